From an optimization exercise on the open Yosys and OpenROAD flow, aimed at small area and a short achievable clock period; shortcuts taken in it are not production practice. RTL that was checked went through simulation tests only; none was proved equivalent to the original. The runs stand in the order in which they began. Some may have run side by side, so a run need not build on the results above it, and the first need not be the original design. The series may have gaps, and a smaller design here may also do less where the tests do not look. The RTL of runs 2, 7 to 16, 18, 19, 22, 24, 26, 30, 31 and 35 was laid out without a check of its function.

**flow/run.sh**
```bash
#!/bin/bash
# synth_recipe.tcl (not shown) runs the flow's synth.tcl, then flattens the netlist and writes it again
# the make line also repeats each setting of config.mk as NAME=value (left out here)
make -C /OpenROAD-flow-scripts/flow DESIGN_CONFIG=/design/flow/config.mk WORK_HOME=/design/flow/orfs CLKGATE_MAP_FILE= SYNTH_SCRIPT=/design/flow/synth_recipe.tcl finish
```
**flow/config.mk**
```make
export PLATFORM = sky130hd
export DESIGN_NAME = cordic_cos
export DESIGN_NICKNAME = cordic_cos
export VERILOG_FILES = /design/flow/design.v
export SDC_FILE = /design/flow/constraint.sdc
export NUM_CORES = 4
export LEC_CHECK = 0
export CAP_MARGIN = 20
export CORE_MARGIN = 2
export CORE_UTILIZATION = 40
export SLEW_MARGIN = 20
```
**flow/constraint.sdc**
```tcl
create_clock -name core_clock -period 10.0 [get_ports {clk}]
set_input_delay 2.0000 -clock core_clock [delete_from_list [all_inputs] [get_ports {clk}]]
set_output_delay 2.0000 -clock core_clock [all_outputs]
set_load 0.01 [all_outputs]
```
**flow/design.v**
```verilog
`timescale 1ns/1ps
module lut_arctan(
    input  wire [4:0] idx,        
    output reg  [31:0] atan_val
);
    always @(*) begin
        case(idx)
            5'd0:  atan_val = 32'h3243F6A9;  
            5'd1:  atan_val = 32'h1DAC6705;  
            5'd2:  atan_val = 32'h0FADBAFC;  
            5'd3:  atan_val = 32'h07F56EA6;
            5'd4:  atan_val = 32'h03FEAB76;
            5'd5:  atan_val = 32'h01FFD55B;
            5'd6:  atan_val = 32'h00FFFABA;
            5'd7:  atan_val = 32'h007FFFD5;
            5'd8:  atan_val = 32'h003FFFFF;
            5'd9:  atan_val = 32'h001FFFFF;
            5'd10: atan_val = 32'h000FFFFF;
            5'd11: atan_val = 32'h0007FFFF;
            5'd12: atan_val = 32'h0003FFFF;
            5'd13: atan_val = 32'h0001FFFF;
            5'd14: atan_val = 32'h0000FFFF;
            5'd15: atan_val = 32'h00007FFF;
            default: atan_val = 32'h0;
        endcase
    end
endmodule
module cordic_cos #(
    parameter WIDTH = 32,
    parameter ITER  = 16        
)(
    input  wire                 clk,
    input  wire                 rst,
    input  wire [WIDTH-1:0]     angle_in,   
    output reg  [WIDTH-1:0]     cos_out,    
    output reg  [WIDTH-1:0]     sin_out     
);
    localparam [WIDTH-1:0] K = 32'h4DBA76D0;
    reg signed [WIDTH-1:0] x, y;
    reg [WIDTH-1:0] z;
    reg [4:0] i;
    reg busy;
    wire [WIDTH-1:0] atan_val;
    lut_arctan arctan_lookup(.idx(i[4:0]), .atan_val(atan_val));
    always @(posedge clk or posedge rst) begin
        if (rst) begin
            x       <= 0;
            y       <= 0;
            z       <= 0;
            i       <= 0;
            busy    <= 0;
            cos_out <= 0;
            sin_out <= 0;
        end else begin
            if (!busy) begin
                x    <= K;
                y    <= 0;
                z    <= angle_in;
                i    <= 0;
                busy <= 1;
            end else if (i < ITER) begin
                if (z[WIDTH-1] == 0) begin  
                    x <= x - (y >>> i);
                    y <= y + (x >>> i);
                    z <= z - atan_val;
                end else begin
                    x <= x + (y >>> i);
                    y <= y - (x >>> i);
                    z <= z + atan_val;
                end
                i <= i + 1;
            end else begin
                cos_out <= x;
                sin_out <= y;
                busy <= 0;
            end
        end
    end
endmodule
```
==> results.toml, run 1 <==
[placed_design]
io_buffers = 97
dp_hpwl_mm = 46.60
dp_cells = 2726
gp_congestion = 1.041

[routing]
dr.pass1.iters = 6
drt_iter0_drc = 1751
drcViolationCount = 0
vias_per_cell = 6.195
ant_nets = 0
drt-total-wl_mm = 63.89
wl_per_cell_um = 23.15
route.vias.total = 17098

[sta]
fmax_ghz = 0.1312
hold_viol_final = 0
grt_setup_unrepaired = "false"
worst_slew_pin_slew_ns = 1.040
finClkSkew_ns = 0.01617
slew_viol_final = 0
setup_viol = 0
relSlewSlack_pct = 28.65
fin_tns_setup_ns = 0
fin_crit_ns = 7.622
finalCritPeriodShare_pct = 76.22

[synthesis]
synth-edff-count = 0
avgSynthCellArea_um2 = 8.278
ys_types = 90
synthCells = 2148
ys_ff_latch = 166
netlist_area_mm2 = 0.01778
synthTopCellsByArea = "dfrtp_1 (23%), mux4_2 (9.0%), ha_1 (8.2%)"
yosysTopAreaCell = "dfrtp_1"
synth_ff_type = "dfrtp_1"
synth_nets = 2301
synth_warnings = 2
async_flop_share_pct = 100.0
netlist.area_leader.share_pct = 23.36
yosysSeqAreaShare_pct = 23.36

[global_routing]
grt_use_total_pct = 27.84
overflow = 0
grt_max_degree = 126
grt_pass1_wl_mm = 99.62
antenna_found_initial = 2
grt_pass1_vias = 16755

[clock_tree]
htreeDepth = 4
numCtsBuffers = 17
cts_resized = 0
root_buffer = "clkbuf_16"
cts.hold.buffers_added = 0
numClockSinks = 166
clk_pin_slew_ns = 0.07
cts_tree = "built"
clock_latency_ns = 0.50
cts_setup_buffers = 0
clock_path_buffers = 2

[layout]
synthToLayoutAreaGrowth_pct = 10.99
drive_above_1_share_pct = 9.649
final_core_util_pct = 44.82
instances_no_fill = 2760
fin_nets = 2306
fill_cells = 4423

[floorplanning]
dieWidth_um = 214.8
initial_core_util_pct = 40.38
coreArea_mm2 = 0.04403
fp.dieH_um = 214.8
die-area_mm2 = 0.04615
rows = 77
io_pins = 98

[run]
maxCapViolCount = 0

[setup_path]
crit_fanout = 63
r2r_start = "i[1]"
setup.worst_path.start_class = "flip-flop"
critPathKind = "flip-flop to flip-flop"
reg2reg_to = "x[31]"
cp.required_ns = 10.37
crit_path_end = "x[31]"
end_kind = "flip-flop"
worstPathArrival_ns = 7.99
r2r_cells = 23
worstSetupStartpoint = "i[1]"
r2r_slack_ns = 2.38

[outcome]
status = "finished clean"

[worst_hold_path]
worstHoldPathType = "flip-flop to flip-flop"
==> worst min-delay path by stage <==
| stage | from | endpoint | slack (ns) | cells after the start |
|---|---|---|---|---|
| after floorplan | z[27] | z[27] | 0.48 | 2 |
| after global placement | sin_out[20] | sin_out[20] | 0.46 | 2 |
| after detailed placement | sin_out[20] | sin_out[20] | 0.46 | 2 |
| after CTS | sin_out[20] | sin_out[20] | 0.48 | 2 |
| after global routing | cos_out[14] | cos_out[14] | 0.50 | 2 |
| final | cos_out[12] | cos_out[12] | 0.47 | 2 |
==> layout by cell type, fill, tap and decap left out, types with 9 or more instances in the layout <==
master / count
a211oi_1: 16
nand3_1: 31
a22oi_1: 12
clkbuf_16: 17
mux4_2: 71
xnor2_1: 90
nor2b_1: 21
a21o_1: 48
clkdlybuf4s50_1: 97
ha_1: 116
nor2_1: 175
o211ai_1: 24
mux2_2: 36
o21ai_0: 98
o21bai_1: 14
dfrtp_1: 159
inv_1: 43
nand2_1: 360
xor2_1: 71
nor3_1: 36
a31oi_1: 30
o21a_1: 10
a221o_1: 11
a21oi_1: 207
o22ai_1: 19
o31ai_1: 9
and3_1: 23
a211o_1: 10
and2_1: 14
buf_4: 24
nand2b_1: 27
mux2i_1: 73
==> cell families after synthesis <==
group	count (synthesis)	synth area share, %
and+or+nand+nor	744	18.70
DFF	166	23.36
muxes	183	15.59
xor gates and xnor gates	162	8.022
AOI/OAI and AO/OA	588	21.27
adders and majority gates	119	8.500
buffers and inverters	186	4.560
==> cell usage after synthesis (all sizes together), types with 17 or more instances <==
master  count
a21o       48
o211ai     24
inv        48
nor2b      22
nor3       41
mux2       38
ha        116
o22ai      19
nand2     360
a31oi      30
mux4       71
o21ai      99
a21oi     207
a211oi     17
nor2      177
nand3      32
xnor2      91
and3       24
buf        67
dfrtp     166
clkbuf     69
xor2       71
nand2b     27
mux2i      74
==> registers in the layout, indices dropped and copies added, names as in the netlist <==
name,cells
x,32
sin_out,32
y,32
z,32
i,5
cos_out,32
busy,1
==> final cells by class <==
| type | instances | area [µm²] | area share [%] |
|---|---|---|---|
| flip-flops and latches | 166 | 4173 | 21.14 |
| well taps | 592 | 740.7 | 3.753 |
| diodes | 2 | 5.005 | 0.02536 |
| repair buffers | 122 | 1171 | 5.934 |
| clock inverters | 13 | 180.2 | 0.9130 |
| inverters | 50 | 192.7 | 0.9764 |
| clock buffers | 19 | 442.9 | 2.244 |
| multi-input cells | 1796 | 12830 | 65.01 |
==> metal layers <==
| layer | wire [µm] | GRT usage (%) | vias up |
|---|---|---|---|
| li1 | - | - | 7834 |
| met4 | 2328 | 11.62 | 0 |
| met2 | 28920 | 44.16 | 775 |
| met1 | 27170 | 36.74 | 8339 |
| met5 | 0 | 0 | - |
| met3 | 5472 | 6.016 | 150 |
==> per-stage QoR <==
step | cell area [µm²] | setup slack, ns | hold slack, ns
2_1_floorplan | 17780 | 3.510 | 0.4767
3_3_place_gp | 19110 | 2.667 | 0.4595
3_5_place_dp | 19110 | 2.522 | 0.4630
4_1_cts | 19730 | 2.490 | 0.4792
5_1_grt | 19730 | 1.834 | 0.4977
6_report | 19740 | 2.378 | 0.4715
==> worst max-delay path, cell delays in order, from the launching register on <==
cell	delay, ns
dfrtp_4	0.95
buf_4	0.84
mux4_2	0.62
mux2i_1	0.35
o2bb2ai_1	0.16
nor3_1	0.43
ha_1	0.25
and3_1	0.21
and2_1	0.18
and3_1	0.31
nor2_1	0.08
xnor2_1	0.17
ha_1	0.41
nand2_1	0.07
o21ai_0	0.23
a311oi_1	0.09
o21a_1	0.16
o31a_1	0.33
o311ai_0	0.77
nand4_1	0.17
a21oi_1	0.19
xnor2_1	0.16
nand3_1	0.09
nor3b_2	0.18
Power of run 1 is not shown: the default activity estimate is doubtful for this run.
==> run 2: changes to the inputs <==
==> flow/design.v (replaced) <==
`timescale 1ns/1ps
module cordic_cos (
    input  wire        clk,
    input  wire        rst,
    input  wire [31:0] angle_in,
    output reg  [31:0] cos_out,
    output reg  [31:0] sin_out
);
    localparam [31:0] K = 32'h4DBA76D0;
    reg [4:0] c;
    wire load = c[4] & c[0];
    wire publ = c[4] & ~c[0];
    always @(posedge clk or posedge rst) begin
        if (rst)
            c <= 5'd17;
        else if (c[4])
            c <= c[0] ? 5'd0 : 5'd17;
        else
            c <= c + 5'd1;
    end
    reg [31:0] atan;
    always @(*) begin
        case (c[3:0])
            4'd0:  atan = 32'h3243F6A9;
            4'd1:  atan = 32'h1DAC6705;
            4'd2:  atan = 32'h0FADBAFC;
            4'd3:  atan = 32'h07F56EA6;
            4'd4:  atan = 32'h03FEAB76;
            4'd5:  atan = 32'h01FFD55B;
            4'd6:  atan = 32'h00FFFABA;
            4'd7:  atan = 32'h007FFFD5;
            4'd8:  atan = 32'h003FFFFF;
            4'd9:  atan = 32'h001FFFFF;
            4'd10: atan = 32'h000FFFFF;
            4'd11: atan = 32'h0007FFFF;
            4'd12: atan = 32'h0003FFFF;
            4'd13: atan = 32'h0001FFFF;
            4'd14: atan = 32'h0000FFFF;
            default: atan = 32'h00007FFF;
        endcase
    end
    reg signed [31:0] x, y;
    reg        [31:0] z;
    wire signed [31:0] xs = x >>> c[3:0];
    wire signed [31:0] ys = y >>> c[3:0];
    wire neg = z[31];
    wire [31:0] xn = x + (ys ^ {32{~neg}}) + {31'd0, ~neg};
    wire [31:0] yn = y + (xs ^ {32{neg}})  + {31'd0, neg};
    wire [31:0] zn = z + (atan ^ {32{~neg}}) + {31'd0, ~neg};
    always @(posedge clk) begin
        if (load) begin
            x <= K;
            y <= 32'd0;
            z <= angle_in;
        end else begin
            x <= xn;
            y <= yn;
            z <= zn;
        end
    end
    always @(posedge clk or posedge rst) begin
        if (rst) begin
            cos_out <= 32'd0;
            sin_out <= 32'd0;
        end else if (publ) begin
            cos_out <= x;
            sin_out <= y;
        end
    end
endmodule
==> run 2 against run 1 <==
Compared with the run above: still clean; maximum frequency increased by 25%; worst setup slack better by 1.5 ns; via count decreased by 30%; critical endpoint is now y[28].
==> results.toml, run 2 <==
[layout]
fin_area_mm2 = 0.01584
fin_nets = 1795
synthToLayoutAreaGrowth_pct = 13.67
fill_cells = 3422
drive_above_1_share_pct = 11.30
mostFrequentLayoutCell = "nand2_1"
n_antenna_cell = 0
final_cell_mix = "nand2_1 (176), a21oi_1 (141), nor2_1 (138), xnor2_1 (131), ha_1 (108)"

[sta]
relSlewSlack_pct = 38.27
slew_viol_final = 0
fin_tns_setup_ns = 0
finClkSkew_ns = 0.01403
grt_setup_unrepaired = "false"
hold_viol_final = 0
worst_slew_pin_slew_ns = 0.9259
setup_viol = 0
finalCritPeriodShare_pct = 60.85
fin_crit_ns = 6.085
fmax_ghz = 0.1643

[synthesis]
netlist_area_mm2 = 0.01394
synthTopCellsByArea = "dfxtp_1 (14%), dfrtp_1 (12%), ha_1 (9.7%)"
netlist_top_cells_count = "nand2_1 (177), a21oi_1 (141), nor2_1 (140)"
synth_ff_type = "dfxtp_1"
netlist.area_leader.share_pct = 13.79
ys_ff_latch = 165
yosysSeqAreaShare_pct = 26.19
yosysTopAreaCell = "dfxtp_1"
async_flop_share_pct = 41.82
synth_most_common_cell = "nand2_1"
synthCells = 1607
ys_types = 75
synth_nets = 1752
synth_warnings = 1
synth-edff-count = 0
avgSynthCellArea_um2 = 8.674

[clock_tree]
numClockSinks = 165
cts_setup_buffers = 0
clk_pin_slew_ns = 0.08
cts_resized = 0
clock_latency_ns = 0.46
cts_tree = "built"
htreeDepth = 4
clock_path_buffers = 2
numCtsBuffers = 17
cts.hold.buffers_added = 0
root_buffer = "clkbuf_16"

[setup_path]
reg2reg_to = "y[28]"
crit_chain = "buf_4 > mux4_2 > mux4_2 > nor2_1 > a21oi_1 > fa_1 > nor2b_1 > o21ai_0 > a21boi_0 > o21ai_0 > o31ai_1 > o21ai_0 > o31ai_1 > a211oi_1 > or3_1 > a21oi_1"
r2r_cells = 16
cp.required_ns = 10.38
cpPeakStageDelay_ns = 0.88
cpMaxStageDelayCell = "dfstp_4"
r2r_slack_ns = 3.92
crit_fanout = 58
setup.worst_path.start_class = "flip-flop"
critPathKind = "flip-flop to flip-flop"
worstPathArrival_ns = 6.46
r2r_start = "c[0]"
end_kind = "flip-flop"
crit_top_cell = "o21ai_0"

[run]
maxCapViolCount = 0

[worst_hold_path]
min_path_cells = 1
min_to = "sin_out[17]"
worstHoldPathType = "flip-flop to flip-flop"
min_from = "sin_out[17]"

[routing]
drt-total-wl_mm = 39.90
drcViolationCount = 0
ant_nets = 0
wl_per_cell_um = 18.84
dr.pass1.iters = 5
vias_per_cell = 5.617
route.vias.total = 11897
drt_iter0_drc = 797

[global_routing]
grt_max_degree = 72
grt_pass1_wl_mm = 64.17
grt_pass1_vias = 11666
grt_use_total_pct = 22.46
overflow = 0
antenna_found_initial = 0

[placed_design]
io_buffers = 97
dp_hpwl_mm = 29.91
placed_cell_area_mm2 = 0.01525
gp_congestion = 0.8972

[outcome]
status = "finished clean"

[floorplanning]
fp.dieH_um = 190.7
io_pins = 98
rows = 68
die-area_mm2 = 0.03636
coreArea_mm2 = 0.03446
initial_core_util_pct = 40.45
dieWidth_um = 190.7
==> run 2: changes by cell type after synthesis, sizes merged, moves of 37 or more <==
cell and change:
nand2 -183, xnor2 +40, mux4 -39, a21oi -66
dfrtp -99, dfxtp +96, mux2 +43, nor2 -37
==> run 2: final cells by class <==
| cell class | count | area [µm²] | share of cell area (%) |
|---|---|---|---|
| Multi-Input combinational cell | 1322 | 9831 | 62.05 |
| Sequential cell | 165 | 3659 | 23.09 |
| Timing Repair Buffer | 110 | 1069 | 6.744 |
| Tap cell | 455 | 569.3 | 3.593 |
| Clock buffer | 19 | 442.9 | 2.796 |
| Clock inverter | 13 | 146.4 | 0.9240 |
| Inverter | 34 | 127.6 | 0.8055 |
==> run 2: worst max path at each step <==
stage | startpoint | slack (ns) | depth (start not counted) | to
floorplan | c[0] | 4.96 | 23 | y[28]
global placement | c[0] | 4.18 | 16 | y[28]
detailed placement | c[0] | 4.01 | 16 | y[28]
CTS | c[0] | 3.98 | 16 | y[28]
global route | c[0] | 3.50 | 16 | y[28]
finish | c[0] | 3.92 | 16 | y[28]
==> run 2: layer usage <==
layer | vias up | global-route usage [%] | wire length, µm
li1 | 5855 | - | -
met1 | 5689 | 30.45 | 18630
met2 | 299 | 35.97 | 18210
met3 | 54 | 4.325 | 2041
met4 | 0 | 7.126 | 1018
met5 | - | 0 | 0
==> run 2: critical path: cells and delay by family (launching register included) <==
kind	cells	cell delay, ns
muxes	2	1.19
DFF	1	0.88
buffers and inverters	1	0.74
and+or+nand+nor	3	0.63
AOI/OAI and AO/OA	9	2.07
adders and majority gates	1	0.43
==> run 2: stage by stage <==
stage | hold WS [ns] | utilization [%] | cells | worst slack [ns]
3_5_place_dp | 0.4955 | 44.27 | 2086 | 4.012
5_1_grt | 0.5233 | 45.98 | 2118 | 3.504
2_1_floorplan | 0.4870 | - | 1607 | 4.959
6_report | 0.5053 | 45.98 | 2118 | 3.915
3_3_place_gp | 0.4924 | 44.27 | 2086 | 4.185
4_1_cts | 0.5116 | 45.98 | 2118 | 3.979
==> run 2: kinds of logic after synthesis <==
logic type                 count (synthesis)  share of synthesized area [%]
AOI/OAI and AO/OA                        435                          19.96
xor gates and xnor gates                 166                          10.43
adders and majority gates                111                          10.13
buffers and inverters                    120                          3.402
DFF                                      165                          26.19
muxes                                    174                          16.10
and+or+nand+nor                          436                          13.80
Power of run 2 is not shown: the default activity estimate is doubtful for this run.
==> run 3: changes to the inputs <==
--- a/flow/design.v
+++ b/flow/design.v
@@ -42,6 +42,11 @@
     reg signed [31:0] x, y;
     reg        [31:0] z;
-    wire signed [31:0] xs = x >>> c[3:0];
-    wire signed [31:0] ys = y >>> c[3:0];
+    reg [3:0] sx, syn;
+    always @(posedge clk) begin
+        sx  <= (load | c[4]) ? 4'd0 : c[3:0] + 4'd1;
+        syn <= ~((load | c[4]) ? 4'd0 : c[3:0] + 4'd1);
+    end
+    wire signed [31:0] xs = x >>> sx;
+    wire signed [31:0] ys = y >>> ~syn;
     wire neg = z[31];
     wire [31:0] xn = x + (ys ^ {32{~neg}}) + {31'd0, ~neg};
--- a/flow/config.mk
+++ b/flow/config.mk
@@ -9,3 +9,4 @@
 export CORE_MARGIN = 2
 export CORE_UTILIZATION = 40
+export SETUP_SLACK_MARGIN = 5
 export SLEW_MARGIN = 20
==> run 3 against run 2 <==
Compared with the run above: still clean on timing, DRC and antenna; worst setup slack gained 1.4 ns; via count grew 0.13%; maximum frequency grew 29%; hold slack gained 0.0012 ns; clock-buffer cell count grew 2; clock skew shrank 0.0034 ns; first-iteration DRC count grew 1.4%; global-route usage shrank 1.1 points; critical path depth is the same; synthesized cell count grew 0.19%; area after synthesis grew 1.6%; critical path type unchanged.
==> results.toml, run 3 <==
[routing]
drt_iter0_drc = 808
dr.pass1.iters = 5
vias_per_cell = 5.614
route.vias.total = 11912
ant_nets = 0
wl_per_cell_um = 18.36
drt-total-wl_mm = 38.96
drcViolationCount = 0

[sta]
hold_viol_final = 0
relSlewSlack_pct = 31.09
setup_viol = 0
slew_viol_final = 0
grt_setup_unrepaired = "true"
finalCritPeriodShare_pct = 47.15
finClkSkew_ns = 0.01065
timing.final.ws_setup_ns = 5.285
fmax_ghz = 0.2121
worst_slew_pin_slew_ns = 1.031
fin_crit_ns = 4.715
fin_tns_setup_ns = 0

[setup_path]
cp.required_ns = 10.32
reg2reg_to = "x[30]"
crit_fanout = 34
crit_path_end = "x[30]"
setup.worst_path.start_class = "flip-flop"
end_kind = "flip-flop"
worstSetupStartpoint = "syn[0]"
worstPathArrival_ns = 5.03
r2r_cells = 16
critPathKind = "flip-flop to flip-flop"
r2r_start = "syn[0]"
r2r_slack_ns = 5.29

[synthesis]
synth_warnings = 1
netlist.area_leader.share_pct = 14.70
avgSynthCellArea_um2 = 8.796
ys_ff_latch = 173
synth-edff-count = 0
netlist_area_mm2 = 0.01416
synthTopCellsByArea = "dfxtp_1 (15%), dfrtp_1 (12%), ha_1 (9.5%)"
yosysSeqAreaShare_pct = 26.91
synthCells = 1610
ys_types = 74
synth_most_common_cell = "nand2_1"
synth_ff_type = "dfxtp_1"
netlist_top_cells_count = "nand2_1 (149), a21oi_1 (129), xnor2_1 (123)"
async_flop_share_pct = 39.88
synth_nets = 1755
yosysTopAreaCell = "dfxtp_1"

[global_routing]
grt_pass1_vias = 11429
grt_max_degree = 70
antenna_found_initial = 1
grt_use_total_pct = 21.33
grt_pass1_wl_mm = 61.86
overflow = 0

[layout]
final_core_util_pct = 46.45
final-seq-area_mm2 = 0.003819
multi_input_area_mm2 = 0.009846
fill_cells = 3427
synthToLayoutAreaGrowth_pct = 13.85
fin_area_mm2 = 0.01612
mostFrequentLayoutCell = "nand2_1"
drive_above_1_share_pct = 11.34
fin_nets = 1799
n_antenna_cell = 0
final_cell_mix = "nand2_1 (148), a21oi_1 (129), xnor2_1 (123), nor2_1 (116), ha_1 (108)"

[clock_tree]
clock_path_buffers = 2
clock_latency_ns = 0.46
cts.hold.buffers_added = 0
cts_tree = "built"
root_buffer = "clkbuf_16"
numCtsBuffers = 17
clk_pin_slew_ns = 0.07
numClockSinks = 173
htreeDepth = 4

[floorplanning]
initial_core_util_pct = 40.79
coreArea_mm2 = 0.03471
io_pins = 98
dieWidth_um = 192.2
rows = 68
die-area_mm2 = 0.03692
fp.dieH_um = 192.2

[placed_design]
io_buffers = 97
dp_hpwl_mm = 29.59
place_ws_ns = 4.448
gp_congestion = 0.9031
placed_cell_area_mm2 = 0.01548

[worst_hold_path]
worstHoldPathType = "flip-flop to flip-flop"

[run]
maxCapViolCount = 0

[outcome]
status = "finished clean"
run 3: cell count changes after synthesis, moves of 9 or more:
cell	previous run	this run
inv_1	32	52
nor2_1	140	118
a21oi_1	141	129
mux2i_1	61	80
nor2b_1	24	15
nand2_1	177	149
run 3: final cells by class:
class,instances,area share [%]
Sequential cell,173,23.68
Tap cell,455,3.531
Multi-Input combinational cell,1296,61.07
Clock inverter,11,0.6829
Inverter,57,1.366
Clock buffer,21,2.856
Timing Repair Buffer,109,6.814
run 3: what timing repair did:
| item | CTS | global route |
|---|---|---|
| gates resized for setup | 6 | 10 |
| setup endpoints to repair | 12 | 6 |
| pin swaps | 0 | 0 |
| setup buffers | 0 | 1 |
| hold endpoints to repair | 0 | 0 |
run 3: worst min-delay path by stage:
stage,startpoint,to,cells after the start
5_1_grt,cos_out[6],cos_out[6],1
3_3_place_gp,cos_out[7],cos_out[7],1
4_1_cts,cos_out[6],cos_out[6],1
6_report,cos_out[16],cos_out[16],1
3_5_place_dp,c[4],sx[3],1
2_1_floorplan,c[4],sx[3],1
run 3: critical path, stage by stage (launching register included):
cell and delay [ns]:
dfxtp_1 0.32, buf_6 0.33, mux4_2 0.62, mux2_2 0.33, o21ai_0 0.20, xnor2_1 0.17, inv_1 0.08, fa_1 0.38
nor2b_1 0.21, o2111ai_1 0.20, a2111oi_2 0.46, nor2_1 0.15, o21bai_2 0.27, a31oi_1 0.27, o2111ai_1 0.31, and3_1 0.19
o21ai_0 0.08
run 3: kinds of logic after synthesis:
family                   share of synthesized area (%)
flip-flops                                       26.91
AND/OR/NAND/NOR                                  13.16
buffers and inverters                            3.782
XOR/XNOR                                         9.339
adder cells (fa/ha/maj)                          9.966
multiplexers                                     17.60
AO/OA/AOI/OAI                                    19.24
run 3: metal layers:
layer	track usage [%]	up-vias	part of all wire, %
li1	-	5889	-
met1	28.73	5722	47
met2	36.16	265	48
met3	2.942	36	3.6
met4	4.786	0	1.3
met5	0	-	0
run 3: metrics by stage:
| step | std cells | hold slack (ns) |
|---|---|---|
| 3_3_place_gp | 2089 | 0.4906 |
| 5_1_grt | 2122 | 0.5172 |
| 3_5_place_dp | 2089 | 0.4953 |
| 2_1_floorplan | 1610 | 0.4708 |
| 4_1_cts | 2121 | 0.5115 |
| 6_report | 2122 | 0.5065 |
Power of run 3 is not shown: the default activity estimate is doubtful for this run.
==> run 4: changes to the inputs <==
==> flow/flow/run.sh (new file) <==
#!/bin/bash
# Standard ORFS layout, with two changes: ABC maps for delay (flow/abc_map.script,
# classic delay-driven "map") instead of ORFS's speed script, and repair_timing aims
# for a larger setup margin. The SDC, period and all other steps are the standard flow's own.
set -euo pipefail
W=$PWD
export MY_ABC_SCRIPT=$W/flow/abc_map.script
export MY_ABC_D=2000
MARGIN=$(cat $W/flow/margin.txt)
bash $W/standard.sh SYNTH_SCRIPT=$W/flow/my_synth.tcl SETUP_SLACK_MARGIN=$MARGIN finish > $W/flow_standard.log 2>&1
==> flow/flow/abc_map.script (new file) <==
strash
dch
map {D}
topo
stime -c
buffer -c
upsize -c {D}
dnsize -c {D}
stime -c
==> flow/flow/margin.txt (new file) <==
6.8
==> flow/flow/my_synth.tcl (new file) <==
proc synth {args} { yosys synth -nofsm -noshare {*}$args }
proc abc {args} {
  set new {}
  set skip 0
  foreach a $args {
    if {$skip} { set skip 0; lappend new $::env(MY_ABC_SCRIPT); continue }
    if {$a eq "-script"} { set skip 1; lappend new $a; continue }
    lappend new $a
  }
  if {[info exists ::env(MY_ABC_D)]} {
    set i [lsearch $new -D]
    if {$i >= 0} { set new [lreplace $new $i [expr {$i+1}]] }
    lappend new -D $::env(MY_ABC_D)
  }
  puts "MY ABC: $new"
  yosys abc {*}$new
}
source $::env(SCRIPTS_DIR)/synth.tcl
# left out here: clear keep_hierarchy, flatten, clean up, hide names made inside functions, write 1_2_yosys.v
==> flow/standard.sh (new file) <==
#!/bin/bash
# synth_recipe.tcl (not shown) runs the flow's synth.tcl, then flattens the netlist and writes it again
# the make line also repeats each setting of config.mk as NAME=value (left out here)
make -C /OpenROAD-flow-scripts/flow DESIGN_CONFIG=/design/flow/config.mk WORK_HOME=/design/flow/orfs CLKGATE_MAP_FILE= SYNTH_SCRIPT=/design/flow/synth_recipe.tcl "${@:-finish}"
--- a/flow/config.mk
+++ b/flow/config.mk
@@ -9,4 +9,3 @@
 export CORE_MARGIN = 2
 export CORE_UTILIZATION = 40
-export SETUP_SLACK_MARGIN = 5
 export SLEW_MARGIN = 20
removed: flow/run.sh
==> run 4 against run 3 <==
Compared with the run above: synthesized cell count up 36%; die area up 5.4%; clock skew up 0.0059 ns.
==> results.toml, run 4 <==
[run]
maxCapViolCount = 0

[synthesis]
yosysTopAreaCell = "dfxtp_1"
ys_types = 72
yosys.area_share.simple_pct = 20.92
netlist_area_mm2 = 0.01494
synth_xor_area_share_pct = 6.684
ys_ff_latch = 173
synth-compound-area-share_pct = 28.14
async_flop_share_pct = 39.88
synth_most_common_cell = "nand2_1"
synthMuxAreaShare_pct = 0.7957
synth_top_family_by_area = "compound AO/OA/AOI/OAI gates"
synth_fa_ha_area_share_pct = 9.448
synth-edff-count = 0
yosysSeqAreaShare_pct = 25.51
synthCells = 2193
netlist.area_leader.share_pct = 13.94
synthTopCellsByArea = "dfxtp_1 (14%), dfrtp_1 (11%), nand2_1 (9.4%)"
synth_nets = 2338
synth_warnings = 1
synth_ff_type = "dfxtp_1"
avgSynthCellArea_um2 = 6.812
netlist_top_cells_count = "nand2_1 (375), a21oi_1 (263), o21ai_0 (261)"

[setup_path]
worstSetupStartpoint = "syn[0]"
r2r_cells = 20
r2r_slack_ns = 6.42
cp.required_ns = 10.37
crit_fanout = 5
reg2reg_to = "x[26]"
critPathKind = "flip-flop to flip-flop"
worstPathArrival_ns = 3.95
end_kind = "flip-flop"
crit_path_end = "x[26]"
r2r_start = "syn[0]"
setup.worst_path.start_class = "flip-flop"

[clock_tree]
clock_latency_ns = 0.47
numClockSinks = 173
cts.hold.buffers_added = 0
numCtsBuffers = 17
htreeDepth = 4
clock_path_buffers = 2
clk_pin_slew_ns = 0.08
cts_tree = "built"
root_buffer = "clkbuf_16"

[routing]
wl_per_cell_um = 20.33
ant_nets = 0
drcViolationCount = 0
vias_per_cell = 5.792
dr.pass1.iters = 5
drt-total-wl_mm = 59.19
route.vias.total = 16860
drt_iter0_drc = 1497

[global_routing]
grt_max_degree = 80
grt_use_total_pct = 27.81
grt_pass1_wl_mm = 84.37
overflow = 0
antenna_found_initial = 0
grt_pass1_vias = 15445

[layout]
drive_above_1_share_pct = 32.30
mostFrequentLayoutCell = "nand2_1"
fill_cells = 3362
synthToLayoutAreaGrowth_pct = 43.27
final_cell_mix = "nand2_1 (313), nor2_1 (179), inv_1 (178), a21oi_1 (177), buf_4 (153)"
final_core_util_pct = 58.32
fin_nets = 2575
n_antenna_cell = 0

[sta]
fmax_ghz = 0.2793
hold_viol_final = 0
whs_ns = 0.5032
grt_setup_unrepaired = "true"
slew_viol_final = 0
fin_crit_ns = 3.580
relSlewSlack_pct = 31.06
finClkSkew_ns = 0.01653
finalCritPeriodShare_pct = 35.80
worst_slew_pin_slew_ns = 1.034
fin_tns_setup_ns = 0
setup_viol = 0

[floorplanning]
rows = 70
fp.dieH_um = 197.3
coreArea_mm2 = 0.03670
initial_core_util_pct = 40.71
dieWidth_um = 197.3
die-area_mm2 = 0.03891
io_pins = 98

[placed_design]
io_buffers = 97
gp_congestion = 0.9666
dp_hpwl_mm = 39.46

[worst_hold_path]
worstHoldPathType = "flip-flop to flip-flop"

[outcome]
status = "finished clean"
## run 4: cell type report
| cell class | count | area, µm² | share of cell area, % |
|---|---|---|---|
| clock buffer | 17 | 425.4 | 1.988 |
| clock inverter | 15 | 170.2 | 0.7951 |
| inverter | 219 | 892.1 | 4.168 |
| multi-input combinational | 1707 | 12360 | 57.74 |
| sequential | 173 | 3839 | 17.94 |
| tap | 468 | 585.6 | 2.736 |
| timing repair buffer | 310 | 3119 | 14.57 |
| timing repair inverter | 2 | 12.51 | 0.05846 |
## run 4: worst min-delay path by stage
stage	from	to	slack (ns)	cells after the start
after floorplan	x[25]	cos_out[25]	0.45	2
after global placement	x[17]	cos_out[17]	0.48	2
after detailed placement	x[21]	cos_out[21]	0.48	2
after CTS	cos_out[3]	cos_out[3]	0.51	1
after global routing	sin_out[17]	sin_out[17]	0.52	1
final	sin_out[16]	sin_out[16]	0.50	1
## run 4: metrics by stage
step / area [µm²] / setup WS (ns) / std cells
global placement: 16170 / 5.614 / 2677
detailed placement: 16170 / 5.605 / 2677
floorplan: 14950 / 6.820 / 2193
CTS: 18360 / 6.543 / 2785
global route: 21400 / 6.272 / 2911
finish: 21400 / 6.420 / 2911
## run 4: cells by family (layout without fill, tap and decap cells)
| logic type | after synthesis | count (layout) |
|---|---|---|
| AOI/OAI and AO/OA | 724 | 724 |
| xor gates and xnor gates | 114 | 114 |
| adders and majority gates | 111 | 111 |
| buffers and inverters | 313 | 563 |
| DFF | 173 | 173 |
| muxes | 11 | 11 |
| and+or+nand+nor | 747 | 747 |
## run 4: timing repair
item	4_1_cts	5_1_grt
cloned	11	11
pin swaps	63	182
resized for setup	355	528
setup buffers	65	115
setup endpoints to repair	148	70
## run 4: per-layer routing
metal | track usage (%) | share of wire (%)
met1 | 34.85 | 41
met2 | 47.78 | 48
met3 | 3.295 | 5.7
met4 | 12.73 | 5.2
met5 | 0 | 0
## run 4: worst max-delay path, cell delays in order (launching register included)
cell and delay, ns:
dfxtp_4 0.42, buf_12 0.17, buf_16 0.14, nand2_4 0.07
o21ai_4 0.08, mux2i_2 0.21, nand2_1 0.11, o21ai_2 0.10
nor2_1 0.08, a31oi_1 0.23, xor2_1 0.23, ha_2 0.34
a21oi_2 0.18, o21ai_1 0.12, a21oi_1 0.18, nand2_2 0.13
a21oi_2 0.18, o21bai_2 0.10, a21oi_2 0.15, o21ai_1 0.07
a21o_1 0.17
Power of run 4 is left out: the tool's default activity adds up to more than one toggle a clock period on the data nets, which glitch-free logic cannot reach.
==> run 5: changes to the inputs <==
==> flow/flow/run.sh (replaced) <==
#!/bin/bash
# Standard ORFS layout, with these changes: ABC maps for delay (flow/abc_map.script,
# classic delay-driven "map") instead of ORFS's speed script, ports are buffered with
# buf_1 (resized later as timing needs), and repair_timing aims for a larger setup
# margin. The SDC, period and all other steps are the standard flow's own.
set -euo pipefail
W=$PWD
export MY_ABC_SCRIPT=$W/flow/abc_map.script
export MY_ABC_D=2000
MARGIN=$(cat $W/flow/margin.txt)
bash $W/standard.sh SYNTH_SCRIPT=$W/flow/my_synth.tcl SETUP_SLACK_MARGIN=$MARGIN \
  "BUFFER_PORTS_ARGS=-buffer_cell sky130_fd_sc_hd__buf_1" finish > $W/flow_standard.log 2>&1
==> flow/flow/abc_map.script (replaced) <==
strash
dch
map -B 0.9 {D}
topo
stime -c
buffer -c
upsize -c {D}
dnsize -c {D}
stime -c
==> flow/flow/margin.txt (replaced) <==
5.8
==> run 5 against run 4 <==
Compared with the run above: clock-buffer cell count grew 3; register-to-register slack worse by 0.33 ns; sequential share of layout area is 6.3 points higher; maximum frequency fell by 8.3%; synthesized cell count fell by 3.4%; flip-flop and latch count did not move; non-clock buffer count is 203 lower; die area is 2.4% lower.
==> results.toml, run 5 <==
[floorplanning]
io_pins = 98
coreArea_mm2 = 0.03574
fp.dieH_um = 194.9
rows = 69
die-area_mm2 = 0.03798
dieWidth_um = 194.9
initial_core_util_pct = 40.78

[worst_hold_path]
min_from = "sin_out[0]"
worstHoldPathType = "flip-flop to flip-flop"

[sta]
hold_viol_final = 0
slew_viol_final = 0
fin_tns_setup_ns = 0
relSlewSlack_pct = 39.44
fmax_ghz = 0.2560
worst_slew_pin_slew_ns = 0.9083
fin_crit_ns = 3.906
grt_setup_unrepaired = "false"
finalCritPeriodShare_pct = 39.06
setup_viol = 0
finClkSkew_ns = 0.01095

[clock_tree]
cts.hold.buffers_added = 0
cts_tree = "built"
numClockSinks = 173
numCtsBuffers = 17
root_buffer = "clkbuf_16"
clock_path_buffers = 2
clock_latency_ns = 0.46
htreeDepth = 4
clk_pin_slew_ns = 0.07

[synthesis]
netlist_top_cells_count = "nand2_1 (455), o21ai_0 (281), inv_1 (214)"
synth-edff-count = 0
ys_ff_latch = 173
avgSynthCellArea_um2 = 6.882
ys_types = 59
synth_nets = 2263
synth_warnings = 1
netlist.area_leader.share_pct = 14.28
yosysTopAreaCell = "dfxtp_1"
synthTopCellsByArea = "dfxtp_1 (14%), nand2_1 (12%), dfrtp_1 (12%)"
synthCells = 2118
netlist_area_mm2 = 0.01458
synth_most_common_cell = "nand2_1"
synth_ff_type = "dfxtp_1"
async_flop_share_pct = 39.88
yosysSeqAreaShare_pct = 26.15

[layout]
final-seq-area_mm2 = 0.003830
fin_nets = 2309
multi_input_area_mm2 = 0.009562
fill_cells = 3767
drive_above_1_share_pct = 6.615
mostFrequentLayoutCell = "nand2_1"
synthToLayoutAreaGrowth_pct = 8.601
final_cell_mix = "nand2_1 (453), o21ai_0 (281), inv_1 (211), a21oi_1 (170), nor2_1 (136)"
n_antenna_cell = 0

[setup_path]
end_kind = "flip-flop"
crit_chain = "o21ai_0 > o21ai_0 > mux2i_1 > mux2i_1 > xor2_1 > ha_1 > a21o_1 > a31oi_1 > o21ai_0 > a21oi_1 > inv_1 > nand4_1 > nand2_1 > nand3_1 > a21o_1 > nand3_1"
worstPathArrival_ns = 4.21
crit_fanout = 53
cpMaxStageDelayCell = "dfxtp_4"
cp.required_ns = 10.30
path_buf_inv = 1
worstSetupStartpoint = "syn[0]"
setup.worst_path.start_class = "flip-flop"
critPathKind = "flip-flop to flip-flop"
cpPeakStageDelay_ns = 0.65
r2r_start = "syn[0]"
path_delay_family = "compound AO/OA/AOI/OAI gates"
crit_top_cell = "o21ai_0"

[global_routing]
grt_pass1_vias = 13346
grt_pass1_wl_mm = 72.79
overflow = 0
grt_use_total_pct = 24.39
antenna_found_initial = 0
grt_max_degree = 81

[routing]
dr.pass1.iters = 5
wl_per_cell_um = 17.56
route.vias.total = 14173
drt_iter0_drc = 1000
vias_per_cell = 5.373
drcViolationCount = 0
drt-total-wl_mm = 46.34
ant_nets = 0

[outcome]
status = "finished clean"

[placed_design]
gp_congestion = 1.016
dp_hpwl_mm = 36.54
io_buffers = 97

[run]
maxCapViolCount = 0
run 5: changes by cell type after synthesis, moves of 13 or more:
cell and delta:
o21ai_0 +20, nand2_2 +24, nand3_1 +31, nor2_1 -96, o211ai_1 -26, a31oi_1 -16, a21oi_1 -93, o21ai_1 -13
nand2_1 +80, mux2i_1 +47
run 5: cell families (layout without fill, tap and decap cells):
family                   count (synthesis)  after routing  share of synthesized area (%)
flip-flops                             173            173                          26.15
buffers and inverters                  302            361                          8.353
adder cells (fa/ha/maj)                111            111                          9.683
AO/OA/AOI/OAI                          569            569                          21.39
AND/OR/NAND/NOR                        790            790                          23.33
multiplexers                            66             66                          4.661
XOR/XNOR                               107            107                          6.430
run 5: stage by stage:
| stage | hold WS, ns | worst slack, ns | std cells | cell area (µm²) | utilization (%) |
|---|---|---|---|---|---|
| 2_1_floorplan | 0.4521 | 6.263 | 2118 | 14580 | - |
| 3_3_place_gp | 0.4652 | 5.502 | 2600 | 15200 | 42.52 |
| 3_5_place_dp | 0.4721 | 5.510 | 2600 | 15200 | 42.52 |
| 4_1_cts | 0.4884 | 5.851 | 2632 | 15740 | 44.04 |
| 5_1_grt | 0.5045 | 5.814 | 2638 | 15830 | 44.29 |
| 6_report | 0.4828 | 6.094 | 2638 | 15830 | 44.29 |
run 5: timing repair:
action                                  in CTS  in global routing
setup buffers                                0                  5
endpoints found under the setup margin       8                 35
gates resized for setup                      5                 12
gates cloned                                 0                  1
run 5: worst register-to-register path: stages, from the launching register on:
cell	delay, ns
dfxtp_4	0.65
o21ai_0	0.22
o21ai_0	0.29
mux2i_1	0.20
mux2i_1	0.24
xor2_1	0.29
ha_1	0.36
a21o_1	0.21
a31oi_1	0.17
o21ai_0	0.16
a21oi_1	0.32
inv_1	0.15
nand4_1	0.10
nand2_1	0.11
nand3_1	0.11
a21o_1	0.12
nand3_1	0.06
run 5: area by class of cell:
type	instances	share of cell area [%]
multi-input combinational	1643	60.41
sequential	173	24.20
inverter	221	5.383
tap	461	3.644
timing repair buffer	107	2.925
clock buffer	20	2.822
clock inverter	12	0.5770
timing repair inverter	1	0.04743
run 5: final timing paths:
check                              end  slack (ns)  cells past startpoint
max                              x[24]        6.09                     16
min                         sin_out[0]        0.48                      2
max reg2reg                      x[24]        6.09                     16
min reg2reg                 sin_out[0]        0.48                      2
max in group asynchronous   cos_out[0]        7.60                      3
min in group asynchronous  cos_out[23]        1.76                      3
run 5: layer usage:
layer / track usage [%] / up-vias / wire [µm]
met2: 41.31 / 349 / 21840
met5: 0 / - / 0
met3: 3.817 / 79 / 2219
met1: 31.34 / 6530 / 20940
li1: - / 7215 / -
met4: 8.821 / 0 / 1331
Power of run 5 is not shown: the default activity estimate is doubtful for this run.
==> run 6: changes to the inputs <==
==> flow/flow/margin.txt (replaced) <==
6.3
==> run 6 against run 5 <==
Compared with the run above: die area is the same; worst setup slack gained 0.38 ns; routed wire length up 2.1%; maximum frequency is 11% higher; largest cell class unchanged; sequential share of layout area shrank 0.53 points; flip-flop and latch count unchanged; critical path type unchanged; cell count grew 0.99%; clock skew is 0.0062 ns higher; cell area up 2.8%; clock-buffer cell count did not move; still clean.
==> results.toml, run 6 <==
[sta]
timing.final.ws_setup_ns = 6.473
grt_setup_unrepaired = "true"
finClkSkew_ns = 0.01716
slew_viol_final = 0
setup_viol = 0
fin_crit_ns = 3.527
finalCritPeriodShare_pct = 35.27
fmax_ghz = 0.2835
relSlewSlack_pct = 39.50
hold_viol_final = 0
fin_tns_setup_ns = 0
worst_slew_pin_slew_ns = 0.9075

[routing]
route.vias.total = 14493
ant_nets = 0
vias_per_cell = 5.440
drt-total-wl_mm = 47.29
wl_per_cell_um = 17.75
drt_iter0_drc = 1202
dr.pass1.iters = 9
drcViolationCount = 0

[synthesis]
synthCells = 2118
synth_ff_type = "dfxtp_1"
synth-edff-count = 0
synthTopCellsByArea = "dfxtp_1 (14%), nand2_1 (12%), dfrtp_1 (12%)"
synth_most_common_cell = "nand2_1"
ys_ff_latch = 173
netlist.area_leader.share_pct = 14.28
yosysSeqAreaShare_pct = 26.15
synth_warnings = 1
async_flop_share_pct = 39.88
avgSynthCellArea_um2 = 6.882
synth_nets = 2263
ys_types = 59
netlist_top_cells_count = "nand2_1 (455), o21ai_0 (281), inv_1 (214)"
netlist_area_mm2 = 0.01458
yosysTopAreaCell = "dfxtp_1"

[setup_path]
reg2reg_to = "y[30]"
crit_fanout = 4
path_buf_inv = 3
cpMaxStageDelayCell = "dfxtp_1"
r2r_slack_ns = 6.47
end_kind = "flip-flop"
r2r_cells = 15
critPathKind = "flip-flop to flip-flop"
worstSetupStartpoint = "x[27]"
worstPathArrival_ns = 3.88
cp.required_ns = 10.36
setup.worst_path.start_class = "flip-flop"
crit_top_cell = "o21ai_0"
crit_chain = "inv_1 > o21ai_0 > o21ai_0 > o21ai_0 > inv_1 > o21ai_0 > xor2_1 > ha_1 > nand2_1 > inv_1 > nand3_1 > nor3_1 > nand4_1 > a21oi_1 > nor2_1"
path_delay_family = "compound AO/OA/AOI/OAI gates"
cpPeakStageDelay_ns = 0.51
r2r_start = "x[27]"

[floorplanning]
dieWidth_um = 194.9
coreArea_mm2 = 0.03574
initial_core_util_pct = 40.78
rows = 69
fp.dieH_um = 194.9
io_pins = 98
die-area_mm2 = 0.03798

[global_routing]
antenna_found_initial = 0
overflow = 0
grt_pass1_wl_mm = 73.13
grt_max_degree = 85
grt_pass1_vias = 13498
grt_use_total_pct = 24.47

[clock_tree]
numCtsBuffers = 17
root_buffer = "clkbuf_16"
cts_tree = "built"
numClockSinks = 173
htreeDepth = 4
clock_latency_ns = 0.47
clk_pin_slew_ns = 0.08
clock_path_buffers = 2

[layout]
mostFrequentLayoutCell = "nand2_1"
drive_above_1_share_pct = 9.351
n_antenna_cell = 0
final_cell_mix = "nand2_1 (453), o21ai_0 (254), inv_1 (207), a21oi_1 (163), nor2_1 (136)"
synthToLayoutAreaGrowth_pct = 11.59
fin_nets = 2335

[outcome]
status = "finished clean"

[worst_hold_path]
min_to = "sin_out[0]"
min_from = "sin_out[0]"
worstHoldPathType = "flip-flop to flip-flop"
min_path_cells = 2

[placed_design]
io_buffers = 97
dp_hpwl_mm = 36.14
gp_congestion = 1.017
place_ws_ns = 5.607

[run]
maxCapViolCount = 0
## run 6: cell counts after synthesis
Identical to the previous run, type by type.
## run 6: tightest hold or removal path: stages (launching register included)
cell     delay [ns]
dfrtp_1        0.34
nand2_1        0.05
o21ai_0        0.05
## run 6: worst max path at each step
stage                        to  slack, ns  cells past startpoint
after detailed placement  x[22]       5.61                     14
final                     y[30]       6.47                     15
after global placement    x[22]       5.71                     12
after CTS                 x[22]       6.20                     16
after floorplan           z[26]       6.81                     18
after global routing      x[22]       6.26                     16
## run 6: layout make-up
class	count	area, µm²
multi-input cells	1643	9687
fillers	3751	19480
repair buffers	132	691.9
well taps	461	576.8
clock inverters	12	98.84
repair inverters	2	12.51
clock buffers	20	467.9
flip-flops and latches	173	3849
inverters	221	880.8
## run 6: kinds of logic (layout without fill, tap and decap cells)
kind of cell | count (synthesis) | after routing | share of synthesized area, %
simple gates | 790 | 790 | 23.33
compound gates | 569 | 569 | 21.39
buf+inv | 302 | 387 | 8.353
flops | 173 | 173 | 26.15
fa+ha+maj | 111 | 111 | 9.683
xor+xnor | 107 | 107 | 6.430
mux | 66 | 66 | 4.661
## run 6: layer usage
layer,GRT usage (%),vias up,share of wire [%]
li1,-,7260,-
met4,8.029,0,2.7
met2,42.42,478,48
met5,0,-,0
met1,30.84,6666,43
met3,4.060,89,6.5
## run 6: timing repair
item | in CTS | in global routing
endpoints found under the setup margin | 60 | 38
hold endpoints to repair | 0 | 0
resized for setup | 21 | 77
pin swaps | 0 | 9
buffers inserted | 4 | 25
cloned | 1 | 1
hold buffers | 0 | 0
## run 6: through the flow
stage / utilization [%] / hold slack, ns / std cells / instance area, µm²
global placement: 42.53 / 0.4650 / 2601 / 15200
detailed placement: 42.53 / 0.4712 / 2601 / 15200
global route: 45.51 / 0.5074 / 2664 / 16260
CTS: 44.35 / 0.4889 / 2638 / 15850
floorplan: - / 0.4521 / 2118 / 14580
finish: 45.51 / 0.4824 / 2664 / 16260
Power of run 6 is not shown: the default activity estimate is doubtful for this run.
==> run 7: changes to the inputs <==
--- a/flow/design.v
+++ b/flow/design.v
@@ -1,3 +1,24 @@
 `timescale 1ns/1ps
+module sra16 (
+    input  wire [31:0] d,
+    input  wire [3:0]  h,
+    input  wire [3:0]  q,
+    output wire [31:0] o
+);
+    wire [46:0] de = {{15{d[31]}}, d};
+    wire [46:0] m;
+    genvar k;
+    generate
+        for (k = 0; k < 44; k = k + 1) begin : lo
+            assign m[k] = (h[0] & de[k]) | (h[1] & de[k+1]) | (h[2] & de[k+2]) | (h[3] & de[k+3]);
+        end
+        for (k = 44; k < 47; k = k + 1) begin : hi
+            assign m[k] = d[31];
+        end
+        for (k = 0; k < 32; k = k + 1) begin : out
+            assign o[k] = (q[0] & m[k]) | (q[1] & m[k+4]) | (q[2] & m[k+8]) | (q[3] & m[k+12]);
+        end
+    endgenerate
+endmodule
 module cordic_cos (
     input  wire        clk,
@@ -40,17 +61,27 @@
         endcase
     end
-    reg signed [31:0] x, y;
-    reg        [31:0] z;
-    reg [3:0] sx, syn;
+    wire [3:0] snext = (load | c[4]) ? 4'd0 : c[3:0] + 4'd1;
+    wire [3:0] hn = 4'b0001 << snext[1:0];
+    wire [3:0] qn = 4'b0001 << snext[3:2];
+    reg  [3:0] hx, qx, hyn, qyn;
     always @(posedge clk) begin
-        sx  <= (load | c[4]) ? 4'd0 : c[3:0] + 4'd1;
-        syn <= ~((load | c[4]) ? 4'd0 : c[3:0] + 4'd1);
+        hx  <= hn;
+        qx  <= qn;
+        hyn <= ~hn;
+        qyn <= ~qn;
     end
-    wire signed [31:0] xs = x >>> sx;
-    wire signed [31:0] ys = y >>> ~syn;
-    wire neg = z[31];
-    wire [31:0] xn = x + (ys ^ {32{~neg}}) + {31'd0, ~neg};
-    wire [31:0] yn = y + (xs ^ {32{neg}})  + {31'd0, neg};
-    wire [31:0] zn = z + (atan ^ {32{~neg}}) + {31'd0, ~neg};
+    reg [31:0] x, y, z;
+    wire [31:0] xs, ys;
+    sra16 shx (.d(x), .h(hx), .q(qx), .o(xs));
+    sra16 shy (.d(y), .h(~hyn), .q(~qyn), .o(ys));
+    wire [31:0] sx = {32{~z[31]}};    
+    wire [31:0] sy = {32{z[31]}};     
+    wire [31:0] ax = x ^ sx, ay = y ^ sy, az = z ^ sx;
+    wire [31:0] cx = (ax + ys) ^ ax ^ ys;        
+    wire [31:0] cy = (ay + xs) ^ ay ^ xs;
+    wire [31:0] cz = (az + atan) ^ az ^ atan;
+    wire [31:0] xn = x ^ ys ^ cx;
+    wire [31:0] yn = y ^ xs ^ cy;
+    wire [31:0] zn = z ^ atan ^ cz;
     always @(posedge clk) begin
         if (load) begin
==> flow/flow/margin.txt (replaced) <==
7.0
==> run 7 against run 6 <==
Compared with the run above: clock skew decreased by 0.0052 ns; core utilization rose by 8.9 points; global-route usage rose by 2.2 points; hold slack gained 0.0013 ns; flip-flop and latch count is 8 higher; register-to-register slack improved by 0.45 ns; cell area is 27% higher; critical path depth rose by 3; largest cell class unchanged; critical endpoint is now y[25]; die area increased by 5.8%; cell count is 14% higher.
==> results.toml, run 7 <==
[outcome]
status = "finished clean"

[routing]
route.vias.total = 17329
wl_per_cell_um = 19.18
drt-total-wl_mm = 58.36
vias_per_cell = 5.697
dr.pass1.iters = 8
drcViolationCount = 0
ant_nets = 0
drt_iter0_drc = 1712

[setup_path]
worstPathArrival_ns = 3.44
crit_fanout = 6
cp.required_ns = 10.36
critPathKind = "flip-flop to flip-flop"
end_kind = "flip-flop"
setup.worst_path.start_class = "flip-flop"

[global_routing]
gr-usage-met3_pct = 5.422
grt_use_total_pct = 26.71
gr-usage-met1_pct = 35.78
overflow = 0
grt_max_degree = 108
busiest_layer = "met2"
grt_pass1_wl_mm = 85.48
met2_usage_pct = 42.09
antenna_found_initial = 0
grt_pass1_vias = 15439

[synthesis]
yosysSeqAreaShare_pct = 25.71
synthCells = 2282
ys_ff_latch = 181
synth_warnings = 1
netlist_area_mm2 = 0.01544
async_flop_share_pct = 38.12
synth-edff-count = 0
synth_nets = 2419
yosysTopAreaCell = "dfxtp_1"
netlist.area_leader.share_pct = 14.52
avgSynthCellArea_um2 = 6.768
ys_types = 48
netlist_top_cells_count = "nand2_1 (486), inv_1 (216), o21ai_0 (206)"
synth_ff_type = "dfxtp_1"
synthTopCellsByArea = "dfxtp_1 (15%), nand2_1 (12%), dfrtp_1 (11%)"
synth_most_common_cell = "nand2_1"

[sta]
finalCritPeriodShare_pct = 30.80
hold_viol_final = 0
setup_viol = 0
worst_slew_pin_slew_ns = 0.9161
relSlewSlack_pct = 38.93
fmax_ghz = 0.3247
slew_viol_final = 0
fin_crit_ns = 3.080
grt_setup_unrepaired = "true"
finClkSkew_ns = 0.01193
fin_tns_setup_ns = 0

[floorplanning]
coreArea_mm2 = 0.03784
io_pins = 98
rows = 71
dieWidth_um = 200.5
fp.dieH_um = 200.5
die-area_mm2 = 0.04020
initial_core_util_pct = 40.81

[placed_design]
gp_congestion = 1.036
dp_hpwl_mm = 41.15
io_buffers = 97

[clock_tree]
numCtsBuffers = 17
clk_pin_slew_ns = 0.07
htreeDepth = 4
numClockSinks = 181
root_buffer = "clkbuf_16"
clock_latency_ns = 0.47
clock_path_buffers = 2
cts_tree = "built"

[layout]
mostFrequentLayoutCell = "nand2_1"
final_cell_mix = "nand2_1 (420), buf_4 (192), inv_1 (177), o21ai_0 (149), a21oi_1 (142)"
n_antenna_cell = 0
fin_nets = 2655
synthToLayoutAreaGrowth_pct = 33.41
drive_above_1_share_pct = 29.79

[run]
maxCapViolCount = 0

[worst_hold_path]
worstHoldPathType = "flip-flop to flip-flop"
run 7: cell count changes after synthesis, moves of 22 or more:
cell      change
nand2_1      +31
o21ai_0      -75
o22ai_1      +78
o221ai_1     +22
nand2_2      -23
xnor2_1      +92
nor2_1       +61
a21oi_1      +33
mux2i_1      -51
run 7: final timing paths:
| kind | cells past startpoint | slack, ns | endpoint | startpoint |
|---|---|---|---|---|
| max | 18 | 6.92 | y[25] | hx[1] |
| min | 2 | 0.48 | cos_out[2] | cos_out[2] |
| max reg2reg | 18 | 6.92 | y[25] | hx[1] |
| min reg2reg | 2 | 0.48 | cos_out[2] | cos_out[2] |
| max in group asynchronous | 3 | 7.55 | c[2] | rst |
| min in group asynchronous | 3 | 1.83 | cos_out[21] | rst |
run 7: repair_timing:
item / 4_1_cts / 5_1_grt
hold buffers: 0 / 0
setup endpoints to repair: 113 / 130
gates cloned: 4 / 3
pin swaps: 24 / 126
endpoints found under the hold margin: 0 / 0
resized for setup: 182 / 469
setup buffers: 73 / 126
run 7: final cells by class:
| cell class | instances | area [µm²] |
|---|---|---|
| multi-input cells | 1786 | 12190 |
| clock buffers | 19 | 442.9 |
| well taps | 511 | 639.4 |
| flip-flops and latches | 181 | 4053 |
| repair buffers | 304 | 2178 |
| repair inverters | 5 | 35.03 |
| inverters | 223 | 904.6 |
| clock inverters | 13 | 162.7 |
| fillers | 3577 | 17240 |
run 7: through the flow:
step	hold slack, ns	utilization [%]	setup WS (ns)	std cells	area (µm²)
global route	0.5024	54.45	6.816	3042	20600
floorplan	0.4740	-	7.181	2282	15450
detailed placement	0.4706	42.55	6.026	2804	16100
global placement	0.4661	42.55	6.058	2804	16100
CTS	0.4887	47.24	6.956	2913	17880
finish	0.4837	54.45	6.920	3042	20600
run 7: logic make-up (layout without fill, tap and decap cells):
family	Yosys count	count (layout)	share of synthesized area [%]
AOI/OAI and AO/OA	640	640	24.12
DFF	181	181	25.71
adders and majority gates	103	103	8.490
buffers and inverters	315	564	8.061
xor gates and xnor gates	195	195	11.06
and+or+nand+nor	848	848	22.55
run 7: worst max-delay path, cell delays in order (launching register included):
cell,delay (ns)
dfxtp_4,0.39
clkinvlp_4,0.19
buf_6,0.14
o22ai_1,0.09
nor2_2,0.21
inv_1,0.13
a22oi_1,0.24
o221ai_2,0.20
ha_4,0.35
nand2_1,0.10
inv_1,0.14
nand2_2,0.09
nand2_4,0.09
o21bai_4,0.14
nand4_1,0.17
nand2_2,0.13
nand2_1,0.05
nand2_1,0.05
nor2_1,0.05
run 7: routing by layer:
| metal | routed length [µm] | up-vias |
|---|---|---|
| met5 | 0 | - |
| met4 | 2909 | 0 |
| met3 | 5101 | 176 |
| met2 | 25750 | 849 |
| met1 | 24590 | 8059 |
| li1 | - | 8245 |
Power of run 7 is left out: the tool's default activity adds up to more than one toggle a clock period on the data nets, which glitch-free logic cannot reach.
==> run 8: changes to the inputs <==
==> flow/flow/margin.txt (replaced) <==
6.8
==> run 8 against run 7 <==
Compared with the run above: still clean on timing, DRC and antenna; maximum frequency fell by 2.0%; critical path depth down 4; worst setup slack worse by 0.064 ns; non-clock buffer count is 119 lower; clock skew down 0.0012 ns; synthesized cell count stayed put; register-to-register slack lost 0.06 ns; cell area is 12% lower; flip-flop and latch count unchanged; largest cell class unchanged; highest routed layer is now met5.
==> results.toml, run 8 <==
[synthesis]
synth_warnings = 1
netlist_top_cells_count = "nand2_1 (486), inv_1 (216), o21ai_0 (206)"
async_flop_share_pct = 38.12
synthCells = 2282
avgSynthCellArea_um2 = 6.768
synth-edff-count = 0
synth_ff_type = "dfxtp_1"
synth_nets = 2419
synth_most_common_cell = "nand2_1"
ys_ff_latch = 181
netlist_area_mm2 = 0.01544
yosysTopAreaCell = "dfxtp_1"
ys_types = 48
synthTopCellsByArea = "dfxtp_1 (15%), nand2_1 (12%), dfrtp_1 (11%)"
yosysSeqAreaShare_pct = 25.71
netlist.area_leader.share_pct = 14.52

[routing]
wl_per_cell_um = 18.81
vias_per_cell = 5.684
dr.pass1.iters = 8
route.vias.total = 16613
drcViolationCount = 0
drt-total-wl_mm = 54.98
drt_iter0_drc = 1729
ant_nets = 0

[floorplanning]
io_pins = 98
coreArea_mm2 = 0.03784
die-area_mm2 = 0.04020
initial_core_util_pct = 40.81
fp.dieH_um = 200.5
rows = 71
dieWidth_um = 200.5

[sta]
fmax_ghz = 0.3181
finClkSkew_ns = 0.01071
setup_viol = 0
grt_setup_unrepaired = "true"
worst_slew_pin_slew_ns = 0.9180
fin_crit_ns = 3.144
slew_viol_final = 0
relSlewSlack_pct = 38.80
hold_viol_final = 0
fin_tns_setup_ns = 0
finalCritPeriodShare_pct = 31.44

[setup_path]
reg2reg_to = "y[25]"
end_kind = "flip-flop"
r2r_slack_ns = 6.86
r2r_start = "hx[2]"
worstPathArrival_ns = 3.51
crit_fanout = 17
critPathKind = "flip-flop to flip-flop"
cp.required_ns = 10.36
worstSetupStartpoint = "hx[2]"
r2r_cells = 14
setup.worst_path.start_class = "flip-flop"
crit_path_end = "y[25]"

[layout]
synthToLayoutAreaGrowth_pct = 17.79
final_cell_mix = "nand2_1 (474), inv_1 (195), a21oi_1 (179), o21ai_0 (170), nor2_1 (170)"
drive_above_1_share_pct = 13.27
n_antenna_cell = 0
final-seq-area_mm2 = 0.004028
fill_cells = 3879
mostFrequentLayoutCell = "nand2_1"
fin_nets = 2536
multi_input_area_mm2 = 0.01088

[worst_hold_path]
worstHoldPathType = "flip-flop to flip-flop"
min_path_cells = 2

[global_routing]
grt_pass1_wl_mm = 83.63
overflow = 0
grt_pass1_vias = 15069
grt_max_degree = 108
grt_use_total_pct = 26.23
antenna_found_initial = 1

[clock_tree]
htreeDepth = 4
numCtsBuffers = 17
clk_pin_slew_ns = 0.07
cts.hold.buffers_added = 0
cts_tree = "built"
numClockSinks = 181
clock_latency_ns = 0.47
clock_path_buffers = 2
root_buffer = "clkbuf_16"

[placed_design]
gp_congestion = 1.036
dp_hpwl_mm = 41.15
io_buffers = 97

[outcome]
status = "finished clean"

[run]
maxCapViolCount = 0
==> run 8: final cells by class <==
class                   count  share of cell area (%)
multi-input cells        1786                   59.81
flip-flops and latches    181                   22.14
repair buffers            185                   6.155
inverters                 223                   4.862
well taps                 511                   3.514
clock buffers              19                   2.435
clock inverters            13                  0.8941
repair inverters            5                  0.1926
==> run 8: logic make-up after synthesis <==
kind of cell    count (synthesis)  synth area share, %
xor+xnor                      195                11.06
compound gates                640                24.12
simple gates                  848                22.55
fa+ha+maj                     103                8.490
flops                         181                25.71
buf+inv                       315                8.061
==> run 8: stage by stage <==
| step | utilization (%) | instance area, µm² | cells | worst slack, ns | hold slack [ns] |
|---|---|---|---|---|---|
| 2_1_floorplan | - | 15450 | 2282 | 7.181 | 0.4740 |
| 3_3_place_gp | 42.55 | 16100 | 2804 | 6.058 | 0.4661 |
| 3_5_place_dp | 42.55 | 16100 | 2804 | 6.026 | 0.4706 |
| 4_1_cts | 45.22 | 17110 | 2860 | 6.803 | 0.4887 |
| 5_1_grt | 48.07 | 18190 | 2923 | 6.738 | 0.5024 |
| 6_report | 48.07 | 18190 | 2923 | 6.856 | 0.4839 |
==> run 8: how the worst min path moves through the flow <==
stage | from | end | slack, ns
after CTS | cos_out[2] | cos_out[2] | 0.49
after global routing | cos_out[1] | cos_out[1] | 0.50
after floorplan | y[0] | sin_out[0] | 0.47
after global placement | cos_out[16] | cos_out[16] | 0.47
after detailed placement | cos_out[2] | cos_out[2] | 0.47
final | cos_out[2] | cos_out[2] | 0.48
==> run 8: what timing repair did <==
| item | in CTS | in global routing |
|---|---|---|
| cloned | 4 | 2 |
| buffers inserted | 20 | 61 |
| endpoints found under the hold margin | 0 | 0 |
| gates resized for setup | 66 | 179 |
| pin swaps | 2 | 50 |
| setup endpoints to repair | 68 | 70 |
==> run 8: critical path: stages (launching register included) <==
cell and delay (ns):
dfxtp_4 0.43, inv_6 0.17, o22ai_1 0.11, o21ai_0 0.48
o2111ai_1 0.24, ha_1 0.43, nand3_1 0.10, nand2_1 0.20
a21oi_2 0.13, o21bai_1 0.27, nand4_1 0.17, nand2_1 0.15
nand2_1 0.06, nand2_1 0.05, nor2_1 0.04
==> run 8: metal layers <==
layer  wire length, µm  GRT usage (%)  vias up
li1                  -              -     8002
met1             23990          35.12     7639
met2             23710          40.59      807
met3              4754          5.536      163
met4              2517          11.75        2
met5                18              0        -
Power of run 8 is left out for the same reason.
==> run 9: changes to the inputs <==
==> flow/flow/run.sh (replaced) <==
#!/bin/bash
# Standard ORFS layout (standard.sh and its settings), with these changes:
# - ABC maps for delay (flow/abc_map.script, classic delay-driven "map") instead of
#   ORFS's speed script;
# - ports are buffered with buf_1 (resized later as timing needs);
# - repair_timing aims for a larger setup margin up to CTS (flow/margin_cts.txt) than
#   after global routing (flow/margin_grt.txt);
# - flow/extra.txt: further ORFS variables for the steps after CTS.
# The SDC, period and all other steps are the standard flow's own.
set -euo pipefail
W=$PWD
export MY_ABC_SCRIPT=$W/flow/abc_map.script
M1=$(cat $W/flow/margin_cts.txt)
M2=$(cat $W/flow/margin_grt.txt)
EXTRA=$(cat $W/flow/extra.txt)
bash $W/standard.sh SYNTH_SCRIPT=$W/flow/my_synth.tcl SETUP_SLACK_MARGIN=$M1 \
  "BUFFER_PORTS_ARGS=-buffer_cell sky130_fd_sc_hd__buf_1" cts > $W/flow_to_cts.log 2>&1
bash $W/standard.sh SYNTH_SCRIPT=$W/flow/my_synth.tcl SETUP_SLACK_MARGIN=$M2 \
  "BUFFER_PORTS_ARGS=-buffer_cell sky130_fd_sc_hd__buf_1" $EXTRA finish > $W/flow_finish.log 2>&1
==> flow/flow/extra.txt (new file) <==
RECOVER_POWER=100
==> flow/flow/margin_cts.txt (new file) <==
7.0
==> flow/flow/margin_grt.txt (new file) <==
6.0
--- a/flow/config.mk
+++ b/flow/config.mk
@@ -8,4 +8,4 @@
 export CAP_MARGIN = 20
 export CORE_MARGIN = 2
-export CORE_UTILIZATION = 40
+export CORE_UTILIZATION = 65
 export SLEW_MARGIN = 20
removed: flow/flow/margin.txt
==> run 9 against run 8 <==
Compared with the run above: now fails the layout checks on max-capacitance violations, max-slew violations; cell count fell by 7.8%; via count up 2.7%; non-clock buffer count is 34 lower; worst setup slack worse by 2.2 ns.
==> results.toml, run 9 <==
[setup_path]
crit_path_end = "x[19]"
cp.required_ns = 10.29
r2r_cells = 5
worstPathArrival_ns = 5.64
setup.worst_path.start_class = "flip-flop"
worstSetupStartpoint = "c[0]"
end_kind = "flip-flop"
crit_fanout = 72
reg2reg_to = "x[19]"
r2r_slack_ns = 4.65
r2r_start = "c[0]"
critPathKind = "flip-flop to flip-flop"

[outcome]
status = "complete, but fails checks"
so_faults = "max-capacitance violations, max-slew violations"

[clock_tree]
htreeDepth = 4
clock_latency_ns = 0.45
numCtsBuffers = 17
cts.hold.buffers_added = 0
cts_tree = "built"
root_buffer = "clkbuf_16"
clk_pin_slew_ns = 0.07
numClockSinks = 181
clock_path_buffers = 2

[synthesis]
synth_ff_type = "dfxtp_1"
yosysTopAreaCell = "dfxtp_1"
ys_types = 48
netlist_top_cells_count = "nand2_1 (486), inv_1 (216), o21ai_0 (206)"
netlist_area_mm2 = 0.01544
netlist.area_leader.share_pct = 14.52
synth_nets = 2419
synth_most_common_cell = "nand2_1"
synth_warnings = 1
ys_ff_latch = 181
avgSynthCellArea_um2 = 6.768
synthCells = 2282
synthTopCellsByArea = "dfxtp_1 (15%), nand2_1 (12%), dfrtp_1 (11%)"
synth-edff-count = 0
yosysSeqAreaShare_pct = 25.71
async_flop_share_pct = 38.12

[worst_hold_path]
worstHoldPathType = "flip-flop to flip-flop"

[global_routing]
grt_max_degree = 130
grt_pass1_vias = 15601
overflow = 0
grt_use_total_pct = 42.48
grt_pass1_wl_mm = 82.33
antenna_found_initial = 1

[sta]
setup_viol = 0
worst_slew_pin_slew_ns = 3.673
grt_setup_unrepaired = "false"
finClkSkew_ns = 0.01695
slew_viol_final = 331
relSlewSlack_pct = -144.9
fin_crit_ns = 5.350
fin_tns_setup_ns = 0
fmax_ghz = 0.1869
hold_viol_final = 0
finalCritPeriodShare_pct = 53.50

[layout]
drive_above_1_share_pct = 7.573
final_core_util_pct = 73.58
synthToLayoutAreaGrowth_pct = 11.49
mostFrequentLayoutCell = "nand2_1"
fin_area_mm2 = 0.01722
final_cell_mix = "nand2_1 (485), inv_1 (206), o21ai_0 (198), a21oi_1 (198), nor2_1 (187)"
fin_nets = 2501
n_antenna_cell = 0

[placed_design]
dp_hpwl_mm = 38.99
gp_congestion = 1.042
placed_cell_area_mm2 = 0.01586
io_buffers = 97

[floorplanning]
rows = 56
io_pins = 98
coreArea_mm2 = 0.02340
fp.dieH_um = 158.1
dieWidth_um = 158.1
die-area_mm2 = 0.02501
initial_core_util_pct = 66.00

[routing]
vias_per_cell = 6.330
drcViolationCount = 0
dr.pass1.iters = 11
drt-total-wl_mm = 53.61
drt_iter0_drc = 2490
ant_nets = 0
route.vias.total = 17067
wl_per_cell_um = 19.88

[run]
maxCapViolCount = 4
[run 9: routing by layer]
metal  GRT usage, %  vias up  part of all wire (%)
met5              0        -                     0
met4          22.35        0                   6.2
met3          9.581      243                    12
met2          64.76     1173                    42
met1          56.10     7713                    39
li1               -     7938                     -
[run 9: kinds of logic after synthesis]
kind of cell	Yosys count	synth area share, %
AOI/OAI and AO/OA	640	24.12
xor gates and xnor gates	195	11.06
adders and majority gates	103	8.490
buffers and inverters	315	8.061
DFF	181	25.71
and+or+nand+nor	848	22.55
[run 9: what timing repair did]
item	in CTS	in global routing
buffers inserted	49	0
setup endpoints to repair	85	0
resized for setup	135	0
[run 9: worst min path at each step]
stage / from / endpoint / slack, ns / depth (start not counted)
3_5_place_dp: sin_out[9] / sin_out[9] / 0.47 / 2
6_report: cos_out[27] / cos_out[27] / 0.48 / 2
2_1_floorplan: y[0] / sin_out[0] / 0.47 / 2
5_1_grt: cos_out[27] / cos_out[27] / 0.51 / 2
3_3_place_gp: cos_out[15] / cos_out[15] / 0.46 / 2
4_1_cts: cos_out[27] / cos_out[27] / 0.49 / 2
[run 9: per-stage QoR]
step	hold WS (ns)	cells	setup slack (ns)
6_report	0.4817	2696	4.650
5_1_grt	0.5073	2696	4.218
4_1_cts	0.4869	2696	6.961
3_5_place_dp	0.4704	2611	6.030
3_3_place_gp	0.4634	2611	6.097
2_1_floorplan	0.4740	2282	7.181
[run 9: final cells by class]
cell class	count	area [µm²]
sequential	181	3995
fill	1957	6183
clock buffer	22	529.3
inverter	223	873.3
timing repair inverter	4	27.53
tap	319	399.1
timing repair buffer	151	837.1
clock inverter	10	76.32
multi-input combinational	1786	10480
[run 9: critical path, cell delays in order (launching register included)]
cell      delay, ns
dfstp_1        0.40
clkbuf_1       0.16
nand2_1        1.99
inv_1          1.84
a21oi_1        0.55
o21ai_0        0.20
Power of run 9 is left out for the same reason.
==> run 10: changes to the inputs <==
==> flow/flow/extra.txt (replaced) <==
==> run 10 against run 9 <==
Compared with the run above: now clean on timing, DRC and antenna; non-clock buffer count stayed put; critical path depth increased by 6; global-route usage unchanged; cell area grew 0.84%; clock skew grew 0.0043 ns; flip-flop and latch count unchanged; first-iteration DRC count decreased by 1.8%; area after synthesis stayed put; cell count unchanged; synthesized cell count did not move.
==> results.toml, run 10 <==
[setup_path]
cpPeakStageDelay_ns = 0.64
r2r_slack_ns = 6.54
worstSetupStartpoint = "y[28]"
path_buf_inv = 1
r2r_cells = 11
path_delay_family = "compound AO/OA/AOI/OAI gates"
end_kind = "flip-flop"
crit_fanout = 5
worstPathArrival_ns = 3.77
cpMaxStageDelayCell = "o21ai_0"
critPathKind = "flip-flop to flip-flop"
cp.required_ns = 10.31
crit_chain = "inv_1 > o21ai_0 > a21oi_1 > o221ai_1 > ha_1 > a21oi_1 > o21ai_0 > a21o_1 > o21bai_1 > a21oi_1 > o21ai_0"
r2r_start = "y[28]"
reg2reg_to = "x[19]"
setup.worst_path.start_class = "flip-flop"

[sta]
relSlewSlack_pct = 28.72
timing.final.ws_setup_ns = 6.536
grt_setup_unrepaired = "false"
finClkSkew_ns = 0.02123
fin_tns_setup_ns = 0
finalCritPeriodShare_pct = 34.64
slew_viol_final = 0
fin_crit_ns = 3.464
fmax_ghz = 0.2887
worst_slew_pin_slew_ns = 1.069
hold_viol_final = 0
setup_viol = 0

[floorplanning]
rows = 56
coreArea_mm2 = 0.02340
die-area_mm2 = 0.02501
io_pins = 98
dieWidth_um = 158.1
initial_core_util_pct = 66.00
fp.dieH_um = 158.1

[global_routing]
grt_max_degree = 130
antenna_found_initial = 1
grt_use_total_pct = 42.48
overflow = 0
grt_pass1_vias = 15601
grt_pass1_wl_mm = 82.33

[worst_hold_path]
min_from = "cos_out[27]"
min_path_cells = 2
worstHoldPathType = "flip-flop to flip-flop"
min_to = "cos_out[27]"

[clock_tree]
cts_tree = "built"
clock_latency_ns = 0.46
numCtsBuffers = 17
root_buffer = "clkbuf_16"
clk_pin_slew_ns = 0.09
clock_path_buffers = 2
htreeDepth = 4
numClockSinks = 181

[synthesis]
netlist_top_cells_count = "nand2_1 (486), inv_1 (216), o21ai_0 (206)"
netlist.area_leader.share_pct = 14.52
ys_ff_latch = 181
synth_warnings = 1
synthTopCellsByArea = "dfxtp_1 (15%), nand2_1 (12%), dfrtp_1 (11%)"
synthCells = 2282
synth_most_common_cell = "nand2_1"
synth_nets = 2419
async_flop_share_pct = 38.12
ys_types = 48
yosysTopAreaCell = "dfxtp_1"
synth-edff-count = 0
avgSynthCellArea_um2 = 6.768
netlist_area_mm2 = 0.01544
yosysSeqAreaShare_pct = 25.71
synth_ff_type = "dfxtp_1"

[routing]
vias_per_cell = 6.328
drcViolationCount = 0
dr.pass1.iters = 8
route.vias.total = 17059
wl_per_cell_um = 19.86
drt-total-wl_mm = 53.54
ant_nets = 0
drt_iter0_drc = 2444

[placed_design]
dp_hpwl_mm = 38.99
dp_cells = 2611
place_ws_ns = 6.030
io_buffers = 97
gp_congestion = 1.042

[layout]
instances_no_fill = 2696
final_cell_mix = "nand2_1 (483), inv_1 (205), a21oi_1 (194), nor2_1 (187), o21ai_0 (186)"
drive_above_1_share_pct = 8.835
mostFrequentLayoutCell = "nand2_1"
fin_nets = 2501
fill_cells = 1922
synthToLayoutAreaGrowth_pct = 12.43
n_antenna_cell = 0

[run]
maxCapViolCount = 0

[outcome]
status = "finished clean"
==> run 10: worst register-to-register path, delay by kind of cell (launching register included) <==
family | cells | cell delay [ns]
AOI/OAI and AO/OA | 9 | 2.18
adders and majority gates | 1 | 0.36
buffers and inverters | 1 | 0.18
DFF | 1 | 0.59
==> run 10: worst max-delay path by stage <==
stage / end / cells past startpoint
3_5_place_dp: y[22] / 15
4_1_cts: x[12] / 16
3_3_place_gp: x[26] / 13
6_report: x[19] / 11
5_1_grt: x[25] / 15
2_1_floorplan: x[26] / 17
==> run 10: routing by layer <==
| metal | track usage, % | routed length (µm) | vias to the layer above |
|---|---|---|---|
| met5 | 0 | 0 | - |
| met4 | 22.35 | 3168 | 0 |
| met3 | 9.581 | 6459 | 229 |
| met2 | 64.76 | 22760 | 1149 |
| met1 | 56.10 | 21150 | 7745 |
| li1 | - | - | 7936 |
==> run 10: logic make-up after synthesis <==
logic type / share of synthesized area, %
compound gates: 24.12
xor+xnor: 11.06
fa+ha+maj: 8.490
buf+inv: 8.061
flops: 25.71
simple gates: 22.55
==> run 10: what timing repair did <==
| item | CTS | global route |
|---|---|---|
| gates resized for setup | 135 | 0 |
| endpoints found under the setup margin | 85 | 0 |
| buffers inserted | 49 | 0 |
| hold buffers | 0 | 0 |
==> run 10: area by class of cell <==
| cell class | instances | area (µm²) | share of cell area [%] |
|---|---|---|---|
| repair inverters | 4 | 27.53 | 0.1585 |
| well taps | 319 | 399.1 | 2.299 |
| repair buffers | 151 | 875.8 | 5.044 |
| clock buffers | 22 | 529.3 | 3.048 |
| clock inverters | 10 | 76.32 | 0.4395 |
| flip-flops and latches | 181 | 4004 | 23.06 |
| inverters | 223 | 878.3 | 5.058 |
| multi-input cells | 1786 | 10570 | 60.89 |
==> run 10: per-stage QoR <==
step / cell area, µm² / util [%] / hold slack [ns]
finish: 17360 / 74.20 / 0.4808
global route: 17360 / 74.20 / 0.5073
CTS: 17360 / 74.20 / 0.4869
detailed placement: 15860 / 67.77 / 0.4704
global placement: 15860 / 67.77 / 0.4634
floorplan: 15450 / - / 0.4740
Power of run 10 is left out for the same reason.
==> run 11: changes to the inputs <==
==> flow/flow/run.sh (replaced) <==
#!/bin/bash
# Standard ORFS layout (standard.sh and its settings), with these changes:
# - adders use Yosys's default Brent-Kung carry network instead of ORFS's Kogge-Stone
#   extra map (SYNTH_OPERATIONS_ARGS set, so synth.tcl adds no -extra-map);
# - ABC maps for delay (flow/abc_map.script, classic delay-driven "map") instead of
#   ORFS's speed script;
# - ports are buffered with buf_1 (resized later as timing needs);
# - repair_timing aims for a larger setup margin (flow/margin.txt).
# The SDC, period and all other steps are the standard flow's own.
set -euo pipefail
W=$PWD
export MY_ABC_SCRIPT=$W/flow/abc_map.script
M=$(cat $W/flow/margin.txt)
bash $W/standard.sh SYNTH_SCRIPT=$W/flow/my_synth.tcl SYNTH_OPERATIONS_ARGS=-nofsm \
  SETUP_SLACK_MARGIN=$M "BUFFER_PORTS_ARGS=-buffer_cell sky130_fd_sc_hd__buf_1" \
  finish > $W/flow_standard.log 2>&1
==> flow/flow/margin.txt (new file) <==
6.8
--- a/flow/config.mk
+++ b/flow/config.mk
@@ -8,4 +8,4 @@
 export CAP_MARGIN = 20
 export CORE_MARGIN = 2
-export CORE_UTILIZATION = 65
+export CORE_UTILIZATION = 40
 export SLEW_MARGIN = 20
removed: flow/flow/extra.txt
removed: flow/flow/margin_cts.txt
removed: flow/flow/margin_grt.txt
==> run 11 against run 10 <==
Compared with the run above: critical path depth up 6; die area up 44%; first-iteration DRC count down 43%; via count down 21%; global-route usage down 19 points; clock skew down 0.0099 ns; maximum frequency down 9.4%; flip-flop and latch count unchanged; worst setup slack worse by 0.36 ns; critical endpoint is now y[22].
==> results.toml, run 11 <==
[sta]
whs_ns = 0.4819
relSlewSlack_pct = 37.51
grt_setup_unrepaired = "true"
hold_viol_final = 0
setup_viol = 0
slew_viol_final = 0
timing.final.ws_setup_ns = 6.175
fin_tns_setup_ns = 0
fmax_ghz = 0.2614
fin_crit_ns = 3.825
worst_slew_pin_slew_ns = 0.9373
finClkSkew_ns = 0.01131
finalCritPeriodShare_pct = 38.25

[setup_path]
cpMaxStageDelayCell = "fa_2"
end_kind = "flip-flop"
crit_top_cell = "buf_4"
cpPeakStageDelay_ns = 0.60
crit_chain = "clkinvlp_2 > o22ai_1 > nor3_2 > buf_4 > inv_1 > ha_1 > nand4_1 > nor2_1 > nand2_1 > nand2_2 > buf_6 > inv_4 > o21bai_4 > a31oi_4 > fa_2 > buf_4 > a21oi_2"
crit_fanout = 11
cp.required_ns = 10.34
path_delay_family = "buffers and inverters"
worstPathArrival_ns = 4.16
setup.worst_path.start_class = "flip-flop"
path_buf_inv = 6
critPathKind = "flip-flop to flip-flop"

[synthesis]
synth_nets = 1907
yosysTopAreaCell = "dfxtp_1"
ys_ff_latch = 181
netlist.area_leader.share_pct = 16.10
yosysSeqAreaShare_pct = 28.85
synth_ff_type = "dfxtp_1"
synthTopCellsByArea = "dfxtp_1 (16%), dfrtp_1 (12%), ha_1 (8.4%)"
synth_warnings = 1
async_flop_share_pct = 38.12
synthCells = 1733
ys_types = 53
synth-edff-count = 1
avgSynthCellArea_um2 = 7.962
netlist_top_cells_count = "nand2_1 (217), inv_1 (210), o21ai_0 (167)"
netlist_area_mm2 = 0.01380
synth_most_common_cell = "nand2_1"

[global_routing]
antenna_found_initial = 0
busiest_layer = "met2"
grt_use_total_pct = 23.51
met2_usage_pct = 38.62
grt_pass1_vias = 12307
grt_max_degree = 130
gr-usage-met1_pct = 30.41
overflow = 0
gr-usage-met3_pct = 3.837
grt_pass1_wl_mm = 66.52

[placed_design]
place_ws_ns = 5.225
dp_hpwl_mm = 28.16
gp_congestion = 0.9234
io_buffers = 97

[layout]
final_cell_mix = "nand2_1 (199), inv_1 (161), o21ai_0 (129), buf_4 (123), a21oi_1 (102)"
n_antenna_cell = 0
fill_cells = 3004
synthToLayoutAreaGrowth_pct = 34.25
mostFrequentLayoutCell = "nand2_1"
drive_above_1_share_pct = 30.88
fin_nets = 2104

[clock_tree]
root_buffer = "clkbuf_16"
numClockSinks = 181
htreeDepth = 4
clk_pin_slew_ns = 0.08
cts.hold.buffers_added = 0
cts_tree = "built"
clock_latency_ns = 0.47
clock_path_buffers = 2
numCtsBuffers = 17

[routing]
ant_nets = 0
route.vias.total = 13418
dr.pass1.iters = 6
drt_iter0_drc = 1405
drcViolationCount = 0
vias_per_cell = 5.595
wl_per_cell_um = 19.14
drt-total-wl_mm = 45.91

[floorplanning]
io_pins = 98
fp.dieH_um = 189.7
coreArea_mm2 = 0.03429
rows = 68
initial_core_util_pct = 40.24
die-area_mm2 = 0.03600
dieWidth_um = 189.7

[worst_hold_path]
worstHoldPathType = "flip-flop to flip-flop"

[outcome]
status = "finished clean"

[run]
maxCapViolCount = 0
## run 11: layout make-up
type / count / area [µm²] / share of cell area [%]
Timing Repair inverter: 10 / 92.59 / 0.4998
Clock buffer: 17 / 425.4 / 2.297
Multi-Input combinational cell: 1234 / 10350 / 55.87
Inverter: 224 / 938.4 / 5.066
Timing Repair Buffer: 262 / 1979 / 10.69
Clock inverter: 15 / 135.1 / 0.7295
Sequential cell: 181 / 4035 / 21.78
Tap cell: 455 / 569.3 / 3.073
## run 11: cells by family after synthesis
family | after synthesis | synth area share (%)
buf+inv | 318 | 9.213
compound gates | 502 | 22.65
flops | 181 | 28.85
simple gates | 418 | 12.99
xor+xnor | 174 | 11.04
fa+ha+maj | 140 | 15.25
## run 11: stage by stage
step                      std cells  cell area, µm²  util (%)
final                          2398           18520     54.03
after detailed placement       2198           14540     42.41
after floorplan                1733           14040         -
after global placement         2198           14540     42.41
after CTS                      2321           16860     49.18
after global routing           2398           18520     54.03
## run 11: path summary, 6_finish.rpt
path	start	end	slack, ns	cells past startpoint
setup / recovery	qx[1]	y[22]	6.18	17
hold / removal	cos_out[3]	cos_out[3]	0.48	2
setup reg to reg	qx[1]	y[22]	6.18	17
hold reg to reg	cos_out[3]	cos_out[3]	0.48	2
max in group asynchronous	rst	c[2]	7.54	3
min in group asynchronous	rst	cos_out[12]	1.83	3
## run 11: worst register-to-register path, cell delays in order (launching register included)
cell	delay, ns
dfxtp_2	0.51
clkinvlp_2	0.56
o22ai_1	0.42
nor3_2	0.08
buf_4	0.16
inv_1	0.06
ha_1	0.18
nand4_1	0.17
nor2_1	0.14
nand2_1	0.08
nand2_2	0.13
buf_6	0.13
inv_4	0.04
o21bai_4	0.17
a31oi_4	0.11
fa_2	0.60
buf_4	0.11
a21oi_2	0.04
## run 11: per-layer routing
layer / vias up / part of all wire (%) / wire, µm
met5: - / 0 / 0
met4: 0 / 4.9 / 2238
met3: 162 / 7.6 / 3497
met2: 633 / 47 / 21590
met1: 6358 / 40 / 18580
li1: 6265 / - / -
## run 11: repair_timing
item / CTS / global route
gates cloned: 11 / 4
endpoints found under the setup margin: 86 / 74
gates resized for setup: 225 / 226
setup buffers: 80 / 73
pin swaps: 85 / 104
Power of run 11 is not shown: the default activity estimate is doubtful for this run.
==> run 12: changes to the inputs <==
==> flow/flow/margin.txt (replaced) <==
6.5
==> run 12 against run 11 <==
Compared with the run above: maximum frequency fell by 2.2%; cell count fell by 1.3%; clock-buffer cell count rose by 10; still clean on timing, DRC and antenna.
==> results.toml, run 12 <==
[synthesis]
netlist.area_leader.share_pct = 16.10
ys_types = 53
ys_ff_latch = 181
synthTopCellsByArea = "dfxtp_1 (16%), dfrtp_1 (12%), ha_1 (8.4%)"
synth_nets = 1907
netlist_area_mm2 = 0.01380
netlist_top_cells_count = "nand2_1 (217), inv_1 (210), o21ai_0 (167)"
async_flop_share_pct = 38.12
synth_warnings = 1
synthCells = 1733
avgSynthCellArea_um2 = 7.962
synth-edff-count = 1
synth_most_common_cell = "nand2_1"
yosysSeqAreaShare_pct = 28.85
yosysTopAreaCell = "dfxtp_1"
synth_ff_type = "dfxtp_1"

[clock_tree]
clock_latency_ns = 0.46
clock_path_buffers = 2
clk_pin_slew_ns = 0.07
numClockSinks = 181
root_buffer = "clkbuf_16"
cts_tree = "built"
numCtsBuffers = 17
cts.hold.buffers_added = 0
htreeDepth = 4

[floorplanning]
initial_core_util_pct = 40.24
dieWidth_um = 189.7
io_pins = 98
die-area_mm2 = 0.03600
coreArea_mm2 = 0.03429
rows = 68
fp.dieH_um = 189.7

[outcome]
status = "finished clean"

[sta]
setup_viol = 0
finalCritPeriodShare_pct = 39.11
relSlewSlack_pct = 32.03
grt_setup_unrepaired = "true"
worst_slew_pin_slew_ns = 1.020
fin_crit_ns = 3.911
fin_tns_setup_ns = 0
hold_viol_final = 0
slew_viol_final = 0
fmax_ghz = 0.2557
finClkSkew_ns = 0.01502

[routing]
drcViolationCount = 0
vias_per_cell = 5.522
ant_nets = 0
route.vias.total = 13075
drt_iter0_drc = 1003
wl_per_cell_um = 18.76
drt-total-wl_mm = 44.41
dr.pass1.iters = 7

[global_routing]
grt_use_total_pct = 24.06
grt_pass1_vias = 12551
overflow = 0
antenna_found_initial = 0
grt_pass1_wl_mm = 67.88
grt_max_degree = 130

[setup_path]
crit_fanout = 6
cp.required_ns = 10.30
setup.worst_path.start_class = "flip-flop"
critPathKind = "flip-flop to flip-flop"
end_kind = "flip-flop"
worstPathArrival_ns = 4.21

[layout]
final-seq-area_mm2 = 0.004023
final_core_util_pct = 51.06
synthToLayoutAreaGrowth_pct = 26.88
mostFrequentLayoutCell = "nand2_1"
fin_nets = 2074
fill_cells = 3250
final_cell_mix = "nand2_1 (201), inv_1 (180), o21ai_0 (146), buf_4 (115), a21oi_1 (108)"
fin_area_mm2 = 0.01751
drive_above_1_share_pct = 23.89
instances_no_fill = 2368
n_antenna_cell = 0
multi_input_area_mm2 = 0.009752

[placed_design]
placed_cell_area_mm2 = 0.01440
dp_hpwl_mm = 28.53
io_buffers = 97
gp_congestion = 0.9236
dp_cells = 2198

[worst_hold_path]
worstHoldPathType = "flip-flop to flip-flop"

[run]
maxCapViolCount = 0
## run 12: area by class of cell
class / count / share of cell area (%)
clock buffers: 27 / 2.995
clock inverters: 5 / 0.3431
inverters: 224 / 5.153
repair inverters: 8 / 0.3216
multi-input cells: 1234 / 55.70
flip-flops and latches: 181 / 22.98
repair buffers: 234 / 9.255
well taps: 455 / 3.252
## run 12: worst max-delay path, cell delays in order (launching register included)
cell,delay (ns)
dfxtp_4,0.39
clkinvlp_4,0.16
o22ai_1,0.12
a221oi_2,0.39
buf_4,0.20
o221ai_1,0.17
fa_2,0.41
inv_2,0.07
nor2_2,0.05
a211oi_2,0.28
o21ai_2,0.13
nand2_1,0.09
nand2_2,0.11
buf_4,0.16
inv_2,0.08
o21bai_4,0.09
a31oi_4,0.15
fa_2,0.47
o21ai_1,0.16
a21oi_1,0.07
## run 12: stage by stage
stage,hold slack [ns],worst slack [ns]
2_1_floorplan,0.4740,6.484
3_3_place_gp,0.4642,5.391
3_5_place_dp,0.4719,5.348
4_1_cts,0.4882,6.342
5_1_grt,0.5080,5.925
6_report,0.4784,6.089
## run 12: what timing repair did
item,in CTS,in global routing
pin swaps,65,77
buffers inserted,92,35
endpoints found under the setup margin,71,53
gates resized for setup,211,122
gates cloned,11,0
## run 12: final timing paths
kind                             start     endpoint  slack [ns]  depth (start not counted)
setup / recovery                 hx[1]        y[22]        6.09                         19
hold reg to reg            cos_out[30]  cos_out[30]        0.48                          2
hold / removal             cos_out[30]  cos_out[30]        0.48                          2
setup reg to reg                 hx[1]        y[22]        6.09                         19
min in group asynchronous          rst  cos_out[19]        1.82                          3
max in group asynchronous          rst         c[1]        7.49                          3
## run 12: logic make-up (layout without fill, tap and decap cells)
logic type | count (synthesis) | in the layout | synth area share, %
simple gates | 418 | 418 | 12.99
compound gates | 502 | 502 | 22.65
xor+xnor | 174 | 174 | 11.04
buf+inv | 318 | 498 | 9.213
flops | 181 | 181 | 28.85
fa+ha+maj | 140 | 140 | 15.25
## run 12: per-layer routing
metal  part of all wire (%)  track usage [%]  up-vias  wire length [µm]
met5                      0                0        -                 0
met2                     47            39.42      529             21070
met4                    4.3            11.66        0              1916
li1                       -                -     6212                 -
met3                    6.6            4.962       95              2926
met1                     42            30.27     6239             18500
Power of run 12 is not shown: the default activity estimate is doubtful for this run.
==> run 13: changes to the inputs <==
==> flow/flow/run.sh (replaced) <==
#!/bin/bash
# The standard layout (standard.sh, with its config and SDC), with these changes:
# - synthesis runs ORFS's synth.tcl through flow/my_synth.tcl, which differs from
#   synth_recipe.tcl only in the ABC script: flow/abc_map.script (delay-driven
#   mapping) with the delay target in flow/abc_d.txt;
# - repair_timing aims for the setup margin in flow/margin.txt;
# - flow/make_args.txt: further ORFS variables, one per line (port buffer cell, ...).
# The clock period, SDC, reset and I/O constraints are the standard flow's own.
set -euo pipefail
W=$PWD
export MY_ABC_SCRIPT=$W/flow/abc_map.script
export MY_ABC_D=$(cat $W/flow/abc_d.txt)
M=$(cat $W/flow/margin.txt)
ARGS=()
while IFS= read -r line; do [ -n "$line" ] && ARGS+=("$line"); done < $W/flow/make_args.txt
bash $W/standard.sh SYNTH_SCRIPT=$W/flow/my_synth.tcl SETUP_SLACK_MARGIN=$M "${ARGS[@]}" \
  finish > $W/flow_standard.log 2>&1
==> flow/flow/abc_d.txt (new file) <==
1000
==> flow/flow/make_args.txt (new file) <==
BUFFER_PORTS_ARGS=-buffer_cell sky130_fd_sc_hd__buf_1
ADDER_MAP_FILE=
==> flow/flow/margin.txt (replaced) <==
6.8
==> run 13 against run 12 <==
Compared with the run above: sequential share of layout area shrank 2.7 points; flip-flop and latch count unchanged; critical endpoint is now cos_out[0]; critical path depth fell by 18; routed wire length grew 37%; register-to-register slack improved by 0.89 ns; core utilization decreased by 7.7 points; area after synthesis is 33% higher.
==> results.toml, run 13 <==
[clock_tree]
cts.hold.buffers_added = 0
clk_pin_slew_ns = 0.09
clock_latency_ns = 0.52
cts_tree = "built"
clock_path_buffers = 2
numCtsBuffers = 17
htreeDepth = 4
numClockSinks = 181
root_buffer = "clkbuf_16"

[routing]
drcViolationCount = 0
drt_iter0_drc = 1537
wl_per_cell_um = 15.67
ant_nets = 0
vias_per_cell = 4.928
route.vias.total = 19131
dr.pass1.iters = 6
drt-total-wl_mm = 60.84

[worst_hold_path]
min_to = "cos_out[11]"
min_from = "cos_out[11]"
min_path_cells = 2
worstHoldPathType = "flip-flop to flip-flop"

[layout]
n_antenna_cell = 0
synthToLayoutAreaGrowth_pct = 6.943
fin_nets = 3303
drive_above_1_share_pct = 9.476
final_cell_mix = "nand2_1 (1134), nor2_1 (415), inv_1 (375), o21ai_0 (185), nand3_1 (158)"
mostFrequentLayoutCell = "nand2_1"

[synthesis]
netlist_top_cells_count = "nand2_1 (1136), nor2_1 (415), inv_1 (376)"
yosysTopAreaCell = "nand2_1"
netlist_area_mm2 = 0.01842
yosysSeqAreaShare_pct = 21.56
netlist.area_leader.share_pct = 23.15
synth_nets = 3274
synth_warnings = 1
synth-edff-count = 0
synthMuxAreaShare_pct = 0.7337
synth_fa_ha_area_share_pct = 0
synthCells = 3240
async_flop_share_pct = 38.12
synth_xor_area_share_pct = 9.654
ys_ff_latch = 181
synth_most_common_cell = "nand2_1"
avgSynthCellArea_um2 = 5.684
synth_top_family_by_area = "simple AND/OR/NAND/NOR gates"
synthTopCellsByArea = "nand2_1 (23%), dfxtp_1 (12%), dfrtp_1 (9.1%)"
ys_types = 44
synth-compound-area-share_pct = 10.80
yosys.area_share.simple_pct = 45.77
synth_ff_type = "dfxtp_1"

[setup_path]
crit_chain = "buf_1"
cpMaxStageDelayCell = "dfrtp_1"
r2r_start = "qyn[3]"
path_buf_inv = 1
critPathKind = "flip-flop to output pin"
crit_fanout = 2
end_kind = "output pin"
r2r_slack_ns = 6.98
cp.required_ns = 8.00
setup.worst_path.start_class = "flip-flop"
cpPeakStageDelay_ns = 0.41
r2r_cells = 15
path_delay_family = "flip-flops"
worstSetupStartpoint = "cos_out[0]"
reg2reg_to = "x[17]"
worstPathArrival_ns = 1.11

[global_routing]
grt_pass1_wl_mm = 96.05
grt_max_degree = 72
antenna_found_initial = 0
grt_use_total_pct = 25.99
overflow = 0
grt_pass1_vias = 17580

[sta]
fmax_ghz = 0.3220
relSlewSlack_pct = 38.37
worst_slew_pin_slew_ns = 0.9244
fin_tns_setup_ns = 0
finClkSkew_ns = 0.01759
setup_viol = 0
hold_viol_final = 0
fin_crit_ns = 3.105
finalCritPeriodShare_pct = 31.05
grt_setup_unrepaired = "true"
slew_viol_final = 0

[placed_design]
gp_congestion = 0.9324
io_buffers = 97
dp_hpwl_mm = 48.17

[floorplanning]
fp.dieH_um = 218.6
initial_core_util_pct = 40.58
io_pins = 98
dieWidth_um = 218.6
die-area_mm2 = 0.04777
rows = 78
coreArea_mm2 = 0.04538

[run]
maxCapViolCount = 0

[outcome]
status = "finished clean"
-- run 13: area by class of cell --
class / count / area, µm²
clock buffers: 17 / 425.4
clock inverters: 15 / 187.7
well taps: 600 / 750.7
fillers: 5106 / 25690
inverters: 413 / 1565
repair buffers: 103 / 432.9
flip-flops and latches: 181 / 3993
multi-input cells: 2553 / 12340
-- run 13: per-stage QoR --
step	instances	utilization (%)	hold slack (ns)	area, µm²	setup WS, ns
after global placement	3849	41.92	0.4646	19020	6.560
after CTS	3882	43.32	0.4899	19660	6.830
after floorplan	3240	-	0.4646	18420	7.246
after detailed placement	3849	41.92	0.4710	19020	6.578
after global routing	3882	43.40	0.5063	19700	6.795
final	3882	43.40	0.4828	19700	6.895
-- run 13: cell families (layout without fill, tap and decap cells) --
family / Yosys count / count (layout)
and+or+nand+nor: 1965 / 1965
buffers and inverters: 506 / 548
AOI/OAI and AO/OA: 373 / 373
xor gates and xnor gates: 203 / 203
DFF: 181 / 181
muxes: 12 / 12
-- run 13: worst max-delay path by stage --
stage,end,cells past startpoint
floorplan,c[1],1
global placement,z[21],10
detailed placement,z[21],10
CTS,y[11],15
global route,y[31],18
finish,cos_out[0],1
-- run 13: layer usage --
metal | vias up | GRT usage (%) | wire length, µm
li1 | 10006 | - | -
met1 | 8509 | 34.40 | 27900
met2 | 534 | 43.11 | 28160
met3 | 82 | 4.342 | 3326
met4 | 0 | 7.823 | 1451
met5 | - | 0 | 0
-- run 13: repair_timing --
| item | 4_1_cts | 5_1_grt |
|---|---|---|
| endpoints found under the setup margin | 42 | 63 |
| pin swaps | 0 | 0 |
| buffers inserted | 1 | 0 |
| resized for setup | 2 | 21 |
Power of run 13 is not shown: the default activity estimate is doubtful for this run.
==> run 14: changes to the inputs <==
==> flow/flow/abc_d.txt (replaced) <==
1500
==> flow/flow/abc_map.script (replaced) <==
strash
dch
amap
topo
stime -c
buffer -c
upsize -c {D}
dnsize -c {D}
stime -c
==> run 14 against run 13 <==
Compared with the run above: cell count down 23%; non-clock buffer count increased by 368; cell area increased by 12%; maximum frequency down 18%; area after synthesis fell by 19%; register-to-register slack worse by 0.75 ns; sequential share of layout area shrank 1.8 points; clock-buffer cell count unchanged; critical path type is now flip-flop to flip-flop; largest cell class unchanged.
==> results.toml, run 14 <==
[clock_tree]
numCtsBuffers = 17
numClockSinks = 181
clock_latency_ns = 0.48
cts.hold.buffers_added = 0
root_buffer = "clkbuf_16"
clk_pin_slew_ns = 0.08
clock_path_buffers = 2
cts_tree = "built"
htreeDepth = 4

[routing]
vias_per_cell = 6.406
dr.pass1.iters = 10
ant_nets = 0
drt-total-wl_mm = 66.14
route.vias.total = 19026
drcViolationCount = 0
wl_per_cell_um = 22.27
drt_iter0_drc = 2437

[synthesis]
netlist_top_cells_count = "nor2_1 (367), o22ai_1 (207), a21oi_1 (171)"
yosysTopAreaCell = "dfxtp_1"
netlist.area_leader.share_pct = 15.08
ys_ff_latch = 181
synthCells = 2084
netlist_area_mm2 = 0.01487
synthTopCellsByArea = "dfxtp_1 (15%), dfrtp_1 (11%), nor2_1 (9.3%)"
synth_warnings = 1
synth_ff_type = "dfxtp_1"
yosysSeqAreaShare_pct = 26.70
avgSynthCellArea_um2 = 7.137
async_flop_share_pct = 38.12
ys_types = 72
synth-edff-count = 0
synth_most_common_cell = "nor2_1"
synth_nets = 2118

[setup_path]
crit_chain = "buf_12 > inv_12 > buf_12 > o22ai_1 > a221oi_2 > buf_4 > nor2_1 > nor2_1 > o221ai_2 > o21ai_2 > or3_4 > o21a_1 > nor3_4 > a2111oi_2 > o21ai_1 > a31oi_2 > o21ai_1 > a21oi_1"
cp.required_ns = 10.40
crit_fanout = 6
path_depth = 18
path_delay_family = "compound AO/OA/AOI/OAI gates"
worstPathArrival_ns = 4.17
setup.worst_path.start_class = "flip-flop"
worstSetupStartpoint = "hx[2]"
path_buf_inv = 4
cpPeakStageDelay_ns = 0.44
r2r_start = "hx[2]"
r2r_slack_ns = 6.23
r2r_cells = 18
reg2reg_to = "y[31]"
critPathKind = "flip-flop to flip-flop"
cpMaxStageDelayCell = "nor2_1"
crit_path_end = "y[31]"
end_kind = "flip-flop"

[run]
maxCapViolCount = 0

[global_routing]
grt_use_total_pct = 30.90
grt_pass1_vias = 17042
grt_pass1_wl_mm = 94.32
antenna_found_initial = 2
grt_max_degree = 85
overflow = 0

[sta]
finClkSkew_ns = 0.01745
worst_slew_pin_slew_ns = 0.9196
fin_tns_setup_ns = 0
finalCritPeriodShare_pct = 37.69
timing.final.ws_setup_ns = 6.231
hold_viol_final = 0
grt_setup_unrepaired = "true"
relSlewSlack_pct = 38.70
whs_ns = 0.5245
slew_viol_final = 0
fmax_ghz = 0.2654
setup_viol = 0
fin_crit_ns = 3.769

[floorplanning]
dieWidth_um = 196.8
die-area_mm2 = 0.03874
io_pins = 98
initial_core_util_pct = 40.63
fp.dieH_um = 196.8
coreArea_mm2 = 0.03661
rows = 70

[layout]
fin_area_mm2 = 0.02214
fin_nets = 2522
synthToLayoutAreaGrowth_pct = 48.84
final_cell_mix = "buf_4 (303), nor2_1 (295), o22ai_1 (179), a21oi_1 (155), nand2_1 (111)"
drive_above_1_share_pct = 41.10
mostFrequentLayoutCell = "buf_4"

[placed_design]
dp_hpwl_mm = 40.26
io_buffers = 97
placed_cell_area_mm2 = 0.01538
place_ws_ns = 5.485
gp_congestion = 0.9903

[worst_hold_path]
min_from = "cos_out[25]"
worstHoldPathType = "flip-flop to flip-flop"

[outcome]
status = "finished clean"
## run 14: changes by cell type after synthesis, sizes merged, moves of 43 or more
cell	previous run	this run
o21a	4	80
nand3	162	0
xnor2	57	0
a221oi	0	62
o22a	0	43
nand2	1202	143
inv	411	185
or3	0	52
nor2	520	378
o22ai	0	209
a21oi	114	174
xor2	146	0
## run 14: cell families after synthesis
kind of cell           synth area share, %
flip-flops                           26.70
buffers and inverters                8.261
AO/OA/AOI/OAI                        44.21
AND/OR/NAND/NOR                      20.83
## run 14: repair_timing
item,CTS,global route
buffers inserted,240,119
setup endpoints to repair,83,67
gates cloned,10,1
endpoints found under the hold margin,0,0
pin swaps,143,149
resized for setup,507,291
## run 14: how the worst min path moves through the flow
| stage | to | slack (ns) | cells after the start |
|---|---|---|---|
| final | cos_out[25] | 0.52 | 2 |
| after global routing | sin_out[26] | 0.54 | 2 |
| after CTS | sin_out[10] | 0.53 | 2 |
| after detailed placement | sin_out[13] | 0.51 | 2 |
| after global placement | cos_out[23] | 0.50 | 2 |
| after floorplan | cos_out[31] | 0.49 | 2 |
## run 14: final cells by class
type	count	area (µm²)
inverters	186	839.6
diodes	1	2.502
multi-input cells	1624	12270
repair inverters	7	67.56
well taps	468	585.6
clock buffers	17	425.4
fillers	3021	14470
flip-flops and latches	181	4095
repair buffers	471	3690
clock inverters	15	162.7
## run 14: tightest hold or removal path, delay by kind of cell, from the launching register on
kind             cells  cell delay [ns]
AO/OA/AOI/OAI        1             0.10
flip-flops           1             0.34
AND/OR/NAND/NOR      1             0.05
## run 14: metrics by stage
step | instances | utilization [%]
floorplan | 2084 | -
global placement | 2565 | 42.02
detailed placement | 2565 | 42.02
CTS | 2847 | 54.62
global route | 2969 | 60.46
finish | 2970 | 60.47
## run 14: metal layers
metal	global-route usage [%]	share of wire, %
met5	0	0.10
met2	49.48	45
met1	38.94	39
met4	15.04	6.1
met3	7.512	10
Power of run 14 is not shown: the default activity estimate is doubtful for this run.
==> run 15: changes to the inputs <==
==> flow/flow/abc_d.txt (replaced) <==
2000
==> flow/flow/abc_map.script (replaced) <==
strash
dch
map -B 0.9 {D}
topo
stime -c
buffer -c
upsize -c {D}
dnsize -c {D}
stime -c
==> flow/flow/make_args.txt (replaced) <==
BUFFER_PORTS_ARGS=-buffer_cell sky130_fd_sc_hd__buf_1
CTS_ARGS=-sink_clustering_enable -repair_clock_nets -dont_use_dummy_load
==> run 15 against run 14 <==
Compared with the run above: still clean on timing, DRC and antenna; hold slack worse by 0.041 ns; worst setup slack better by 0.65 ns; critical path type unchanged; global-route usage is 4.8 points lower.
==> results.toml, run 15 <==
[setup_path]
worstSetupStartpoint = "hyn[3]"
worstPathArrival_ns = 3.46
cpPeakStageDelay_ns = 0.39
setup.worst_path.start_class = "flip-flop"
cp.required_ns = 10.34
path_buf_inv = 4
path_delay_family = "compound AO/OA/AOI/OAI gates"
r2r_cells = 15
path_depth = 15
cpMaxStageDelayCell = "ha_1"
end_kind = "flip-flop"
reg2reg_to = "x[25]"
r2r_start = "hyn[3]"
critPathKind = "flip-flop to flip-flop"
r2r_slack_ns = 6.89
crit_fanout = 9
crit_path_end = "x[25]"
crit_chain = "clkinvlp_4 > buf_4 > buf_4 > a21oi_1 > o21ai_2 > a22oi_1 > o221ai_2 > ha_1 > nand2_1 > nor2_2 > inv_1 > nor4_1 > nand2_1 > a21oi_1 > nor2_1"

[layout]
final_cell_mix = "nand2_1 (474), inv_1 (197), a21oi_1 (174), o21ai_0 (169), nor2_1 (168)"
mostFrequentLayoutCell = "nand2_1"
synthToLayoutAreaGrowth_pct = 16.91
n_antenna_cell = 0
final_core_util_pct = 47.71
drive_above_1_share_pct = 13.17
fin_nets = 2538

[routing]
route.vias.total = 16566
dr.pass1.iters = 6
wl_per_cell_um = 19.02
drcViolationCount = 0
vias_per_cell = 5.693
drt-total-wl_mm = 55.34
ant_nets = 0
drt_iter0_drc = 1854

[global_routing]
grt_use_total_pct = 26.08
grt_max_degree = 108
grt_pass1_vias = 15018
grt_pass1_wl_mm = 83.23
antenna_found_initial = 1
overflow = 0

[floorplanning]
coreArea_mm2 = 0.03784
fp.dieH_um = 200.5
rows = 71
dieWidth_um = 200.5
initial_core_util_pct = 40.81
io_pins = 98
die-area_mm2 = 0.04020

[synthesis]
synthTopCellsByArea = "dfxtp_1 (15%), nand2_1 (12%), dfrtp_1 (11%)"
synth_most_common_cell = "nand2_1"
ys_ff_latch = 181
async_flop_share_pct = 38.12
synth_ff_type = "dfxtp_1"
synth-edff-count = 0
avgSynthCellArea_um2 = 6.768
synth_nets = 2419
netlist_top_cells_count = "nand2_1 (486), inv_1 (216), o21ai_0 (206)"
netlist.area_leader.share_pct = 14.52
yosysSeqAreaShare_pct = 25.71
yosysTopAreaCell = "dfxtp_1"
synth_warnings = 1
ys_types = 48
netlist_area_mm2 = 0.01544
synthCells = 2282

[sta]
setup_viol = 0
hold_viol_final = 0
finClkSkew_ns = 0.01936
worst_slew_pin_slew_ns = 0.9095
fin_crit_ns = 3.114
fin_tns_setup_ns = 0
grt_setup_unrepaired = "true"
fmax_ghz = 0.3211
slew_viol_final = 0
relSlewSlack_pct = 39.36
finalCritPeriodShare_pct = 31.14
whs_ns = 0.4832

[outcome]
status = "finished clean"

[worst_hold_path]
worstHoldPathType = "flip-flop to flip-flop"

[clock_tree]
root_buffer = "clkbuf_16"
cts_tree = "built"
htreeDepth = 4
clock_latency_ns = 0.46
numCtsBuffers = 17
clk_pin_slew_ns = 0.07
clock_path_buffers = 2
numClockSinks = 181
cts.hold.buffers_added = 0

[placed_design]
gp_congestion = 1.036
dp_hpwl_mm = 41.15
io_buffers = 97

[run]
maxCapViolCount = 0
run 15: worst min path at each step:
stage                           start           to  slack [ns]  cells after the start
after CTS                  cos_out[2]   cos_out[2]        0.49                      2
after global routing       cos_out[1]   cos_out[1]        0.50                      2
final                      cos_out[2]   cos_out[2]        0.48                      2
after detailed placement   cos_out[2]   cos_out[2]        0.47                      2
after floorplan                  y[0]   sin_out[0]        0.47                      2
after global placement    cos_out[16]  cos_out[16]        0.47                      2
run 15: area by class of cell:
type,count,area (µm²)
Multi-Input combinational cell,1786,10890
Sequential cell,181,4026
Inverter,223,888.4
Timing Repair inverter,5,35.03
Clock buffer,17,425.4
Timing Repair Buffer,187,1149
Fill cell,3907,19790
Tap cell,511,639.4
run 15: logic make-up after synthesis:
family,after synthesis,share of synthesized area (%)
simple gates,848,22.55
buf+inv,315,8.061
compound gates,640,24.12
flops,181,25.71
xor+xnor,195,11.06
fa+ha+maj,103,8.490
run 15: through the flow:
step           area, µm²  setup WS [ns]  instances
6_report           18060          6.886       2910
5_1_grt            18060          6.736       2910
4_1_cts            16890          6.796       2848
3_5_place_dp       16100          6.026       2804
3_3_place_gp       16100          6.058       2804
2_1_floorplan      15450          7.181       2282
run 15: worst reg2reg max path, delay by kind of cell, from the launching register on:
| family | cells | cell delay (ns) |
|---|---|---|
| flops | 1 | 0.38 |
| buf+inv | 4 | 0.55 |
| compound gates | 5 | 0.88 |
| simple gates | 5 | 0.82 |
| fa+ha+maj | 1 | 0.39 |
run 15: layer usage:
metal / part of all wire (%) / vias to the layer above / GRT usage [%]
li1: - / 7973 / -
met5: 0.034 / - / 0
met4: 4.0 / 2 / 11.14
met1: 43 / 7628 / 35.34
met2: 44 / 828 / 40.30
met3: 8.9 / 135 / 5.227
run 15: repair_timing:
action,in CTS,in global routing
hold endpoints to repair,0,0
resized for setup,62,195
setup endpoints to repair,68,68
buffers inserted,23,60
cloned,4,2
pin swaps,1,48
Power of run 15 is not shown: default switching activity piles up to over one toggle a cycle in this logic, so the estimate is an artifact.
==> run 16: changes to the inputs <==
--- a/flow/design.v
+++ b/flow/design.v
@@ -61,18 +61,16 @@
         endcase
     end
-    wire [3:0] snext = (load | c[4]) ? 4'd0 : c[3:0] + 4'd1;
-    wire [3:0] hn = 4'b0001 << snext[1:0];
-    wire [3:0] qn = 4'b0001 << snext[3:2];
-    reg  [3:0] hx, qx, hyn, qyn;
+    wire [1:0] lnext = c[4] ? 2'd0 : c[1:0] + 2'd1;
+    wire [3:0] hn = 4'b0001 << lnext;
+    reg  [3:0] hx, hyn;
     always @(posedge clk) begin
         hx  <= hn;
-        qx  <= qn;
         hyn <= ~hn;
-        qyn <= ~qn;
     end
+    wire [3:0] qs = 4'b0001 << c[3:2];
     reg [31:0] x, y, z;
     wire [31:0] xs, ys;
-    sra16 shx (.d(x), .h(hx), .q(qx), .o(xs));
-    sra16 shy (.d(y), .h(~hyn), .q(~qyn), .o(ys));
+    sra16 shx (.d(x), .h(hx), .q(qs), .o(xs));
+    sra16 shy (.d(y), .h(~hyn), .q(qs), .o(ys));
     wire [31:0] sx = {32{~z[31]}};    
     wire [31:0] sy = {32{z[31]}};     
==> run 16 against run 15 <==
Compared with the run above: still clean on timing, DRC and antenna; synthesized cell count shrank 2.1%; register-to-register slack lost 0.10 ns; maximum frequency shrank 3.2%; sequential share of layout area shrank 1.4 points; first-iteration DRC count shrank 1.8%; critical path depth is the same; via count grew 0.80%; core utilization grew 0.90 points; clock skew grew 0.0011 ns; global-route usage grew 1.6 points; routed wire length grew 2.8%; hold slack lost 0.0029 ns; critical path type unchanged.
==> results.toml, run 16 <==
[clock_tree]
numClockSinks = 173
root_buffer = "clkbuf_16"
clock_path_buffers = 2
cts_tree = "built"
clk_pin_slew_ns = 0.06
clock_latency_ns = 0.45
cts.hold.buffers_added = 0
numCtsBuffers = 17
htreeDepth = 4

[setup_path]
worstPathArrival_ns = 3.55
crit_fanout = 32
cp.required_ns = 10.33
end_kind = "flip-flop"
setup.worst_path.start_class = "flip-flop"
critPathKind = "flip-flop to flip-flop"

[global_routing]
grt_use_total_pct = 27.70
grt_max_degree = 124
grt_pass1_vias = 14945
antenna_found_initial = 0
grt_pass1_wl_mm = 84.75
overflow = 0

[routing]
vias_per_cell = 5.786
wl_per_cell_um = 19.71
drt-total-wl_mm = 56.88
ant_nets = 0
route.vias.total = 16699
drcViolationCount = 0
wl_met1_mm = 24.65
dr.max_layer_used = "met4"
dr_wl_met2_mm = 24.57
route.met3.wl_mm = 5.094
drt_iter0_drc = 1820
dr.pass1.iters = 8

[synthesis]
netlist_area_mm2 = 0.01531
synthCells = 2234
yosysTopAreaCell = "dfxtp_1"
synthTopCellsByArea = "dfxtp_1 (14%), dfrtp_1 (11%), nand2_1 (10%)"
ys_ff_latch = 173
synth_warnings = 1
ys_types = 56
avgSynthCellArea_um2 = 6.852
async_flop_share_pct = 39.88
synth-edff-count = 0
synth_nets = 2371
yosysSeqAreaShare_pct = 24.90
synth_ff_type = "dfxtp_1"
netlist.area_leader.share_pct = 13.60
synth_most_common_cell = "nand2_1"
netlist_top_cells_count = "nand2_1 (426), inv_1 (221), a21oi_1 (215)"

[run]
maxCapViolCount = 0

[worst_hold_path]
worstHoldPathType = "flip-flop to flip-flop"

[layout]
drive_above_1_share_pct = 14.48
mostFrequentLayoutCell = "nand2_1"
synthToLayoutAreaGrowth_pct = 19.62
final_cell_mix = "nand2_1 (414), inv_1 (204), a21oi_1 (195), nor2_1 (176), o21ai_0 (168)"
fin_nets = 2514
final-seq-area_mm2 = 0.003832
final_core_util_pct = 48.61
fill_cells = 3838
multi_input_area_mm2 = 0.01094
n_antenna_cell = 0

[sta]
hold_viol_final = 0
setup_viol = 0
grt_setup_unrepaired = "true"
whs_ns = 0.4803
worst_slew_pin_slew_ns = 0.9730
fin_crit_ns = 3.217
fmax_ghz = 0.3109
slew_viol_final = 0
finClkSkew_ns = 0.02044
finalCritPeriodShare_pct = 32.17
relSlewSlack_pct = 35.14
fin_tns_setup_ns = 0

[floorplanning]
die-area_mm2 = 0.03985
coreArea_mm2 = 0.03767
dieWidth_um = 199.6
fp.dieH_um = 199.6
io_pins = 98
initial_core_util_pct = 40.64
rows = 71

[outcome]
status = "finished clean"

[placed_design]
dp_hpwl_mm = 41.10
gp_congestion = 1.043
io_buffers = 97
run 16: final timing paths:
check                      cells past startpoint     endpoint       start  slack [ns]
max in group asynchronous                      3         c[2]         rst        7.51
min reg2reg                                    2   sin_out[4]  sin_out[4]        0.48
max reg2reg                                   15        x[23]      hyn[0]        6.78
min                                            2   sin_out[4]  sin_out[4]        0.48
max                                           15        x[23]      hyn[0]        6.78
min in group asynchronous                      3  sin_out[27]         rst        1.83
run 16: metrics by stage:
stage / area [µm²] / std cells / setup WS, ns
2_1_floorplan: 15310 / 2234 / 7.004
3_3_place_gp: 15930 / 2759 / 5.847
3_5_place_dp: 15930 / 2759 / 5.788
4_1_cts: 17080 / 2809 / 6.767
5_1_grt: 18310 / 2886 / 6.684
6_report: 18310 / 2886 / 6.783
run 16: per-layer routing:
| metal | GRT usage (%) | vias to the layer above |
|---|---|---|
| met4 | 11.19 | 0 |
| met5 | 0 | - |
| met2 | 42.81 | 916 |
| met1 | 38.18 | 7717 |
| li1 | - | 7892 |
| met3 | 4.675 | 174 |
run 16: cell families after synthesis:
| logic type | share of synthesized area [%] |
|---|---|
| and+or+nand+nor | 21.51 |
| muxes | 0.07355 |
| AOI/OAI and AO/OA | 24.95 |
| xor gates and xnor gates | 11.10 |
| DFF | 24.90 |
| buffers and inverters | 8.901 |
| adders and majority gates | 8.566 |
run 16: what timing repair did:
| action | in CTS | in global routing |
|---|---|---|
| endpoints found under the setup margin | 87 | 68 |
| gates cloned | 8 | 4 |
| buffers inserted | 25 | 73 |
| gates resized for setup | 95 | 165 |
| pin swaps | 6 | 55 |
run 16: final cells by class:
class                   instances  share of cell area (%)
repair buffers                212                   8.200
clock buffers                  17                   2.323
well taps                     511                   3.492
multi-input cells            1738                   59.76
repair inverters                6                  0.2460
flip-flops and latches        173                   20.93
inverters                     229                   5.050
run 16: worst max-delay path: stages, from the launching register on:
cell and delay, ns:
dfxtp_1 0.36, buf_12 0.21, o22ai_1 0.13, nor3_2 0.17
buf_4 0.15, inv_1 0.06, a22oi_1 0.17, o221ai_1 0.19
ha_1 0.42, a21oi_1 0.30, o21ai_1 0.19, a21oi_1 0.18
nand2_2 0.13, a21o_1 0.18, a21oi_1 0.11, o21ai_0 0.11
Power of run 16 is left out for the same reason.
==> run 17: changes to the inputs <==
--- a/flow/design.v
+++ b/flow/design.v
@@ -20,4 +20,37 @@
         end
     endgenerate
+endmodule
+module carries32 (
+    input  wire [31:0] a,
+    input  wire [31:0] b,
+    output wire [31:0] c
+);
+    wire [31:0] g [0:6];
+    wire [31:0] p [0:6];
+    assign g[0] = a & b;
+    assign p[0] = a ^ b;
+    genvar l, k;
+    generate
+        for (l = 0; l < 5; l = l + 1) begin : ks
+            for (k = 0; k < 32; k = k + 1) begin : bk
+                if ((k & 1) && k >= (1 << l)) begin : n
+                    assign g[l+1][k] = g[l][k] | (p[l][k] & g[l][k - (1 << l)]);
+                    assign p[l+1][k] = p[l][k] & p[l][k - (1 << l)];
+                end else begin : w
+                    assign g[l+1][k] = g[l][k];
+                    assign p[l+1][k] = p[l][k];
+                end
+            end
+        end
+        for (k = 0; k < 32; k = k + 1) begin : ev
+            if (!(k & 1) && k >= 2) begin : n
+                assign g[6][k] = g[5][k] | (p[5][k] & g[5][k-1]);
+            end else begin : w
+                assign g[6][k] = g[5][k];
+            end
+            assign p[6][k] = p[5][k];
+        end
+    endgenerate
+    assign c = {g[6][30:0], 1'b0};
 endmodule
 module cordic_cos (
@@ -61,22 +94,27 @@
         endcase
     end
-    wire [1:0] lnext = c[4] ? 2'd0 : c[1:0] + 2'd1;
-    wire [3:0] hn = 4'b0001 << lnext;
-    reg  [3:0] hx, hyn;
+    wire [3:0] snext = (load | c[4]) ? 4'd0 : c[3:0] + 4'd1;
+    wire [3:0] hn = 4'b0001 << snext[1:0];
+    wire [3:0] qn = 4'b0001 << snext[3:2];
+    reg  [3:0] hx, qx, hyn, qyn;
     always @(posedge clk) begin
         hx  <= hn;
+        qx  <= qn;
         hyn <= ~hn;
+        qyn <= ~qn;
     end
-    wire [3:0] qs = 4'b0001 << c[3:2];
     reg [31:0] x, y, z;
+    reg        zpos;
     wire [31:0] xs, ys;
-    sra16 shx (.d(x), .h(hx), .q(qs), .o(xs));
-    sra16 shy (.d(y), .h(~hyn), .q(qs), .o(ys));
-    wire [31:0] sx = {32{~z[31]}};    
+    sra16 shx (.d(x), .h(hx), .q(qx), .o(xs));
+    sra16 shy (.d(y), .h(~hyn), .q(~qyn), .o(ys));
+    wire [31:0] sx = {32{zpos}};      
     wire [31:0] sy = {32{z[31]}};     
     wire [31:0] ax = x ^ sx, ay = y ^ sy, az = z ^ sx;
-    wire [31:0] cx = (ax + ys) ^ ax ^ ys;        
-    wire [31:0] cy = (ay + xs) ^ ay ^ xs;
-    wire [31:0] cz = (az + atan) ^ az ^ atan;
+    wire [31:0] cx, cy;                          
+    carries32 kx (.a(ax), .b(ys), .c(cx));
+    carries32 ky (.a(ay), .b(xs), .c(cy));
+    wire [31:0] cz;
+    carries32 kz (.a(az), .b(atan), .c(cz));
     wire [31:0] xn = x ^ ys ^ cx;
     wire [31:0] yn = y ^ xs ^ cy;
@@ -84,4 +122,5 @@
     always @(posedge clk) begin
         if (load) begin
+            zpos <= ~angle_in[31];
             x <= K;
             y <= 32'd0;
@@ -90,4 +129,5 @@
             x <= xn;
             y <= yn;
+            zpos <= ~zn[31];
             z <= zn;
         end
==> flow/flow/margin.txt (replaced) <==
7.0
==> run 17 against run 16 <==
Compared with the run above: clock-buffer cell count unchanged; critical path depth rose by 3; hold slack improved by 0.00093 ns; critical endpoint is now zpos; largest cell class unchanged.
==> results.toml, run 17 <==
[outcome]
status = "finished clean"

[setup_path]
cpMaxStageDelayCell = "dfstp_2"
critPathKind = "flip-flop to flip-flop"
setup.worst_path.start_class = "flip-flop"
crit_top_cell = "ha_4"
crit_chain = "buf_6 > ha_4 > inv_4 > ha_4 > o22ai_4 > inv_2 > ha_4 > a21o_1 > a21oi_2 > nand2_2 > a21oi_4 > o21ai_4 > nand2_1 > nand4_1 > nand3_1 > nand3_1 > nand2_1 > inv_1"
path_buf_inv = 4
cpPeakStageDelay_ns = 0.59
worstPathArrival_ns = 3.41
end_kind = "flip-flop"
cp.required_ns = 10.35
crit_fanout = 4
path_delay_family = "compound AO/OA/AOI/OAI gates"

[global_routing]
antenna_found_initial = 0
overflow = 0
grt_max_degree = 103
grt_use_total_pct = 25.66
grt_pass1_wl_mm = 74.34
grt_pass1_vias = 13788

[synthesis]
synthTopCellsByArea = "dfxtp_1 (16%), dfrtp_1 (12%), xor2_1 (11%)"
synthCells = 2044
synth_nets = 2176
synth_ff_type = "dfxtp_1"
synth_most_common_cell = "nand2_1"
synth_warnings = 2
netlist.area_leader.share_pct = 15.81
avgSynthCellArea_um2 = 6.999
synth-edff-count = 0
yosysTopAreaCell = "dfxtp_1"
ys_types = 54
async_flop_share_pct = 37.91
netlist_area_mm2 = 0.01431
netlist_top_cells_count = "nand2_1 (380), inv_1 (224), nor2_1 (192)"
ys_ff_latch = 182
yosysSeqAreaShare_pct = 27.90

[routing]
ant_nets = 0
drcViolationCount = 0
wl_per_cell_um = 18.62
route.vias.total = 15139
dr.pass1.iters = 6
drt_iter0_drc = 1334
drt-total-wl_mm = 50.98
vias_per_cell = 5.529

[clock_tree]
clock_latency_ns = 0.45
numClockSinks = 182
htreeDepth = 4
root_buffer = "clkbuf_16"
clk_pin_slew_ns = 0.06
numCtsBuffers = 17
cts_tree = "built"
clock_path_buffers = 2

[sta]
slew_viol_final = 0
finClkSkew_ns = 0.01989
fin_crit_ns = 3.059
relSlewSlack_pct = 39.41
fin_tns_setup_ns = 0
setup_viol = 0
fmax_ghz = 0.3269
worst_slew_pin_slew_ns = 0.9089
grt_setup_unrepaired = "true"
hold_viol_final = 0
finalCritPeriodShare_pct = 30.59

[run]
maxCapViolCount = 0

[floorplanning]
coreArea_mm2 = 0.03540
rows = 69
die-area_mm2 = 0.03729
fp.dieH_um = 193.1
initial_core_util_pct = 40.42
dieWidth_um = 193.1
io_pins = 98

[layout]
fin_nets = 2411
drive_above_1_share_pct = 30.26
mostFrequentLayoutCell = "nand2_1"
n_antenna_cell = 0
final_cell_mix = "nand2_1 (334), xor2_1 (186), buf_4 (177), inv_1 (155), nor2_1 (140)"
synthToLayoutAreaGrowth_pct = 31.15

[placed_design]
gp_congestion = 0.9505
dp_hpwl_mm = 34.96
io_buffers = 97

[worst_hold_path]
worstHoldPathType = "flip-flop to flip-flop"
## run 17: changes by cell type after synthesis, sizes merged, moves of 12 or more
cell	before	now
nand2	438	400
a21oi	215	180
nand3	78	54
xor2	93	186
nand4	16	2
xnor2	101	25
o21ai	207	186
o22ai	81	93
buf	60	34
clkbuf	35	49
o221ai	37	24
nor3	31	16
o21bai	14	2
## run 17: final timing paths
check | startpoint | to | slack, ns | cells past startpoint
min in group asynchronous | rst | cos_out[18] | 1.81 | 3
worst max register to register | c[0] | zpos | 6.94 | 18
worst min register to register | sin_out[28] | sin_out[28] | 0.48 | 2
worst max-delay path | c[0] | zpos | 6.94 | 18
max in group asynchronous | rst | c[3] | 7.45 | 3
worst min-delay path | sin_out[28] | sin_out[28] | 0.48 | 2
## run 17: metal layers
metal / up-vias / global-route usage (%) / wire length [µm] / share of wire [%]
met5: - / 0 / 0 / 0
li1: 7298 / - / - / -
met4: 0 / 10.11 / 1938 / 3.8
met2: 602 / 42.93 / 24280 / 48
met3: 134 / 2.914 / 2995 / 5.9
met1: 7105 / 33.76 / 21770 / 43
## run 17: what timing repair did
item | 4_1_cts | 5_1_grt
gates cloned | 5 | 0
pin swaps | 40 | 127
gates resized for setup | 207 | 368
setup endpoints to repair | 85 | 109
setup buffers | 68 | 123
hold buffers | 0 | 0
## run 17: area by class of cell
| cell class | count | area, µm² |
|---|---|---|
| well taps | 461 | 576.8 |
| repair inverters | 5 | 40.04 |
| flip-flops and latches | 182 | 4059 |
| clock buffers | 17 | 425.4 |
| fillers | 3408 | 16630 |
| inverters | 234 | 945.9 |
| multi-input cells | 1545 | 10680 |
| repair buffers | 294 | 2038 |
## run 17: logic make-up after synthesis
family | Yosys count | synth area share, %
fa+ha+maj | 98 | 8.571
compound gates | 552 | 22.37
buf+inv | 317 | 8.790
xor+xnor | 211 | 12.92
simple gates | 684 | 19.45
flops | 182 | 27.90
## run 17: through the flow
step                worst slack, ns  std cells  cell area, µm²  hold slack, ns  util, %
finish                        6.941       2738           18760          0.4812    53.01
global route                  6.750       2738           18760          0.5065    53.01
CTS                           6.990       2615           16520          0.4874    46.68
detailed placement            6.116       2525           14940          0.4708    42.20
global placement              6.105       2525           14940          0.4635    42.20
floorplan                     7.055       2044           14310          0.4652        -
## run 17: worst min-delay path: stages (launching register included)
cell	delay (ns)
dfrtp_1	0.34
nand2_1	0.05
o21ai_0	0.06
Power of run 17 is not shown: the default activity estimate is doubtful for this run.
==> run 18: changes to the inputs <==
--- a/flow/design.v
+++ b/flow/design.v
@@ -115,6 +115,5 @@
     carries32 kx (.a(ax), .b(ys), .c(cx));
     carries32 ky (.a(ay), .b(xs), .c(cy));
-    wire [31:0] cz;
-    carries32 kz (.a(az), .b(atan), .c(cz));
+    wire [31:0] cz = (az + atan) ^ az ^ atan;
     wire [31:0] xn = x ^ ys ^ cx;
     wire [31:0] yn = y ^ xs ^ cy;
==> flow/flow/margin.txt (replaced) <==
6.8
==> run 18 against run 17 <==
Compared with the run above: critical path type unchanged; non-clock buffer count fell by 74; clock skew rose by 0.0024 ns; worst setup slack lost 0.14 ns; still clean on timing, DRC and antenna; cell count decreased by 0.44%; clock-buffer cell count stayed put; cell area fell by 5.1%; synthesized cell count is 3.0% higher; highest routed layer unchanged; routed wire length shrank 3.4%; die area increased by 1.8%; register-to-register slack got worse by 0.14 ns.
==> results.toml, run 18 <==
[outcome]
status = "finished clean"

[layout]
fill_cells = 3611
synthToLayoutAreaGrowth_pct = 22.19
drive_above_1_share_pct = 19.82
mostFrequentLayoutCell = "nand2_1"
fin_nets = 2399
final_cell_mix = "nand2_1 (379), xor2_1 (191), inv_1 (178), nor2_1 (168), o21ai_0 (149)"
instances_no_fill = 2726
n_antenna_cell = 0

[setup_path]
end_kind = "flip-flop"
path_buf_inv = 3
setup.worst_path.start_class = "flip-flop"
r2r_slack_ns = 6.80
crit_chain = "buf_12 > o22ai_1 > a21oi_1 > o21ai_0 > a21oi_1 > o211ai_1 > ha_1 > a21oi_2 > inv_1 > a21oi_2 > inv_1 > a21oi_2 > nand2_2 > nand2_1 > nand2_1 > nand2_2 > nand3_1 > nand2_1 > nor2_1"
r2r_start = "hyn[1]"
cpMaxStageDelayCell = "dfxtp_4"
cp.required_ns = 10.34
cpPeakStageDelay_ns = 0.44
worstPathArrival_ns = 3.54
path_delay_family = "compound AO/OA/AOI/OAI gates"
critPathKind = "flip-flop to flip-flop"
crit_fanout = 7
r2r_cells = 19
reg2reg_to = "x[31]"

[clock_tree]
root_buffer = "clkbuf_16"
clk_pin_slew_ns = 0.07
clock_path_buffers = 2
cts_tree = "built"
htreeDepth = 4
clock_latency_ns = 0.46
numCtsBuffers = 17
numClockSinks = 182

[synthesis]
yosysTopAreaCell = "dfxtp_1"
synthCells = 2106
async_flop_share_pct = 37.91
netlist_area_mm2 = 0.01457
netlist.area_leader.share_pct = 15.53
avgSynthCellArea_um2 = 6.918
synth_ff_type = "dfxtp_1"
synth-edff-count = 0
synthTopCellsByArea = "dfxtp_1 (16%), dfrtp_1 (12%), xor2_1 (11%)"
synth_warnings = 2
ys_ff_latch = 182
synth_nets = 2238
netlist_top_cells_count = "nand2_1 (401), inv_1 (221), nor2_1 (207)"
ys_types = 52
yosysSeqAreaShare_pct = 27.40
synth_most_common_cell = "nand2_1"

[global_routing]
busiest_layer = "met2"
grt_max_degree = 130
met2_usage_pct = 42.77
gr-usage-met3_pct = 4.164
grt_pass1_vias = 13823
gr-usage-met1_pct = 31.28
overflow = 0
antenna_found_initial = 0
grt_use_total_pct = 24.95
grt_pass1_wl_mm = 75.24

[run]
maxCapViolCount = 0

[routing]
vias_per_cell = 5.520
drcViolationCount = 0
ant_nets = 0
drt-total-wl_mm = 49.24
drt_iter0_drc = 1355
dr.pass1.iters = 7
wl_per_cell_um = 18.06
route.vias.total = 15048

[sta]
fmax_ghz = 0.3125
setup_viol = 0
worst_slew_pin_slew_ns = 1.039
slew_viol_final = 0
fin_crit_ns = 3.200
whs_ns = 0.4800
fin_tns_setup_ns = 0
hold_viol_final = 0
finalCritPeriodShare_pct = 32.00
grt_setup_unrepaired = "true"
finClkSkew_ns = 0.02230
relSlewSlack_pct = 30.73

[worst_hold_path]
min_to = "cos_out[8]"
min_path_cells = 2
min_from = "cos_out[8]"
worstHoldPathType = "flip-flop to flip-flop"

[floorplanning]
initial_core_util_pct = 40.76
rows = 69
die-area_mm2 = 0.03796
dieWidth_um = 194.8
io_pins = 98
coreArea_mm2 = 0.03574
fp.dieH_um = 194.8

[placed_design]
dp_hpwl_mm = 35.19
dp_cells = 2585
io_buffers = 97
gp_congestion = 0.9793
run 18: cell count changes in the layout (fill, tap and decap cells not counted), moves of 14 or more:
cell and delta:
buf_4 -68, nand2_1 +45, buf_1 +41, clkbuf_2 -36, a21oi_1 +28, nor2_1 +28
o21ai_0 +25, inv_1 +23, inv_2 -23, nand2_2 -23, nand3_1 +17, ha_4 -16
buf_6 -14
run 18: how the worst max path moves through the flow:
| stage | cells after the start | slack [ns] | from | to |
|---|---|---|---|---|
| 2_1_floorplan | 19 | 6.84 | c[0] | z[26] |
| 6_report | 19 | 6.80 | hyn[1] | x[31] |
| 3_3_place_gp | 16 | 5.86 | hyn[0] | x[29] |
| 5_1_grt | 19 | 6.68 | hyn[1] | x[31] |
| 4_1_cts | 17 | 6.76 | y[30] | x[29] |
| 3_5_place_dp | 16 | 5.86 | hyn[0] | x[29] |
run 18: metrics by stage:
stage | setup slack (ns) | area [µm²] | util, %
detailed placement | 5.861 | 15180 | 42.47
finish | 6.800 | 17800 | 49.81
floorplan | 6.841 | 14570 | -
global placement | 5.856 | 15180 | 42.47
global route | 6.684 | 17800 | 49.81
CTS | 6.762 | 16270 | 45.52
run 18: final cells by class:
| class | count | area [µm²] | share of cell area [%] |
|---|---|---|---|
| clock buffers | 17 | 425.4 | 2.390 |
| inverters | 234 | 944.7 | 5.306 |
| repair buffers | 220 | 1426 | 8.012 |
| well taps | 461 | 576.8 | 3.240 |
| multi-input cells | 1607 | 10350 | 58.13 |
| repair inverters | 5 | 33.78 | 0.1898 |
| flip-flops and latches | 182 | 4046 | 22.73 |
run 18: what timing repair did:
item	CTS	global route
resized for setup	100	245
buffers inserted	37	82
pin swaps	13	82
setup endpoints to repair	80	67
gates cloned	2	3
hold buffers	0	0
run 18: worst reg2reg max path: stages, from the launching register on:
cell,delay [ns]
dfxtp_4,0.44
buf_12,0.14
o22ai_1,0.06
a21oi_1,0.13
o21ai_0,0.22
a21oi_1,0.21
o211ai_1,0.20
ha_1,0.39
a21oi_2,0.18
inv_1,0.07
a21oi_2,0.20
inv_1,0.10
a21oi_2,0.15
nand2_2,0.13
nand2_1,0.09
nand2_1,0.10
nand2_2,0.09
nand3_1,0.06
nand2_1,0.07
nor2_1,0.05
run 18: kinds of logic (layout without fill, tap and decap cells):
family                   count (synthesis)  count (layout)  share of synthesized area, %
flip-flops                             182             182                         27.40
AND/OR/NAND/NOR                        738             738                         20.76
buffers and inverters                  317             476                         8.640
AO/OA/AOI/OAI                          565             565                         22.36
XOR/XNOR                               206             206                         12.38
adder cells (fa/ha/maj)                 98              98                         8.468
run 18: routing by layer:
metal / wire [µm] / up-vias
li1: - / 7379
met1: 20660 / 6943
met2: 23320 / 607
met3: 3311 / 119
met4: 1948 / 0
met5: 0 / -
Power of run 18 is not shown: the default activity estimate is doubtful for this run.
==> run 19: changes to the inputs <==
--- a/flow/design.v
+++ b/flow/design.v
@@ -2,5 +2,6 @@
 module sra16 (
     input  wire [31:0] d,
-    input  wire [3:0]  h,
+    input  wire [3:0]  ha,
+    input  wire [3:0]  hb,
     input  wire [3:0]  q,
     output wire [31:0] o
@@ -10,6 +11,9 @@
     genvar k;
     generate
-        for (k = 0; k < 44; k = k + 1) begin : lo
-            assign m[k] = (h[0] & de[k]) | (h[1] & de[k+1]) | (h[2] & de[k+2]) | (h[3] & de[k+3]);
+        for (k = 0; k < 22; k = k + 1) begin : lo
+            assign m[k] = (ha[0] & de[k]) | (ha[1] & de[k+1]) | (ha[2] & de[k+2]) | (ha[3] & de[k+3]);
+        end
+        for (k = 22; k < 44; k = k + 1) begin : mid
+            assign m[k] = (hb[0] & de[k]) | (hb[1] & de[k+1]) | (hb[2] & de[k+2]) | (hb[3] & de[k+3]);
         end
         for (k = 44; k < 47; k = k + 1) begin : hi
@@ -97,16 +101,25 @@
     wire [3:0] hn = 4'b0001 << snext[1:0];
     wire [3:0] qn = 4'b0001 << snext[3:2];
-    reg  [3:0] hx, qx, hyn, qyn;
+    reg  [3:0] hxa, hxbn, qx, qyn, hya, hybn;
     always @(posedge clk) begin
-        hx  <= hn;
-        qx  <= qn;
-        hyn <= ~hn;
-        qyn <= ~qn;
+        hxa  <= hn;
+        hxbn <= ~hn;
+        qx   <= qn;
+        qyn  <= ~qn;
+    end
+    always @(posedge clk or posedge rst) begin
+        if (rst) begin
+            hya  <= 4'b0000;
+            hybn <= 4'b1111;
+        end else begin
+            hya  <= hn;
+            hybn <= ~hn;
+        end
     end
     reg [31:0] x, y, z;
     reg        zpos;
     wire [31:0] xs, ys;
-    sra16 shx (.d(x), .h(hx), .q(qx), .o(xs));
-    sra16 shy (.d(y), .h(~hyn), .q(~qyn), .o(ys));
+    sra16 shx (.d(x), .ha(hxa), .hb(~hxbn), .q(qx), .o(xs));
+    sra16 shy (.d(y), .ha(hya), .hb(~hybn), .q(~qyn), .o(ys));
     wire [31:0] sx = {32{zpos}};      
     wire [31:0] sy = {32{z[31]}};     
@@ -115,5 +128,6 @@
     carries32 kx (.a(ax), .b(ys), .c(cx));
     carries32 ky (.a(ay), .b(xs), .c(cy));
-    wire [31:0] cz = (az + atan) ^ az ^ atan;
+    wire [31:0] cz;
+    carries32 kz (.a(az), .b(atan), .c(cz));
     wire [31:0] xn = x ^ ys ^ cx;
     wire [31:0] yn = y ^ xs ^ cy;
==> run 19 against run 18 <==
Compared with the run above: still clean; die area increased by 0.93%; global-route usage decreased by 1.5 points; cell area decreased by 3.4%; cell count decreased by 1.8%; largest cell class unchanged.
==> results.toml, run 19 <==
[floorplanning]
die-area_mm2 = 0.03832
io_pins = 98
fp.dieH_um = 195.7
coreArea_mm2 = 0.03643
rows = 70
initial_core_util_pct = 40.36
dieWidth_um = 195.7

[synthesis]
yosys.area_share.simple_pct = 21.09
synthMuxAreaShare_pct = 0.07657
ys_types = 52
synth_top_family_by_area = "simple AND/OR/NAND/NOR gates"
synth_ff_type = "dfxtp_1"
synth_xor_area_share_pct = 12.33
synth_most_common_cell = "nand2_1"
yosysTopAreaCell = "dfxtp_1"
synth_warnings = 2
yosysSeqAreaShare_pct = 28.53
ys_ff_latch = 190
avgSynthCellArea_um2 = 7.047
async_flop_share_pct = 40.53
synth-compound-area-share_pct = 20.97
netlist_top_cells_count = "nand2_1 (403), inv_1 (225), nor2_1 (193)"
synthCells = 2087
netlist.area_leader.share_pct = 15.38
synth-edff-count = 0
synth_nets = 2219
netlist_area_mm2 = 0.01471
synth_fa_ha_area_share_pct = 8.338
synthTopCellsByArea = "dfxtp_1 (15%), dfrtp_1 (12%), xor2_1 (11%)"

[sta]
relSlewSlack_pct = 30.23
finalCritPeriodShare_pct = 31.17
fmax_ghz = 0.3208
grt_setup_unrepaired = "true"
finClkSkew_ns = 0.02643
worst_slew_pin_slew_ns = 1.047
fin_tns_setup_ns = 0
slew_viol_final = 0
setup_viol = 0
fin_crit_ns = 3.117
hold_viol_final = 0

[setup_path]
worstPathArrival_ns = 3.47
crit_fanout = 8
cp.required_ns = 10.35
setup.worst_path.start_class = "flip-flop"
critPathKind = "flip-flop to flip-flop"
end_kind = "flip-flop"

[clock_tree]
root_buffer = "clkbuf_16"
clock_path_buffers = 2
cts_tree = "built"
clk_pin_slew_ns = 0.07
numCtsBuffers = 17
clock_latency_ns = 0.46
cts.hold.buffers_added = 0
htreeDepth = 4
numClockSinks = 190

[routing]
vias_per_cell = 5.378
drt-total-wl_mm = 46.42
dr.pass1.iters = 6
ant_nets = 0
drt_iter0_drc = 1046
drcViolationCount = 0
wl_per_cell_um = 17.34
route.vias.total = 14397

[placed_design]
gp_congestion = 0.9246
dp_hpwl_mm = 34.12
io_buffers = 97

[outcome]
status = "finished clean"

[global_routing]
overflow = 0
antenna_found_initial = 0
grt_use_total_pct = 23.44
grt_max_degree = 129
grt_pass1_wl_mm = 71.17
grt_pass1_vias = 13148

[run]
maxCapViolCount = 0

[layout]
fill_cells = 3710
multi_input_area_mm2 = 0.009921
final_cell_mix = "nand2_1 (389), inv_1 (189), xor2_1 (181), nor2_1 (157), o21ai_0 (141)"
mostFrequentLayoutCell = "nand2_1"
final-seq-area_mm2 = 0.004242
drive_above_1_share_pct = 17.25
n_antenna_cell = 0
synthToLayoutAreaGrowth_pct = 16.89
fin_nets = 2343

[worst_hold_path]
worstHoldPathType = "flip-flop to flip-flop"
==> run 19: cell types whose count changed in the layout (fill, tap and decap cells not counted), sizes merged, moves of 8 or more <==
cell    previous run  this run
a21oi            193       163
buf              220       183
xnor2             15        26
nand2            416       440
xor2             191       181
inv              223       231
nor2             209       197
o221ai            32        17
==> run 19: through the flow <==
step	setup WS (ns)	util [%]	instance area, µm²	instances	hold slack [ns]
final	6.883	47.18	17190	2677	0.4808
after floorplan	6.881	-	14710	2087	0.4634
after CTS	6.768	44.01	16040	2609	0.4875
after detailed placement	6.335	42.13	15350	2578	0.4717
after global routing	6.729	47.18	17190	2677	0.5118
after global placement	6.396	42.13	15350	2578	0.4643
==> run 19: per-layer routing <==
layer	routed length (µm)	GRT usage, %	part of all wire [%]	up-vias
met5	0	0	0	-
met4	1114	8.558	2.4	0
met3	2400	3.335	5.2	71
met2	22160	39.37	48	462
met1	20740	30.74	45	6705
li1	-	-	-	7159
==> run 19: what timing repair did <==
item	in CTS	in global routing
setup buffers	13	67
cloned	1	1
gates resized for setup	53	208
endpoints found under the setup margin	62	64
pin swaps	4	58
==> run 19: cell type report <==
cell class | count | area share, %
clock buffer | 17 | 2.475
timing repair inverter | 2 | 0.08734
inverter | 241 | 5.626
timing repair buffer | 183 | 6.019
sequential | 190 | 24.67
tap | 468 | 3.406
multi-input combinational | 1576 | 57.71
==> run 19: final timing paths <==
| kind | startpoint | end | slack [ns] | depth (start not counted) |
|---|---|---|---|---|
| min in group asynchronous | rst | sin_out[0] | 1.78 | 3 |
| max in group asynchronous | rst | c[2] | 7.63 | 3 |
| worst min-delay path | sin_out[22] | sin_out[22] | 0.48 | 2 |
| worst min register to register | sin_out[22] | sin_out[22] | 0.48 | 2 |
| worst max-delay path | hybn[0] | x[31] | 6.88 | 17 |
| worst max register to register | hybn[0] | x[31] | 6.88 | 17 |
==> run 19: worst max-delay path, stage by stage, from the launching register on <==
cell	delay, ns
dfstp_2	0.62
buf_4	0.15
o22ai_1	0.12
nor2_2	0.24
o21a_1	0.16
o221ai_1	0.22
ha_1	0.38
nand2_1	0.08
nor2_1	0.14
inv_1	0.08
o21ai_1	0.23
nand3_1	0.11
nand2_1	0.08
a21oi_1	0.04
nand2_2	0.13
nand2_2	0.06
a21oi_1	0.12
nor2_1	0.06
==> run 19: cell families after synthesis <==
logic type / Yosys count
buffers and inverters: 321
XOR/XNOR: 207
multiplexers: 1
adder cells (fa/ha/maj): 98
AO/OA/AOI/OAI: 528
flip-flops: 190
AND/OR/NAND/NOR: 742
Power of run 19 is not shown: the default activity estimate is doubtful for this run.
==> run 20: changes to the inputs <==
--- a/flow/design.v
+++ b/flow/design.v
@@ -2,6 +2,5 @@
 module sra16 (
     input  wire [31:0] d,
-    input  wire [3:0]  ha,
-    input  wire [3:0]  hb,
+    input  wire [3:0]  h,
     input  wire [3:0]  q,
     output wire [31:0] o
@@ -11,9 +10,6 @@
     genvar k;
     generate
-        for (k = 0; k < 22; k = k + 1) begin : lo
-            assign m[k] = (ha[0] & de[k]) | (ha[1] & de[k+1]) | (ha[2] & de[k+2]) | (ha[3] & de[k+3]);
-        end
-        for (k = 22; k < 44; k = k + 1) begin : mid
-            assign m[k] = (hb[0] & de[k]) | (hb[1] & de[k+1]) | (hb[2] & de[k+2]) | (hb[3] & de[k+3]);
+        for (k = 0; k < 44; k = k + 1) begin : lo
+            assign m[k] = (h[0] & de[k]) | (h[1] & de[k+1]) | (h[2] & de[k+2]) | (h[3] & de[k+3]);
         end
         for (k = 44; k < 47; k = k + 1) begin : hi
@@ -101,25 +97,16 @@
     wire [3:0] hn = 4'b0001 << snext[1:0];
     wire [3:0] qn = 4'b0001 << snext[3:2];
-    reg  [3:0] hxa, hxbn, qx, qyn, hya, hybn;
+    reg  [3:0] hx, qx, hyn, qyn;
     always @(posedge clk) begin
-        hxa  <= hn;
-        hxbn <= ~hn;
-        qx   <= qn;
-        qyn  <= ~qn;
-    end
-    always @(posedge clk or posedge rst) begin
-        if (rst) begin
-            hya  <= 4'b0000;
-            hybn <= 4'b1111;
-        end else begin
-            hya  <= hn;
-            hybn <= ~hn;
-        end
+        hx  <= hn;
+        qx  <= qn;
+        hyn <= ~hn;
+        qyn <= ~qn;
     end
     reg [31:0] x, y, z;
     reg        zpos;
     wire [31:0] xs, ys;
-    sra16 shx (.d(x), .ha(hxa), .hb(~hxbn), .q(qx), .o(xs));
-    sra16 shy (.d(y), .ha(hya), .hb(~hybn), .q(~qyn), .o(ys));
+    sra16 shx (.d(x), .h(hx), .q(qx), .o(xs));
+    sra16 shy (.d(y), .h(~hyn), .q(~qyn), .o(ys));
     wire [31:0] sx = {32{zpos}};      
     wire [31:0] sy = {32{z[31]}};     
==> run 20 against run 19 <==
Compared with the run above: still clean; non-clock buffer count rose by 7; worst setup slack lost 0.013 ns; cell count down 1.6%; die area shrank 2.7%; sequential share of layout area decreased by 0.81 points; area after synthesis down 2.7%; first-iteration DRC count increased by 32%; core utilization is 0.74 points higher; via count is 0.10% higher; critical path type unchanged; highest routed layer unchanged.
==> results.toml, run 20 <==
[clock_tree]
htreeDepth = 4
clock_latency_ns = 0.45
root_buffer = "clkbuf_16"
cts.hold.buffers_added = 0
clock_path_buffers = 2
numClockSinks = 182
numCtsBuffers = 17
cts_tree = "built"
clk_pin_slew_ns = 0.07

[sta]
finalCritPeriodShare_pct = 31.30
hold_viol_final = 0
relSlewSlack_pct = 31.47
worst_slew_pin_slew_ns = 1.028
grt_setup_unrepaired = "true"
finClkSkew_ns = 0.02003
fmax_ghz = 0.3195
fin_tns_setup_ns = 0
fin_crit_ns = 3.130
setup_viol = 0
slew_viol_final = 0

[synthesis]
synth_warnings = 2
synth-edff-count = 0
netlist_top_cells_count = "nand2_1 (380), inv_1 (224), nor2_1 (192)"
ys_ff_latch = 182
netlist.area_leader.share_pct = 15.81
netlist_area_mm2 = 0.01431
synthTopCellsByArea = "dfxtp_1 (16%), dfrtp_1 (12%), xor2_1 (11%)"
synthCells = 2044
synth_ff_type = "dfxtp_1"
synth_most_common_cell = "nand2_1"
ys_types = 54
async_flop_share_pct = 37.91
avgSynthCellArea_um2 = 6.999
yosysSeqAreaShare_pct = 27.90
yosysTopAreaCell = "dfxtp_1"
synth_nets = 2176

[global_routing]
antenna_found_initial = 0
overflow = 0
grt_use_total_pct = 24.75
grt_pass1_wl_mm = 71.43
grt_max_degree = 103
grt_pass1_vias = 13179

[layout]
n_antenna_cell = 0
synthToLayoutAreaGrowth_pct = 18.58
fin_nets = 2306
mostFrequentLayoutCell = "nand2_1"
fill_cells = 3595
drive_above_1_share_pct = 17.59
final_cell_mix = "nand2_1 (361), xor2_1 (186), inv_1 (179), nor2_1 (151), a21oi_1 (151)"

[worst_hold_path]
min_path_cells = 2
worstHoldPathType = "flip-flop to flip-flop"
min_from = "sin_out[28]"

[floorplanning]
io_pins = 98
initial_core_util_pct = 40.42
rows = 69
die-area_mm2 = 0.03729
fp.dieH_um = 193.1
dieWidth_um = 193.1
coreArea_mm2 = 0.03540

[setup_path]
setup.worst_path.start_class = "flip-flop"
critPathKind = "flip-flop to flip-flop"
r2r_cells = 18
end_kind = "flip-flop"
worstSetupStartpoint = "hx[2]"
r2r_start = "hx[2]"
cp.required_ns = 10.32
crit_fanout = 17
worstPathArrival_ns = 3.45

[run]
maxCapViolCount = 0

[routing]
drcViolationCount = 0
wl_per_cell_um = 18.09
route.vias.total = 14412
drt_iter0_drc = 1381
dr.pass1.iters = 5
vias_per_cell = 5.474
drt-total-wl_mm = 47.64
ant_nets = 0

[placed_design]
dp_hpwl_mm = 34.96
io_buffers = 97
gp_congestion = 0.9505

[outcome]
status = "finished clean"
run 20: per-layer routing:
metal,part of all wire (%),wire length (µm),track usage [%]
met1,45,21400,32.71
met2,47,22540,41.26
met3,4.6,2197,2.896
met4,3.1,1499,9.586
met5,0,0,0
run 20: path summary, 6_finish.rpt:
check	end	slack, ns
setup / recovery	y[24]	6.87
hold / removal	sin_out[28]	0.48
setup reg to reg	y[24]	6.87
hold reg to reg	sin_out[28]	0.48
max in group asynchronous	c[3]	7.43
min in group asynchronous	cos_out[14]	1.81
run 20: stage by stage:
step	std cells	hold WS, ns	setup WS (ns)	util, %	area (µm²)
3_5_place_dp	2525	0.4708	6.116	42.20	14940
3_3_place_gp	2525	0.4635	6.105	42.20	14940
5_1_grt	2633	0.5054	6.695	47.93	16960
2_1_floorplan	2044	0.4652	7.055	-	14310
6_report	2633	0.4791	6.870	47.93	16960
4_1_cts	2555	0.4874	6.790	44.21	15650
run 20: timing repair:
action	CTS	global route
cloned	2	2
gates resized for setup	68	233
pin swaps	2	62
setup endpoints to repair	78	61
setup buffers	11	76
run 20: worst max-delay path: stages, from the launching register on:
cell and delay (ns):
dfxtp_4 0.52, clkinv_4 0.21, o22ai_1 0.21, nor2_1 0.08, inv_1 0.10, a22oi_1 0.09, o211ai_1 0.11, buf_4 0.17
ha_4 0.21, a21oi_2 0.13, inv_1 0.09, a31oi_1 0.18, inv_1 0.12, a21oi_2 0.18, nor2_1 0.05, a211oi_1 0.16
nand2_1 0.15, xor2_1 0.19, nor2_1 0.06
run 20: area by class of cell:
type                            count  area, µm²  share of cell area [%]
Multi-Input combinational cell   1545       9823                   57.91
Tap cell                          461      576.8                   3.400
Timing Repair inverter              4      31.28                  0.1844
Timing Repair Buffer              190       1102                   6.498
Clock buffer                       17      425.4                   2.508
Inverter                          234      955.9                   5.635
Sequential cell                   182       4049                   23.87
run 20: cells by family (layout without fill, tap and decap cells):
| family | after synthesis | in the layout | share of synthesized area [%] |
|---|---|---|---|
| AOI/OAI and AO/OA | 552 | 552 | 22.37 |
| xor gates and xnor gates | 211 | 211 | 12.92 |
| adders and majority gates | 98 | 98 | 8.571 |
| buffers and inverters | 317 | 445 | 8.790 |
| DFF | 182 | 182 | 27.90 |
| and+or+nand+nor | 684 | 684 | 19.45 |
Power of run 20 is not shown: the default activity estimate is doubtful for this run.
==> run 21: changes to the inputs <==
==> flow/flow/margin.txt (replaced) <==
6.2
==> run 21 against run 20 <==
Compared with the run above: via count is 4.3% lower; routed wire length decreased by 4.5%; cell count shrank 3.3%; clock skew grew 0.0043 ns; cell area down 8.8%; global-route usage down 0.27 points; first-iteration DRC count fell by 10%; non-clock buffer count is 82 lower; critical path depth decreased by 2; clock-buffer cell count stayed put; register-to-register slack lost 0.48 ns; highest routed layer is now met5.
==> results.toml, run 21 <==
[outcome]
status = "finished clean"

[floorplanning]
initial_core_util_pct = 40.42
io_pins = 98
fp.dieH_um = 193.1
dieWidth_um = 193.1
die-area_mm2 = 0.03729
rows = 69
coreArea_mm2 = 0.03540

[layout]
drive_above_1_share_pct = 4.746
mostFrequentLayoutCell = "nand2_1"
fin_nets = 2220
synthToLayoutAreaGrowth_pct = 8.116
n_antenna_cell = 0
final_cell_mix = "nand2_1 (378), inv_1 (221), nor2_1 (192), xor2_1 (186), a21oi_1 (177)"

[synthesis]
ys_types = 54
synth_xor_area_share_pct = 12.92
netlist.area_leader.share_pct = 15.81
yosysTopAreaCell = "dfxtp_1"
synth_top_family_by_area = "compound AO/OA/AOI/OAI gates"
synth_most_common_cell = "nand2_1"
synth_warnings = 2
avgSynthCellArea_um2 = 6.999
synth-edff-count = 0
netlist_area_mm2 = 0.01431
synth_fa_ha_area_share_pct = 8.571
synth_ff_type = "dfxtp_1"
synthMuxAreaShare_pct = 0
synthTopCellsByArea = "dfxtp_1 (16%), dfrtp_1 (12%), xor2_1 (11%)"
async_flop_share_pct = 37.91
synth_nets = 2176
yosysSeqAreaShare_pct = 27.90
synthCells = 2044
netlist_top_cells_count = "nand2_1 (380), inv_1 (224), nor2_1 (192)"
ys_ff_latch = 182
yosys.area_share.simple_pct = 19.45
synth-compound-area-share_pct = 22.37

[routing]
ant_nets = 0
route.vias.total = 13796
drt-total-wl_mm = 45.49
wl_per_cell_um = 17.86
vias_per_cell = 5.417
drt_iter0_drc = 1243
drcViolationCount = 0
dr.pass1.iters = 6

[run]
maxCapViolCount = 0

[clock_tree]
clock_path_buffers = 2
clk_pin_slew_ns = 0.08
htreeDepth = 4
numCtsBuffers = 17
cts_tree = "built"
root_buffer = "clkbuf_16"
clock_latency_ns = 0.46
cts.hold.buffers_added = 0
numClockSinks = 182

[setup_path]
worstPathArrival_ns = 3.97
setup.worst_path.start_class = "flip-flop"
critPathKind = "flip-flop to flip-flop"
end_kind = "flip-flop"
crit_fanout = 27
cp.required_ns = 10.36

[global_routing]
overflow = 0
grt_pass1_wl_mm = 70.41
grt_pass1_vias = 12727
grt_max_degree = 102
grt_use_total_pct = 24.48
antenna_found_initial = 1

[sta]
hold_viol_final = 0
slew_viol_final = 0
finClkSkew_ns = 0.02429
fin_tns_setup_ns = 0
worst_slew_pin_slew_ns = 1.040
finalCritPeriodShare_pct = 36.09
fin_crit_ns = 3.609
relSlewSlack_pct = 30.66
grt_setup_unrepaired = "true"
fmax_ghz = 0.2771
setup_viol = 0

[placed_design]
gp_congestion = 0.9516
io_buffers = 97
dp_hpwl_mm = 34.97

[worst_hold_path]
worstHoldPathType = "flip-flop to flip-flop"
## run 21: cell types whose count changed in the layout (fill, tap and decap cells not counted), moves of 19 or more
cell / change
buf_4: -76
inv_1: +42
nor2_1: +41
a21oi_2: -25
nor2_2: -38
o21ai_1: -19
a21oi_1: +26
inv_2: -32
o21ai_0: +29
## run 21: cell families (layout without fill, tap and decap cells)
kind of cell,Yosys count,count (layout)
compound gates,552,552
xor+xnor,211,211
fa+ha+maj,98,98
buf+inv,317,359
flops,182,182
simple gates,684,684
## run 21: path summary, 6_finish.rpt
| path | start | endpoint | slack, ns | depth (start not counted) |
|---|---|---|---|---|
| worst max-delay path | hx[0] | y[29] | 6.39 | 16 |
| worst min register to register | sin_out[8] | sin_out[8] | 0.48 | 2 |
| worst max register to register | hx[0] | y[29] | 6.39 | 16 |
| min in group asynchronous | rst | cos_out[20] | 1.76 | 3 |
| max in group asynchronous | rst | c[1] | 7.58 | 3 |
| worst min-delay path | sin_out[8] | sin_out[8] | 0.48 | 2 |
## run 21: worst max-delay path: stages (launching register included)
cell	delay, ns
dfxtp_1	0.67
inv_4	0.25
o211ai_1	0.37
inv_1	0.10
nor2_1	0.28
a21oi_1	0.07
o211ai_1	0.27
ha_1	0.34
a21oi_1	0.19
o21ai_0	0.15
a21oi_1	0.22
o221a_2	0.22
nand2_1	0.08
nand2_1	0.10
nand3_1	0.08
nand2_1	0.08
nor2_1	0.05
## run 21: per-stage QoR
stage	hold WS, ns	instances	utilization (%)	setup WS [ns]	area, µm²
6_report	0.4807	2547	43.70	6.391	15470
5_1_grt	0.4998	2547	43.70	6.130	15470
4_1_cts	0.4866	2543	43.43	6.279	15370
3_5_place_dp	0.4711	2526	42.21	6.038	14940
3_3_place_gp	0.4632	2526	42.21	6.125	14940
2_1_floorplan	0.4652	2044	-	6.263	14310
## run 21: layer usage
layer,global-route usage (%),share of wire (%)
met5,0,0.029
met3,3.475,5.4
met1,32.10,45
met4,10.87,3.8
met2,40.00,46
## run 21: cell type report
type | count | area [µm²]
clock buffer | 17 | 425.4
fill | 3691 | 19930
inverter | 234 | 894.6
multi-input combinational | 1545 | 9097
sequential | 182 | 4014
tap | 461 | 576.8
timing repair buffer | 108 | 459.2
## run 21: timing repair
action	in CTS	in global routing
resized for setup	4	17
setup buffers	0	4
setup endpoints to repair	7	33
Power of run 21 is not shown: the default activity estimate is doubtful for this run.
==> run 22: changes to the inputs <==
--- a/flow/design.v
+++ b/flow/design.v
@@ -53,4 +53,29 @@
     endgenerate
     assign c = {g[6][30:0], 1'b0};
+endmodule
+module carries32s (
+    input  wire [31:0] a,
+    input  wire [31:0] b,
+    output wire [31:0] c
+);
+    wire [31:0] g [0:5];
+    wire [31:0] p [0:5];
+    assign g[0] = a & b;
+    assign p[0] = a ^ b;
+    genvar l, k;
+    generate
+        for (l = 0; l < 5; l = l + 1) begin : sk
+            for (k = 0; k < 32; k = k + 1) begin : bk
+                if ((k >> l) & 1) begin : n
+                    assign g[l+1][k] = g[l][k] | (p[l][k] & g[l][((k >> l) << l) - 1]);
+                    assign p[l+1][k] = p[l][k] & p[l][((k >> l) << l) - 1];
+                end else begin : w
+                    assign g[l+1][k] = g[l][k];
+                    assign p[l+1][k] = p[l][k];
+                end
+            end
+        end
+    endgenerate
+    assign c = {g[5][30:0], 1'b0};
 endmodule
 module cordic_cos (
@@ -113,6 +138,6 @@
     wire [31:0] ax = x ^ sx, ay = y ^ sy, az = z ^ sx;
     wire [31:0] cx, cy;                          
-    carries32 kx (.a(ax), .b(ys), .c(cx));
-    carries32 ky (.a(ay), .b(xs), .c(cy));
+    carries32s kx (.a(ax), .b(ys), .c(cx));
+    carries32s ky (.a(ay), .b(xs), .c(cy));
     wire [31:0] cz;
     carries32 kz (.a(az), .b(atan), .c(cz));
==> flow/flow/margin.txt (replaced) <==
6.5
==> run 22 against run 21 <==
Compared with the run above: critical endpoint is now x[24]; highest routed layer is now met4; cell area is 5.4% higher; die area up 0.47%; largest cell class unchanged; cell count is 2.3% higher; via count is 1.5% higher; clock-buffer cell count is the same.
==> results.toml, run 22 <==
[synthesis]
synth_warnings = 3
synth_ff_type = "dfxtp_1"
synth-edff-count = 0
synth_most_common_cell = "nand2_1"
synthCells = 2066
async_flop_share_pct = 37.91
ys_types = 50
netlist_top_cells_count = "nand2_1 (397), inv_1 (252), nor2_1 (189), xor2_1 (189), a21oi_1 (154)"
netlist_area_mm2 = 0.01438
synthTopCellsByArea = "dfxtp_1 (16%), dfrtp_1 (12%), xor2_1 (12%)"
avgSynthCellArea_um2 = 6.958
ys_ff_latch = 182
netlist.area_leader.share_pct = 15.74
yosysTopAreaCell = "dfxtp_1"
synth_nets = 2197
yosysSeqAreaShare_pct = 27.77

[routing]
wl_per_cell_um = 17.12
ant_nets = 0
vias_per_cell = 5.375
drcViolationCount = 0
drt_iter0_drc = 986
route.vias.total = 14002
drt-total-wl_mm = 44.59
dr.pass1.iters = 6

[sta]
grt_setup_unrepaired = "true"
finalCritPeriodShare_pct = 33.88
timing.final.ws_setup_ns = 6.612
worst_slew_pin_slew_ns = 0.9972
finClkSkew_ns = 0.02180
relSlewSlack_pct = 33.42
setup_viol = 0
slew_viol_final = 0
hold_viol_final = 0
fmax_ghz = 0.2952
fin_crit_ns = 3.388
fin_tns_setup_ns = 0

[clock_tree]
cts.hold.buffers_added = 0
clock_path_buffers = 2
htreeDepth = 4
numCtsBuffers = 17
cts_tree = "built"
root_buffer = "clkbuf_16"
clock_latency_ns = 0.46
numClockSinks = 182
clk_pin_slew_ns = 0.07

[run]
maxCapViolCount = 0

[outcome]
status = "finished clean"

[floorplanning]
die-area_mm2 = 0.03747
io_pins = 98
fp.dieH_um = 193.6
rows = 69
coreArea_mm2 = 0.03548
initial_core_util_pct = 40.51
dieWidth_um = 193.6

[layout]
final_cell_mix = "nand2_1 (393), inv_1 (228), xor2_1 (189), nor2_1 (170), a21oi_1 (139)"
n_antenna_cell = 0
mostFrequentLayoutCell = "nand2_1"
fin_nets = 2277
drive_above_1_share_pct = 10.91
synthToLayoutAreaGrowth_pct = 13.41

[global_routing]
grt_use_total_pct = 23.11
antenna_found_initial = 0
overflow = 0
grt_max_degree = 130
grt_pass1_vias = 12970
grt_pass1_wl_mm = 69.88

[setup_path]
critPathKind = "flip-flop to flip-flop"
cp.required_ns = 10.30
end_kind = "flip-flop"
crit_fanout = 15
setup.worst_path.start_class = "flip-flop"
worstPathArrival_ns = 3.68

[placed_design]
gp_congestion = 0.9484
dp_hpwl_mm = 32.65
io_buffers = 97
place_ws_ns = 5.759

[worst_hold_path]
worstHoldPathType = "flip-flop to flip-flop"
-- run 22: metal layers --
layer	GRT usage [%]	part of all wire, %	vias up
met5	0	0	-
met2	35.49	43	443
li1	-	-	6984
met3	4.184	5.9	75
met4	7.040	2.6	0
met1	32.86	49	6500
-- run 22: cells by family after synthesis --
| family | share of synthesized area, % |
|---|---|
| AND/OR/NAND/NOR | 21.19 |
| AO/OA/AOI/OAI | 20.64 |
| buffers and inverters | 9.296 |
| XOR/XNOR | 12.67 |
| flip-flops | 27.77 |
| adder cells (fa/ha/maj) | 8.443 |
-- run 22: area by class of cell --
type | instances | area, µm²
fill | 3605 | 19180
multi-input combinational | 1540 | 9452
sequential | 182 | 4038
inverter | 264 | 1045
timing repair buffer | 138 | 748.2
tap | 461 | 576.8
clock buffer | 17 | 425.4
timing repair inverter | 3 | 18.77
-- run 22: worst max-delay path, cell delays in order, from the launching register on --
cell and delay [ns]:
dfxtp_4 0.45, clkbuf_8 0.22, o22ai_1 0.09, a221oi_2 0.41, o211ai_1 0.32, ha_1 0.38
a21o_1 0.20, a21oi_1 0.23, nor2_1 0.11, a311oi_4 0.23, buf_4 0.17, nand2_2 0.14
nand2_2 0.11, nand2_1 0.05, nand2_1 0.05, nand3_1 0.06
-- run 22: path summary, 6_finish.rpt --
| path | start | to | slack [ns] | cells after the start |
|---|---|---|---|---|
| setup reg to reg | hyn[1] | x[24] | 6.61 | 15 |
| setup / recovery | hyn[1] | x[24] | 6.61 | 15 |
| hold / removal | sin_out[5] | sin_out[5] | 0.48 | 2 |
| hold reg to reg | sin_out[5] | sin_out[5] | 0.48 | 2 |
| min in group asynchronous | rst | cos_out[25] | 1.85 | 3 |
| max in group asynchronous | rst | c[3] | 7.45 | 3 |
-- run 22: stage by stage --
stage                     std cells  instance area [µm²]  util (%)  hold WS [ns]
after floorplan                2066                14380         -        0.4652
after global placement         2548                15030     42.35        0.4667
after CTS                      2574                15690     44.21        0.4882
after global routing           2605                16300     45.95        0.4978
final                          2605                16300     45.95        0.4805
after detailed placement       2548                15040     42.37        0.4718
-- run 22: timing repair --
action                     in CTS  in global routing
buffers inserted                8                 28
pin swaps                       1                 11
resized for setup              40                114
cloned                          1                  3
setup endpoints to repair      63                 51
Power of run 22 is not shown: the default activity estimate is doubtful for this run.
==> run 23: changes to the inputs <==
--- a/flow/design.v
+++ b/flow/design.v
@@ -53,29 +53,4 @@
     endgenerate
     assign c = {g[6][30:0], 1'b0};
-endmodule
-module carries32s (
-    input  wire [31:0] a,
-    input  wire [31:0] b,
-    output wire [31:0] c
-);
-    wire [31:0] g [0:5];
-    wire [31:0] p [0:5];
-    assign g[0] = a & b;
-    assign p[0] = a ^ b;
-    genvar l, k;
-    generate
-        for (l = 0; l < 5; l = l + 1) begin : sk
-            for (k = 0; k < 32; k = k + 1) begin : bk
-                if ((k >> l) & 1) begin : n
-                    assign g[l+1][k] = g[l][k] | (p[l][k] & g[l][((k >> l) << l) - 1]);
-                    assign p[l+1][k] = p[l][k] & p[l][((k >> l) << l) - 1];
-                end else begin : w
-                    assign g[l+1][k] = g[l][k];
-                    assign p[l+1][k] = p[l][k];
-                end
-            end
-        end
-    endgenerate
-    assign c = {g[5][30:0], 1'b0};
 endmodule
 module cordic_cos (
@@ -138,6 +113,6 @@
     wire [31:0] ax = x ^ sx, ay = y ^ sy, az = z ^ sx;
     wire [31:0] cx, cy;                          
-    carries32s kx (.a(ax), .b(ys), .c(cx));
-    carries32s ky (.a(ay), .b(xs), .c(cy));
+    carries32 kx (.a(ax), .b(ys), .c(cx));
+    carries32 ky (.a(ay), .b(xs), .c(cy));
     wire [31:0] cz;
     carries32 kz (.a(az), .b(atan), .c(cz));
--- a/flow/config.mk
+++ b/flow/config.mk
@@ -8,4 +8,4 @@
 export CAP_MARGIN = 20
 export CORE_MARGIN = 2
-export CORE_UTILIZATION = 40
+export CORE_UTILIZATION = 50
 export SLEW_MARGIN = 20
==> run 23 against run 22 <==
Compared with the run above: still clean; critical path depth up 3; cell count fell by 5.2%; hold slack lost 0.0016 ns; flip-flop and latch count unchanged; maximum frequency increased by 2.2%; worst setup slack better by 0.073 ns; register-to-register slack better by 0.07 ns.
==> results.toml, run 23 <==
[global_routing]
grt_max_degree = 100
grt_use_total_pct = 30.32
grt_pass1_vias = 12851
overflow = 0
antenna_found_initial = 0
grt_pass1_wl_mm = 71.73

[sta]
relSlewSlack_pct = 40.21
hold_viol_final = 0
fmax_ghz = 0.3017
whs_ns = 0.4789
worst_slew_pin_slew_ns = 0.8968
grt_setup_unrepaired = "true"
fin_tns_setup_ns = 0
finClkSkew_ns = 0.02442
fin_crit_ns = 3.315
timing.final.ws_setup_ns = 6.685
slew_viol_final = 0
setup_viol = 0
finalCritPeriodShare_pct = 33.15

[setup_path]
cpMaxStageDelayCell = "nor2_1"
crit_fanout = 5
cp.required_ns = 10.34
worstPathArrival_ns = 3.65
cpPeakStageDelay_ns = 0.39
crit_chain = "inv_1 > o22ai_1 > nor2_1 > o22ai_1 > a21oi_1 > nand2_1 > ha_1 > nand2_1 > nor2_1 > inv_1 > o21ai_1 > nand3_1 > o311ai_0 > a21oi_1 > nand2_2 > nand2_1 > a21oi_1 > nor2_1"
path_buf_inv = 2
path_delay_family = "simple AND/OR/NAND/NOR gates"
end_kind = "flip-flop"
setup.worst_path.start_class = "flip-flop"
critPathKind = "flip-flop to flip-flop"

[run]
maxCapViolCount = 0

[floorplanning]
die-area_mm2 = 0.02998
fp.dieH_um = 173.2
rows = 61
coreArea_mm2 = 0.02801
dieWidth_um = 173.2
initial_core_util_pct = 51.07
io_pins = 98

[routing]
route.vias.total = 13929
drt-total-wl_mm = 45.88
drt_iter0_drc = 1426
ant_nets = 0
wl_per_cell_um = 18.57
vias_per_cell = 5.639
drcViolationCount = 0
dr.pass1.iters = 6

[synthesis]
ys_ff_latch = 182
netlist_area_mm2 = 0.01431
synth-edff-count = 0
netlist_top_cells_count = "nand2_1 (380), inv_1 (224), nor2_1 (192)"
synth_most_common_cell = "nand2_1"
netlist.area_leader.share_pct = 15.81
async_flop_share_pct = 37.91
avgSynthCellArea_um2 = 6.999
ys_types = 54
yosysSeqAreaShare_pct = 27.90
yosysTopAreaCell = "dfxtp_1"
synthTopCellsByArea = "dfxtp_1 (16%), dfrtp_1 (12%), xor2_1 (11%)"
synth_warnings = 2
synthCells = 2044
synth_ff_type = "dfxtp_1"
synth_nets = 2176

[layout]
final-seq-area_mm2 = 0.004028
multi_input_area_mm2 = 0.009213
mostFrequentLayoutCell = "nand2_1"
final_cell_mix = "nand2_1 (377), inv_1 (211), xor2_1 (186), nor2_1 (180), a21oi_1 (176)"
fin_nets = 2226
n_antenna_cell = 0
fin_area_mm2 = 0.01556
drive_above_1_share_pct = 7.027
fill_cells = 2845
synthToLayoutAreaGrowth_pct = 8.746

[placed_design]
gp_congestion = 0.9582
io_buffers = 97
place_ws_ns = 6.119
placed_cell_area_mm2 = 0.01484
dp_hpwl_mm = 35.26

[clock_tree]
numCtsBuffers = 17
root_buffer = "clkbuf_16"
clock_path_buffers = 2
cts_tree = "built"
numClockSinks = 182
clock_latency_ns = 0.45
clk_pin_slew_ns = 0.07
htreeDepth = 4

[outcome]
status = "finished clean"

[worst_hold_path]
worstHoldPathType = "flip-flop to flip-flop"
[run 23: changes by cell type in the layout (fill, tap and decap cells not counted), sizes merged, moves of 7 or more]
cell,delta
o22ai,+9
o21a,+9
a21oi,+26
nand3,-26
a22oi,-8
inv,-28
a221oi,-7
o211ai,-11
o21bai,-7
nand2,-20
buf,-26
o21ai,+41
[run 23: stage by stage]
step                      std cells  utilization (%)
after global routing           2470            55.54
after global placement         2443            52.98
after floorplan                2044                -
after detailed placement       2443            52.98
after CTS                      2465            54.75
final                          2470            55.54
[run 23: repair_timing]
item                                    in CTS  in global routing
gates resized for setup                     11                 68
endpoints found under the setup margin      36                 52
hold buffers                                 0                  0
pin swaps                                    0                  1
setup buffers                                5                  2
gates cloned                                 0                  3
[run 23: layout make-up]
| class | count | area share, % |
|---|---|---|
| repair buffers | 111 | 3.040 |
| inverters | 234 | 5.951 |
| multi-input cells | 1545 | 59.22 |
| clock buffers | 17 | 2.734 |
| well taps | 378 | 3.040 |
| repair inverters | 3 | 0.1287 |
| flip-flops and latches | 182 | 25.89 |
[run 23: path summary, 6_finish.rpt]
kind                             start  cells past startpoint  slack [ns]          end
min in group asynchronous          rst                      3        1.83  cos_out[25]
hold / removal             cos_out[23]                      2        0.48  cos_out[23]
setup reg to reg                 y[28]                     18        6.69        x[31]
max in group asynchronous          rst                      3        7.51         c[2]
setup / recovery                 y[28]                     18        6.69        x[31]
hold reg to reg            cos_out[23]                      2        0.48  cos_out[23]
[run 23: logic make-up after synthesis]
kind of cell / after synthesis / synth area share (%)
AOI/OAI and AO/OA: 552 / 22.37
xor gates and xnor gates: 211 / 12.92
adders and majority gates: 98 / 8.571
buffers and inverters: 317 / 8.790
DFF: 182 / 27.90
and+or+nand+nor: 684 / 19.45
[run 23: metal layers]
layer | up-vias | part of all wire, % | track usage [%]
met5 | - | 0 | 0
met4 | 0 | 2.7 | 9.958
met3 | 71 | 7.1 | 4.529
met2 | 566 | 45 | 48.73
met1 | 6387 | 45 | 41.73
li1 | 6905 | - | -
[run 23: worst min-delay path: stages, from the launching register on]
cell	delay (ns)
dfrtp_1	0.34
nand2_1	0.05
o21ai_0	0.05
Power of run 23 is not shown: the default activity estimate is doubtful for this run.
==> run 24: changes to the inputs <==
--- a/flow/design.v
+++ b/flow/design.v
@@ -73,7 +73,9 @@
             c <= c + 5'd1;
     end
+    reg [3:0] ia;
+    always @(posedge clk) ia <= c[4] ? 4'd0 : c[3:0] + 4'd1;
     reg [31:0] atan;
     always @(*) begin
-        case (c[3:0])
+        case (ia)
             4'd0:  atan = 32'h3243F6A9;
             4'd1:  atan = 32'h1DAC6705;
--- a/flow/config.mk
+++ b/flow/config.mk
@@ -8,4 +8,4 @@
 export CAP_MARGIN = 20
 export CORE_MARGIN = 2
-export CORE_UTILIZATION = 50
+export CORE_UTILIZATION = 40
 export SLEW_MARGIN = 20
==> run 24 against run 23 <==
Compared with the run above: still clean; routed wire length rose by 4.1%; non-clock buffer count up 9; clock-buffer cell count up 8; synthesized cell count down 0.54%; area after synthesis grew 4.6%; die area grew 30%; register-to-register slack got worse by 0.07 ns; flip-flop and latch count grew 29; sequential share of layout area is 1.9 points higher; via count grew 1.3%; largest cell class unchanged.
==> results.toml, run 24 <==
[outcome]
status = "finished clean"

[layout]
fin_nets = 2236
synthToLayoutAreaGrowth_pct = 10.97
fin_area_mm2 = 0.01660
drive_above_1_share_pct = 9.467
mostFrequentLayoutCell = "nand2_1"
n_antenna_cell = 0
final_cell_mix = "nand2_1 (344), inv_1 (200), xor2_1 (195), a21oi_1 (182), nor2_1 (157)"

[sta]
fin_tns_setup_ns = 0
whs_ns = 0.4792
hold_viol_final = 0
setup_viol = 0
worst_slew_pin_slew_ns = 0.9207
grt_setup_unrepaired = "true"
fmax_ghz = 0.2955
timing.final.ws_setup_ns = 6.616
slew_viol_final = 0
fin_crit_ns = 3.384
finalCritPeriodShare_pct = 33.84
relSlewSlack_pct = 38.62
finClkSkew_ns = 0.02750

[worst_hold_path]
worstHoldPathType = "flip-flop to flip-flop"
min_path_cells = 2
min_from = "sin_out[26]"
min_to = "sin_out[26]"

[routing]
wl_per_cell_um = 18.57
dr.pass1.iters = 5
drt-total-wl_mm = 47.74
vias_per_cell = 5.491
drt_iter0_drc = 1201
drcViolationCount = 0
route.vias.total = 14112
ant_nets = 0

[synthesis]
netlist_area_mm2 = 0.01496
synth_nets = 2165
synth_most_common_cell = "nand2_1"
yosysTopAreaCell = "dfxtp_1"
netlist_top_cells_count = "nand2_1 (346), inv_1 (212), xor2_1 (195)"
ys_ff_latch = 211
synth_warnings = 2
netlist.area_leader.share_pct = 19.00
synthTopCellsByArea = "dfxtp_1 (19%), xor2_1 (11%), dfrtp_1 (11%)"
ys_types = 59
async_flop_share_pct = 32.70
synthCells = 2033
synth-edff-count = 0
avgSynthCellArea_um2 = 7.358
synth_ff_type = "dfxtp_1"
yosysSeqAreaShare_pct = 30.56

[placed_design]
dp_hpwl_mm = 35.79
placed_cell_area_mm2 = 0.01560
gp_congestion = 0.9312
place_ws_ns = 6.042
io_buffers = 97

[floorplanning]
fp.dieH_um = 197.4
die-area_mm2 = 0.03896
io_pins = 98
initial_core_util_pct = 40.76
coreArea_mm2 = 0.03670
dieWidth_um = 197.4
rows = 70

[setup_path]
critPathKind = "flip-flop to flip-flop"
crit_chain = "buf_4 > inv_6 > o22ai_1 > nor2_2 > inv_1 > a21oi_1 > o211ai_1 > ha_1 > a21oi_1 > inv_1 > a31oi_1 > inv_1 > a21oi_1 > nor2_1 > a211oi_1 > nand2_1 > nand2_1 > nand3_1 > nand2_1 > nor2_1"
r2r_cells = 20
r2r_slack_ns = 6.62
path_depth = 20
path_buf_inv = 5
end_kind = "flip-flop"
path_delay_family = "compound AO/OA/AOI/OAI gates"
cpPeakStageDelay_ns = 0.35
setup.worst_path.start_class = "flip-flop"
cp.required_ns = 10.41
r2r_start = "hx[2]"
worstSetupStartpoint = "hx[2]"
cpMaxStageDelayCell = "ha_1"
crit_fanout = 17
reg2reg_to = "y[25]"
worstPathArrival_ns = 3.80

[global_routing]
antenna_found_initial = 2
overflow = 0
grt_use_total_pct = 23.81
grt_pass1_wl_mm = 72.30
grt_max_degree = 129
grt_pass1_vias = 12965

[clock_tree]
numCtsBuffers = 25
clock_path_buffers = 3
root_buffer = "clkbuf_16"
clock_latency_ns = 0.54
cts_tree = "built"
htreeDepth = 1
numClockSinks = 211
cts.hold.buffers_added = 0
clk_pin_slew_ns = 0.06

[run]
maxCapViolCount = 0
run 24: timing repair:
action                                  CTS  global route
endpoints found under the setup margin   33            42
gates cloned                              0             2
buffers inserted                          4            11
pin swaps                                 0             4
gates resized for setup                  19            59
run 24: layout make-up:
class,instances,area (µm²)
Clock buffer,25,625.6
Timing Repair Buffer,120,566.8
Multi-Input combinational cell,1517,9304
Tap cell,468,585.6
Inverter,227,899.6
Fill cell,3770,20100
Sequential cell,211,4606
Timing Repair inverter,2,12.51
run 24: worst reg2reg max path, cell delays in order (launching register included):
cell and delay [ns]:
dfxtp_1 0.30, buf_4 0.20, inv_6 0.18, o22ai_1 0.12
nor2_2 0.22, inv_1 0.17, a21oi_1 0.24, o211ai_1 0.19
ha_1 0.35, a21oi_1 0.15, inv_1 0.07, a31oi_1 0.16
inv_1 0.08, a21oi_1 0.18, nor2_1 0.06, a211oi_1 0.17
nand2_1 0.15, nand2_1 0.10, nand3_1 0.07, nand2_1 0.07
nor2_1 0.04
run 24: worst max-delay path by stage:
stage | end
after floorplan | x[25]
after global placement | x[25]
after detailed placement | x[25]
after CTS | x[25]
after global routing | y[25]
final | y[25]
run 24: kinds of logic after synthesis:
family                   Yosys count  synth area share [%]
AO/OA/AOI/OAI                    553                 21.65
XOR/XNOR                         214                 12.53
adder cells (fa/ha/maj)           98                 8.197
buffers and inverters            305                 8.356
flip-flops                       211                 30.56
AND/OR/NAND/NOR                  652                 18.71
run 24: through the flow:
step	util, %	cells
after floorplan	-	2033
after CTS	44.45	2557
after global placement	42.51	2528
final	45.23	2570
after global routing	45.23	2570
after detailed placement	42.51	2528
run 24: routing by layer:
| metal | vias up | global-route usage [%] | part of all wire, % |
|---|---|---|---|
| met1 | 6574 | 31.61 | 44 |
| met4 | 0 | 10.67 | 4.5 |
| met5 | - | 0 | 0 |
| li1 | 6950 | - | - |
| met2 | 487 | 38.46 | 45 |
| met3 | 101 | 3.346 | 6.3 |
Power of run 24 is not shown: the default activity estimate is doubtful for this run.
==> run 25: changes to the inputs <==
--- a/flow/design.v
+++ b/flow/design.v
@@ -73,9 +73,7 @@
             c <= c + 5'd1;
     end
-    reg [3:0] ia;
-    always @(posedge clk) ia <= c[4] ? 4'd0 : c[3:0] + 4'd1;
     reg [31:0] atan;
     always @(*) begin
-        case (ia)
+        case (c[3:0])
             4'd0:  atan = 32'h3243F6A9;
             4'd1:  atan = 32'h1DAC6705;
==> run 25 against run 24 <==
Compared with the run above: global-route usage is 0.75 points higher; critical path type unchanged; via count down 1.5%; die area decreased by 4.3%; synthesized cell count is 0.54% higher; flip-flop and latch count fell by 29; still clean; hold slack about the same; non-clock buffer count stayed put; critical endpoint is now z[26]; routed wire length fell by 4.4%; register-to-register slack improved by 0.08 ns; core utilization down 0.79 points.
==> results.toml, run 25 <==
[outcome]
status = "finished clean"

[sta]
timing.final.ws_setup_ns = 6.700
setup_viol = 0
fin_crit_ns = 3.300
slew_viol_final = 0
whs_ns = 0.4790
finalCritPeriodShare_pct = 33.00
fmax_ghz = 0.3030
fin_tns_setup_ns = 0
relSlewSlack_pct = 30.99
finClkSkew_ns = 0.02198
hold_viol_final = 0
grt_setup_unrepaired = "true"
worst_slew_pin_slew_ns = 1.035

[clock_tree]
numClockSinks = 182
root_buffer = "clkbuf_16"
clk_pin_slew_ns = 0.06
numCtsBuffers = 17
clock_latency_ns = 0.45
clock_path_buffers = 2
cts.hold.buffers_added = 0
htreeDepth = 4
cts_tree = "built"

[routing]
drcViolationCount = 0
vias_per_cell = 5.428
ant_nets = 0
drt-total-wl_mm = 45.62
drt_iter0_drc = 1296
dr.pass1.iters = 6
wl_per_cell_um = 17.81
route.vias.total = 13902

[setup_path]
reg2reg_to = "z[26]"
crit_fanout = 8
r2r_slack_ns = 6.70
setup.worst_path.start_class = "flip-flop"
end_kind = "flip-flop"
critPathKind = "flip-flop to flip-flop"
path_buf_inv = 2
path_delay_family = "simple AND/OR/NAND/NOR gates"
cp.required_ns = 10.33
crit_chain = "clkinvlp_4 > ha_2 > nand2_1 > a21oi_2 > inv_1 > ha_1 > a21o_1 > a21oi_1 > o21ai_1 > nand2_1 > nand3_2 > nand2_1 > o211ai_1 > or2_2 > nand3_1 > nand2_1"
cpMaxStageDelayCell = "dfstp_2"
cpPeakStageDelay_ns = 0.63
r2r_cells = 16
crit_top_cell = "nand2_1"
worstPathArrival_ns = 3.63
r2r_start = "c[0]"

[synthesis]
yosysSeqAreaShare_pct = 27.90
synthCells = 2044
netlist_top_cells_count = "nand2_1 (380), inv_1 (224), nor2_1 (192)"
synth-edff-count = 0
ys_ff_latch = 182
ys_types = 54
netlist.area_leader.share_pct = 15.81
netlist_area_mm2 = 0.01431
async_flop_share_pct = 37.91
synth_warnings = 2
synth_nets = 2176
synth_most_common_cell = "nand2_1"
synthTopCellsByArea = "dfxtp_1 (16%), dfrtp_1 (12%), xor2_1 (11%)"
synth_ff_type = "dfxtp_1"
yosysTopAreaCell = "dfxtp_1"
avgSynthCellArea_um2 = 6.999

[placed_design]
io_buffers = 97
dp_cells = 2525
place_ws_ns = 6.116
dp_hpwl_mm = 34.96
gp_congestion = 0.9505

[floorplanning]
rows = 69
fp.dieH_um = 193.1
io_pins = 98
coreArea_mm2 = 0.03540
die-area_mm2 = 0.03729
dieWidth_um = 193.1
initial_core_util_pct = 40.42

[layout]
final_cell_mix = "nand2_1 (377), inv_1 (216), xor2_1 (186), nor2_1 (178), a21oi_1 (175)"
mostFrequentLayoutCell = "nand2_1"
fill_cells = 3693
n_antenna_cell = 0
synthToLayoutAreaGrowth_pct = 9.970
drive_above_1_share_pct = 7.381
instances_no_fill = 2561
fin_nets = 2234

[global_routing]
overflow = 0
grt_max_degree = 103
grt_pass1_vias = 13129
grt_use_total_pct = 24.56
antenna_found_initial = 0
grt_pass1_wl_mm = 70.86

[worst_hold_path]
min_from = "sin_out[28]"
min_path_cells = 2
worstHoldPathType = "flip-flop to flip-flop"
min_to = "sin_out[28]"

[run]
maxCapViolCount = 0
[run 25: worst max-delay path by stage]
stage	start	end	slack, ns	depth (start not counted)
6_report	c[0]	z[26]	6.70	16
5_1_grt	hyn[2]	x[31]	6.45	19
4_1_cts	hyn[2]	x[31]	6.45	19
3_5_place_dp	hyn[0]	x[31]	6.12	17
3_3_place_gp	hyn[0]	x[31]	6.11	17
2_1_floorplan	c[0]	z[27]	7.06	17
[run 25: kinds of logic after synthesis]
| logic type | Yosys count | synth area share (%) |
|---|---|---|
| AOI/OAI and AO/OA | 552 | 22.37 |
| xor gates and xnor gates | 211 | 12.92 |
| adders and majority gates | 98 | 8.571 |
| buffers and inverters | 317 | 8.790 |
| DFF | 182 | 27.90 |
| and+or+nand+nor | 684 | 19.45 |
[run 25: per-stage QoR]
| stage | utilization, % | area (µm²) |
|---|---|---|
| CTS | 43.64 | 15450 |
| finish | 44.45 | 15730 |
| global route | 44.45 | 15730 |
| floorplan | - | 14310 |
| global placement | 42.20 | 14940 |
| detailed placement | 42.20 | 14940 |
[run 25: cell type report]
cell class	instances	area, µm²	share of cell area, %
multi-input cells	1545	9226	58.64
flip-flops and latches	182	4024	25.58
clock buffers	17	425.4	2.704
inverters	234	920.9	5.853
repair inverters	2	15.01	0.09543
well taps	461	576.8	3.666
repair buffers	120	544.3	3.460
[run 25: layer usage]
| layer | GRT usage (%) | vias to the layer above | part of all wire [%] |
|---|---|---|---|
| met5 | 0 | - | 0 |
| met4 | 9.732 | 0 | 3.5 |
| met3 | 2.824 | 86 | 5.2 |
| met2 | 40.87 | 486 | 46 |
| met1 | 32.47 | 6393 | 45 |
| li1 | - | 6937 | - |
[run 25: what timing repair did]
action	4_1_cts	5_1_grt
gates resized for setup	17	63
endpoints found under the hold margin	0	0
buffers inserted	3	14
cloned	0	2
pin swaps	1	6
setup endpoints to repair	46	56
[run 25: worst register-to-register path, stage by stage, from the launching register on]
cell and delay, ns:
dfstp_2 0.63, clkinvlp_4 0.14, ha_2 0.39, nand2_1 0.11, a21oi_2 0.24, inv_1 0.07, ha_1 0.20, a21o_1 0.17
a21oi_1 0.21, o21ai_1 0.12, nand2_1 0.11, nand3_2 0.14, nand2_1 0.09, o211ai_1 0.14, or2_2 0.31, nand3_1 0.07
nand2_1 0.06
Power of run 25 is not shown: the default activity estimate is doubtful for this run.
==> run 26: changes to the inputs <==
--- a/flow/design.v
+++ b/flow/design.v
@@ -62,14 +62,15 @@
 );
     localparam [31:0] K = 32'h4DBA76D0;
-    reg [4:0] c;
+    reg  [4:0] cr;
+    wire [4:0] c = cr ^ 5'd17;
     wire load = c[4] & c[0];
     wire publ = c[4] & ~c[0];
     always @(posedge clk or posedge rst) begin
         if (rst)
-            c <= 5'd17;
+            cr <= 5'd0;
         else if (c[4])
-            c <= c[0] ? 5'd0 : 5'd17;
+            cr <= c[0] ? 5'd17 : 5'd0;
         else
-            c <= c + 5'd1;
+            cr <= (c + 5'd1) ^ 5'd17;
     end
     reg [31:0] atan;
==> run 26 against run 25 <==
Compared with the run above: still clean; first-iteration DRC count shrank 14%; maximum frequency shrank 0.57%; clock skew grew 0.0064 ns; sequential share of layout area shrank 0.54 points; area after synthesis grew 2.1%; cell area grew 2.3%; non-clock buffer count is the same; clock-buffer cell count is the same; critical path depth grew 5; register-to-register slack lost 0.02 ns; hold slack lost 0.0028 ns; flip-flop and latch count is the same.
==> results.toml, run 26 <==
[clock_tree]
cts_tree = "built"
numClockSinks = 182
htreeDepth = 4
root_buffer = "clkbuf_16"
clock_path_buffers = 2
clk_pin_slew_ns = 0.06
clock_latency_ns = 0.46
numCtsBuffers = 17

[synthesis]
synth_ff_type = "dfxtp_1"
async_flop_share_pct = 37.91
ys_ff_latch = 182
synthCells = 2079
yosysSeqAreaShare_pct = 27.30
netlist_top_cells_count = "nand2_1 (415), inv_1 (231), xor2_1 (187)"
synth_nets = 2211
netlist.area_leader.share_pct = 15.48
ys_types = 55
yosysTopAreaCell = "dfxtp_1"
synth_most_common_cell = "nand2_1"
synth_warnings = 2
synthTopCellsByArea = "dfxtp_1 (15%), dfrtp_1 (12%), xor2_1 (11%)"
netlist_area_mm2 = 0.01461
avgSynthCellArea_um2 = 7.029
synth-edff-count = 0

[layout]
instances_no_fill = 2597
fill_cells = 3766
fin_nets = 2263
mostFrequentLayoutCell = "nand2_1"
final_cell_mix = "nand2_1 (415), inv_1 (226), xor2_1 (187), a21oi_1 (173)"
drive_above_1_share_pct = 8.549
n_antenna_cell = 0
synthToLayoutAreaGrowth_pct = 10.10

[routing]
dr.pass1.iters = 6
wl_per_cell_um = 18.03
ant_nets = 0
drcViolationCount = 0
drt-total-wl_mm = 46.82
route.vias.total = 14227
drt_iter0_drc = 1112
vias_per_cell = 5.478

[sta]
hold_viol_final = 0
fin_crit_ns = 3.319
slew_viol_final = 0
grt_setup_unrepaired = "true"
worst_slew_pin_slew_ns = 1.124
fin_tns_setup_ns = 0
finClkSkew_ns = 0.02834
relSlewSlack_pct = 25.08
fmax_ghz = 0.3013
whs_ns = 0.4762
setup_viol = 0
finalCritPeriodShare_pct = 33.19

[floorplanning]
coreArea_mm2 = 0.03626
io_pins = 98
rows = 70
dieWidth_um = 195.1
initial_core_util_pct = 40.30
fp.dieH_um = 195.1
die-area_mm2 = 0.03808

[setup_path]
worstPathArrival_ns = 3.66
crit_top_cell = "nand2_1"
setup.worst_path.start_class = "flip-flop"
cpPeakStageDelay_ns = 0.30
crit_chain = "buf_4 > nand2_1 > nand2_1 > a221oi_2 > inv_1 > nand2_1 > o211ai_1 > buf_4 > ha_1 > a21oi_1 > inv_1 > a31oi_1 > inv_1 > a21oi_1 > nor2_1 > a211oi_1 > nand2_1 > nand2_1 > nand3_1 > nand2_1 > nor2_1"
path_buf_inv = 5
path_delay_family = "compound AO/OA/AOI/OAI gates"
critPathKind = "flip-flop to flip-flop"
end_kind = "flip-flop"
cpMaxStageDelayCell = "ha_1"
crit_fanout = 30
cp.required_ns = 10.34

[run]
maxCapViolCount = 0

[placed_design]
io_buffers = 97
dp_hpwl_mm = 35.62
gp_congestion = 0.9470
dp_cells = 2564

[global_routing]
overflow = 0
grt_pass1_vias = 13435
grt_use_total_pct = 24.41
grt_max_degree = 71
antenna_found_initial = 0
grt_pass1_wl_mm = 73.75

[worst_hold_path]
worstHoldPathType = "flip-flop to flip-flop"

[outcome]
status = "finished clean"
run 26: cell types whose count changed in the layout (fill, tap and decap cells not counted), sizes merged, moves of 6 or more:
cell,before,now
o211ai,14,20
nand2,400,444
inv,226,239
nor2,195,182
o22ai,93,60
a221oi,6,18
run 26: path summary, 6_finish.rpt:
kind	slack (ns)	cells past startpoint	from	endpoint
max in group asynchronous	7.75	4	rst	cos_out[22]
setup reg to reg	6.68	21	hx[3]	y[25]
hold / removal	0.48	2	cos_out[31]	cos_out[31]
min in group asynchronous	1.64	3	rst	sin_out[1]
hold reg to reg	0.48	2	cos_out[31]	cos_out[31]
setup / recovery	6.68	21	hx[3]	y[25]
run 26: layout make-up:
cell class | count | area, µm² | share of cell area [%]
inverter | 246 | 973.4 | 6.050
tap | 468 | 585.6 | 3.639
timing repair inverter | 1 | 7.507 | 0.04666
timing repair buffer | 120 | 566.8 | 3.523
multi-input combinational | 1563 | 9502 | 59.06
clock buffer | 17 | 425.4 | 2.644
sequential | 182 | 4029 | 25.04
run 26: worst min-delay path, stage by stage (launching register included):
cell,delay (ns)
dfrtp_1,0.34
nand2_1,0.05
o21ai_0,0.05
run 26: cells by family (layout without fill, tap and decap cells):
family	count (synthesis)	in the layout	synth area share [%]
flops	182	182	27.30
compound gates	538	538	21.93
xor+xnor	209	209	12.53
buf+inv	334	384	9.350
fa+ha+maj	98	98	8.391
simple gates	718	718	20.51
run 26: per-stage QoR:
| stage | setup slack, ns | utilization [%] | cell area (µm²) |
|---|---|---|---|
| finish | 6.681 | 44.37 | 16090 |
| global route | 6.462 | 44.37 | 16090 |
| CTS | 6.511 | 43.23 | 15680 |
| detailed placement | 6.052 | 41.93 | 15200 |
| global placement | 6.129 | 41.93 | 15200 |
| floorplan | 7.121 | - | 14620 |
run 26: what timing repair did:
action | CTS | global route
cloned | 0 | 1
hold buffers | 0 | 0
endpoints found under the hold margin | 0 | 0
buffers inserted | 0 | 14
endpoints found under the setup margin | 53 | 53
resized for setup | 17 | 81
pin swaps | 0 | 5
run 26: routing by layer:
layer	routed length (µm)	global-route usage, %
met3	2625	3.161
met4	1112	7.294
met1	22200	34.47
met5	0	0
met2	20880	38.85
Power of run 26 is not shown: the default activity estimate is doubtful for this run.
==> run 27: changes to the inputs <==
--- a/flow/design.v
+++ b/flow/design.v
@@ -62,15 +62,14 @@
 );
     localparam [31:0] K = 32'h4DBA76D0;
-    reg  [4:0] cr;
-    wire [4:0] c = cr ^ 5'd17;
+    reg [4:0] c;
     wire load = c[4] & c[0];
     wire publ = c[4] & ~c[0];
     always @(posedge clk or posedge rst) begin
         if (rst)
-            cr <= 5'd0;
+            c <= 5'd17;
         else if (c[4])
-            cr <= c[0] ? 5'd17 : 5'd0;
+            c <= c[0] ? 5'd0 : 5'd17;
         else
-            cr <= (c + 5'd1) ^ 5'd17;
+            c <= c + 5'd1;
     end
     reg [31:0] atan;
==> flow/flow/margin.txt (replaced) <==
6.6
==> run 27 against run 26 <==
Compared with the run above: critical endpoint unchanged; die area is 2.1% lower; largest cell class unchanged; flip-flop and latch count stayed put; global-route usage is 0.22 points higher; worst setup slack better by 0.057 ns; sequential share of layout area is 0.15 points higher; highest routed layer unchanged; synthesized cell count is 1.7% lower; still clean; via count is 1.5% lower; area after synthesis is 2.1% lower; clock-buffer cell count stayed put; register-to-register slack better by 0.06 ns; critical path depth is 3 lower.
==> results.toml, run 27 <==
[setup_path]
setup.worst_path.start_class = "flip-flop"
critPathKind = "flip-flop to flip-flop"
worstSetupStartpoint = "x[23]"
r2r_start = "x[23]"
end_kind = "flip-flop"
path_depth = 18
path_buf_inv = 4
r2r_cells = 18
cpPeakStageDelay_ns = 0.42
crit_path_end = "y[25]"
r2r_slack_ns = 6.74
cpMaxStageDelayCell = "a221oi_4"
crit_fanout = 6
cp.required_ns = 10.35
crit_chain = "inv_1 > o22ai_1 > a221oi_4 > o211ai_1 > buf_4 > ha_1 > a21oi_1 > inv_1 > a31oi_1 > inv_1 > a21oi_1 > nor2_1 > a211oi_1 > nand2_1 > nand2_1 > nand3_1 > nand2_1 > nor2_1"
path_delay_family = "compound AO/OA/AOI/OAI gates"
worstPathArrival_ns = 3.61
reg2reg_to = "y[25]"

[routing]
drt_iter0_drc = 1306
dr.pass1.iters = 5
vias_per_cell = 5.432
ant_nets = 0
wl_per_cell_um = 17.95
route.vias.total = 14014
drcViolationCount = 0
drt-total-wl_mm = 46.31

[global_routing]
busiest_layer = "met2"
gr-usage-met3_pct = 2.824
gr-usage-met1_pct = 32.56
antenna_found_initial = 0
grt_max_degree = 103
met2_usage_pct = 40.99
overflow = 0
grt_use_total_pct = 24.63
grt_pass1_vias = 13137
grt_pass1_wl_mm = 71.06

[layout]
mostFrequentLayoutCell = "nand2_1"
synthToLayoutAreaGrowth_pct = 11.83
fill_cells = 3672
final_cell_mix = "nand2_1 (377), inv_1 (205), xor2_1 (186), a21oi_1 (174), nor2_1 (168)"
n_antenna_cell = 0
drive_above_1_share_pct = 9.627
fin_nets = 2253
final_core_util_pct = 45.20

[synthesis]
netlist_area_mm2 = 0.01431
synth_ff_type = "dfxtp_1"
synth-edff-count = 0
avgSynthCellArea_um2 = 6.999
synth_nets = 2176
synth_most_common_cell = "nand2_1"
synth_warnings = 2
synthTopCellsByArea = "dfxtp_1 (16%), dfrtp_1 (12%), xor2_1 (11%)"
netlist_top_cells_count = "nand2_1 (380), inv_1 (224), nor2_1 (192)"
synthCells = 2044
ys_ff_latch = 182
yosysTopAreaCell = "dfxtp_1"
yosysSeqAreaShare_pct = 27.90
ys_types = 54
netlist.area_leader.share_pct = 15.81
async_flop_share_pct = 37.91

[floorplanning]
dieWidth_um = 193.1
fp.dieH_um = 193.1
coreArea_mm2 = 0.03540
initial_core_util_pct = 40.42
rows = 69
die-area_mm2 = 0.03729
io_pins = 98

[clock_tree]
clk_pin_slew_ns = 0.07
htreeDepth = 4
clock_path_buffers = 2
root_buffer = "clkbuf_16"
numClockSinks = 182
cts_tree = "built"
numCtsBuffers = 17
clock_latency_ns = 0.45

[sta]
fin_crit_ns = 3.262
slew_viol_final = 0
grt_setup_unrepaired = "true"
fmax_ghz = 0.3065
relSlewSlack_pct = 30.73
timing.final.ws_setup_ns = 6.738
finClkSkew_ns = 0.02110
fin_tns_setup_ns = 0
hold_viol_final = 0
setup_viol = 0
finalCritPeriodShare_pct = 32.62
worst_slew_pin_slew_ns = 1.039

[worst_hold_path]
worstHoldPathType = "flip-flop to flip-flop"
min_path_cells = 2

[placed_design]
dp_hpwl_mm = 34.96
io_buffers = 97
place_ws_ns = 6.116
gp_congestion = 0.9505

[outcome]
status = "finished clean"

[run]
maxCapViolCount = 0
## run 27: cell count changes after synthesis, moves of 5 or more
cell      delta
o22ai_1     +33
inv_1        -7
nand3_1      +5
nand2_4      -5
nor2_1      +17
o21ai_0      -7
buf_6        -5
nand2_1     -35
o211ai_1     -7
o21ai_1     +12
a221oi_1     -8
## run 27: worst min-delay path by stage
stage | slack, ns | from | endpoint
after floorplan | 0.47 | x[0] | x[0]
after global placement | 0.46 | cos_out[31] | cos_out[31]
after detailed placement | 0.47 | sin_out[28] | sin_out[28]
after CTS | 0.49 | sin_out[28] | sin_out[28]
after global routing | 0.51 | cos_out[9] | cos_out[9]
final | 0.48 | sin_out[28] | sin_out[28]
## run 27: cell families after synthesis
group,Yosys count,share of synthesized area (%)
and+or+nand+nor,684,19.45
xor gates and xnor gates,211,12.92
AOI/OAI and AO/OA,552,22.37
buffers and inverters,317,8.790
adders and majority gates,98,8.571
DFF,182,27.90
## run 27: routing by layer
metal  vias up  share of wire, %
met4         0               3.3
met3        80               5.0
met5         -                 0
li1       6977                 -
met1      6472                45
met2       485                47
## run 27: timing repair
action	CTS	global route
setup buffers	5	30
pin swaps	0	15
gates cloned	0	3
setup endpoints to repair	56	59
hold buffers	0	0
resized for setup	27	97
## run 27: metrics by stage
stage | instance area [µm²] | hold slack (ns) | std cells
3_3_place_gp | 14940 | 0.4635 | 2525
4_1_cts | 15490 | 0.4874 | 2547
5_1_grt | 16000 | 0.5054 | 2580
2_1_floorplan | 14310 | 0.4652 | 2044
3_5_place_dp | 14940 | 0.4708 | 2525
6_report | 16000 | 0.4791 | 2580
## run 27: final cells by class
cell class | instances | area, µm² | share of cell area [%]
inverter | 234 | 940.9 | 5.881
timing repair inverter | 3 | 22.52 | 0.1408
multi-input combinational | 1545 | 9320 | 58.25
tap | 461 | 576.8 | 3.605
sequential | 182 | 4030 | 25.19
timing repair buffer | 138 | 683.2 | 4.270
clock buffer | 17 | 425.4 | 2.659
## run 27: worst min-delay path: stages (launching register included)
cell and delay (ns):
dfrtp_1 0.34, nand2_1 0.05, o21ai_0 0.05
Power of run 27 is not shown: the default activity estimate is doubtful for this run.
==> run 28: changes to the inputs <==
==> flow/flow/abc_d.txt (replaced) <==
1500
==> flow/flow/abc_map.script (replaced) <==
strash
&get -n
&st
&dch
&nf
&put
buffer -c
topo
stime -c
upsize -c {D}
dnsize -c {D}
stime -c
==> flow/flow/margin.txt (replaced) <==
6.3
==> run 28 against run 27 <==
Compared with the run above: still clean on timing, DRC and antenna; sequential share of layout area increased by 0.98 points; die area decreased by 5.5%; clock-buffer cell count unchanged; flip-flop and latch count unchanged; cell area decreased by 3.6%; maximum frequency decreased by 10%; worst setup slack got worse by 0.36 ns; critical endpoint is now x[21]; highest routed layer unchanged.
==> results.toml, run 28 <==
[floorplanning]
rows = 67
fp.dieH_um = 187.7
dieWidth_um = 187.7
die-area_mm2 = 0.03522
initial_core_util_pct = 40.45
io_pins = 98
coreArea_mm2 = 0.03336

[layout]
fin_area_mm2 = 0.01542
mostFrequentLayoutCell = "nand2_1"
drive_above_1_share_pct = 11.30
final_cell_mix = "nand2_1 (211), a21oi_1 (168), o21ai_0 (126), xor2_1 (125), nor2_1 (101)"
multi_input_area_mm2 = 0.009482
fin_nets = 1833
fill_cells = 3390
final-seq-area_mm2 = 0.004036
n_antenna_cell = 0
synthToLayoutAreaGrowth_pct = 14.28

[global_routing]
antenna_found_initial = 0
grt_max_degree = 96
grt_use_total_pct = 22.46
grt_pass1_wl_mm = 63.27
grt_pass1_vias = 11597
overflow = 0

[clock_tree]
clk_pin_slew_ns = 0.06
htreeDepth = 4
numClockSinks = 182
cts.hold.buffers_added = 0
clock_path_buffers = 2
clock_latency_ns = 0.45
cts_tree = "built"
root_buffer = "clkbuf_16"
numCtsBuffers = 17

[worst_hold_path]
min_path_cells = 2
worstHoldPathType = "flip-flop to flip-flop"
min_from = "sin_out[9]"
min_to = "sin_out[9]"

[sta]
fin_crit_ns = 3.625
finalCritPeriodShare_pct = 36.25
grt_setup_unrepaired = "true"
fmax_ghz = 0.2759
slew_viol_final = 0
fin_tns_setup_ns = 0
worst_slew_pin_slew_ns = 0.9861
finClkSkew_ns = 0.02502
hold_viol_final = 0
relSlewSlack_pct = 34.26
setup_viol = 0

[routing]
ant_nets = 0
vias_per_cell = 5.824
drt-total-wl_mm = 40.79
drt_iter0_drc = 1297
dr.pass1.iters = 10
drcViolationCount = 0
wl_per_cell_um = 19.00
route.vias.total = 12504

[setup_path]
end_kind = "flip-flop"
setup.worst_path.start_class = "flip-flop"
r2r_cells = 14
r2r_start = "hyn[3]"
critPathKind = "flip-flop to flip-flop"
cp.required_ns = 10.38
cpMaxStageDelayCell = "dfxtp_4"
r2r_slack_ns = 6.37
reg2reg_to = "x[21]"
crit_chain = "clkinvlp_4 > buf_4 > a221oi_4 > o22a_1 > o221ai_1 > ha_1 > a21oi_1 > o21ai_0 > a21o_1 > a31oi_2 > o21ai_0 > a21oi_1 > xor3_1 > nand2_1"
cpPeakStageDelay_ns = 0.44
crit_fanout = 9
worstPathArrival_ns = 4.01

[placed_design]
placed_cell_area_mm2 = 0.01407
io_buffers = 97
dp_hpwl_mm = 29.60
gp_congestion = 0.9441

[synthesis]
synth_nets = 1795
synthCells = 1663
yosysSeqAreaShare_pct = 29.58
ys_types = 62
netlist_area_mm2 = 0.01350
synthTopCellsByArea = "dfxtp_1 (17%), dfrtp_1 (12%), ha_1 (9.1%)"
synth_ff_type = "dfxtp_1"
ys_ff_latch = 182
synth_warnings = 2
netlist.area_leader.share_pct = 16.76
synth_most_common_cell = "nand2_1"
netlist_top_cells_count = "nand2_1 (214), a21oi_1 (186), o21ai_0 (137)"
yosysTopAreaCell = "dfxtp_1"
synth-edff-count = 0
avgSynthCellArea_um2 = 8.115
async_flop_share_pct = 37.91

[run]
maxCapViolCount = 0

[outcome]
status = "finished clean"
-- run 28: how the worst max path moves through the flow --
stage | start | to
floorplan | hyn[1] | x[27]
global placement | hyn[2] | x[27]
detailed placement | hyn[2] | x[27]
CTS | c[0] | z[27]
global route | hyn[3] | x[21]
finish | hyn[3] | x[21]
-- run 28: repair_timing --
action / 4_1_cts / 5_1_grt
gates cloned: 1 / 1
endpoints found under the setup margin: 49 / 47
pin swaps: 1 / 24
buffers inserted: 7 / 19
gates resized for setup: 60 / 85
-- run 28: logic make-up after synthesis --
kind of cell	share of synthesized area, %
AOI/OAI and AO/OA	26.57
and+or+nand+nor	11.80
adders and majority gates	9.086
DFF	29.58
muxes	2.911
buffers and inverters	5.016
xor gates and xnor gates	15.04
-- run 28: worst max-delay path, delay by kind of cell, from the launching register on --
family	cells	cell delay, ns
fa+ha+maj	1	0.29
simple gates	1	0.07
xor+xnor	1	0.22
flops	1	0.44
compound gates	9	2.20
buf+inv	2	0.32
-- run 28: area by class of cell --
type	instances	area share, %
Clock buffer	17	2.758
Inverter	65	1.752
Multi-Input combinational cell	1302	61.48
Sequential cell	182	26.17
Tap cell	448	3.635
Timing Repair Buffer	131	4.097
Timing Repair inverter	2	0.1055
-- run 28: per-layer routing --
layer	up-vias	wire [µm]	part of all wire [%]	GRT usage, %
li1	6057	-	-	-
met1	5941	17570	43	28.52
met2	424	19530	48	38.35
met3	82	2074	5.1	3.294
met4	0	1615	4.0	8.873
met5	-	0	0	0
-- run 28: per-stage QoR --
step / utilization (%) / setup slack, ns / hold slack [ns] / cells
5_1_grt: 46.22 / 6.210 / 0.4993 / 2147
2_1_floorplan: - / 6.404 / 0.4636 / 1663
3_5_place_dp: 42.17 / 5.497 / 0.4700 / 2102
6_report: 46.22 / 6.375 / 0.4749 / 2147
4_1_cts: 44.57 / 6.302 / 0.4833 / 2127
3_3_place_gp: 42.17 / 5.650 / 0.4615 / 2102
Power of run 28 is not shown: the default activity estimate is doubtful for this run.
==> run 29: changes to the inputs <==
==> flow/flow/margin.txt (replaced) <==
6.6
==> run 29 against run 28 <==
Compared with the run above: maximum frequency up 1.7%; register-to-register slack better by 0.06 ns; core utilization is 6.0 points higher; first-iteration DRC count is 13% higher; global-route usage is 1.4 points higher; routed wire length grew 9.9%; clock skew fell by 0.0060 ns.
==> results.toml, run 29 <==
[sta]
worst_slew_pin_slew_ns = 1.152
relSlewSlack_pct = 23.11
grt_setup_unrepaired = "true"
fmax_ghz = 0.2805
hold_viol_final = 0
slew_viol_final = 0
finClkSkew_ns = 0.01902
fin_crit_ns = 3.565
finalCritPeriodShare_pct = 35.65
setup_viol = 0
fin_tns_setup_ns = 0

[routing]
ant_nets = 0
drt_iter0_drc = 1460
vias_per_cell = 5.852
dr.pass1.iters = 14
drcViolationCount = 0
drt-total-wl_mm = 44.81
route.vias.total = 13289
wl_per_cell_um = 19.73

[synthesis]
netlist_area_mm2 = 0.01350
synth_warnings = 2
synthTopCellsByArea = "dfxtp_1 (17%), dfrtp_1 (12%), ha_1 (9.1%)"
yosysTopAreaCell = "dfxtp_1"
ys_ff_latch = 182
async_flop_share_pct = 37.91
synth-edff-count = 0
synth_nets = 1795
yosysSeqAreaShare_pct = 29.58
netlist.area_leader.share_pct = 16.76
synth_ff_type = "dfxtp_1"
ys_types = 62
synth_most_common_cell = "nand2_1"
synthCells = 1663
avgSynthCellArea_um2 = 8.115
netlist_top_cells_count = "nand2_1 (214), a21oi_1 (186), o21ai_0 (137)"

[floorplanning]
dieWidth_um = 187.7
fp.dieH_um = 187.7
io_pins = 98
rows = 67
initial_core_util_pct = 40.45
coreArea_mm2 = 0.03336
die-area_mm2 = 0.03522

[global_routing]
antenna_found_initial = 1
grt_use_total_pct = 23.81
overflow = 0
met2_usage_pct = 39.52
grt_max_degree = 105
gr-usage-met3_pct = 3.668
grt_pass1_wl_mm = 67.30
gr-usage-met1_pct = 30.24
busiest_layer = "met2"
grt_pass1_vias = 12321

[setup_path]
setup.worst_path.start_class = "flip-flop"
crit_fanout = 7
critPathKind = "flip-flop to flip-flop"
end_kind = "flip-flop"
r2r_start = "hx[2]"
r2r_slack_ns = 6.44
cp.required_ns = 10.37
worstPathArrival_ns = 3.93
worstSetupStartpoint = "hx[2]"

[layout]
n_antenna_cell = 0
final_cell_mix = "nand2_1 (191), a21oi_1 (137), xor2_1 (125), buf_4 (121), o21ai_0 (104)"
drive_above_1_share_pct = 25.73
mostFrequentLayoutCell = "nand2_1"
fill_cells = 3110
final-seq-area_mm2 = 0.004066
multi_input_area_mm2 = 0.01034
synthToLayoutAreaGrowth_pct = 29.14
fin_nets = 1957
fin_area_mm2 = 0.01743

[clock_tree]
htreeDepth = 4
clk_pin_slew_ns = 0.07
root_buffer = "clkbuf_16"
clock_latency_ns = 0.45
numClockSinks = 182
cts_tree = "built"
numCtsBuffers = 17
clock_path_buffers = 2

[placed_design]
gp_congestion = 0.9639
placed_cell_area_mm2 = 0.01410
io_buffers = 97
dp_hpwl_mm = 29.67

[worst_hold_path]
worstHoldPathType = "flip-flop to flip-flop"
min_from = "sin_out[15]"

[run]
maxCapViolCount = 0

[outcome]
status = "finished clean"
## run 29: kinds of logic (layout without fill, tap and decap cells)
family | Yosys count | in the layout | synth area share [%]
mux | 35 | 35 | 2.911
compound gates | 561 | 561 | 26.57
buf+inv | 179 | 339 | 5.016
xor+xnor | 225 | 225 | 15.04
simple gates | 383 | 383 | 11.80
flops | 182 | 182 | 29.58
fa+ha+maj | 98 | 98 | 9.086
## run 29: path summary, 6_finish.rpt
kind,to,depth (start not counted)
setup / recovery,y[29],13
hold / removal,sin_out[15],2
setup reg to reg,y[29],13
hold reg to reg,sin_out[15],2
max in group asynchronous,c[3],3
min in group asynchronous,cos_out[9],3
## run 29: what timing repair did
action                                  CTS  global route
gates resized for setup                 159           219
hold buffers                              0             0
buffers inserted                         62            86
endpoints found under the setup margin   70            52
pin swaps                                44           103
cloned                                    2             0
## run 29: metrics by stage
| step | util, % | hold slack, ns | setup WS (ns) | instances |
|---|---|---|---|---|
| floorplan | - | 0.4636 | 6.630 | 1663 |
| global placement | 42.27 | 0.4641 | 5.645 | 2104 |
| detailed placement | 42.27 | 0.4744 | 5.538 | 2104 |
| CTS | 47.29 | 0.4882 | 6.574 | 2185 |
| global route | 52.24 | 0.5075 | 6.353 | 2271 |
| finish | 52.24 | 0.4816 | 6.435 | 2271 |
## run 29: critical path, cell delays in order (launching register included)
cell and delay [ns]:
dfxtp_4 0.38, buf_4 0.18, a222oi_1 0.35, nand2_1 0.20, a222oi_1 0.35, nand2_1 0.30
ha_4 0.32, nand4_1 0.16, nor3_1 0.08, a211o_2 0.41, a311o_1 0.35, a21oi_2 0.18
o21ai_1 0.08, a21oi_1 0.14
## run 29: area by class of cell
cell class                 count  share of cell area (%)
timing repair buffer         255                   10.00
sequential                   182                   23.33
clock buffer                  17                   2.441
tap                          448                   3.216
inverter                      65                   1.572
timing repair inverter         2                  0.1077
multi-input combinational   1302                   59.33
## run 29: routing by layer
metal  share of wire [%]  vias up  wire length (µm)
met5                   0        -                 0
met4                 3.7        0              1645
met3                 6.1      120              2745
met2                  48      580             21500
met1                  42     6280             18910
li1                    -     6309                 -
Power of run 29 is not shown: the default activity estimate is doubtful for this run.
==> run 30: changes to the inputs <==
--- a/flow/design.v
+++ b/flow/design.v
@@ -97,16 +97,15 @@
     wire [3:0] hn = 4'b0001 << snext[1:0];
     wire [3:0] qn = 4'b0001 << snext[3:2];
-    reg  [3:0] hx, qx, hyn, qyn;
+    reg  [3:0] hx, qs, hyn;
     always @(posedge clk) begin
         hx  <= hn;
-        qx  <= qn;
+        qs  <= qn;
         hyn <= ~hn;
-        qyn <= ~qn;
     end
     reg [31:0] x, y, z;
     reg        zpos;
     wire [31:0] xs, ys;
-    sra16 shx (.d(x), .h(hx), .q(qx), .o(xs));
-    sra16 shy (.d(y), .h(~hyn), .q(~qyn), .o(ys));
+    sra16 shx (.d(x), .h(hx), .q(qs), .o(xs));
+    sra16 shy (.d(y), .h(~hyn), .q(qs), .o(ys));
     wire [31:0] sx = {32{zpos}};      
     wire [31:0] sy = {32{z[31]}};     
==> flow/flow/abc_d.txt (replaced) <==
2000
==> flow/flow/abc_map.script (replaced) <==
strash
dch
map -B 0.9 {D}
topo
stime -c
buffer -c
upsize -c {D}
dnsize -c {D}
stime -c
==> run 30 against run 29 <==
Compared with the run above: flip-flop and latch count down 4; global-route usage up 0.73 points; routed wire length up 2.0%; first-iteration DRC count down 7.8%; die area up 5.5%.
==> results.toml, run 30 <==
[layout]
fin_area_mm2 = 0.01591
mostFrequentLayoutCell = "nand2_1"
synthToLayoutAreaGrowth_pct = 11.69
fin_nets = 2244
final_cell_mix = "nand2_1 (397), inv_1 (209), xor2_1 (187), a21oi_1 (174), nor2_1 (155)"
drive_above_1_share_pct = 9.384

[setup_path]
r2r_start = "hyn[2]"
r2r_cells = 16
critPathKind = "flip-flop to flip-flop"
setup.worst_path.start_class = "flip-flop"
crit_top_cell = "nand2_1"
r2r_slack_ns = 6.70
reg2reg_to = "x[31]"
path_depth = 16
crit_path_end = "x[31]"
path_delay_family = "compound AO/OA/AOI/OAI gates"
path_buf_inv = 2
end_kind = "flip-flop"
crit_chain = "inv_4 > a221oi_1 > o221ai_1 > ha_1 > nand2_1 > nor2_1 > inv_1 > o21ai_2 > nand3_1 > o311ai_0 > a21oi_1 > nand2_1 > nand2_1 > nand3_1 > nand2_1 > nor2_1"
cp.required_ns = 10.38
worstPathArrival_ns = 3.68
crit_fanout = 20
cpPeakStageDelay_ns = 0.65
worstSetupStartpoint = "hyn[2]"
cpMaxStageDelayCell = "a221oi_1"

[routing]
ant_nets = 0
wl_per_cell_um = 17.77
drt-total-wl_mm = 45.72
dr.pass1.iters = 6
route.vias.total = 14085
drcViolationCount = 0
drt_iter0_drc = 1346
vias_per_cell = 5.476

[global_routing]
overflow = 0
antenna_found_initial = 0
grt_pass1_vias = 13153
grt_pass1_wl_mm = 70.89
grt_max_degree = 102
gr-usage-met3_pct = 3.819
busiest_layer = "met2"
met2_usage_pct = 40.93
gr-usage-met1_pct = 31.33
grt_use_total_pct = 24.54

[sta]
finalCritPeriodShare_pct = 33.01
fmax_ghz = 0.3029
slew_viol_final = 0
fin_crit_ns = 3.301
grt_setup_unrepaired = "true"
fin_tns_setup_ns = 0
worst_slew_pin_slew_ns = 0.9197
hold_viol_final = 0
finClkSkew_ns = 0.02728
setup_viol = 0
relSlewSlack_pct = 38.69

[synthesis]
synth_warnings = 2
avgSynthCellArea_um2 = 6.970
synth_ff_type = "dfxtp_1"
yosysSeqAreaShare_pct = 27.45
async_flop_share_pct = 38.76
netlist_top_cells_count = "nand2_1 (402), inv_1 (224), xor2_1 (187)"
ys_ff_latch = 178
yosysTopAreaCell = "dfxtp_1"
synth_nets = 2176
synthCells = 2044
synth_most_common_cell = "nand2_1"
synthTopCellsByArea = "dfxtp_1 (15%), dfrtp_1 (12%), xor2_1 (11%)"
synth-edff-count = 0
ys_types = 53
netlist.area_leader.share_pct = 15.32
netlist_area_mm2 = 0.01425

[clock_tree]
htreeDepth = 4
root_buffer = "clkbuf_16"
cts_tree = "built"
clock_latency_ns = 0.46
numCtsBuffers = 17
clock_path_buffers = 2
numClockSinks = 178
clk_pin_slew_ns = 0.07

[placed_design]
io_buffers = 97
gp_congestion = 0.9608
placed_cell_area_mm2 = 0.01488
dp_hpwl_mm = 34.42

[floorplanning]
coreArea_mm2 = 0.03531
initial_core_util_pct = 40.35
io_pins = 98
fp.dieH_um = 192.7
dieWidth_um = 192.7
rows = 69
die-area_mm2 = 0.03714

[worst_hold_path]
worstHoldPathType = "flip-flop to flip-flop"

[outcome]
status = "finished clean"

[run]
maxCapViolCount = 0
run 30: cell count changes in the layout (fill, tap and decap cells not counted), sizes merged, moves of 62 or more:
cell,previous run,this run
nor2,104,178
buf,254,131
inv,61,232
xor2,125,187
nand2,214,419
xnor2,96,23
run 30: cell families after synthesis:
group / share of synthesized area (%)
adder cells (fa/ha/maj): 8.606
flip-flops: 27.45
buffers and inverters: 9.001
AND/OR/NAND/NOR: 19.83
AO/OA/AOI/OAI: 22.12
XOR/XNOR: 12.91
multiplexers: 0.07903
run 30: worst min path at each step:
stage	startpoint	endpoint	depth (start not counted)
4_1_cts	sin_out[7]	sin_out[7]	2
3_5_place_dp	cos_out[4]	cos_out[4]	2
2_1_floorplan	x[0]	x[0]	1
6_report	sin_out[7]	sin_out[7]	2
5_1_grt	sin_out[17]	sin_out[17]	2
3_3_place_gp	cos_out[24]	cos_out[24]	2
run 30: what timing repair did:
item / 4_1_cts / 5_1_grt
hold buffers: 0 / 0
buffers inserted: 8 / 19
pin swaps: 0 / 12
gates resized for setup: 32 / 102
cloned: 1 / 0
setup endpoints to repair: 64 / 61
run 30: cell type report:
type,count,area (µm²)
Antenna cell,1,2.502
Clock buffer,17,425.4
Fill cell,3664,19400
Inverter,237,950.9
Multi-Input combinational cell,1546,9361
Sequential cell,178,3954
Tap cell,461,576.8
Timing Repair Buffer,131,634.4
Timing Repair inverter,1,7.507
run 30: through the flow:
stage | utilization, % | worst slack (ns) | hold WS [ns] | std cells
after floorplan | - | 7.056 | 0.4630 | 2044
after CTS | 43.74 | 6.613 | 0.4866 | 2552
final | 45.07 | 6.699 | 0.4807 | 2572
after global routing | 45.06 | 6.517 | 0.5062 | 2571
after global placement | 42.14 | 5.950 | 0.4634 | 2526
after detailed placement | 42.14 | 5.945 | 0.4713 | 2526
run 30: routing by layer:
| metal | wire length [µm] | up-vias |
|---|---|---|
| met1 | 20370 | 6541 |
| met3 | 2414 | 123 |
| met4 | 1845 | 0 |
| met5 | 0 | - |
| li1 | - | 6935 |
| met2 | 21080 | 486 |
run 30: worst reg2reg max path: stages (launching register included):
cell	delay (ns)
dfxtp_4	0.46
inv_4	0.16
a221oi_1	0.65
o221ai_1	0.35
ha_1	0.39
nand2_1	0.08
nor2_1	0.14
inv_1	0.10
o21ai_2	0.20
nand3_1	0.09
o311ai_0	0.11
a21oi_1	0.07
nand2_1	0.13
nand2_1	0.08
nand3_1	0.07
nand2_1	0.05
nor2_1	0.11
Power of run 30 is not shown: the default activity estimate is doubtful for this run.
==> run 31: changes to the inputs <==
--- a/flow/design.v
+++ b/flow/design.v
@@ -54,4 +54,39 @@
     assign c = {g[6][30:0], 1'b0};
 endmodule
+module carries32bk (
+    input  wire [31:0] a,
+    input  wire [31:0] b,
+    output wire [31:0] c
+);
+    wire [31:0] g [0:9];
+    wire [31:0] t [0:9];
+    assign g[0] = a & b;
+    assign t[0] = a ^ b;
+    genvar l, k;
+    generate
+        for (l = 0; l < 5; l = l + 1) begin : up
+            for (k = 0; k < 32; k = k + 1) begin : bk
+                if ((k % (2 << l)) == (2 << l) - 1) begin : n
+                    assign g[l+1][k] = g[l][k] | (t[l][k] & g[l][k - (1 << l)]);
+                    assign t[l+1][k] = t[l][k] & t[l][k - (1 << l)];
+                end else begin : w
+                    assign g[l+1][k] = g[l][k];
+                    assign t[l+1][k] = t[l][k];
+                end
+            end
+        end
+        for (l = 3; l >= 0; l = l - 1) begin : dn
+            for (k = 0; k < 32; k = k + 1) begin : bk
+                if (k >= (3 << l) - 1 && (k % (2 << l)) == (1 << l) - 1) begin : n
+                    assign g[9-l][k] = g[8-l][k] | (t[8-l][k] & g[8-l][k - (1 << l)]);
+                end else begin : w
+                    assign g[9-l][k] = g[8-l][k];
+                end
+                assign t[9-l][k] = t[8-l][k];
+            end
+        end
+    endgenerate
+    assign c = {g[9][30:0], 1'b0};
+endmodule
 module cordic_cos (
     input  wire        clk,
@@ -97,15 +132,16 @@
     wire [3:0] hn = 4'b0001 << snext[1:0];
     wire [3:0] qn = 4'b0001 << snext[3:2];
-    reg  [3:0] hx, qs, hyn;
+    reg  [3:0] hx, qx, hyn, qyn;
     always @(posedge clk) begin
         hx  <= hn;
-        qs  <= qn;
+        qx  <= qn;
         hyn <= ~hn;
+        qyn <= ~qn;
     end
     reg [31:0] x, y, z;
     reg        zpos;
     wire [31:0] xs, ys;
-    sra16 shx (.d(x), .h(hx), .q(qs), .o(xs));
-    sra16 shy (.d(y), .h(~hyn), .q(qs), .o(ys));
+    sra16 shx (.d(x), .h(hx), .q(qx), .o(xs));
+    sra16 shy (.d(y), .h(~hyn), .q(~qyn), .o(ys));
     wire [31:0] sx = {32{zpos}};      
     wire [31:0] sy = {32{z[31]}};     
@@ -115,5 +151,5 @@
     carries32 ky (.a(ay), .b(xs), .c(cy));
     wire [31:0] cz;
-    carries32 kz (.a(az), .b(atan), .c(cz));
+    carries32bk kz (.a(az), .b(atan), .c(cz));
     wire [31:0] xn = x ^ ys ^ cx;
     wire [31:0] yn = y ^ xs ^ cy;
==> run 31 against run 30 <==
Compared with the run above: still clean; clock-buffer cell count did not move; area after synthesis shrank 1.4%; global-route usage is 0.32 points lower.
==> results.toml, run 31 <==
[routing]
vias_per_cell = 5.539
dr.pass1.iters = 6
drt_iter0_drc = 1446
drcViolationCount = 0
ant_nets = 0
route.vias.total = 13821
wl_per_cell_um = 18.31
drt-total-wl_mm = 45.68

[synthesis]
ys_types = 48
synth_most_common_cell = "nand2_1"
synthTopCellsByArea = "dfxtp_1 (16%), dfrtp_1 (12%), xor2_1 (12%)"
ys_ff_latch = 182
netlist.area_leader.share_pct = 16.11
synth_nets = 2093
async_flop_share_pct = 37.91
synthCells = 1961
synth_ff_type = "dfxtp_1"
yosysTopAreaCell = "dfxtp_1"
synth-edff-count = 0
yosysSeqAreaShare_pct = 28.42
avgSynthCellArea_um2 = 7.161
netlist_area_mm2 = 0.01404
netlist_top_cells_count = "nand2_1 (345), inv_1 (207), xor2_1 (187)"
synth_warnings = 3

[floorplanning]
rows = 68
initial_core_util_pct = 40.65
die-area_mm2 = 0.03662
fp.dieH_um = 191.4
coreArea_mm2 = 0.03454
io_pins = 98
dieWidth_um = 191.4

[setup_path]
reg2reg_to = "y[26]"
worstPathArrival_ns = 3.66
crit_path_end = "y[26]"
cpMaxStageDelayCell = "dfxtp_2"
r2r_start = "hx[1]"
path_depth = 18
r2r_cells = 18
setup.worst_path.start_class = "flip-flop"
path_buf_inv = 5
crit_top_cell = "a21oi_1"
cpPeakStageDelay_ns = 0.47
r2r_slack_ns = 6.72
path_delay_family = "compound AO/OA/AOI/OAI gates"
end_kind = "flip-flop"
cp.required_ns = 10.37
crit_chain = "clkinvlp_4 > buf_4 > o22ai_1 > a21oi_1 > o21ai_1 > inv_1 > o221ai_1 > ha_1 > nand2_1 > inv_1 > a21oi_1 > o21ai_0 > inv_1 > o21ai_0 > a21oi_1 > nand2_1 > or2_1 > a21oi_1"
crit_fanout = 5
worstSetupStartpoint = "hx[1]"
critPathKind = "flip-flop to flip-flop"

[global_routing]
antenna_found_initial = 0
grt_max_degree = 79
grt_use_total_pct = 24.22
grt_pass1_wl_mm = 68.28
grt_pass1_vias = 12309
overflow = 0

[layout]
fin_area_mm2 = 0.01584
instances_no_fill = 2495
multi_input_area_mm2 = 0.009230
synthToLayoutAreaGrowth_pct = 12.77
final_core_util_pct = 45.85
mostFrequentLayoutCell = "nand2_1"
drive_above_1_share_pct = 10.59
n_antenna_cell = 0
final-seq-area_mm2 = 0.004026
final_cell_mix = "nand2_1 (343), xor2_1 (187), inv_1 (183), a21oi_1 (172), o21ai_0 (157)"
fill_cells = 3593
fin_nets = 2174

[placed_design]
dp_cells = 2440
io_buffers = 97
dp_hpwl_mm = 34.16
placed_cell_area_mm2 = 0.01470
gp_congestion = 0.9653

[clock_tree]
clock_path_buffers = 2
cts_tree = "built"
numClockSinks = 182
clock_latency_ns = 0.45
htreeDepth = 4
root_buffer = "clkbuf_16"
clk_pin_slew_ns = 0.07
cts.hold.buffers_added = 0
numCtsBuffers = 17

[sta]
fmax_ghz = 0.3045
grt_setup_unrepaired = "true"
hold_viol_final = 0
setup_viol = 0
fin_tns_setup_ns = 0
relSlewSlack_pct = 28.45
finClkSkew_ns = 0.03578
worst_slew_pin_slew_ns = 1.073
slew_viol_final = 0
finalCritPeriodShare_pct = 32.84
fin_crit_ns = 3.284

[outcome]
status = "finished clean"

[worst_hold_path]
worstHoldPathType = "flip-flop to flip-flop"

[run]
maxCapViolCount = 0
## run 31: cell count changes after synthesis, sizes merged, moves of 6 or more
cell    delta
nand2     -45
nor2      -19
clkbuf     -6
inv       -22
o221ai     +6
o21ai      +6
nor3       -6
o211ai     -6
## run 31: worst min path at each step
stage / startpoint / to / depth (start not counted)
floorplan: y[0] / y[0] / 1
global placement: cos_out[24] / cos_out[24] / 2
detailed placement: sin_out[13] / sin_out[13] / 2
CTS: sin_out[13] / sin_out[13] / 2
global route: sin_out[4] / sin_out[4] / 2
finish: cos_out[20] / cos_out[20] / 2
## run 31: final cells by class
| cell class | count | share of cell area [%] |
|---|---|---|
| clock buffer | 17 | 2.686 |
| inverter | 216 | 5.507 |
| multi-input combinational | 1483 | 58.28 |
| sequential | 182 | 25.42 |
| tap | 455 | 3.595 |
| timing repair buffer | 137 | 4.266 |
| timing repair inverter | 5 | 0.2370 |
## run 31: cells by family after synthesis
family / synth area share, %
and+or+nand+nor: 18.93
AOI/OAI and AO/OA: 22.37
buffers and inverters: 8.241
xor gates and xnor gates: 13.22
DFF: 28.42
adders and majority gates: 8.731
muxes: 0.08018
## run 31: layer usage
layer	vias to the layer above	wire [µm]	part of all wire [%]	global-route usage, %
li1	6762	-	-	-
met1	6423	19960	44	31.79
met2	545	19930	44	37.73
met3	91	4093	9.0	6.628
met4	0	1701	3.7	9.260
met5	-	0	0	0
## run 31: timing repair
| action | 4_1_cts | 5_1_grt |
|---|---|---|
| resized for setup | 38 | 105 |
| hold endpoints to repair | 0 | 0 |
| setup endpoints to repair | 57 | 52 |
| setup buffers | 6 | 27 |
| cloned | 2 | 3 |
| pin swaps | 0 | 13 |
## run 31: tightest hold or removal path: stages, from the launching register on
cell     delay, ns
dfrtp_1       0.34
nand2_1       0.05
o21ai_0       0.06
## run 31: through the flow
stage | setup slack (ns) | hold slack [ns]
6_report | 6.716 | 0.4812
5_1_grt | 6.553 | 0.4971
4_1_cts | 6.541 | 0.4873
3_5_place_dp | 6.038 | 0.4709
3_3_place_gp | 6.048 | 0.4651
2_1_floorplan | 6.875 | 0.4632
Power of run 31 is not shown: the default activity estimate is doubtful for this run.
==> run 32: changes to the inputs <==
--- a/flow/design.v
+++ b/flow/design.v
@@ -53,39 +53,4 @@
     endgenerate
     assign c = {g[6][30:0], 1'b0};
-endmodule
-module carries32bk (
-    input  wire [31:0] a,
-    input  wire [31:0] b,
-    output wire [31:0] c
-);
-    wire [31:0] g [0:9];
-    wire [31:0] t [0:9];
-    assign g[0] = a & b;
-    assign t[0] = a ^ b;
-    genvar l, k;
-    generate
-        for (l = 0; l < 5; l = l + 1) begin : up
-            for (k = 0; k < 32; k = k + 1) begin : bk
-                if ((k % (2 << l)) == (2 << l) - 1) begin : n
-                    assign g[l+1][k] = g[l][k] | (t[l][k] & g[l][k - (1 << l)]);
-                    assign t[l+1][k] = t[l][k] & t[l][k - (1 << l)];
-                end else begin : w
-                    assign g[l+1][k] = g[l][k];
-                    assign t[l+1][k] = t[l][k];
-                end
-            end
-        end
-        for (l = 3; l >= 0; l = l - 1) begin : dn
-            for (k = 0; k < 32; k = k + 1) begin : bk
-                if (k >= (3 << l) - 1 && (k % (2 << l)) == (1 << l) - 1) begin : n
-                    assign g[9-l][k] = g[8-l][k] | (t[8-l][k] & g[8-l][k - (1 << l)]);
-                end else begin : w
-                    assign g[9-l][k] = g[8-l][k];
-                end
-                assign t[9-l][k] = t[8-l][k];
-            end
-        end
-    endgenerate
-    assign c = {g[9][30:0], 1'b0};
 endmodule
 module cordic_cos (
@@ -151,5 +116,5 @@
     carries32 ky (.a(ay), .b(xs), .c(cy));
     wire [31:0] cz;
-    carries32bk kz (.a(az), .b(atan), .c(cz));
+    carries32 kz (.a(az), .b(atan), .c(cz));
     wire [31:0] xn = x ^ ys ^ cx;
     wire [31:0] yn = y ^ xs ^ cy;
--- a/flow/config.mk
+++ b/flow/config.mk
@@ -6,6 +6,6 @@
 export NUM_CORES = 4
 export LEC_CHECK = 0
-export CAP_MARGIN = 20
+export CAP_MARGIN = 5
 export CORE_MARGIN = 2
 export CORE_UTILIZATION = 40
-export SLEW_MARGIN = 20
+export SLEW_MARGIN = 5
==> run 32 against run 31 <==
Compared with the run above: still clean; non-clock buffer count is 1 higher; via count grew 1.4%; routed wire length grew 1.4%.
==> results.toml, run 32 <==
[layout]
mostFrequentLayoutCell = "nand2_1"
fin_nets = 2253
final_cell_mix = "nand2_1 (377), inv_1 (205), xor2_1 (186), a21oi_1 (174), nor2_1 (168)"
n_antenna_cell = 0
final_core_util_pct = 45.20
fill_cells = 3672
synthToLayoutAreaGrowth_pct = 11.83
final-seq-area_mm2 = 0.004030
drive_above_1_share_pct = 9.627
fin_area_mm2 = 0.01600
multi_input_area_mm2 = 0.009320

[floorplanning]
die-area_mm2 = 0.03729
coreArea_mm2 = 0.03540
fp.dieH_um = 193.1
rows = 69
io_pins = 98
initial_core_util_pct = 40.42
dieWidth_um = 193.1

[setup_path]
worstPathArrival_ns = 3.61
end_kind = "flip-flop"
crit_fanout = 6
cp.required_ns = 10.35
reg2reg_to = "y[25]"
crit_chain = "inv_1 > o22ai_1 > a221oi_4 > o211ai_1 > buf_4 > ha_1 > a21oi_1 > inv_1 > a31oi_1 > inv_1 > a21oi_1 > nor2_1 > a211oi_1 > nand2_1 > nand2_1 > nand3_1 > nand2_1 > nor2_1"
r2r_cells = 18
cpMaxStageDelayCell = "a221oi_4"
path_buf_inv = 4
path_delay_family = "compound AO/OA/AOI/OAI gates"
r2r_slack_ns = 6.74
setup.worst_path.start_class = "flip-flop"
r2r_start = "x[23]"
critPathKind = "flip-flop to flip-flop"
cpPeakStageDelay_ns = 0.42

[placed_design]
place_ws_ns = 6.116
gp_congestion = 0.9505
placed_cell_area_mm2 = 0.01494
dp_hpwl_mm = 34.96
io_buffers = 97

[clock_tree]
clock_path_buffers = 2
cts.hold.buffers_added = 0
clk_pin_slew_ns = 0.07
numClockSinks = 182
clock_latency_ns = 0.45
root_buffer = "clkbuf_16"
cts_tree = "built"
htreeDepth = 4
numCtsBuffers = 17

[sta]
grt_setup_unrepaired = "true"
fmax_ghz = 0.3065
fin_tns_setup_ns = 0
hold_viol_final = 0
finalCritPeriodShare_pct = 32.62
finClkSkew_ns = 0.02110
slew_viol_final = 0
relSlewSlack_pct = 30.73
timing.final.ws_setup_ns = 6.738
fin_crit_ns = 3.262
setup_viol = 0
worst_slew_pin_slew_ns = 1.039

[run]
maxCapViolCount = 0

[global_routing]
grt_max_degree = 103
grt_use_total_pct = 24.63
grt_pass1_wl_mm = 71.06
overflow = 0
grt_pass1_vias = 13137
antenna_found_initial = 0

[synthesis]
netlist.area_leader.share_pct = 15.81
synth_ff_type = "dfxtp_1"
synth_nets = 2176
async_flop_share_pct = 37.91
synthTopCellsByArea = "dfxtp_1 (16%), dfrtp_1 (12%), xor2_1 (11%)"
synth-edff-count = 0
avgSynthCellArea_um2 = 6.999
yosysSeqAreaShare_pct = 27.90
synthCells = 2044
synth_most_common_cell = "nand2_1"
ys_ff_latch = 182
ys_types = 54
yosysTopAreaCell = "dfxtp_1"
netlist_area_mm2 = 0.01431
synth_warnings = 2
netlist_top_cells_count = "nand2_1 (380), inv_1 (224), nor2_1 (192)"

[worst_hold_path]
min_from = "sin_out[28]"
worstHoldPathType = "flip-flop to flip-flop"
min_to = "sin_out[28]"
min_path_cells = 2

[routing]
drcViolationCount = 0
dr.pass1.iters = 5
drt_iter0_drc = 1306
wl_per_cell_um = 17.95
ant_nets = 0
vias_per_cell = 5.432
route.vias.total = 14014
drt-total-wl_mm = 46.31

[outcome]
status = "finished clean"
## run 32: cell count changes after synthesis, sizes merged, moves of 6 or more
cell and delta:
nor2 +36, nand2 +26, inv +18, o221ai -8, a221oi -7, o22ai +7, a21o +6
## run 32: cells by family (layout without fill, tap and decap cells)
group           Yosys count  count (layout)  synth area share [%]
xor+xnor                211             211                 12.92
fa+ha+maj                98              98                 8.571
simple gates            684             684                 19.45
compound gates          552             552                 22.37
buf+inv                 317             392                 8.790
flops                   182             182                 27.90
## run 32: layer usage
layer	up-vias	wire (µm)	share of wire, %	GRT usage (%)
met2	485	21560	47	40.99
met3	80	2336	5.0	2.824
li1	6977	-	-	-
met1	6472	20880	45	32.56
met4	0	1530	3.3	9.732
met5	-	0	0	0
## run 32: what timing repair did
item | CTS | global route
pin swaps | 0 | 15
buffers inserted | 5 | 30
gates cloned | 0 | 3
endpoints found under the setup margin | 56 | 59
resized for setup | 27 | 97
hold endpoints to repair | 0 | 0
## run 32: through the flow
| step | hold WS (ns) | cells |
|---|---|---|
| 2_1_floorplan | 0.4652 | 2044 |
| 4_1_cts | 0.4874 | 2547 |
| 3_5_place_dp | 0.4708 | 2525 |
| 3_3_place_gp | 0.4635 | 2525 |
| 5_1_grt | 0.5054 | 2580 |
| 6_report | 0.4791 | 2580 |
## run 32: how the worst max path moves through the flow
stage / to / cells after the start / startpoint / slack [ns]
2_1_floorplan: z[27] / 17 / c[0] / 7.06
3_3_place_gp: x[31] / 17 / hyn[0] / 6.11
3_5_place_dp: x[31] / 17 / hyn[0] / 6.12
4_1_cts: x[31] / 19 / hyn[3] / 6.51
5_1_grt: z[27] / 18 / c[0] / 6.56
6_report: y[25] / 18 / x[23] / 6.74
## run 32: final cells by class
type / instances / share of cell area, %
multi-input combinational: 1545 / 58.25
sequential: 182 / 25.19
inverter: 234 / 5.881
timing repair buffer: 138 / 4.270
tap: 461 / 3.605
clock buffer: 17 / 2.659
timing repair inverter: 3 / 0.1408
## run 32: worst reg2reg max path, delay by kind of cell, from the launching register on
kind	cells	cell delay (ns)
AO/OA/AOI/OAI	7	1.42
adder cells (fa/ha/maj)	1	0.30
buffers and inverters	4	0.65
flip-flops	1	0.32
AND/OR/NAND/NOR	6	0.46
Power of run 32 is not shown: the default activity estimate is doubtful for this run.
==> run 33: changes to the inputs <==
--- a/flow/config.mk
+++ b/flow/config.mk
@@ -6,6 +6,6 @@
 export NUM_CORES = 4
 export LEC_CHECK = 0
-export CAP_MARGIN = 5
+export CAP_MARGIN = 20
 export CORE_MARGIN = 2
-export CORE_UTILIZATION = 40
-export SLEW_MARGIN = 5
+export CORE_UTILIZATION = 45
+export SLEW_MARGIN = 20
==> run 33 against run 32 <==
Compared with the run above: cell count shrank 2.8%; first-iteration DRC count down 4.2%; highest routed layer unchanged; clock-buffer cell count stayed put; cell area is 1.3% lower; synthesized cell count unchanged; register-to-register slack improved by 0.03 ns; critical path type unchanged; core utilization is 5.1 points higher; largest cell class unchanged; sequential share of layout area rose by 0.33 points.
==> results.toml, run 33 <==
[setup_path]
cpPeakStageDelay_ns = 0.60
path_depth = 18
critPathKind = "flip-flop to flip-flop"
end_kind = "flip-flop"
setup.worst_path.start_class = "flip-flop"
r2r_cells = 18
crit_top_cell = "nand2_1"
path_delay_family = "simple AND/OR/NAND/NOR gates"
cpMaxStageDelayCell = "dfstp_2"
crit_chain = "clkinvlp_4 > ha_2 > nand2_1 > a21oi_2 > inv_1 > ha_1 > nand2_1 > nor2_1 > a21boi_4 > o21ai_4 > nand2_1 > nand4_1 > buf_4 > nand2_1 > nand2_1 > nand3_1 > nand2_1 > inv_1"
cp.required_ns = 10.35
worstPathArrival_ns = 3.58
path_buf_inv = 4
crit_fanout = 5

[placed_design]
dp_hpwl_mm = 34.93
io_buffers = 97
gp_congestion = 0.9200

[synthesis]
yosysSeqAreaShare_pct = 27.90
ys_ff_latch = 182
netlist.area_leader.share_pct = 15.81
async_flop_share_pct = 37.91
netlist_area_mm2 = 0.01431
synthCells = 2044
netlist_top_cells_count = "nand2_1 (380), inv_1 (224), nor2_1 (192)"
synth_ff_type = "dfxtp_1"
synth_warnings = 2
synth_most_common_cell = "nand2_1"
yosysTopAreaCell = "dfxtp_1"
synth_nets = 2176
ys_types = 54
synthTopCellsByArea = "dfxtp_1 (16%), dfrtp_1 (12%), xor2_1 (11%)"
synth-edff-count = 0
avgSynthCellArea_um2 = 6.999

[routing]
ant_nets = 0
dr.pass1.iters = 5
drcViolationCount = 0
drt_iter0_drc = 1251
vias_per_cell = 5.601
wl_per_cell_um = 18.35
drt-total-wl_mm = 46.05
route.vias.total = 14054

[sta]
finalCritPeriodShare_pct = 32.32
relSlewSlack_pct = 37.35
fin_crit_ns = 3.232
worst_slew_pin_slew_ns = 0.9398
setup_viol = 0
hold_viol_final = 0
fmax_ghz = 0.3094
fin_tns_setup_ns = 0
slew_viol_final = 0
grt_setup_unrepaired = "true"
finClkSkew_ns = 0.02503

[layout]
synthToLayoutAreaGrowth_pct = 10.42
drive_above_1_share_pct = 9.207
fin_nets = 2241
final_cell_mix = "nand2_1 (378), inv_1 (195), xor2_1 (186), a21oi_1 (174), nor2_1 (170)"
n_antenna_cell = 0
mostFrequentLayoutCell = "nand2_1"

[clock_tree]
numCtsBuffers = 17
cts_tree = "built"
clock_path_buffers = 2
clock_latency_ns = 0.47
numClockSinks = 182
clk_pin_slew_ns = 0.06
htreeDepth = 4
root_buffer = "clkbuf_16"

[outcome]
status = "finished clean"

[floorplanning]
rows = 65
initial_core_util_pct = 45.57
io_pins = 98
fp.dieH_um = 182.3
coreArea_mm2 = 0.03139
dieWidth_um = 182.3
die-area_mm2 = 0.03323

[run]
maxCapViolCount = 0

[worst_hold_path]
min_path_cells = 2
worstHoldPathType = "flip-flop to flip-flop"

[global_routing]
grt_pass1_vias = 12891
grt_pass1_wl_mm = 70.55
antenna_found_initial = 0
overflow = 0
grt_max_degree = 109
grt_use_total_pct = 27.42
run 33: cell counts after synthesis:
No cell type changed its count.
run 33: path summary, 6_finish.rpt:
path / slack, ns / end / startpoint
setup reg to reg: 6.77 / zpos / c[0]
setup / recovery: 6.77 / zpos / c[0]
hold / removal: 0.48 / sin_out[28] / sin_out[28]
hold reg to reg: 0.48 / sin_out[28] / sin_out[28]
min in group asynchronous: 1.85 / cos_out[13] / rst
max in group asynchronous: 7.48 / c[3] / rst
run 33: final cells by class:
cell class              count  area [µm²]
clock buffers              17       425.4
fillers                  3187       15600
inverters                 234       932.1
multi-input cells        1545        9259
flip-flops and latches    182        4031
well taps                 402       503.0
repair buffers            126       623.1
repair inverters            3       22.52
run 33: cells by family after synthesis:
group | after synthesis | synth area share (%)
buf+inv | 317 | 8.790
simple gates | 684 | 19.45
compound gates | 552 | 22.37
xor+xnor | 211 | 12.92
flops | 182 | 27.90
fa+ha+maj | 98 | 8.571
run 33: timing repair:
item                                    4_1_cts  5_1_grt
gates cloned                                  0        3
buffers inserted                              6       17
endpoints found under the setup margin       47       51
hold buffers                                  0        0
pin swaps                                     0        7
resized for setup                            25       95
run 33: per-stage QoR:
stage / setup WS [ns] / utilization [%] / instances / hold slack [ns] / instance area, µm²
after floorplan: 7.055 / - / 2044 / 0.4652 / 14310
after global placement: 6.162 / 47.35 / 2466 / 0.4633 / 14860
after detailed placement: 6.134 / 47.35 / 2466 / 0.4705 / 14860
after CTS: 6.622 / 49.10 / 2489 / 0.4856 / 15410
after global routing: 6.543 / 50.32 / 2509 / 0.5065 / 15800
final: 6.768 / 50.32 / 2509 / 0.4795 / 15800
run 33: tightest hold or removal path: cells and delay by family, from the launching register on:
| kind | cells | cell delay, ns |
|---|---|---|
| and+or+nand+nor | 1 | 0.05 |
| AOI/OAI and AO/OA | 1 | 0.06 |
| DFF | 1 | 0.34 |
run 33: layer usage:
metal | global-route usage (%) | wire length, µm | vias to the layer above
met1 | 35.99 | 20390 | 6528
met2 | 44.84 | 21100 | 486
met5 | 0 | 0 | -
li1 | - | - | 6950
met3 | 4.829 | 3075 | 90
met4 | 10.84 | 1481 | 0
Power of run 33 is not shown: the default activity estimate is doubtful for this run.
==> run 34: changes to the inputs <==
==> flow/flow/margin.txt (replaced) <==
6.7
==> run 34 against run 33 <==
Compared with the run above: still clean on timing, DRC and antenna; clock-buffer cell count stayed put; worst setup slack better by 0.098 ns; core utilization is 1.5 points higher; flip-flop and latch count stayed put.
==> results.toml, run 34 <==
[floorplanning]
initial_core_util_pct = 45.57
dieWidth_um = 182.3
coreArea_mm2 = 0.03139
die-area_mm2 = 0.03323
rows = 65
io_pins = 98
fp.dieH_um = 182.3

[clock_tree]
numCtsBuffers = 17
clock_path_buffers = 2
root_buffer = "clkbuf_16"
htreeDepth = 4
cts.hold.buffers_added = 0
clock_latency_ns = 0.46
clk_pin_slew_ns = 0.06
numClockSinks = 182
cts_tree = "built"

[setup_path]
path_buf_inv = 4
setup.worst_path.start_class = "flip-flop"
worstPathArrival_ns = 3.48
path_delay_family = "compound AO/OA/AOI/OAI gates"
crit_fanout = 5
crit_top_cell = "nand2_1"
cpMaxStageDelayCell = "dfstp_2"
cpPeakStageDelay_ns = 0.60
cp.required_ns = 10.34
crit_chain = "clkinvlp_4 > buf_4 > ha_1 > inv_1 > a21oi_1 > o21ai_1 > ha_1 > nand2_2 > inv_1 > a21oi_1 > o21ai_0 > a21oi_1 > nand2_2 > nand2_1 > nand2_1 > nand2_1 > nand2_1 > xnor2_1 > nand2_1 > nand2_1"
critPathKind = "flip-flop to flip-flop"
end_kind = "flip-flop"

[synthesis]
yosysTopAreaCell = "dfxtp_1"
synthTopCellsByArea = "dfxtp_1 (16%), dfrtp_1 (12%), xor2_1 (11%)"
synth_ff_type = "dfxtp_1"
netlist_top_cells_count = "nand2_1 (380), inv_1 (224), nor2_1 (192)"
yosysSeqAreaShare_pct = 27.90
avgSynthCellArea_um2 = 6.999
synth_most_common_cell = "nand2_1"
netlist.area_leader.share_pct = 15.81
synth_nets = 2176
netlist_area_mm2 = 0.01431
synth-edff-count = 0
async_flop_share_pct = 37.91
ys_ff_latch = 182
synth_warnings = 2
synthCells = 2044
ys_types = 54

[layout]
fin_nets = 2269
multi_input_area_mm2 = 0.009472
drive_above_1_share_pct = 13.02
final_core_util_pct = 51.82
final_cell_mix = "nand2_1 (371), xor2_1 (186), inv_1 (182), a21oi_1 (169), nor2_1 (158)"
final-seq-area_mm2 = 0.004035
fin_area_mm2 = 0.01627
synthToLayoutAreaGrowth_pct = 13.71
fill_cells = 3155
mostFrequentLayoutCell = "nand2_1"
n_antenna_cell = 0

[sta]
finalCritPeriodShare_pct = 31.34
fin_crit_ns = 3.134
fmax_ghz = 0.3191
slew_viol_final = 0
finClkSkew_ns = 0.02651
grt_setup_unrepaired = "true"
worst_slew_pin_slew_ns = 0.9324
relSlewSlack_pct = 37.84
hold_viol_final = 0
setup_viol = 0
fin_tns_setup_ns = 0

[routing]
drcViolationCount = 0
ant_nets = 0
drt_iter0_drc = 1257
route.vias.total = 14174
drt-total-wl_mm = 46.98
dr.pass1.iters = 7
wl_per_cell_um = 18.52
vias_per_cell = 5.587

[placed_design]
dp_hpwl_mm = 34.93
placed_cell_area_mm2 = 0.01486
io_buffers = 97
gp_congestion = 0.9200

[global_routing]
grt_use_total_pct = 27.44
grt_pass1_wl_mm = 70.63
antenna_found_initial = 0
overflow = 0
grt_max_degree = 109
grt_pass1_vias = 12910

[worst_hold_path]
worstHoldPathType = "flip-flop to flip-flop"

[outcome]
status = "finished clean"

[run]
maxCapViolCount = 0
run 34: cell counts after synthesis:
Identical to the previous run, type by type.
run 34: repair_timing:
action	in CTS	in global routing
gates resized for setup	32	161
setup endpoints to repair	61	64
cloned	0	3
pin swaps	0	28
setup buffers	7	44
run 34: cell families (layout without fill, tap and decap cells):
group                      Yosys count  in the layout  synth area share (%)
and+or+nand+nor                    684            684                 19.45
AOI/OAI and AO/OA                  552            552                 22.37
buffers and inverters              317            408                 8.790
xor gates and xnor gates           211            211                 12.92
DFF                                182            182                 27.90
adders and majority gates           98             98                 8.571
run 34: metrics by stage:
step	instances	hold slack, ns	setup slack, ns
floorplan	2044	0.4652	7.055
global placement	2466	0.4633	6.162
detailed placement	2466	0.4705	6.134
CTS	2490	0.4856	6.701
global route	2537	0.5065	6.630
finish	2537	0.4787	6.866
run 34: area by class of cell:
class / instances / area share, %
clock buffers: 17 / 2.615
inverters: 234 / 5.784
multi-input cells: 1545 / 58.22
flip-flops and latches: 182 / 24.80
well taps: 402 / 3.092
repair buffers: 154 / 5.345
repair inverters: 3 / 0.1384
run 34: tightest hold or removal path: cells and delay by family (launching register included):
kind	cells	cell delay, ns
AO/OA/AOI/OAI	1	0.06
flip-flops	1	0.34
AND/OR/NAND/NOR	1	0.05
run 34: final timing paths:
kind / cells past startpoint / end / startpoint / slack (ns)
hold reg to reg: 2 / sin_out[6] / sin_out[6] / 0.48
max in group asynchronous: 3 / c[2] / rst / 7.44
hold / removal: 2 / sin_out[6] / sin_out[6] / 0.48
setup / recovery: 20 / z[29] / c[0] / 6.87
min in group asynchronous: 3 / cos_out[21] / rst / 1.85
setup reg to reg: 20 / z[29] / c[0] / 6.87
run 34: per-layer routing:
metal	up-vias	GRT usage (%)	share of wire (%)
met2	508	44.60	46
met1	6555	35.98	44
li1	7014	-	-
met3	97	4.889	6.6
met5	-	0	0
met4	0	11.45	3.5
Power of run 34 is not shown: the default activity estimate is doubtful for this run.
==> run 35: changes to the inputs <==
--- a/flow/design.v
+++ b/flow/design.v
@@ -53,4 +53,39 @@
     endgenerate
     assign c = {g[6][30:0], 1'b0};
+endmodule
+module carries32bk (
+    input  wire [31:0] a,
+    input  wire [31:0] b,
+    output wire [31:0] c
+);
+    wire [31:0] g [0:9];
+    wire [31:0] t [0:9];
+    assign g[0] = a & b;
+    assign t[0] = a ^ b;
+    genvar l, k;
+    generate
+        for (l = 0; l < 5; l = l + 1) begin : up
+            for (k = 0; k < 32; k = k + 1) begin : bk
+                if ((k % (2 << l)) == (2 << l) - 1) begin : n
+                    assign g[l+1][k] = g[l][k] | (t[l][k] & g[l][k - (1 << l)]);
+                    assign t[l+1][k] = t[l][k] & t[l][k - (1 << l)];
+                end else begin : w
+                    assign g[l+1][k] = g[l][k];
+                    assign t[l+1][k] = t[l][k];
+                end
+            end
+        end
+        for (l = 3; l >= 0; l = l - 1) begin : dn
+            for (k = 0; k < 32; k = k + 1) begin : bk
+                if (k >= (3 << l) - 1 && (k % (2 << l)) == (1 << l) - 1) begin : n
+                    assign g[9-l][k] = g[8-l][k] | (t[8-l][k] & g[8-l][k - (1 << l)]);
+                end else begin : w
+                    assign g[9-l][k] = g[8-l][k];
+                end
+                assign t[9-l][k] = t[8-l][k];
+            end
+        end
+    endgenerate
+    assign c = {g[9][30:0], 1'b0};
 endmodule
 module cordic_cos (
@@ -116,5 +151,5 @@
     carries32 ky (.a(ay), .b(xs), .c(cy));
     wire [31:0] cz;
-    carries32 kz (.a(az), .b(atan), .c(cz));
+    carries32bk kz (.a(az), .b(atan), .c(cz));
     wire [31:0] xn = x ^ ys ^ cx;
     wire [31:0] yn = y ^ xs ^ cy;
==> flow/flow/margin.txt (replaced) <==
6.6
==> run 35 against run 34 <==
Compared with the run above: routed wire length decreased by 3.0%; worst setup slack got worse by 0.11 ns; critical path depth down 2; via count is 1.2% lower; first-iteration DRC count is 19% lower; synthesized cell count is 4.1% lower; flip-flop and latch count is the same; clock skew fell by 0.0075 ns; non-clock buffer count increased by 3; critical path type unchanged; critical endpoint is now x[27].
==> results.toml, run 35 <==
[setup_path]
cp.required_ns = 10.31
crit_fanout = 10
path_buf_inv = 5
crit_chain = "clkinvlp_4 > buf_4 > buf_4 > a221oi_4 > o221ai_2 > ha_1 > nand2_1 > inv_1 > a21oi_1 > o21ai_2 > inv_1 > o21ai_1 > a21oi_1 > nand2_1 > nand2_1 > nand2_1 > nand2_1 > nand3_1"
worstPathArrival_ns = 3.55
cpMaxStageDelayCell = "a221oi_4"
end_kind = "flip-flop"
setup.worst_path.start_class = "flip-flop"
cpPeakStageDelay_ns = 0.48
critPathKind = "flip-flop to flip-flop"
crit_top_cell = "nand2_1"
path_delay_family = "compound AO/OA/AOI/OAI gates"

[sta]
grt_setup_unrepaired = "true"
finClkSkew_ns = 0.01896
fmax_ghz = 0.3080
worst_slew_pin_slew_ns = 0.9406
finalCritPeriodShare_pct = 32.47
fin_tns_setup_ns = 0
hold_viol_final = 0
setup_viol = 0
fin_crit_ns = 3.247
relSlewSlack_pct = 37.30
slew_viol_final = 0

[global_routing]
grt_pass1_vias = 12679
grt_max_degree = 111
overflow = 0
antenna_found_initial = 0
grt_pass1_wl_mm = 69.00
grt_use_total_pct = 26.68

[placed_design]
io_buffers = 97
dp_hpwl_mm = 33.52
dp_cells = 2380
gp_congestion = 0.9777
placed_cell_area_mm2 = 0.01462

[floorplanning]
die-area_mm2 = 0.03264
rows = 64
coreArea_mm2 = 0.03067
dieWidth_um = 180.7
initial_core_util_pct = 45.79
io_pins = 98
fp.dieH_um = 180.7

[synthesis]
synth_warnings = 3
netlist.area_leader.share_pct = 16.11
synth-edff-count = 0
yosysTopAreaCell = "dfxtp_1"
synthTopCellsByArea = "dfxtp_1 (16%), dfrtp_1 (12%), xor2_1 (12%)"
ys_types = 48
yosysSeqAreaShare_pct = 28.42
netlist_top_cells_count = "nand2_1 (345), inv_1 (207), xor2_1 (187)"
async_flop_share_pct = 37.91
synth_nets = 2093
synthCells = 1961
netlist_area_mm2 = 0.01404
synth_most_common_cell = "nand2_1"
avgSynthCellArea_um2 = 7.161
synth_ff_type = "dfxtp_1"
ys_ff_latch = 182

[clock_tree]
numCtsBuffers = 17
clk_pin_slew_ns = 0.07
clock_latency_ns = 0.45
htreeDepth = 4
cts_tree = "built"
cts.hold.buffers_added = 0
numClockSinks = 182
clock_path_buffers = 2
root_buffer = "clkbuf_16"

[routing]
dr.pass1.iters = 6
route.vias.total = 14007
drt-total-wl_mm = 45.57
drcViolationCount = 0
wl_per_cell_um = 18.54
drt_iter0_drc = 1017
ant_nets = 0
vias_per_cell = 5.699

[layout]
final_cell_mix = "nand2_1 (342), xor2_1 (187), inv_1 (174), a21oi_1 (171), o21ai_0 (160)"
mostFrequentLayoutCell = "nand2_1"
drive_above_1_share_pct = 12.28
multi_input_area_mm2 = 0.009350
synthToLayoutAreaGrowth_pct = 14.37
final-seq-area_mm2 = 0.004031
fill_cells = 3080
fin_area_mm2 = 0.01606
fin_nets = 2195
instances_no_fill = 2458

[outcome]
status = "finished clean"

[worst_hold_path]
worstHoldPathType = "flip-flop to flip-flop"

[run]
maxCapViolCount = 0
## run 35: changes by cell type after synthesis, sizes merged, moves of 5 or more
cell / previous run / this run
a21o: 10 / 4
clkbuf: 49 / 44
inv: 232 / 214
nand2: 400 / 374
nor2: 195 / 159
a221oi: 6 / 13
or2: 10 / 15
o221ai: 24 / 32
o22ai: 93 / 86
## run 35: worst paths after layout
path                            startpoint     endpoint  slack (ns)  cells past startpoint
worst max-delay path                hyn[2]        x[27]        6.75                     18
worst min-delay path            cos_out[2]   cos_out[2]        0.48                      2
worst max register to register      hyn[2]        x[27]        6.75                     18
worst min register to register  cos_out[2]   cos_out[2]        0.48                      2
max in group asynchronous              rst         c[1]        7.49                      3
min in group asynchronous              rst  sin_out[19]        1.82                      3
## run 35: repair_timing
item | in CTS | in global routing
pin swaps | 0 | 15
cloned | 0 | 6
gates resized for setup | 43 | 123
setup endpoints to repair | 59 | 65
setup buffers | 7 | 47
## run 35: worst register-to-register path, cell delays in order, from the launching register on
cell	delay [ns]
dfxtp_4	0.41
clkinvlp_4	0.10
buf_4	0.21
buf_4	0.18
a221oi_4	0.48
o221ai_2	0.25
ha_1	0.34
nand2_1	0.13
inv_1	0.05
a21oi_1	0.23
o21ai_2	0.10
inv_1	0.08
o21ai_1	0.06
a21oi_1	0.13
nand2_1	0.11
nand2_1	0.09
nand2_1	0.05
nand2_1	0.05
nand3_1	0.06
## run 35: per-stage QoR
step / setup WS [ns] / hold WS (ns) / util, %
after detailed placement: 5.822 / 0.4704 / 47.67
after floorplan: 6.875 / 0.4632 / -
after global placement: 5.906 / 0.4641 / 47.67
after global routing: 6.542 / 0.5005 / 52.36
after CTS: 6.554 / 0.4852 / 49.73
final: 6.753 / 0.4769 / 52.37
## run 35: final cells by class
type / count / share of cell area [%]
timing repair inverter: 6 / 0.2649
tap: 396 / 3.085
inverter: 216 / 5.469
timing repair buffer: 157 / 5.204
sequential: 182 / 25.10
clock buffer: 17 / 2.649
multi-input combinational: 1483 / 58.21
antenna: 1 / 0.01558
## run 35: metal layers
layer	vias to the layer above	GRT usage [%]	wire length [µm]
li1	6815	-	-
met1	6494	34.58	20070
met2	576	42.71	20350
met3	122	5.356	3176
met4	0	12.23	1970
met5	-	0	0
## run 35: logic make-up (layout without fill, tap and decap cells)
group                      count (synthesis)  count (layout)  synth area share, %
and+or+nand+nor                          627             627                18.93
AOI/OAI and AO/OA                        545             545                22.37
buffers and inverters                    296             396                8.241
xor gates and xnor gates                 212             212                13.22
DFF                                      182             182                28.42
adders and majority gates                 98              98                8.731
muxes                                      1               1              0.08018
other                                      0               1                    0
Power of run 35 is not shown: the default activity estimate is doubtful for this run.

static timing again, ports no longer ideal:
No port has a modelled driver above. Below, the same layouts with a new extraction and two added sets of constraints.
Step 1 assumes that a clkbuf_16 drives the clock port and a buf_2 every other input.
Step 2 adds t to the input delays and takes it off the output delays; t is the mean of the earliest and latest rising clock arrival at the registers after step 1. Input paths then give back, and output paths get back, about the clock's delay inside the block.
a / b / c = ideal / step 1 / step 2; a / b = the first two.
run	t (ns)	slack for setup (ns)	worst slew at a driven data input, ns	pins driven straight from the clock port
run 1	0.548	2.378 / 2.378 / 2.378	0.04	1
run 2	0.503	3.915 / 3.915 / 3.915	0.04	1
run 3	0.502	5.285 / 5.285 / 5.285	0.04	1
run 4	0.518	6.420 / 6.420 / 6.420	0.04	1
run 5	0.506	6.094 / 6.094 / 6.094	0.04	1
run 6	0.510	6.473 / 6.473 / 6.473	0.05	1
run 7	0.519	6.920 / 6.890 / 6.920	0.03	1
run 8	0.519	6.856 / 6.856 / 6.856	0.03	1
run 9	0.494	4.650 / 4.650 / 4.471	0.03	1
run 10	0.497	6.536 / 6.536 / 6.536	0.03	1
run 11	0.514	6.175 / 6.175 / 6.175	0.03	1
run 12	0.506	6.089 / 6.089 / 6.089	0.03	1
run 13	0.567	6.895 / 6.837 / 6.984	0.03	1
run 14	0.521	6.231 / 6.231 / 6.231	0.05	1
run 15	0.502	6.886 / 6.886 / 6.886	0.03	1
run 16	0.497	6.783 / 6.783 / 6.783	0.05	1
run 17	0.496	6.941 / 6.941 / 6.941	0.04	1
run 18	0.501	6.800 / 6.800 / 6.800	0.06	1
run 19	0.506	6.883 / 6.883 / 6.883	0.03	1
run 20	0.492	6.870 / 6.870 / 6.870	0.04	1
run 21	0.497	6.391 / 6.391 / 6.391	0.04	1
run 22	0.498	6.612 / 6.612 / 6.612	0.04	1
run 23	0.495	6.685 / 6.685 / 6.685	0.03	1
run 24	0.584	6.616 / 6.616 / 6.616	0.04	1
run 25	0.488	6.700 / 6.700 / 6.700	0.04	1
run 26	0.506	6.681 / 6.681 / 6.681	0.03	1
run 27	0.490	6.738 / 6.738 / 6.738	0.04	1
run 28	0.489	6.375 / 6.375 / 6.375	0.04	1
run 29	0.495	6.435 / 6.435 / 6.435	0.04	1
run 30	0.503	6.699 / 6.699 / 6.699	0.04	1
run 31	0.494	6.716 / 6.716 / 6.716	0.04	1
run 32	0.490	6.738 / 6.738 / 6.738	0.04	1
run 33	0.506	6.768 / 6.768 / 6.768	0.04	1
run 34	0.503	6.866 / 6.866 / 6.866	0.04	1
run 35	0.493	6.753 / 6.753 / 6.753	0.03	1
For run 9, which loses most, drivers alone change the setup slack by 0.000 ns; drivers and shift together by -0.179 ns. The worst setup slack also covers recovery checks on asynchronous resets.
